From an optimization exercise on the open Yosys and OpenROAD flow, aimed at small area and a short achievable clock period; shortcuts taken in it are not production practice.
Function was checked by simulation only, so behaviour that the tests miss may differ from the original.
The runs stand in the order in which they began. Some may have run side by side, so a run need not build on the results above it, and the first need not be the original design.
The series may have gaps, and a smaller design here may also do less where the tests do not look.

`design/flow/run.sh`:
```
#!/bin/bash
# synth_recipe.tcl (not shown) runs the flow's synth.tcl, then flattens the netlist and writes it again
# the make line also repeats each setting of config.mk as NAME=value (left out here)
make -C /OpenROAD-flow-scripts/flow DESIGN_CONFIG=/design/flow/config.mk WORK_HOME=/design/flow/orfs CLKGATE_MAP_FILE= SYNTH_SCRIPT=/design/flow/synth_recipe.tcl finish
```
`design/flow/config.mk`:
```
export PLATFORM = sky130hd
export DESIGN_NAME = neuron
export DESIGN_NICKNAME = neuron
export VERILOG_FILES = /design/flow/design.v
export SDC_FILE = /design/flow/constraint.sdc
export NUM_CORES = 4
export LEC_CHECK = 0
export CAP_MARGIN = 20
export CORE_MARGIN = 2
export CORE_UTILIZATION = 40
export PLACE_DENSITY = 0.6
export SLEW_MARGIN = 20
```
`design/flow/constraint.sdc`:
```
create_clock -name core_clock -period 120.0 [get_ports {CLK}]
set_input_delay 24.0000 -clock core_clock [delete_from_list [all_inputs] [get_ports {CLK}]]
set_output_delay 24.0000 -clock core_clock [all_outputs]
set_load 0.01 [all_outputs]
```
`design/flow/design.v`:
```
`timescale 1ns/100ps
module priority_encoder(
			input [24:0] significand,
			input [7:0] Exponent_a,
			output reg [24:0] Significand,
			output [7:0] Exponent_sub
			);
reg [4:0] shift;
always @(significand)
begin
	casex (significand)
		25'b1_1xxx_xxxx_xxxx_xxxx_xxxx_xxxx :	begin
													Significand = significand;
									 				shift = 5'd0;
								 			  	end
		25'b1_01xx_xxxx_xxxx_xxxx_xxxx_xxxx : 	begin						
										 			Significand = significand << 1;
									 				shift = 5'd1;
								 			  	end
		25'b1_001x_xxxx_xxxx_xxxx_xxxx_xxxx : 	begin						
										 			Significand = significand << 2;
									 				shift = 5'd2;
								 				end
		25'b1_0001_xxxx_xxxx_xxxx_xxxx_xxxx : 	begin 							
													Significand = significand << 3;
								 	 				shift = 5'd3;
								 				end
		25'b1_0000_1xxx_xxxx_xxxx_xxxx_xxxx : 	begin						
									 				Significand = significand << 4;
								 	 				shift = 5'd4;
								 				end
		25'b1_0000_01xx_xxxx_xxxx_xxxx_xxxx : 	begin						
									 				Significand = significand << 5;
								 	 				shift = 5'd5;
								 				end
		25'b1_0000_001x_xxxx_xxxx_xxxx_xxxx : 	begin						 
									 				Significand = significand << 6;
								 	 				shift = 5'd6;
								 				end
		25'b1_0000_0001_xxxx_xxxx_xxxx_xxxx : 	begin						 
									 				Significand = significand << 7;
								 	 				shift = 5'd7;
								 				end
		25'b1_0000_0000_1xxx_xxxx_xxxx_xxxx : 	begin						 
									 				Significand = significand << 8;
								 	 				shift = 5'd8;
								 				end
		25'b1_0000_0000_01xx_xxxx_xxxx_xxxx : 	begin						 
									 				Significand = significand << 9;
								 	 				shift = 5'd9;
								 				end
		25'b1_0000_0000_001x_xxxx_xxxx_xxxx : 	begin						 
									 				Significand = significand << 10;
								 	 				shift = 5'd10;
								 				end
		25'b1_0000_0000_0001_xxxx_xxxx_xxxx : 	begin						 
									 				Significand = significand << 11;
								 	 				shift = 5'd11;
								 				end
		25'b1_0000_0000_0000_1xxx_xxxx_xxxx : 	begin						 
									 				Significand = significand << 12;
								 	 				shift = 5'd12;
								 				end
		25'b1_0000_0000_0000_01xx_xxxx_xxxx : 	begin						 
									 				Significand = significand << 13;
								 	 				shift = 5'd13;
								 				end
		25'b1_0000_0000_0000_001x_xxxx_xxxx : 	begin						 
									 				Significand = significand << 14;
								 	 				shift = 5'd14;
								 				end
		25'b1_0000_0000_0000_0001_xxxx_xxxx  : 	begin						 
									 				Significand = significand << 15;
								 	 				shift = 5'd15;
								 				end
		25'b1_0000_0000_0000_0000_1xxx_xxxx : 	begin						 
									 				Significand = significand << 16;
								 	 				shift = 5'd16;
								 				end
		25'b1_0000_0000_0000_0000_01xx_xxxx : 	begin						 
											 		Significand = significand << 17;
										 	 		shift = 5'd17;
												end
		25'b1_0000_0000_0000_0000_001x_xxxx : 	begin						 
									 				Significand = significand << 18;
								 	 				shift = 5'd18;
								 				end
		25'b1_0000_0000_0000_0000_0001_xxxx : 	begin						 
									 				Significand = significand << 19;
								 	 				shift = 5'd19;
												end
		25'b1_0000_0000_0000_0000_0000_1xxx :	begin						 
									 				Significand = significand << 20;
								 					shift = 5'd20;
								 				end
		25'b1_0000_0000_0000_0000_0000_01xx : 	begin						 
									 				Significand = significand << 21;
								 	 				shift = 5'd21;
								 				end
		25'b1_0000_0000_0000_0000_0000_001x : 	begin						 
									 				Significand = significand << 22;
								 	 				shift = 5'd22;
								 				end
		25'b1_0000_0000_0000_0000_0000_0001 : 	begin						 
									 				Significand = significand << 23;
								 	 				shift = 5'd23;
								 				end
		25'b1_0000_0000_0000_0000_0000_0000 : 	begin						 
								 					Significand = significand << 24;
							 	 					shift = 5'd24;
								 				end
		default : 	begin
						Significand = (~significand) + 1'b1;
						shift = 8'd0;
					end
	endcase
end
assign Exponent_sub = Exponent_a - shift;
endmodule
`timescale 1ns/100ps
module Addition_Subtraction(
input [31:0] a_operand,b_operand,  
input AddBar_Sub,				   
output Exception,
output [31:0] result               
);
wire operation_sub_addBar;
wire Comp_enable;
wire output_sign;
wire [31:0] operand_a,operand_b;
wire [23:0] significand_a,significand_b;
wire [7:0] exponent_diff;
wire [23:0] significand_b_add_sub;
wire [7:0] exponent_b_add_sub;
wire [24:0] significand_add;
wire [30:0] add_sum;
wire [23:0] significand_sub_complement;
wire [24:0] significand_sub;
wire [30:0] sub_diff;
wire [24:0] subtraction_diff; 
wire [7:0] exponent_sub;
wire [7:0] exp_a, exp_b;
wire perform;
assign {Comp_enable,operand_a,operand_b} = (a_operand[30:0] < b_operand[30:0]) ? {1'b1,b_operand,a_operand} : {1'b0,a_operand,b_operand};
assign exp_a = operand_a[30:23];
assign exp_b = operand_b[30:23];
assign Exception = (&operand_a[30:23]) | (&operand_b[30:23]);
assign output_sign = AddBar_Sub ? Comp_enable ? !operand_a[31] : operand_a[31] : operand_a[31] ;
assign operation_sub_addBar = AddBar_Sub ? operand_a[31] ^ operand_b[31] : ~(operand_a[31] ^ operand_b[31]);
assign significand_a = (|operand_a[30:23]) ? {1'b1,operand_a[22:0]} : {1'b0,operand_a[22:0]};
assign significand_b = (|operand_b[30:23]) ? {1'b1,operand_b[22:0]} : {1'b0,operand_b[22:0]};
assign exponent_diff = operand_a[30:23] - operand_b[30:23];
assign significand_b_add_sub = significand_b >> exponent_diff;
assign exponent_b_add_sub = operand_b[30:23] + exponent_diff; 
assign perform = (operand_a[30:23] == exponent_b_add_sub);
assign significand_add = (perform & operation_sub_addBar) ? (significand_a + significand_b_add_sub) : 25'd0; 
assign add_sum[22:0] = significand_add[24] ? significand_add[23:1] : significand_add[22:0];
assign add_sum[30:23] = significand_add[24] ? (1'b1 + operand_a[30:23]) : operand_a[30:23];
assign significand_sub_complement = (perform & !operation_sub_addBar) ? ~(significand_b_add_sub) + 24'd1 : 24'd0 ; 
assign significand_sub = perform ? (significand_a + significand_sub_complement) : 25'd0;
priority_encoder pe(significand_sub,operand_a[30:23],subtraction_diff,exponent_sub);
assign sub_diff[30:23] = exponent_sub;
assign sub_diff[22:0] = subtraction_diff[22:0];
assign result = Exception ? 32'b0 : ((!operation_sub_addBar) ? {output_sign,sub_diff} : {output_sign,add_sum});
endmodule
`timescale 1ns/100ps
module Multiplication(
		input [31:0] a_operand,
		input [31:0] b_operand,
		output Exception,Overflow,Underflow,
		output [31:0] result
		);
wire sign,product_round,normalised,zero;
wire [8:0] exponent,sum_exponent;
wire [22:0] product_mantissa;
wire [23:0] operand_a,operand_b;
wire [47:0] product,product_normalised;  
assign sign = a_operand[31] ^ b_operand[31];
assign Exception = (&a_operand[30:23]) | (&b_operand[30:23]);
assign operand_a = (|a_operand[30:23]) ? {1'b1,a_operand[22:0]} : {1'b0,a_operand[22:0]};
assign operand_b = (|b_operand[30:23]) ? {1'b1,b_operand[22:0]} : {1'b0,b_operand[22:0]};
assign product = operand_a * operand_b;			 
assign product_round = |product_normalised[22:0];   
assign normalised = product[47] ? 1'b1 : 1'b0;	
assign product_normalised = normalised ? product : product << 1;	 
assign product_mantissa = product_normalised[46:24] + {21'b0,(product_normalised[23] & product_round)};
assign zero = Exception ? 1'b0 : (product_mantissa == 23'd0) ? 1'b1 : 1'b0;
assign sum_exponent = a_operand[30:23] + b_operand[30:23];
assign exponent = sum_exponent - 8'd127 + normalised;
assign Overflow = ((exponent[8] & !exponent[7]) & !zero) ;  
assign Underflow = ((exponent[8] & exponent[7]) & !zero) ? 1'b1 : 1'b0; 
assign result = Exception ? 32'd0 : zero ? {sign,31'd0} : Overflow ? {sign,8'hFF,23'd0} : Underflow ? {sign,31'd0} : {sign,exponent[7:0],product_mantissa};
endmodule
`timescale 1ns/100ps
module Comparison (
	input [31:0] a_operand,
	input [31:0] b_operand,
	output reg [1:0] result
	);
    always @ (*) 
    begin
      result = 2'b00;
      if (a_operand[31] == 1'b1 & b_operand[31] == 1'b1)
      begin
        if (a_operand[30:23] == b_operand[30:23]) 
          begin
          if (a_operand[22:0] == b_operand[22:0]) begin
              result = 2'b00;
          end 
          else begin
            if (a_operand[22:0] > b_operand[22:0]) result = 2'b10;
            else result = 2'b01;
          end
        end
        else begin
          if (a_operand[30:23] > b_operand[30:23]) result = 2'b10;
          else result = 2'b01;
        end
      end 
      if (a_operand[31] == 1'b0 & b_operand[31] == 1'b1)
      begin
        result = 2'b01;
      end 
      if (a_operand[31] == 1'b1 & b_operand[31] == 1'b0)
      begin
        result = 2'b10;
      end 
      if (a_operand[31] == 1'b0 & b_operand[31] == 1'b0)
      begin
        if (a_operand[30:23] == b_operand[30:23]) begin
          if (a_operand[22:0] == b_operand[22:0]) begin
              result = 2'b00;
          end 
          else begin
            if (a_operand[22:0] > b_operand[22:0]) result = 2'b01;
            else result = 2'b10;
          end
        end
        else begin
          if (a_operand[30:23] > b_operand[30:23]) result = 2'b01;
          else result = 2'b10;
        end
      end    
    end
endmodule
`timescale 1ns/100ps
module neuron (CLK, INIT, RESET, SPIKED, V_OUT, U_OUT, I, a, b, c, d);
    localparam POINT_ZERO_FOUR = 32'h3d23d70a;
    localparam FIVE = 32'h40a00000;
    localparam ONE_FORTY = 32'h430c0000;
    localparam THIRTY = 32'h41f00000;
    input CLK, INIT, RESET;
    input [31:0] I, a, b, c, d;
    output SPIKED;
    output [31:0] V_OUT, U_OUT;
    reg [31:0] V;    
    reg [31:0] U;    
    assign V_OUT = V;
    assign U_OUT = U;
    wire [31:0] POINT_ZERO_FOUR_V, POINT_ZERO_FOUR_V_SQUARED, FIVE_V, B_V, 
                B_V_MINUS_U, ADD1_OUT, ADD2_OUT, ADD3_OUT, DV, DU, V_NEW, U_NEW, U_PLUS_D;
    wire [1:0] COMPARE_RESULT;
    wire Mul1_Exception, Mul1_Overflow, Mul1_Underflow,
         Mul2_Exception, Mul2_Overflow, Mul2_Underflow,
         Mul3_Exception, Mul3_Overflow, Mul3_Underflow,
         Mul4_Exception, Mul4_Overflow, Mul4_Underflow,
         Mul5_Exception, Mul5_Overflow, Mul5_Underflow,
         Add1_Exception, Add2_Exception, Add3_Exception,
         Add4_Exception, Add5_Exception, Add6_Exception,
         Add7_Exception, Add8_Exception;
    Multiplication mul1 (POINT_ZERO_FOUR, V, Mul1_Exception, Mul1_Overflow, Mul1_Underflow, POINT_ZERO_FOUR_V);
    Multiplication mul2 (POINT_ZERO_FOUR_V, V, Mul2_Exception, Mul2_Overflow, Mul2_Underflow, POINT_ZERO_FOUR_V_SQUARED);
    Multiplication mul3 (FIVE, V, Mul3_Exception, Mul3_Overflow, Mul3_Underflow, FIVE_V);
    Addition_Subtraction add1 (POINT_ZERO_FOUR_V_SQUARED, FIVE_V, 1'b0, Add1_Exception, ADD1_OUT);
    Addition_Subtraction add2 (ADD1_OUT, ONE_FORTY, 1'b0, Add2_Exception, ADD2_OUT);
    Addition_Subtraction add3 (ADD2_OUT, U, 1'b1, Add3_Exception, ADD3_OUT);
    Addition_Subtraction add4 (ADD3_OUT, I, 1'b0, Add4_Exception, DV);
    Addition_Subtraction add7 (V, DV, 1'b0, Add7_Exception, V_NEW);
    Multiplication mul4 (b, V, Mul4_Exception, Mul4_Overflow, Mul4_Underflow, B_V);
    Addition_Subtraction add5 (B_V, U, 1'b1, Add5_Exception, B_V_MINUS_U);
    Multiplication mul5 (a, B_V_MINUS_U, Mul5_Exception, Mul5_Overflow, Mul5_Underflow, DU);
    Addition_Subtraction add8 (U, DU, 1'b0, Add8_Exception, U_NEW);
    Addition_Subtraction add6 (U, d, 1'b0, Add6_Exception, U_PLUS_D);
    Comparison CuI (V, THIRTY, COMPARE_RESULT);
    assign SPIKED = (COMPARE_RESULT == 2'b00) | (COMPARE_RESULT == 2'b01);
    always @ (posedge CLK)
    begin
        if (INIT)
        begin
            V <= c;
            U <= 32'd0;
        end
        else if (RESET)
        begin
            V <= c;
            U <= U_PLUS_D;
        end
        else
        begin
            V <= V_NEW;
            U <= U_NEW;
        end
    end
endmodule
```
==> impl_metrics.ini, run 1 <==
[synth]
syn_avg_cell_area_um2 = 7.18
synthTopCellsByArea = fa_1 (22%), ha_1 (13%), nand2_1 (6.7%), inv_1 (6.4%), xnor2_1 (4.7%)
syn_inst = 21700
synth_edf_count = 0
yosysWarnings = 3
synth_top_area_cell = fa_1
synth_top_area_share_pct = 21.8
yosysSeqAreaShare_pct = 0.824
netlist_area_um2 = 155000
synth_common_cells = nand2_1 (2775), inv_1 (2637), fa_1 (1696)
ys.flop_type = dfxtp_1
async_flop_share_pct = 0
yosys_register_bits = 64
synth_cell_types = 135
synth_most_common_cell = nand2_1

[setup_path]
arrival_ps = 108620
slowest_stage = nor3_1
reg2reg_from = V[28]
path_class = flop to flop
endpoint_kind = flop
critical_path.startpoint_type = flop
cpPeakStageDelay_ps = 850
cp_common_cell = a21oi_1
critPathBufInv = 37
reg2regPathDepth = 395
crit_family = compound AO/OA/AOI/OAI gates
cp_num_cells = 395
cp_max_fo = 69
cp_data_required_time_ps = 120310
crit_path_start = V[28]

[timing]
max_freq_mhz = 9.23
drv_slew = 0
worstMarginPinSlew_ps = 1330
setup_tns_ps = 0
setup_viol_count_final = 0
hold_violations = 0
finClkSkew_ps = 25.6
min_period_over_period_pct = 90.3
rsz0062_at_grt = false
finalCriticalPeriod_ps = 108320
relSlewSlack_pct = 10.6
whs_ps = 1010
fin_ws_ps = 11680

[clock_tree]
cts.reportedPaths.clkPinSlew_ps = 60
cts_tree = done
cts-htree-levels = 3
cts_root_buf = clkbuf_16
postCtsSetupBuffers = 0
cts_resized = 0
clock-sinks = 64
ctsHoldBuffers = 0
numCtsBuffers = 9
cts_buffer_depth = 2
clk_latency_ps = 440

[layout]
final_layout_size_suffix_gt1_share_pct = 5.44
n_fill_cell = 40500
nets = 24800
synthToLayoutAreaGrowth_pct = 6.49

[place]
place_ws_ps = 13870
dp_hpwl_mm = 552
port_buffers = 227
gp_congestion = 1.07

[die]
io-pin-count = 228
start_util_pct = 40.2
die_w_um = 627
fp.dieH_um = 627
coreArea_um2 = 386000
core.rowCount = 228
fp.dieArea_um2 = 394000

[route]
top_layer = met5
met1_length_mm = 291
drc = 0
dr.pass1.iters = 13
ant_nets = 0
dr_total_vias = 167000
drtIter0Drc = 21900
viasPerCell = 6.29
wl_met2_mm = 298
drt_wl_total_mm = 702
wl_met3_mm = 71.6
avgRoutedWirePerCell_um = 26.5

[min_path]
hold_path_class = flop to flop
holdPathStages = 3
hp-start = V[31]

[global_route]
track_usage_pct = 34.7
grt_pass1_vias = 162000
grt_antenna_before_repair = 45
grt_pass1_wl_mm = 1050
grt-ovfl-total = 0
grt_max_degree = 79

[flow_run]
cap_violations = 0

[status]
status = finished clean
==> worst paths after layout <==
| check | endpoint | slack (ps) |
|---|---|---|
| max | V[30] | 11680 |
| min | V[31] | 1010 |
| max reg2reg | V[30] | 11680 |
| min reg2reg | V[31] | 1010 |
==> cell type report <==
class                           instances  area [um2]  area share, %
Antenna cell                           23        57.6         0.0348
Clock buffer                            9         225          0.136
Clock inverter                          7        62.6         0.0378
Inverter                             2686       10100           6.09
Multi-Input combinational cell      17700      140000           84.7
Sequential cell                        64        1340          0.809
Tap cell                             5175        6470           3.91
Timing Repair Buffer                  871        7080           4.28
==> cells by family after synthesis <==
| family | after synthesis | synth area share [%] |
|---|---|---|
| AO/OA/AOI/OAI | 5310 | 22.7 |
| flip-flops | 64 | 0.824 |
| multiplexers | 489 | 3.41 |
| adder cells (fa/ha/maj) | 3303 | 34.8 |
| buffers and inverters | 3897 | 9.50 |
| XOR/XNOR | 1151 | 6.53 |
| other | 1 | 0.00241 |
| AND/OR/NAND/NOR | 7442 | 22.3 |
==> sequential cells by signal, indices dropped and copies added, names as in the netlist <==
signal,count
U,32
V,32
==> layout by cell type, fill, tap and decap left out, types with 369 or more instances in the layout <==
cell / synthesis / final
mux2i_1: 369 / 369
a21oi_1: 1365 / 1355
o21ai_0: 1058 / 1056
nor3_1: 623 / 609
nand2_1: 2775 / 2774
nor2_1: 1694 / 1678
xnor2_1: 829 / 796
ha_1: 1607 / 1607
fa_1: 1696 / 1696
inv_1: 2637 / 2637
and2_1: 440 / 442
nand3_1: 500 / 499
buf_4: 15 / 643
==> worst min-delay path, cell delays in order, from the launching register on <==
cell     delay (ps)
dfxtp_1         560
nand2_1         150
nand2_1          70
a22o_1          190
==> layer usage <==
layer	vias up	global-route usage, %
li1	74400	-
met1	81300	46.9
met2	9296	52.6
met3	1928	7.00
met4	32	16.8
met5	-	0
==> stage by stage <==
stage	instance area, um2	cells	utilization, %
floorplan	155000	21700	-
global placement	165000	26500	42.8
detailed placement	165000	26500	42.8
CTS	165000	26500	42.8
global route	166000	26500	42.9
finish	166000	26500	42.9
Power of run 1 is not shown: default switching activity piles up to over one toggle a cycle in this logic, so the estimate is an artifact.
==> run 2: changes to the inputs <==
==> design/flow/design.v (replaced) <==
module lzc24 (
    input  [23:0] d,
    output reg [4:0] lz
);
    integer i;
    always @(*) begin
        lz = 5'd24;
        for (i = 0; i < 24; i = i + 1)
            if (d[i]) lz = 5'd23 - i;
    end
endmodule
module fp_add (
    input  [31:0] x,
    input  [31:0] y,
    input         sub,
    output [31:0] r
);
    wire        swap = x[30:0] < y[30:0];
    wire [31:0] A = swap ? y : x;
    wire [31:0] B = swap ? x : y;
    wire        exc = (&x[30:23]) | (&y[30:23]);
    wire        sign = (sub & swap) ? ~A[31] : A[31];
    wire        addop = ~(sub ^ x[31] ^ y[31]);
    wire [23:0] sa = {|A[30:23], A[22:0]};
    wire [23:0] sbr = {|B[30:23], B[22:0]};
    wire [7:0]  ed = A[30:23] - B[30:23];
    wire [23:0] sb = (ed > 8'd23) ? 24'd0 : (sbr >> ed[4:0]);
    wire [24:0] S = {1'b0, sa} + {1'b0, addop ? sb : ~sb} + {24'd0, ~addop};
    wire        sbz = ~|sb;
    wire [22:0] m_add = S[24] ? S[23:1] : S[22:0];
    wire [7:0]  e_add = A[30:23] + {7'd0, S[24]};
    wire [23:0] D = S[23:0];
    wire [4:0]  lz;
    lzc24 u_lzc (.d(D), .lz(lz));
    wire [23:0] Dn = D << lz;
    wire [22:0] m_neg = ~sa[22:0] + 23'd1;
    wire [22:0] m_sub = sbz ? m_neg : Dn[22:0];
    wire [7:0]  e_sub = sbz ? A[30:23] : (A[30:23] - {3'd0, lz});
    assign r = exc ? 32'd0 : addop ? {sign, e_add, m_add} : {sign, e_sub, m_sub};
endmodule
module fp_mul_round (
    input  [31:0] x,
    input  [31:0] y,
    input  [47:0] P,
    output [31:0] r
);
    wire        sign = x[31] ^ y[31];
    wire        exc = (&x[30:23]) | (&y[30:23]);
    wire        n = P[47];
    wire [22:0] hi = n ? P[46:24] : P[45:23];
    wire        rb = n ? P[23] : P[22];
    wire        st = n ? (|P[22:0]) : (|P[21:0]);
    wire        inc = rb & st;
    wire [22:0] mant = hi + {22'd0, inc};
    wire        zero = inc ? (&hi) : ~|hi;
    wire [8:0]  e9 = {1'b0, x[30:23]} + {1'b0, y[30:23]} - 9'd127 + {8'd0, n};
    assign r = exc ? 32'd0 :
               zero ? {sign, 31'd0} :
               e9[8] ? (e9[7] ? {sign, 31'd0} : {sign, 8'hff, 23'd0}) :
               {sign, e9[7:0], mant};
endmodule
module fp_mul (
    input  [31:0] x,
    input  [31:0] y,
    output [31:0] r
);
    wire [23:0] mx = {|x[30:23], x[22:0]};
    wire [23:0] my = {|y[30:23], y[22:0]};
    wire [47:0] P = mx * my;
    fp_mul_round u_r (.x(x), .y(y), .P(P), .r(r));
endmodule
module fp_mul_c004 (
    input  [31:0] y,
    output [31:0] r
);
    wire [23:0] my = {|y[30:23], y[22:0]};
    wire [47:0] m = {24'd0, my};
    wire [47:0] P = (m << 23) + (m << 21) + (m << 18) + (m << 3) + (m << 1)
                  - (m << 13) - (m << 11) - (m << 8);
    fp_mul_round u_r (.x(32'h3d23d70a), .y(y), .P(P), .r(r));
endmodule
module fp_mul_c5 (
    input  [31:0] y,
    output [31:0] r
);
    wire [23:0] my = {|y[30:23], y[22:0]};
    wire [26:0] q = {3'd0, my} + {1'b0, my, 2'b00};
    wire [47:0] P = {q, 21'd0};
    fp_mul_round u_r (.x(32'h40a00000), .y(y), .P(P), .r(r));
endmodule
module ge_thirty (
    input  [31:0] v,
    output        ge
);
    assign ge = ~v[31] & (v[30:0] >= 31'h41f00000);
endmodule
`timescale 1ns/100ps
module neuron (CLK, INIT, RESET, SPIKED, V_OUT, U_OUT, I, a, b, c, d);
    localparam ONE_FORTY = 32'h430c0000;
    input CLK, INIT, RESET;
    input [31:0] I, a, b, c, d;
    output SPIKED;
    output [31:0] V_OUT, U_OUT;
    reg [31:0] V;    
    reg [31:0] U;    
    assign V_OUT = V;
    assign U_OUT = U;
    wire [31:0] P04V, P04VV, FIVE_V, ADD1_OUT, ADD2_OUT, ADD3_OUT, DV, V_NEW;
    wire [31:0] B_V, B_V_MINUS_U, DU, U_ADDEND, U_SUM;
    fp_mul_c004 mul1 (.y(V), .r(P04V));
    fp_mul      mul2 (.x(P04V), .y(V), .r(P04VV));
    fp_mul_c5   mul3 (.y(V), .r(FIVE_V));
    fp_add      add1 (.x(P04VV), .y(FIVE_V), .sub(1'b0), .r(ADD1_OUT));
    fp_add      add2 (.x(ADD1_OUT), .y(ONE_FORTY), .sub(1'b0), .r(ADD2_OUT));
    fp_add      add3 (.x(ADD2_OUT), .y(U), .sub(1'b1), .r(ADD3_OUT));
    fp_add      add4 (.x(ADD3_OUT), .y(I), .sub(1'b0), .r(DV));
    fp_add      add7 (.x(V), .y(DV), .sub(1'b0), .r(V_NEW));
    fp_mul      mul4 (.x(b), .y(V), .r(B_V));
    fp_add      add5 (.x(B_V), .y(U), .sub(1'b1), .r(B_V_MINUS_U));
    fp_mul      mul5 (.x(a), .y(B_V_MINUS_U), .r(DU));
    assign U_ADDEND = RESET ? d : DU;
    fp_add      add8 (.x(U), .y(U_ADDEND), .sub(1'b0), .r(U_SUM));
    ge_thirty cmp (.v(V), .ge(SPIKED));
    always @(posedge CLK) begin
        if (INIT) begin
            V <= c;
            U <= 32'd0;
        end else if (RESET) begin
            V <= c;
            U <= U_SUM;
        end else begin
            V <= V_NEW;
            U <= U_SUM;
        end
    end
endmodule
--- a/design/flow/config.mk
+++ b/design/flow/config.mk
@@ -7,2 +7,3 @@
 export LEC_CHECK = 0
+export ABC_AREA = 1
 export CAP_MARGIN = 20
==> impl_metrics.ini, run 2 <==
[clock_tree]
numCtsBuffers = 9
cts_tree = done
cts-htree-levels = 3
postCtsSetupBuffers = 0
clock-sinks = 64
cts_resized = 0
ctsHoldBuffers = 0
clk_latency_ps = 450
cts_buffer_depth = 2
cts.reportedPaths.clkPinSlew_ps = 90
cts_root_buf = clkbuf_16

[timing]
drv_slew = 0
max_freq_mhz = 13.4
min_period_over_period_pct = 62.4
relSlewSlack_pct = 16.4
setup_tns_ps = 0
worstMarginPinSlew_ps = 1250
rsz0062_at_grt = false
hold_violations = 0
setup_viol_count_final = 0
finClkSkew_ps = 24.9
finalCriticalPeriod_ps = 74870

[setup_path]
endpoint_kind = flop
cp_max_fo = 94
critical_path.startpoint_type = flop
arrival_ps = 75190
path_class = flop to flop
cpPeakStageDelay_ps = 930
cp_common_cell = nand2_1
slowest_stage = o21ai_0
cp_data_required_time_ps = 120320

[synth]
yosysSeqAreaShare_pct = 1.06
syn_avg_cell_area_um2 = 6.46
ys.flop_type = dfxtp_1
synth_most_common_cell = nand2_1
synth_common_cells = nand2_1 (4881), inv_1 (3324), fa_1 (1559)
async_flop_share_pct = 0
syn_inst = 18900
synthTopCellsByArea = fa_1 (26%), nand2_1 (15%), ha_1 (12%), inv_1 (10%), nor2_1 (4.6%)
synth_cell_types = 108
synth_edf_count = 1
netlist_area_um2 = 122000
synth_top_area_cell = fa_1
yosysWarnings = 2
yosys_register_bits = 64
synth_top_area_share_pct = 25.6

[place]
port_buffers = 227
gp_congestion = 1.00
dp_hpwl_mm = 397

[layout]
final_cell_mix = nand2_1 (4879), inv_1 (3322), fa_1 (1559)
synthToLayoutAreaGrowth_pct = 4.53
final_common_cell = nand2_1
largest_registers = U (32), V (32)
nets = 21500
final_layout_size_suffix_gt1_share_pct = 4.93
fin_util_pct = 42.1
n_fill_cell = 32700

[die]
fp.dieArea_um2 = 309000
fp.dieH_um = 556
start_util_pct = 40.2
die_w_um = 556
coreArea_um2 = 303000
core.rowCount = 202
io-pin-count = 228

[global_route]
grt_antenna_before_repair = 16
track_usage_pct = 30.6
grt_pass1_vias = 118000
grt_max_degree = 95
grt-ovfl-total = 0
grt_pass1_wl_mm = 731

[min_path]
hold_path_class = flop to flop

[route]
drc = 0
dr.pass1.iters = 7
drtIter0Drc = 13000
ant_nets = 0
dr_total_vias = 124000
drt_wl_total_mm = 484
avgRoutedWirePerCell_um = 21.4
viasPerCell = 5.50

[flow_run]
cap_violations = 0

[status]
status = finished clean
run 2: kinds of logic after synthesis:
group / share of synthesized area [%]
flops: 1.06
other cells: 0.00308
buf+inv: 14.0
xor+xnor: 4.87
mux: 0.254
compound gates: 13.4
simple gates: 28.8
fa+ha+maj: 37.6
run 2: final timing paths:
kind               from     to  slack, ps  depth (start not counted)
setup / recovery  V[14]  V[29]      45130                        338
hold / removal    U[30]  U[30]        920                          4
setup reg to reg  V[14]  V[29]      45130                        338
hold reg to reg   U[30]  U[30]        920                          4
run 2: through the flow:
stage | hold WS (ps) | area (um2) | worst slack [ps] | instances
5_1_grt | 965 | 127000 | 37870 | 22600
3_5_place_dp | 897 | 127000 | 45830 | 22600
2_1_floorplan | 567 | 122000 | 57150 | 18900
6_report | 925 | 127000 | 45130 | 22600
3_3_place_gp | 899 | 127000 | 46400 | 22600
4_1_cts | 908 | 127000 | 45550 | 22600
run 2: area by class of cell:
cell class / count / area [um2] / share of cell area, %
inverters: 3503 / 13200 / 10.3
well taps: 3978 / 4980 / 3.90
repair buffers: 449 / 3940 / 3.09
flip-flops and latches: 64 / 1330 / 1.04
clock buffers: 10 / 229 / 0.180
diodes: 5 / 12.5 / 0.00982
clock inverters: 6 / 68.8 / 0.0540
multi-input cells: 14600 / 104000 / 81.4
run 2: metal layers:
layer | wire length, um | vias up | GRT usage (%)
met5 | 42 | - | 0
met4 | 19800 | 6 | 10.8
met3 | 41900 | 760 | 4.41
met2 | 207000 | 5262 | 46.9
met1 | 215000 | 59600 | 43.6
li1 | - | 58600 | -
run 2: critical path, delay by kind of cell (launching register included):
kind,cells,cell delay [ps]
AOI/OAI and AO/OA,109,22890
xor gates and xnor gates,11,2330
adders and majority gates,38,15970
buffers and inverters,45,8870
DFF,1,320
and+or+nand+nor,135,24000
Power of run 2 is left out for the same reason.
--- run 3: outline of the changes from run 2 ---
design/flow/design.v: 136 -> 3174 lines; modules unchanged: 3
  bk_add8: new, 23 lines
  bk_add23: new, 66 lines
  bk_add24: new, 67 lines
  bk_add31: new, 90 lines
  bk_add48: new, 137 lines
  fp_add: edited, 29 -> 39 lines
  fp_mul_round: edited, 21 -> 23 lines
  fp_mul: edited, 10 -> 11 lines
  fp_mul_c004: edited, 10 -> 9 lines
  fp_mul_c5: edited, 9 -> 11 lines
  mul24: new, 2035 lines, shown in part
  mul24_c004: new, 606 lines, not shown
==> module bk_add8 as of run 3 <==
module bk_add8 (input [7:0] a, input [7:0] b, input ci, output [7:0] s, output co);
    wire [7:0] p = a ^ b;
    wire [7:0] g = a & b;
    wire G1 = g[0] | (p[0] & ci);
    wire G2 = g[2] | (p[2] & g[1]);
    wire P2 = p[2] & p[1];
    wire G3 = g[4] | (p[4] & g[3]);
    wire P3 = p[4] & p[3];
    wire G4 = g[6] | (p[6] & g[5]);
    wire P4 = p[6] & p[5];
    wire G5 = G2 | (P2 & G1);
    wire G6 = G4 | (P4 & G3);
    wire P6 = P4 & P3;
    wire G7 = G6 | (P6 & G5);
    wire G8 = G3 | (P3 & G5);
    wire G9 = g[1] | (p[1] & G1);
    wire G10 = g[3] | (p[3] & G5);
    wire G11 = g[5] | (p[5] & G8);
    wire G12 = g[7] | (p[7] & G7);
    wire [8:0] c = {G12, G7, G11, G8, G10, G5, G9, G1, ci};
    assign s = p ^ c[7:0];
    assign co = c[8];
endmodule
==> module bk_add23 as of run 3 <==
module bk_add23 (input [22:0] a, input [22:0] b, input ci, output [22:0] s, output co);
    wire [22:0] p = a ^ b;
    wire [22:0] g = a & b;
    wire G1 = g[0] | (p[0] & ci);
    wire G2 = g[2] | (p[2] & g[1]);
    wire P2 = p[2] & p[1];
    wire G3 = g[4] | (p[4] & g[3]);
    wire P3 = p[4] & p[3];
    wire G4 = g[6] | (p[6] & g[5]);
    wire P4 = p[6] & p[5];
    wire G5 = g[8] | (p[8] & g[7]);
    wire P5 = p[8] & p[7];
    wire G6 = g[10] | (p[10] & g[9]);
    wire P6 = p[10] & p[9];
    wire G7 = g[12] | (p[12] & g[11]);
    wire P7 = p[12] & p[11];
    wire G8 = g[14] | (p[14] & g[13]);
    wire P8 = p[14] & p[13];
    wire G9 = g[16] | (p[16] & g[15]);
    wire P9 = p[16] & p[15];
    wire G10 = g[18] | (p[18] & g[17]);
    wire P10 = p[18] & p[17];
    wire G11 = g[20] | (p[20] & g[19]);
    wire P11 = p[20] & p[19];
    wire G12 = g[22] | (p[22] & g[21]);
    wire P12 = p[22] & p[21];
    wire G13 = G2 | (P2 & G1);
    wire G14 = G4 | (P4 & G3);
    wire P14 = P4 & P3;
    wire G15 = G6 | (P6 & G5);
    wire P15 = P6 & P5;
    wire G16 = G8 | (P8 & G7);
    wire P16 = P8 & P7;
    wire G17 = G10 | (P10 & G9);
    wire P17 = P10 & P9;
    wire G18 = G12 | (P12 & G11);
    wire P18 = P12 & P11;
    wire G19 = G14 | (P14 & G13);
    wire G20 = G16 | (P16 & G15);
    wire P20 = P16 & P15;
    wire G21 = G18 | (P18 & G17);
    wire P21 = P18 & P17;
    wire G22 = G20 | (P20 & G19);
    wire G23 = G21 | (P21 & G22);
    wire G24 = G15 | (P15 & G19);
    wire G25 = G17 | (P17 & G22);
    wire G26 = G3 | (P3 & G13);
    wire G27 = G5 | (P5 & G19);
    wire G28 = G7 | (P7 & G24);
    wire G29 = G9 | (P9 & G22);
    wire G30 = G11 | (P11 & G25);
    wire G31 = g[1] | (p[1] & G1);
    wire G32 = g[3] | (p[3] & G13);
    wire G33 = g[5] | (p[5] & G26);
    wire G34 = g[7] | (p[7] & G19);
    wire G35 = g[9] | (p[9] & G27);
    wire G36 = g[11] | (p[11] & G24);
    wire G37 = g[13] | (p[13] & G28);
    wire G38 = g[15] | (p[15] & G22);
    wire G39 = g[17] | (p[17] & G29);
    wire G40 = g[19] | (p[19] & G25);
    wire G41 = g[21] | (p[21] & G30);
    wire [23:0] c = {G23, G41, G30, G40, G25, G39, G29, G38, G22, G37, G28, G36, G24, G35, G27, G34, G19, G33, G26, G32, G13, G31, G1, ci};
    assign s = p ^ c[22:0];
    assign co = c[23];
endmodule
==> module bk_add24 as of run 3 <==
module bk_add24 (input [23:0] a, input [23:0] b, input ci, output [23:0] s, output co);
    wire [23:0] p = a ^ b;
    wire [23:0] g = a & b;
    wire G1 = g[0] | (p[0] & ci);
    wire G2 = g[2] | (p[2] & g[1]);
    wire P2 = p[2] & p[1];
    wire G3 = g[4] | (p[4] & g[3]);
    wire P3 = p[4] & p[3];
    wire G4 = g[6] | (p[6] & g[5]);
    wire P4 = p[6] & p[5];
    wire G5 = g[8] | (p[8] & g[7]);
    wire P5 = p[8] & p[7];
    wire G6 = g[10] | (p[10] & g[9]);
    wire P6 = p[10] & p[9];
    wire G7 = g[12] | (p[12] & g[11]);
    wire P7 = p[12] & p[11];
    wire G8 = g[14] | (p[14] & g[13]);
    wire P8 = p[14] & p[13];
    wire G9 = g[16] | (p[16] & g[15]);
    wire P9 = p[16] & p[15];
    wire G10 = g[18] | (p[18] & g[17]);
    wire P10 = p[18] & p[17];
    wire G11 = g[20] | (p[20] & g[19]);
    wire P11 = p[20] & p[19];
    wire G12 = g[22] | (p[22] & g[21]);
    wire P12 = p[22] & p[21];
    wire G13 = G2 | (P2 & G1);
    wire G14 = G4 | (P4 & G3);
    wire P14 = P4 & P3;
    wire G15 = G6 | (P6 & G5);
    wire P15 = P6 & P5;
    wire G16 = G8 | (P8 & G7);
    wire P16 = P8 & P7;
    wire G17 = G10 | (P10 & G9);
    wire P17 = P10 & P9;
    wire G18 = G12 | (P12 & G11);
    wire P18 = P12 & P11;
    wire G19 = G14 | (P14 & G13);
    wire G20 = G16 | (P16 & G15);
    wire P20 = P16 & P15;
    wire G21 = G18 | (P18 & G17);
    wire P21 = P18 & P17;
    wire G22 = G20 | (P20 & G19);
    wire G23 = G21 | (P21 & G22);
    wire G24 = G15 | (P15 & G19);
    wire G25 = G17 | (P17 & G22);
    wire G26 = G3 | (P3 & G13);
    wire G27 = G5 | (P5 & G19);
    wire G28 = G7 | (P7 & G24);
    wire G29 = G9 | (P9 & G22);
    wire G30 = G11 | (P11 & G25);
    wire G31 = g[1] | (p[1] & G1);
    wire G32 = g[3] | (p[3] & G13);
    wire G33 = g[5] | (p[5] & G26);
    wire G34 = g[7] | (p[7] & G19);
    wire G35 = g[9] | (p[9] & G27);
    wire G36 = g[11] | (p[11] & G24);
    wire G37 = g[13] | (p[13] & G28);
    wire G38 = g[15] | (p[15] & G22);
    wire G39 = g[17] | (p[17] & G29);
    wire G40 = g[19] | (p[19] & G25);
    wire G41 = g[21] | (p[21] & G30);
    wire G42 = g[23] | (p[23] & G23);
    wire [24:0] c = {G42, G23, G41, G30, G40, G25, G39, G29, G38, G22, G37, G28, G36, G24, G35, G27, G34, G19, G33, G26, G32, G13, G31, G1, ci};
    assign s = p ^ c[23:0];
    assign co = c[24];
endmodule
==> module bk_add31 as of run 3 <==
module bk_add31 (input [30:0] a, input [30:0] b, input ci, output [30:0] s, output co);
    wire [30:0] p = a ^ b;
    wire [30:0] g = a & b;
    wire G1 = g[0] | (p[0] & ci);
    wire G2 = g[2] | (p[2] & g[1]);
    wire P2 = p[2] & p[1];
    wire G3 = g[4] | (p[4] & g[3]);
    wire P3 = p[4] & p[3];
    wire G4 = g[6] | (p[6] & g[5]);
    wire P4 = p[6] & p[5];
    wire G5 = g[8] | (p[8] & g[7]);
    wire P5 = p[8] & p[7];
    wire G6 = g[10] | (p[10] & g[9]);
    wire P6 = p[10] & p[9];
    wire G7 = g[12] | (p[12] & g[11]);
    wire P7 = p[12] & p[11];
    wire G8 = g[14] | (p[14] & g[13]);
    wire P8 = p[14] & p[13];
    wire G9 = g[16] | (p[16] & g[15]);
    wire P9 = p[16] & p[15];
    wire G10 = g[18] | (p[18] & g[17]);
    wire P10 = p[18] & p[17];
    wire G11 = g[20] | (p[20] & g[19]);
    wire P11 = p[20] & p[19];
    wire G12 = g[22] | (p[22] & g[21]);
    wire P12 = p[22] & p[21];
    wire G13 = g[24] | (p[24] & g[23]);
    wire P13 = p[24] & p[23];
    wire G14 = g[26] | (p[26] & g[25]);
    wire P14 = p[26] & p[25];
    wire G15 = g[28] | (p[28] & g[27]);
    wire P15 = p[28] & p[27];
    wire G16 = g[30] | (p[30] & g[29]);
    wire P16 = p[30] & p[29];
    wire G17 = G2 | (P2 & G1);
    wire G18 = G4 | (P4 & G3);
    wire P18 = P4 & P3;
    wire G19 = G6 | (P6 & G5);
    wire P19 = P6 & P5;
    wire G20 = G8 | (P8 & G7);
    wire P20 = P8 & P7;
    wire G21 = G10 | (P10 & G9);
    wire P21 = P10 & P9;
    wire G22 = G12 | (P12 & G11);
    wire P22 = P12 & P11;
    wire G23 = G14 | (P14 & G13);
    wire P23 = P14 & P13;
    wire G24 = G16 | (P16 & G15);
    wire P24 = P16 & P15;
    wire G25 = G18 | (P18 & G17);
    wire G26 = G20 | (P20 & G19);
    wire P26 = P20 & P19;
    wire G27 = G22 | (P22 & G21);
    wire P27 = P22 & P21;
    wire G28 = G24 | (P24 & G23);
    wire P28 = P24 & P23;
    wire G29 = G26 | (P26 & G25);
    wire G30 = G28 | (P28 & G27);
    wire P30 = P28 & P27;
    wire G31 = G30 | (P30 & G29);
    wire G32 = G27 | (P27 & G29);
    wire G33 = G19 | (P19 & G25);
    wire G34 = G21 | (P21 & G29);
    wire G35 = G23 | (P23 & G32);
    wire G36 = G3 | (P3 & G17);
    wire G37 = G5 | (P5 & G25);
    wire G38 = G7 | (P7 & G33);
    wire G39 = G9 | (P9 & G29);
    wire G40 = G11 | (P11 & G34);
    wire G41 = G13 | (P13 & G32);
    wire G42 = G15 | (P15 & G35);
    wire G43 = g[1] | (p[1] & G1);
    wire G44 = g[3] | (p[3] & G17);
    wire G45 = g[5] | (p[5] & G36);
    wire G46 = g[7] | (p[7] & G25);
    wire G47 = g[9] | (p[9] & G37);
    wire G48 = g[11] | (p[11] & G33);
    wire G49 = g[13] | (p[13] & G38);
    wire G50 = g[15] | (p[15] & G29);
    wire G51 = g[17] | (p[17] & G39);
    wire G52 = g[19] | (p[19] & G34);
    wire G53 = g[21] | (p[21] & G40);
    wire G54 = g[23] | (p[23] & G32);
    wire G55 = g[25] | (p[25] & G41);
    wire G56 = g[27] | (p[27] & G35);
    wire G57 = g[29] | (p[29] & G42);
    wire [31:0] c = {G31, G57, G42, G56, G35, G55, G41, G54, G32, G53, G40, G52, G34, G51, G39, G50, G29, G49, G38, G48, G33, G47, G37, G46, G25, G45, G36, G44, G17, G43, G1, ci};
    assign s = p ^ c[30:0];
    assign co = c[31];
endmodule
==> module bk_add48 as of run 3 <==
module bk_add48 (input [47:0] a, input [47:0] b, input ci, output [47:0] s, output co);
    wire [47:0] p = a ^ b;
    wire [47:0] g = a & b;
    wire G1 = g[0] | (p[0] & ci);
    wire G2 = g[2] | (p[2] & g[1]);
    wire P2 = p[2] & p[1];
    wire G3 = g[4] | (p[4] & g[3]);
    wire P3 = p[4] & p[3];
    wire G4 = g[6] | (p[6] & g[5]);
    wire P4 = p[6] & p[5];
    wire G5 = g[8] | (p[8] & g[7]);
    wire P5 = p[8] & p[7];
    wire G6 = g[10] | (p[10] & g[9]);
    wire P6 = p[10] & p[9];
    wire G7 = g[12] | (p[12] & g[11]);
    wire P7 = p[12] & p[11];
    wire G8 = g[14] | (p[14] & g[13]);
    wire P8 = p[14] & p[13];
    wire G9 = g[16] | (p[16] & g[15]);
    wire P9 = p[16] & p[15];
    wire G10 = g[18] | (p[18] & g[17]);
    wire P10 = p[18] & p[17];
    wire G11 = g[20] | (p[20] & g[19]);
    wire P11 = p[20] & p[19];
    wire G12 = g[22] | (p[22] & g[21]);
    wire P12 = p[22] & p[21];
    wire G13 = g[24] | (p[24] & g[23]);
    wire P13 = p[24] & p[23];
    wire G14 = g[26] | (p[26] & g[25]);
    wire P14 = p[26] & p[25];
    wire G15 = g[28] | (p[28] & g[27]);
    wire P15 = p[28] & p[27];
    wire G16 = g[30] | (p[30] & g[29]);
    wire P16 = p[30] & p[29];
    wire G17 = g[32] | (p[32] & g[31]);
    wire P17 = p[32] & p[31];
    wire G18 = g[34] | (p[34] & g[33]);
    wire P18 = p[34] & p[33];
    wire G19 = g[36] | (p[36] & g[35]);
    wire P19 = p[36] & p[35];
    wire G20 = g[38] | (p[38] & g[37]);
    wire P20 = p[38] & p[37];
    wire G21 = g[40] | (p[40] & g[39]);
    wire P21 = p[40] & p[39];
    wire G22 = g[42] | (p[42] & g[41]);
    wire P22 = p[42] & p[41];
    wire G23 = g[44] | (p[44] & g[43]);
    wire P23 = p[44] & p[43];
    wire G24 = g[46] | (p[46] & g[45]);
    wire P24 = p[46] & p[45];
    wire G25 = G2 | (P2 & G1);
    wire G26 = G4 | (P4 & G3);
    wire P26 = P4 & P3;
    wire G27 = G6 | (P6 & G5);
    wire P27 = P6 & P5;
    wire G28 = G8 | (P8 & G7);
    wire P28 = P8 & P7;
    wire G29 = G10 | (P10 & G9);
    wire P29 = P10 & P9;
    wire G30 = G12 | (P12 & G11);
    wire P30 = P12 & P11;
    wire G31 = G14 | (P14 & G13);
    wire P31 = P14 & P13;
    wire G32 = G16 | (P16 & G15);
    wire P32 = P16 & P15;
    wire G33 = G18 | (P18 & G17);
    wire P33 = P18 & P17;
    wire G34 = G20 | (P20 & G19);
    wire P34 = P20 & P19;
    wire G35 = G22 | (P22 & G21);
    wire P35 = P22 & P21;
    wire G36 = G24 | (P24 & G23);
    wire P36 = P24 & P23;
    wire G37 = G26 | (P26 & G25);
    wire G38 = G28 | (P28 & G27);
    wire P38 = P28 & P27;
    wire G39 = G30 | (P30 & G29);
    wire P39 = P30 & P29;
    wire G40 = G32 | (P32 & G31);
    wire P40 = P32 & P31;
    wire G41 = G34 | (P34 & G33);
    wire P41 = P34 & P33;
    wire G42 = G36 | (P36 & G35);
    wire P42 = P36 & P35;
    wire G43 = G38 | (P38 & G37);
    wire G44 = G40 | (P40 & G39);
    wire P44 = P40 & P39;
    wire G45 = G42 | (P42 & G41);
    wire P45 = P42 & P41;
    wire G46 = G44 | (P44 & G43);
    wire G47 = G45 | (P45 & G46);
    wire G48 = G39 | (P39 & G43);
    wire G49 = G41 | (P41 & G46);
    wire G50 = G27 | (P27 & G37);
    wire G51 = G29 | (P29 & G43);
    wire G52 = G31 | (P31 & G48);
    wire G53 = G33 | (P33 & G46);
    wire G54 = G35 | (P35 & G49);
    wire G55 = G3 | (P3 & G25);
    wire G56 = G5 | (P5 & G37);
    wire G57 = G7 | (P7 & G50);
    wire G58 = G9 | (P9 & G43);
    wire G59 = G11 | (P11 & G51);
    wire G60 = G13 | (P13 & G48);
    wire G61 = G15 | (P15 & G52);
    wire G62 = G17 | (P17 & G46);
    wire G63 = G19 | (P19 & G53);
    wire G64 = G21 | (P21 & G49);
    wire G65 = G23 | (P23 & G54);
    wire G66 = g[1] | (p[1] & G1);
    wire G67 = g[3] | (p[3] & G25);
    wire G68 = g[5] | (p[5] & G55);
    wire G69 = g[7] | (p[7] & G37);
    wire G70 = g[9] | (p[9] & G56);
    wire G71 = g[11] | (p[11] & G50);
    wire G72 = g[13] | (p[13] & G57);
    wire G73 = g[15] | (p[15] & G43);
    wire G74 = g[17] | (p[17] & G58);
    wire G75 = g[19] | (p[19] & G51);
    wire G76 = g[21] | (p[21] & G59);
    wire G77 = g[23] | (p[23] & G48);
    wire G78 = g[25] | (p[25] & G60);
    wire G79 = g[27] | (p[27] & G52);
    wire G80 = g[29] | (p[29] & G61);
    wire G81 = g[31] | (p[31] & G46);
    wire G82 = g[33] | (p[33] & G62);
    wire G83 = g[35] | (p[35] & G53);
    wire G84 = g[37] | (p[37] & G63);
    wire G85 = g[39] | (p[39] & G49);
    wire G86 = g[41] | (p[41] & G64);
    wire G87 = g[43] | (p[43] & G54);
    wire G88 = g[45] | (p[45] & G65);
    wire G89 = g[47] | (p[47] & G47);
    wire [48:0] c = {G89, G47, G88, G65, G87, G54, G86, G64, G85, G49, G84, G63, G83, G53, G82, G62, G81, G46, G80, G61, G79, G52, G78, G60, G77, G48, G76, G59, G75, G51, G74, G58, G73, G43, G72, G57, G71, G50, G70, G56, G69, G37, G68, G55, G67, G25, G66, G1, ci};
    assign s = p ^ c[47:0];
    assign co = c[48];
endmodule
==> module fp_add as of run 3 <==
module fp_add (
    input  [31:0] x,
    input  [31:0] y,
    input         sub,
    output [31:0] r
);
    wire [30:0] cmp_s;
    wire        x_ge_y;
    bk_add31 u_cmp (.a(x[30:0]), .b(~y[30:0]), .ci(1'b1), .s(cmp_s), .co(x_ge_y));
    wire        swap = ~x_ge_y;
    wire [30:0] A = swap ? y[30:0] : x[30:0];
    wire [30:0] B = swap ? x[30:0] : y[30:0];
    wire        exc = (&x[30:23]) | (&y[30:23]);
    wire        sign = swap ? (y[31] ^ sub) : x[31];
    wire        addop = ~(sub ^ x[31] ^ y[31]);
    wire [23:0] sa = {|A[30:23], A[22:0]};
    wire [23:0] sbr = {|B[30:23], B[22:0]};
    wire [7:0]  ed;
    wire        ed_co;
    bk_add8 u_ed (.a(A[30:23]), .b(~B[30:23]), .ci(1'b1), .s(ed), .co(ed_co));
    wire        far = (|ed[7:5]) | (&ed[4:3]);
    wire [23:0] sh = sbr >> ed[4:0];
    wire [23:0] sb = far ? 24'd0 : sh;
    wire        neg = ~addop & ~|sb;
    wire [23:0] ia = sa ^ {24{neg}};
    wire [23:0] ib = (sb ^ {24{~addop}}) & {24{~neg}};
    wire [24:0] S;
    bk_add24 u_add (.a(ia), .b(ib), .ci(~addop), .s(S[23:0]), .co(S[24]));
    wire        rsh = addop & S[24];
    wire [23:0] X = rsh ? S[24:1] : S[23:0];
    wire [4:0]  lz;
    lzc24 u_lzc (.d(S[23:0]), .lz(lz));
    wire [4:0]  lzf = (addop | neg) ? 5'd0 : lz;
    wire [23:0] M = X << lzf;
    wire [7:0]  e;
    wire        e_co;
    bk_add8 u_e (.a(A[30:23]), .b(rsh ? 8'd0 : ~{3'd0, lzf}), .ci(1'b1), .s(e), .co(e_co));
    assign r = exc ? 32'd0 : {sign, e, M[22:0]};
endmodule
==> module fp_mul_round, changes in run 3 <==
@@ -13,3 +13,5 @@
     wire        inc = rb & st;
-    wire [22:0] mant = hi + {22'd0, inc};
+    wire [22:0] mant;
+    wire        mant_co;
+    bk_add23 u_inc (.a(hi), .b(23'd0), .ci(inc), .s(mant), .co(mant_co));
     wire        zero = inc ? (&hi) : ~|hi;
==> module fp_mul as of run 3 <==
module fp_mul (
    input  [31:0] x,
    input  [31:0] y,
    output [31:0] r
);
    wire [23:0] mx = {|x[30:23], x[22:0]};
    wire [23:0] my = {|y[30:23], y[22:0]};
    wire [47:0] P;
    mul24 u_m (.x(mx), .y(my), .P(P));
    fp_mul_round u_r (.x(x), .y(y), .P(P), .r(r));
endmodule
==> module fp_mul_c004 as of run 3 <==
module fp_mul_c004 (
    input  [31:0] y,
    output [31:0] r
);
    wire [23:0] my = {|y[30:23], y[22:0]};
    wire [47:0] P;
    mul24_c004 u_m (.m(my), .P(P));
    fp_mul_round u_r (.x(32'h3d23d70a), .y(y), .P(P), .r(r));
endmodule
==> module fp_mul_c5 as of run 3 <==
module fp_mul_c5 (
    input  [31:0] y,
    output [31:0] r
);
    wire [23:0] my = {|y[30:23], y[22:0]};
    wire [26:0] q;
    assign q[1:0] = my[1:0];
    bk_add24 u_q (.a({2'd0, my[23:2]}), .b(my), .ci(1'b0), .s(q[25:2]), .co(q[26]));
    wire [47:0] P = {q, 21'd0};
    fp_mul_round u_r (.x(32'h40a00000), .y(y), .P(P), .r(r));
endmodule
==> module mul24 as of run 3, first 42 of 2035 lines <==
module mul24 (x, y, P);
    input [23:0] x;
    input [23:0] y;
    output [47:0] P;
    wire g1;
    wire g2;
    assign g1 = ~(~(x[0] & y[19]) ^ ~(x[1] & y[18]));
    assign g2 = ~(x[0] & y[19]) | ~(x[1] & y[18]);
    wire g3;
    wire g4;
    assign g3 = ~(x[0] & y[20]) ^ ~(x[1] & y[19]) ^ ~(x[2] & y[18]);
    assign g4 = (~(x[0] & y[20]) & ~(x[1] & y[19])) | (~(x[2] & y[18]) & (~(x[0] & y[20]) ^ ~(x[1] & y[19])));
    wire g5;
    wire g6;
    assign g5 = ~(~(x[3] & y[17]) ^ ~(x[4] & y[16]));
    assign g6 = ~(x[3] & y[17]) | ~(x[4] & y[16]);
    wire g7;
    wire g8;
    assign g7 = ~(x[0] & y[21]) ^ ~(x[1] & y[20]) ^ ~(x[2] & y[19]);
    assign g8 = (~(x[0] & y[21]) & ~(x[1] & y[20])) | (~(x[2] & y[19]) & (~(x[0] & y[21]) ^ ~(x[1] & y[20])));
    wire g9;
    wire g10;
    assign g9 = ~(x[3] & y[18]) ^ ~(x[4] & y[17]) ^ ~(x[5] & y[16]);
    assign g10 = (~(x[3] & y[18]) & ~(x[4] & y[17])) | (~(x[5] & y[16]) & (~(x[3] & y[18]) ^ ~(x[4] & y[17])));
    wire g11;
    wire g12;
    assign g11 = ~(~(x[6] & y[15]) ^ ~(x[7] & y[14]));
    assign g12 = ~(x[6] & y[15]) | ~(x[7] & y[14]);
    wire g13;
    wire g14;
    assign g13 = ~(x[0] & y[22]) ^ ~(x[1] & y[21]) ^ ~(x[2] & y[20]);
    assign g14 = (~(x[0] & y[22]) & ~(x[1] & y[21])) | (~(x[2] & y[20]) & (~(x[0] & y[22]) ^ ~(x[1] & y[21])));
    wire g15;
    wire g16;
    assign g15 = ~(x[3] & y[19]) ^ ~(x[4] & y[18]) ^ ~(x[5] & y[17]);
    assign g16 = (~(x[3] & y[19]) & ~(x[4] & y[18])) | (~(x[5] & y[17]) & (~(x[3] & y[19]) ^ ~(x[4] & y[18])));
    wire g17;
    wire g18;
    assign g17 = ~(x[6] & y[16]) ^ ~(x[7] & y[15]) ^ ~(x[8] & y[14]);
    assign g18 = (~(x[6] & y[16]) & ~(x[7] & y[15])) | (~(x[8] & y[14]) & (~(x[6] & y[16]) ^ ~(x[7] & y[15])));
    wire g19;
    wire g20;
--- a/design/flow/config.mk
+++ b/design/flow/config.mk
@@ -10,4 +10,4 @@
 export CORE_MARGIN = 2
-export CORE_UTILIZATION = 40
-export PLACE_DENSITY = 0.6
+export CORE_UTILIZATION = 60
+export PLACE_DENSITY = 0.75
 export SLEW_MARGIN = 20
==> impl_metrics.ini, run 3 <==
[min_path]
hp-start = U[30]
holdPathEnd = U[30]
hold_path_class = flop to flop
holdPathStages = 4

[timing]
worstMarginPinSlew_ps = 1190
max_freq_mhz = 12.5
finClkSkew_ps = 15.9
finalCriticalPeriod_ps = 80090
setup_tns_ps = 0
relSlewSlack_pct = 20.1
setup_viol_count_final = 0
drv_slew = 0
min_period_over_period_pct = 66.7
hold_violations = 0
rsz0062_at_grt = false

[layout]
largest_registers = U (32), V (32)
synthToLayoutAreaGrowth_pct = 2.40
final_layout_size_suffix_gt1_share_pct = 6.45
n_fill_cell = 17500
multiInputGateArea_um2 = 93900
final_cell_mix = nand2_1 (4066), inv_1 (2706), fa_1 (1766)
nets = 18300
final_common_cell = nand2_1
fin_util_pct = 61.7
register_area_um2 = 1320

[synth]
syn_avg_cell_area_um2 = 6.97
ys.flop_type = dfxtp_1
synth_cell_types = 104
yosysWarnings = 2
async_flop_share_pct = 0
synthTopCellsByArea = fa_1 (32%), nand2_1 (14%), ha_1 (9.5%), inv_1 (9.2%), o21ai_0 (4.9%)
syn_inst = 15800
synth_most_common_cell = nand2_1
netlist_area_um2 = 110000
synth_common_cells = nand2_1 (4068), inv_1 (2706), fa_1 (1766)
synth_top_area_cell = fa_1
yosys_register_bits = 64
synth_edf_count = 1
synth_top_area_share_pct = 32.1
yosysSeqAreaShare_pct = 1.17

[route]
drt_wl_total_mm = 389
ant_nets = 0
avgRoutedWirePerCell_um = 21.6
dr.pass1.iters = 7
drc = 0
viasPerCell = 5.89
drtIter0Drc = 11400
dr_total_vias = 106000

[setup_path]
cp_max_fo = 92
reg2reg_from = V[9]
cp_data_required_time_ps = 120310
slowest_stage = clkinv_1
cp_common_cell = nand2_1
crit_path_start = V[9]
rrSetupSlack_ps = 39910
arrival_ps = 80400
crit_family = simple AND/OR/NAND/NOR gates
endpoint_kind = flop
reg2regPathDepth = 386
rr_endpoint = V[30]
path_class = flop to flop
cpPeakStageDelay_ps = 910
critPathBufInv = 46
critical_path.startpoint_type = flop

[clock_tree]
postCtsSetupBuffers = 0
cts-htree-levels = 3
cts_buffer_depth = 2
ctsHoldBuffers = 0
cts.reportedPaths.clkPinSlew_ps = 60
cts_tree = done
cts_resized = 0
cts_root_buf = clkbuf_16
numCtsBuffers = 9
clk_latency_ps = 420
clock-sinks = 64

[die]
core.rowCount = 157
fp.dieArea_um2 = 187000
io-pin-count = 228
fp.dieH_um = 433
coreArea_um2 = 183000
die_w_um = 433
start_util_pct = 60.3

[global_route]
grt_pass1_wl_mm = 599
grt_max_degree = 125
grt-ovfl-total = 0
track_usage_pct = 41.6
grt_antenna_before_repair = 18
grt_pass1_vias = 104000

[status]
status = finished clean

[place]
gp_congestion = 1.07
dp_hpwl_mm = 310
port_buffers = 227

[flow_run]
cap_violations = 0
## run 3: cell types whose count changed in the layout (fill, tap and decap cells not counted), sizes merged, moves of 128 or more
cell,change
ha,-333
a21oi,-468
o211ai,-128
nand2,-694
inv,-699
xor2,-251
fa,+207
o21ai,-189
nor2,-398
## run 3: cell type report
class	count	area share [%]
Multi-Input combinational cell	12200	83.1
Clock inverter	5	0.0698
Timing Repair Buffer	416	3.26
Clock buffer	11	0.215
Inverter	2810	9.39
Tap cell	2464	2.73
Antenna cell	19	0.0421
Sequential cell	64	1.17
## run 3: kinds of logic after synthesis
logic type	share of synthesized area [%]
xor+xnor	3.77
flops	1.17
other cells	0.00340
mux	0.372
simple gates	29.1
compound gates	10.3
fa+ha+maj	41.5
buf+inv	13.8
## run 3: routing by layer
layer	routed length, um	vias to the layer above	GRT usage, %	share of wire (%)
met5	21	-	0	0.0054
met4	32200	4	27.4	8.3
met3	42100	1482	9.33	11
met2	169000	5803	64.2	43
met1	146000	50200	52.4	38
li1	-	48600	-	-
## run 3: tightest hold or removal path, delay by kind of cell (launching register included)
kind	cells	cell delay [ps]
buffers and inverters	1	80
and+or+nand+nor	1	70
AOI/OAI and AO/OA	2	150
DFF	1	340
## run 3: worst max path at each step
stage                     endpoint  slack, ps  cells after the start
after global placement       V[30]      42990                    390
final                        V[30]      39910                    386
after CTS                    V[30]      41200                    388
after floorplan              V[30]      57190                    402
after detailed placement     V[30]      41340                    383
after global routing         V[30]      32740                    388
## run 3: metrics by stage
step,setup WS (ps),cells,instance area [um2],hold WS (ps)
after global placement,42990,18000,113000,686
after floorplan,57190,15800,110000,593
after global routing,32740,18000,113000,777
after CTS,41200,18000,113000,687
final,39910,18000,113000,700
after detailed placement,41340,18000,113000,676
Power of run 3 is left out for the same reason.
==> run 4: changes to the inputs <==
--- a/design/flow/config.mk
+++ b/design/flow/config.mk
@@ -10,4 +10,4 @@
 export CORE_MARGIN = 2
-export CORE_UTILIZATION = 60
-export PLACE_DENSITY = 0.75
+export CORE_UTILIZATION = 40
+export PLACE_DENSITY = 0.6
 export SLEW_MARGIN = 20
==> impl_metrics.ini, run 4 <==
[clock_tree]
cts_root_buf = clkbuf_16
clock-sinks = 64
postCtsSetupBuffers = 0
numCtsBuffers = 9
cts_buffer_depth = 2
cts.reportedPaths.clkPinSlew_ps = 70
clk_latency_ps = 450
cts-htree-levels = 3
cts_resized = 0
cts_tree = done
ctsHoldBuffers = 0

[synth]
synth_common_cells = nand2_1 (4068), inv_1 (2706), fa_1 (1766)
ys.flop_type = dfxtp_1
syn_inst = 15800
yosysWarnings = 2
synth_edf_count = 1
netlist_area_um2 = 110000
yosys_register_bits = 64
synth_most_common_cell = nand2_1
async_flop_share_pct = 0
synthTopCellsByArea = fa_1 (32%), nand2_1 (14%), ha_1 (9.5%), inv_1 (9.2%), o21ai_0 (4.9%)
syn_avg_cell_area_um2 = 6.97
yosysSeqAreaShare_pct = 1.17
synth_top_area_share_pct = 32.1
synth_top_area_cell = fa_1
synth_cell_types = 104

[setup_path]
path_class = flop to flop
reg2regPathDepth = 374
endpoint_kind = flop
crit_path_start = V[26]
cp_data_required_time_ps = 120310
slowest_stage = o21ai_0
cp_max_fo = 90
arrival_ps = 78190
reg2reg_from = V[26]
cpPeakStageDelay_ps = 1010
rr_endpoint = V[30]
cp_common_cell = nand2_1
rrSetupSlack_ps = 42120
critical_path.endpoint = V[30]
critical_path.startpoint_type = flop

[place]
port_buffers = 227
gp_congestion = 1.00
dp_hpwl_mm = 327

[die]
fp.dieArea_um2 = 280000
coreArea_um2 = 274000
die_w_um = 529
io-pin-count = 228
core.rowCount = 192
start_util_pct = 40.3
fp.dieH_um = 529

[global_route]
grt_pass1_wl_mm = 624
grt_antenna_before_repair = 12
grt_max_degree = 125
track_usage_pct = 28.9
grt-ovfl-total = 0
grt_pass1_vias = 103000

[layout]
final_cell_mix = nand2_1 (4066), inv_1 (2705), fa_1 (1766)
nets = 18300
final_common_cell = nand2_1
largest_registers = U (32), V (32)
final_layout_size_suffix_gt1_share_pct = 6.60
synthToLayoutAreaGrowth_pct = 3.79

[timing]
setup_tns_ps = 0
hold_violations = 0
worstMarginPinSlew_ps = 1370
rsz0062_at_grt = false
drv_slew = 0
finalCriticalPeriod_ps = 77880
setup_viol_count_final = 0
finClkSkew_ps = 41.1
min_period_over_period_pct = 64.9
max_freq_mhz = 12.8
relSlewSlack_pct = 7.72

[route]
avgRoutedWirePerCell_um = 21.4
drt_wl_total_mm = 409
dr.pass1.iters = 6
drtIter0Drc = 9983
dr_total_vias = 104000
ant_nets = 0
drc = 0
viasPerCell = 5.44

[flow_run]
cap_violations = 0

[min_path]
hold_path_class = flop to flop

[status]
status = finished clean
-- run 4: cell types whose count changed in the layout (fill, tap and decap cells not counted), moves of 3 or more --
cell | before | now
buf_4 | 189 | 207
dfxtp_2 | 22 | 19
diode_2 | 19 | 4
dfxtp_4 | 1 | 4
clkdlybuf4s50_1 | 226 | 223
buf_2 | 1 | 4
-- run 4: stage by stage --
step	cell area (um2)	worst slack [ps]	utilization, %	std cells	hold WS (ps)
finish	114000	42120	41.8	19100	744
global route	114000	34970	41.8	19100	797
CTS	114000	42320	41.8	19100	738
detailed placement	114000	42570	41.7	19100	727
global placement	114000	43800	41.7	19100	734
floorplan	110000	57190	-	15800	593
-- run 4: layout make-up --
cell class / count / area [um2]
Inverter: 2810 / 10600
Clock buffer: 11 / 254
Antenna cell: 4 / 10.0
Sequential cell: 64 / 1330
Timing Repair Buffer: 435 / 3830
Clock inverter: 5 / 62.6
Tap cell: 3589 / 4490
Multi-Input combinational cell: 12200 / 93900
Fill cell: 29100 / 159000
-- run 4: routing by layer --
metal	global-route usage, %	up-vias	part of all wire (%)
met5	0	-	0.016
met2	47.9	4321	46
met1	37.5	50300	40
met4	12.3	10	5.1
met3	4.25	877	8.3
li1	-	48600	-
-- run 4: worst min path at each step --
stage / startpoint / to / slack [ps] / depth (start not counted)
floorplan: U[31] / U[31] / 590 / 2
global placement: U[30] / U[30] / 730 / 4
detailed placement: U[30] / U[30] / 730 / 4
CTS: U[30] / U[30] / 740 / 4
global route: U[30] / U[30] / 800 / 4
finish: U[30] / U[30] / 740 / 4
-- run 4: cells by family (layout without fill, tap and decap cells) --
family / count (synthesis) / count (layout) / share of synthesized area (%)
DFF: 64 / 64 / 1.17
AOI/OAI and AO/OA: 1999 / 1999 / 10.3
and+or+nand+nor: 7132 / 7132 / 29.1
other: 1 / 5 / 0.00340
xor gates and xnor gates: 456 / 456 / 3.77
muxes: 41 / 41 / 0.372
buffers and inverters: 3524 / 3261 / 13.8
adders and majority gates: 2600 / 2600 / 41.5
-- run 4: worst max-delay path: cells and delay by family, from the launching register on --
kind	cells	cell delay (ps)
AO/OA/AOI/OAI	78	13980
AND/OR/NAND/NOR	202	34010
flip-flops	1	440
XOR/XNOR	11	2290
buffers and inverters	42	9820
adder cells (fa/ha/maj)	41	16950
Power of run 4 is left out for the same reason.
==> run 5: changes to the inputs <==
--- a/design/flow/config.mk
+++ b/design/flow/config.mk
@@ -8,6 +8,6 @@
 export ABC_AREA = 1
-export CAP_MARGIN = 20
+export CAP_MARGIN = 50
 export CORE_MARGIN = 2
-export CORE_UTILIZATION = 40
-export PLACE_DENSITY = 0.6
-export SLEW_MARGIN = 20
+export CORE_UTILIZATION = 60
+export PLACE_DENSITY = 0.75
+export SLEW_MARGIN = 70
==> impl_metrics.ini, run 5 <==
[status]
status = finished clean

[synth]
ys.flop_type = dfxtp_1
yosysWarnings = 2
synth_most_common_cell = nand2_1
async_flop_share_pct = 0
synth_top_area_cell = fa_1
synth_common_cells = nand2_1 (4068), inv_1 (2706), fa_1 (1766)
yosysSeqAreaShare_pct = 1.17
syn_inst = 15800
synth_cell_types = 104
synth_edf_count = 1
yosys_register_bits = 64
synthTopCellsByArea = fa_1 (32%), nand2_1 (14%), ha_1 (9.5%), inv_1 (9.2%), o21ai_0 (4.9%)
netlist_area_um2 = 110000
synth_top_area_share_pct = 32.1
syn_avg_cell_area_um2 = 6.97

[route]
drc = 0
avgRoutedWirePerCell_um = 21.6
dr_total_vias = 107000
drtIter0Drc = 11300
viasPerCell = 5.90
drt_wl_total_mm = 391
dr.pass1.iters = 6
ant_nets = 0

[timing]
drv_slew = 0
setup_tns_ps = 0
rsz0062_at_grt = false
relSlewSlack_pct = 66.0
hold_violations = 0
setup_viol_count_final = 0
finClkSkew_ps = 23.9
finalCriticalPeriod_ps = 69560
max_freq_mhz = 14.4
worstMarginPinSlew_ps = 508
min_period_over_period_pct = 58.0

[setup_path]
slowest_stage = ha_2
cpPeakStageDelay_ps = 630
rrSetupSlack_ps = 50440
path_class = flop to flop
cp_data_required_time_ps = 120290
endpoint_kind = flop
reg2regPathDepth = 390
cp_common_cell = nand2_1
crit_family = simple AND/OR/NAND/NOR gates
critical_path.startpoint_type = flop
cp_max_fo = 39
critPathBufInv = 53
arrival_ps = 69860
cp_num_cells = 390

[clock_tree]
ctsHoldBuffers = 0
clock-sinks = 64
cts.reportedPaths.clkPinSlew_ps = 70
cts-htree-levels = 3
cts_buffer_depth = 2
numCtsBuffers = 9
cts_tree = done
postCtsSetupBuffers = 0
cts_root_buf = clkbuf_16
cts_resized = 0
clk_latency_ps = 410

[global_route]
track_usage_pct = 41.7
grt-ovfl-total = 0
grt_pass1_wl_mm = 602
grt_antenna_before_repair = 16
grt_pass1_vias = 104000
grt_max_degree = 71

[layout]
largest_registers = U (32), V (32)
synthToLayoutAreaGrowth_pct = 4.73
final_common_cell = nand2_1
final_cell_mix = nand2_1 (4044), inv_1 (2635), fa_1 (1766)
nets = 18400
final_layout_size_suffix_gt1_share_pct = 9.21

[die]
fp.dieH_um = 433
coreArea_um2 = 183000
core.rowCount = 157
start_util_pct = 60.3
die_w_um = 433
fp.dieArea_um2 = 187000
io-pin-count = 228

[flow_run]
cap_violations = 0

[place]
port_buffers = 227
gp_congestion = 1.07
dp_hpwl_mm = 312

[min_path]
holdPathStages = 4
hold_path_class = flop to flop
## run 5: cell counts after synthesis
Identical to the previous run, type by type.
## run 5: worst paths after layout
path | to | start
max | V[30] | V[11]
min | U[30] | U[30]
max reg2reg | V[30] | V[11]
min reg2reg | U[30] | U[30]
## run 5: layout make-up
type	instances	area, um2
Multi-Input combinational cell	12200	95600
Fill cell	17100	67400
Inverter	2810	10700
Timing Repair Buffer	476	4410
Tap cell	2464	3080
Sequential cell	64	1370
Clock buffer	11	254
Clock inverter	5	53.8
Antenna cell	17	42.5
## run 5: worst min-delay path, cell delays in order (launching register included)
cell and delay, ps:
dfxtp_1 350, nand2_1 80, o21ai_0 100, inv_1 80, a21oi_1 50
## run 5: cell families after synthesis
family	after synthesis	share of synthesized area [%]
adders and majority gates	2600	41.5
buffers and inverters	3524	13.8
DFF	64	1.17
other	1	0.00340
AOI/OAI and AO/OA	1999	10.3
xor gates and xnor gates	456	3.77
and+or+nand+nor	7132	29.1
muxes	41	0.372
## run 5: through the flow
stage | utilization, % | area [um2] | setup slack [ps] | hold WS (ps) | instances
after floorplan | - | 110000 | 57190 | 593 | 15800
after global placement | 61.5 | 113000 | 42990 | 686 | 18000
after detailed placement | 62.7 | 115000 | 50910 | 680 | 18000
after CTS | 62.9 | 115000 | 50760 | 695 | 18100
after global routing | 63.1 | 115000 | 44140 | 795 | 18100
final | 63.1 | 115000 | 50440 | 710 | 18100
## run 5: metal layers
| metal | part of all wire [%] | vias to the layer above | track usage [%] |
|---|---|---|---|
| li1 | - | 48700 | - |
| met1 | 37 | 50700 | 52.8 |
| met2 | 44 | 5849 | 64.8 |
| met3 | 11 | 1420 | 8.88 |
| met4 | 8.0 | 2 | 26.5 |
| met5 | 0.0023 | - | 0 |
Power of run 5 is left out for the same reason.
## Run 6: large edit since run 5, in outline
design/flow/design.v: 3174 -> 3085 lines; modules unchanged: 0
  mul24: edited, 2035 -> 1694 lines, shown in part
  mul24_c004: edited, 606 -> 631 lines, not shown
  fa_cell: new, 4 lines
  neuron: edited, 39 -> 388 lines
  u_update: new, 367 lines
  removed: lzc24, bk_add8, bk_add23, bk_add24, bk_add31, bk_add48, fp_add, fp_mul_round, fp_mul, fp_mul_c004, fp_mul_c5, ge_thirty
==> module mul24, changes in run 6, first 30 of 2590 lines <==
@@ -10,4 +10,3 @@
     wire g4;
-    assign g3 = ~(x[0] & y[20]) ^ ~(x[1] & y[19]) ^ ~(x[2] & y[18]);
-    assign g4 = (~(x[0] & y[20]) & ~(x[1] & y[19])) | (~(x[2] & y[18]) & (~(x[0] & y[20]) ^ ~(x[1] & y[19])));
+    fa_cell g3_fa (.a(~(x[0] & y[20])), .b(~(x[1] & y[19])), .c(~(x[2] & y[18])), .s(g3), .co(g4));
     wire g5;
@@ -18,8 +17,6 @@
     wire g8;
-    assign g7 = ~(x[0] & y[21]) ^ ~(x[1] & y[20]) ^ ~(x[2] & y[19]);
-    assign g8 = (~(x[0] & y[21]) & ~(x[1] & y[20])) | (~(x[2] & y[19]) & (~(x[0] & y[21]) ^ ~(x[1] & y[20])));
+    fa_cell g7_fa (.a(~(x[0] & y[21])), .b(~(x[1] & y[20])), .c(~(x[2] & y[19])), .s(g7), .co(g8));
     wire g9;
     wire g10;
-    assign g9 = ~(x[3] & y[18]) ^ ~(x[4] & y[17]) ^ ~(x[5] & y[16]);
-    assign g10 = (~(x[3] & y[18]) & ~(x[4] & y[17])) | (~(x[5] & y[16]) & (~(x[3] & y[18]) ^ ~(x[4] & y[17])));
+    fa_cell g9_fa (.a(~(x[3] & y[18])), .b(~(x[4] & y[17])), .c(~(x[5] & y[16])), .s(g9), .co(g10));
     wire g11;
@@ -30,12 +27,9 @@
     wire g14;
-    assign g13 = ~(x[0] & y[22]) ^ ~(x[1] & y[21]) ^ ~(x[2] & y[20]);
-    assign g14 = (~(x[0] & y[22]) & ~(x[1] & y[21])) | (~(x[2] & y[20]) & (~(x[0] & y[22]) ^ ~(x[1] & y[21])));
+    fa_cell g13_fa (.a(~(x[0] & y[22])), .b(~(x[1] & y[21])), .c(~(x[2] & y[20])), .s(g13), .co(g14));
     wire g15;
     wire g16;
-    assign g15 = ~(x[3] & y[19]) ^ ~(x[4] & y[18]) ^ ~(x[5] & y[17]);
-    assign g16 = (~(x[3] & y[19]) & ~(x[4] & y[18])) | (~(x[5] & y[17]) & (~(x[3] & y[19]) ^ ~(x[4] & y[18])));
+    fa_cell g15_fa (.a(~(x[3] & y[19])), .b(~(x[4] & y[18])), .c(~(x[5] & y[17])), .s(g15), .co(g16));
     wire g17;
     wire g18;
-    assign g17 = ~(x[6] & y[16]) ^ ~(x[7] & y[15]) ^ ~(x[8] & y[14]);
==> module fa_cell as of run 6 <==
module fa_cell (input a, input b, input c, output s, output co);
    assign s = a ^ b ^ c;
    assign co = (a & b) | (c & (a ^ b));
endmodule
==> module neuron as of run 6 <==
module neuron (CLK, INIT, RESET, SPIKED, V_OUT, U_OUT, I, a, b, c, d);
    input CLK, INIT, RESET;
    input [31:0] I, a, b, c, d;
    output SPIKED;
    output [31:0] V_OUT, U_OUT;
    reg [31:0] V;    
    reg [31:0] U;    
    assign V_OUT = V;
    assign U_OUT = U;
    function [8:0] bk_add8;
        input [7:0] a;
        input [7:0] b;
        input ci;
        reg [7:0] p, g;
        reg [8:0] c;
        reg G1, G2, G3, G4, G5, G6, G7, G8, G9, G10, G11, G12, P2, P3, P4, P6;
        begin
            p = a ^ b;
            g = a & b;
            G1 = g[0] | (p[0] & ci);
            G2 = g[2] | (p[2] & g[1]);
            P2 = p[2] & p[1];
            G3 = g[4] | (p[4] & g[3]);
            P3 = p[4] & p[3];
            G4 = g[6] | (p[6] & g[5]);
            P4 = p[6] & p[5];
            G5 = G2 | (P2 & G1);
            G6 = G4 | (P4 & G3);
            P6 = P4 & P3;
            G7 = G6 | (P6 & G5);
            G8 = G3 | (P3 & G5);
            G9 = g[1] | (p[1] & G1);
            G10 = g[3] | (p[3] & G5);
            G11 = g[5] | (p[5] & G8);
            G12 = g[7] | (p[7] & G7);
            c = {G12, G7, G11, G8, G10, G5, G9, G1, ci};
            bk_add8 = {c[8], p ^ c[7:0]};
        end
    endfunction
    function [24:0] bk_add24;
        input [23:0] a;
        input [23:0] b;
        input ci;
        reg [23:0] p, g;
        reg [24:0] c;
        reg G1, G2, G3, G4, G5, G6, G7, G8, G9, G10, G11, G12, G13, G14, G15, G16, G17, G18, G19, G20, G21, G22, G23, G24, G25, G26, G27, G28, G29, G30, G31, G32, G33, G34, G35, G36, G37, G38, G39, G40, G41, G42, P2, P3, P4, P5, P6, P7, P8, P9, P10, P11, P12, P14, P15, P16, P17, P18, P20, P21;
        begin
            p = a ^ b;
            g = a & b;
            G1 = g[0] | (p[0] & ci);
            G2 = g[2] | (p[2] & g[1]);
            P2 = p[2] & p[1];
            G3 = g[4] | (p[4] & g[3]);
            P3 = p[4] & p[3];
            G4 = g[6] | (p[6] & g[5]);
            P4 = p[6] & p[5];
            G5 = g[8] | (p[8] & g[7]);
            P5 = p[8] & p[7];
            G6 = g[10] | (p[10] & g[9]);
            P6 = p[10] & p[9];
            G7 = g[12] | (p[12] & g[11]);
            P7 = p[12] & p[11];
            G8 = g[14] | (p[14] & g[13]);
            P8 = p[14] & p[13];
            G9 = g[16] | (p[16] & g[15]);
            P9 = p[16] & p[15];
            G10 = g[18] | (p[18] & g[17]);
            P10 = p[18] & p[17];
            G11 = g[20] | (p[20] & g[19]);
            P11 = p[20] & p[19];
            G12 = g[22] | (p[22] & g[21]);
            P12 = p[22] & p[21];
            G13 = G2 | (P2 & G1);
            G14 = G4 | (P4 & G3);
            P14 = P4 & P3;
            G15 = G6 | (P6 & G5);
            P15 = P6 & P5;
            G16 = G8 | (P8 & G7);
            P16 = P8 & P7;
            G17 = G10 | (P10 & G9);
            P17 = P10 & P9;
            G18 = G12 | (P12 & G11);
            P18 = P12 & P11;
            G19 = G14 | (P14 & G13);
            G20 = G16 | (P16 & G15);
            P20 = P16 & P15;
            G21 = G18 | (P18 & G17);
            P21 = P18 & P17;
            G22 = G20 | (P20 & G19);
            G23 = G21 | (P21 & G22);
            G24 = G15 | (P15 & G19);
            G25 = G17 | (P17 & G22);
            G26 = G3 | (P3 & G13);
            G27 = G5 | (P5 & G19);
            G28 = G7 | (P7 & G24);
            G29 = G9 | (P9 & G22);
            G30 = G11 | (P11 & G25);
            G31 = g[1] | (p[1] & G1);
            G32 = g[3] | (p[3] & G13);
            G33 = g[5] | (p[5] & G26);
            G34 = g[7] | (p[7] & G19);
            G35 = g[9] | (p[9] & G27);
            G36 = g[11] | (p[11] & G24);
            G37 = g[13] | (p[13] & G28);
            G38 = g[15] | (p[15] & G22);
            G39 = g[17] | (p[17] & G29);
            G40 = g[19] | (p[19] & G25);
            G41 = g[21] | (p[21] & G30);
            G42 = g[23] | (p[23] & G23);
            c = {G42, G23, G41, G30, G40, G25, G39, G29, G38, G22, G37, G28, G36, G24, G35, G27, G34, G19, G33, G26, G32, G13, G31, G1, ci};
            bk_add24 = {c[24], p ^ c[23:0]};
        end
    endfunction
    function [31:0] bk_add31;
        input [30:0] a;
        input [30:0] b;
        input ci;
        reg [30:0] p, g;
        reg [31:0] c;
        reg G1, G2, G3, G4, G5, G6, G7, G8, G9, G10, G11, G12, G13, G14, G15, G16, G17, G18, G19, G20, G21, G22, G23, G24, G25, G26, G27, G28, G29, G30, G31, G32, G33, G34, G35, G36, G37, G38, G39, G40, G41, G42, G43, G44, G45, G46, G47, G48, G49, G50, G51, G52, G53, G54, G55, G56, G57, P2, P3, P4, P5, P6, P7, P8, P9, P10, P11, P12, P13, P14, P15, P16, P18, P19, P20, P21, P22, P23, P24, P26, P27, P28, P30;
        begin
            p = a ^ b;
            g = a & b;
            G1 = g[0] | (p[0] & ci);
            G2 = g[2] | (p[2] & g[1]);
            P2 = p[2] & p[1];
            G3 = g[4] | (p[4] & g[3]);
            P3 = p[4] & p[3];
            G4 = g[6] | (p[6] & g[5]);
            P4 = p[6] & p[5];
            G5 = g[8] | (p[8] & g[7]);
            P5 = p[8] & p[7];
            G6 = g[10] | (p[10] & g[9]);
            P6 = p[10] & p[9];
            G7 = g[12] | (p[12] & g[11]);
            P7 = p[12] & p[11];
            G8 = g[14] | (p[14] & g[13]);
            P8 = p[14] & p[13];
            G9 = g[16] | (p[16] & g[15]);
            P9 = p[16] & p[15];
            G10 = g[18] | (p[18] & g[17]);
            P10 = p[18] & p[17];
            G11 = g[20] | (p[20] & g[19]);
            P11 = p[20] & p[19];
            G12 = g[22] | (p[22] & g[21]);
            P12 = p[22] & p[21];
            G13 = g[24] | (p[24] & g[23]);
            P13 = p[24] & p[23];
            G14 = g[26] | (p[26] & g[25]);
            P14 = p[26] & p[25];
            G15 = g[28] | (p[28] & g[27]);
            P15 = p[28] & p[27];
            G16 = g[30] | (p[30] & g[29]);
            P16 = p[30] & p[29];
            G17 = G2 | (P2 & G1);
            G18 = G4 | (P4 & G3);
            P18 = P4 & P3;
            G19 = G6 | (P6 & G5);
            P19 = P6 & P5;
            G20 = G8 | (P8 & G7);
            P20 = P8 & P7;
            G21 = G10 | (P10 & G9);
            P21 = P10 & P9;
            G22 = G12 | (P12 & G11);
            P22 = P12 & P11;
            G23 = G14 | (P14 & G13);
            P23 = P14 & P13;
            G24 = G16 | (P16 & G15);
            P24 = P16 & P15;
            G25 = G18 | (P18 & G17);
            G26 = G20 | (P20 & G19);
            P26 = P20 & P19;
            G27 = G22 | (P22 & G21);
            P27 = P22 & P21;
            G28 = G24 | (P24 & G23);
            P28 = P24 & P23;
            G29 = G26 | (P26 & G25);
            G30 = G28 | (P28 & G27);
            P30 = P28 & P27;
            G31 = G30 | (P30 & G29);
            G32 = G27 | (P27 & G29);
            G33 = G19 | (P19 & G25);
            G34 = G21 | (P21 & G29);
            G35 = G23 | (P23 & G32);
            G36 = G3 | (P3 & G17);
            G37 = G5 | (P5 & G25);
            G38 = G7 | (P7 & G33);
            G39 = G9 | (P9 & G29);
            G40 = G11 | (P11 & G34);
            G41 = G13 | (P13 & G32);
            G42 = G15 | (P15 & G35);
            G43 = g[1] | (p[1] & G1);
            G44 = g[3] | (p[3] & G17);
            G45 = g[5] | (p[5] & G36);
            G46 = g[7] | (p[7] & G25);
            G47 = g[9] | (p[9] & G37);
            G48 = g[11] | (p[11] & G33);
            G49 = g[13] | (p[13] & G38);
            G50 = g[15] | (p[15] & G29);
            G51 = g[17] | (p[17] & G39);
            G52 = g[19] | (p[19] & G34);
            G53 = g[21] | (p[21] & G40);
            G54 = g[23] | (p[23] & G32);
            G55 = g[25] | (p[25] & G41);
            G56 = g[27] | (p[27] & G35);
            G57 = g[29] | (p[29] & G42);
            c = {G31, G57, G42, G56, G35, G55, G41, G54, G32, G53, G40, G52, G34, G51, G39, G50, G29, G49, G38, G48, G33, G47, G37, G46, G25, G45, G36, G44, G17, G43, G1, ci};
            bk_add31 = {c[31], p ^ c[30:0]};
        end
    endfunction
    function [4:0] lzc24;
        input [23:0] d;
        integer i;
        begin
            lzc24 = 5'd24;
            for (i = 0; i < 24; i = i + 1)
                if (d[i]) lzc24 = 5'd23 - i;
        end
    endfunction
    function [31:0] fp_add;
        input [31:0] x;
        input [31:0] y;
        input sub;
        reg [31:0] cmp;
        reg swap, exc, sign, addop, far, neg, rsh;
        reg [30:0] A, B;
        reg [23:0] sa, sbr, sh, sb, ia, ib, X, M;
        reg [8:0] dxy, dyx, e;
        reg [7:0] ed;
        reg [24:0] S;
        reg [4:0] lz, lzf;
        begin
            cmp = bk_add31(x[30:0], ~y[30:0], 1'b1);
            swap = ~cmp[31];
            A = swap ? y[30:0] : x[30:0];
            B = swap ? x[30:0] : y[30:0];
            exc = (&x[30:23]) | (&y[30:23]);
            sign = swap ? (y[31] ^ sub) : x[31];
            addop = ~(sub ^ x[31] ^ y[31]);
            sa = {|A[30:23], A[22:0]};
            sbr = {|B[30:23], B[22:0]};
            dxy = bk_add8(x[30:23], ~y[30:23], 1'b1);
            dyx = bk_add8(y[30:23], ~x[30:23], 1'b1);
            ed = swap ? dyx[7:0] : dxy[7:0];
            far = (|ed[7:5]) | (&ed[4:3]);
            sh = sbr >> ed[4:0];
            sb = far ? 24'd0 : sh;
            neg = ~addop & ~|sb;
            ia = sa ^ {24{neg}};
            ib = (sb ^ {24{~addop}}) & {24{~neg}};
            S = bk_add24(ia, ib, ~addop);
            rsh = addop & S[24];
            X = rsh ? S[24:1] : S[23:0];
            lz = lzc24(S[23:0]);
            lzf = (addop | neg) ? 5'd0 : lz;
            M = X << lzf;
            e = bk_add8(A[30:23], rsh ? 8'd0 : ~{3'd0, lzf}, 1'b1);
            fp_add = exc ? 32'd0 : {sign, e[7:0], M[22:0]};
        end
    endfunction
    function [23:0] bk_add23;
        input [22:0] a;
        input [22:0] b;
        input ci;
        reg [22:0] p, g;
        reg [23:0] c;
        reg G1, G2, G3, G4, G5, G6, G7, G8, G9, G10, G11, G12, G13, G14, G15, G16, G17, G18, G19, G20, G21, G22, G23, G24, G25, G26, G27, G28, G29, G30, G31, G32, G33, G34, G35, G36, G37, G38, G39, G40, G41, P2, P3, P4, P5, P6, P7, P8, P9, P10, P11, P12, P14, P15, P16, P17, P18, P20, P21;
        begin
            p = a ^ b;
            g = a & b;
            G1 = g[0] | (p[0] & ci);
            G2 = g[2] | (p[2] & g[1]);
            P2 = p[2] & p[1];
            G3 = g[4] | (p[4] & g[3]);
            P3 = p[4] & p[3];
            G4 = g[6] | (p[6] & g[5]);
            P4 = p[6] & p[5];
            G5 = g[8] | (p[8] & g[7]);
            P5 = p[8] & p[7];
            G6 = g[10] | (p[10] & g[9]);
            P6 = p[10] & p[9];
            G7 = g[12] | (p[12] & g[11]);
            P7 = p[12] & p[11];
            G8 = g[14] | (p[14] & g[13]);
            P8 = p[14] & p[13];
            G9 = g[16] | (p[16] & g[15]);
            P9 = p[16] & p[15];
            G10 = g[18] | (p[18] & g[17]);
            P10 = p[18] & p[17];
            G11 = g[20] | (p[20] & g[19]);
            P11 = p[20] & p[19];
            G12 = g[22] | (p[22] & g[21]);
            P12 = p[22] & p[21];
            G13 = G2 | (P2 & G1);
            G14 = G4 | (P4 & G3);
            P14 = P4 & P3;
            G15 = G6 | (P6 & G5);
            P15 = P6 & P5;
            G16 = G8 | (P8 & G7);
            P16 = P8 & P7;
            G17 = G10 | (P10 & G9);
            P17 = P10 & P9;
            G18 = G12 | (P12 & G11);
            P18 = P12 & P11;
            G19 = G14 | (P14 & G13);
            G20 = G16 | (P16 & G15);
            P20 = P16 & P15;
            G21 = G18 | (P18 & G17);
            P21 = P18 & P17;
            G22 = G20 | (P20 & G19);
            G23 = G21 | (P21 & G22);
            G24 = G15 | (P15 & G19);
            G25 = G17 | (P17 & G22);
            G26 = G3 | (P3 & G13);
            G27 = G5 | (P5 & G19);
            G28 = G7 | (P7 & G24);
            G29 = G9 | (P9 & G22);
            G30 = G11 | (P11 & G25);
            G31 = g[1] | (p[1] & G1);
            G32 = g[3] | (p[3] & G13);
            G33 = g[5] | (p[5] & G26);
            G34 = g[7] | (p[7] & G19);
            G35 = g[9] | (p[9] & G27);
            G36 = g[11] | (p[11] & G24);
            G37 = g[13] | (p[13] & G28);
            G38 = g[15] | (p[15] & G22);
            G39 = g[17] | (p[17] & G29);
            G40 = g[19] | (p[19] & G25);
            G41 = g[21] | (p[21] & G30);
            c = {G23, G41, G30, G40, G25, G39, G29, G38, G22, G37, G28, G36, G24, G35, G27, G34, G19, G33, G26, G32, G13, G31, G1, ci};
            bk_add23 = {c[23], p ^ c[22:0]};
        end
    endfunction
    function [31:0] fp_mul_round;
        input [31:0] x;
        input [31:0] y;
        input [47:0] P;
        reg sign, exc, n, rb, st, inc, zero;
        reg [22:0] hi;
        reg [23:0] mant;
        reg [8:0] e9;
        begin
            sign = x[31] ^ y[31];
            exc = (&x[30:23]) | (&y[30:23]);
            n = P[47];
            hi = n ? P[46:24] : P[45:23];
            rb = n ? P[23] : P[22];
            st = n ? (|P[22:0]) : (|P[21:0]);
            inc = rb & st;
            mant = bk_add23(hi, 23'd0, inc);
            zero = inc ? (&hi) : ~|hi;
            e9 = {1'b0, x[30:23]} + {1'b0, y[30:23]} - 9'd127 + {8'd0, n};
            fp_mul_round = exc ? 32'd0 :
                           zero ? {sign, 31'd0} :
                           e9[8] ? (e9[7] ? {sign, 31'd0} : {sign, 8'hff, 23'd0}) :
                           {sign, e9[7:0], mant[22:0]};
        end
    endfunction
    wire [31:0] P04V, P04VV, FIVE_V, ADD1_OUT, ADD2_OUT, ADD3_OUT, DV, V_NEW, U_SUM;
    wire [23:0] mV = {|V[30:23], V[22:0]};
    wire [47:0] P1, P2, P3;
    mul24_c004 m1 (.m(mV), .P(P1));
    assign P04V = fp_mul_round(32'h3d23d70a, V, P1);
    mul24 m2 (.x({|P04V[30:23], P04V[22:0]}), .y(mV), .P(P2));
    assign P04VV = fp_mul_round(P04V, V, P2);
    wire [24:0] q5 = bk_add24({2'd0, mV[23:2]}, mV, 1'b0);
    assign P3 = {q5, mV[1:0], 21'd0};
    assign FIVE_V = fp_mul_round(32'h40a00000, V, P3);
    assign ADD1_OUT = fp_add(P04VV, FIVE_V, 1'b0);
    assign ADD2_OUT = fp_add(ADD1_OUT, 32'h430c0000, 1'b0);
    assign ADD3_OUT = fp_add(ADD2_OUT, U, 1'b1);
    assign DV = fp_add(ADD3_OUT, I, 1'b0);
    assign V_NEW = fp_add(V, DV, 1'b0);
    u_update upd (.V(V), .U(U), .a(a), .b(b), .d(d), .RESET(RESET), .U_SUM(U_SUM));
    assign SPIKED = ~V[31] & (V[30:0] >= 31'h41f00000);
    always @(posedge CLK) begin
        if (INIT) begin
            V <= c;
            U <= 32'd0;
        end else if (RESET) begin
            V <= c;
            U <= U_SUM;
        end else begin
            V <= V_NEW;
            U <= U_SUM;
        end
    end
endmodule
==> module u_update as of run 6 <==
module u_update (
    input  [31:0] V,
    input  [31:0] U,
    input  [31:0] a,
    input  [31:0] b,
    input  [31:0] d,
    input         RESET,
    output [31:0] U_SUM
);
    function [8:0] bk_add8;
        input [7:0] a;
        input [7:0] b;
        input ci;
        reg [7:0] p, g;
        reg [8:0] c;
        reg G1, G2, G3, G4, G5, G6, G7, G8, G9, G10, G11, G12, P2, P3, P4, P6;
        begin
            p = a ^ b;
            g = a & b;
            G1 = g[0] | (p[0] & ci);
            G2 = g[2] | (p[2] & g[1]);
            P2 = p[2] & p[1];
            G3 = g[4] | (p[4] & g[3]);
            P3 = p[4] & p[3];
            G4 = g[6] | (p[6] & g[5]);
            P4 = p[6] & p[5];
            G5 = G2 | (P2 & G1);
            G6 = G4 | (P4 & G3);
            P6 = P4 & P3;
            G7 = G6 | (P6 & G5);
            G8 = G3 | (P3 & G5);
            G9 = g[1] | (p[1] & G1);
            G10 = g[3] | (p[3] & G5);
            G11 = g[5] | (p[5] & G8);
            G12 = g[7] | (p[7] & G7);
            c = {G12, G7, G11, G8, G10, G5, G9, G1, ci};
            bk_add8 = {c[8], p ^ c[7:0]};
        end
    endfunction
    function [24:0] bk_add24;
        input [23:0] a;
        input [23:0] b;
        input ci;
        reg [23:0] p, g;
        reg [24:0] c;
        reg G1, G2, G3, G4, G5, G6, G7, G8, G9, G10, G11, G12, G13, G14, G15, G16, G17, G18, G19, G20, G21, G22, G23, G24, G25, G26, G27, G28, G29, G30, G31, G32, G33, G34, G35, G36, G37, G38, G39, G40, G41, G42, P2, P3, P4, P5, P6, P7, P8, P9, P10, P11, P12, P14, P15, P16, P17, P18, P20, P21;
        begin
            p = a ^ b;
            g = a & b;
            G1 = g[0] | (p[0] & ci);
            G2 = g[2] | (p[2] & g[1]);
            P2 = p[2] & p[1];
            G3 = g[4] | (p[4] & g[3]);
            P3 = p[4] & p[3];
            G4 = g[6] | (p[6] & g[5]);
            P4 = p[6] & p[5];
            G5 = g[8] | (p[8] & g[7]);
            P5 = p[8] & p[7];
            G6 = g[10] | (p[10] & g[9]);
            P6 = p[10] & p[9];
            G7 = g[12] | (p[12] & g[11]);
            P7 = p[12] & p[11];
            G8 = g[14] | (p[14] & g[13]);
            P8 = p[14] & p[13];
            G9 = g[16] | (p[16] & g[15]);
            P9 = p[16] & p[15];
            G10 = g[18] | (p[18] & g[17]);
            P10 = p[18] & p[17];
            G11 = g[20] | (p[20] & g[19]);
            P11 = p[20] & p[19];
            G12 = g[22] | (p[22] & g[21]);
            P12 = p[22] & p[21];
            G13 = G2 | (P2 & G1);
            G14 = G4 | (P4 & G3);
            P14 = P4 & P3;
            G15 = G6 | (P6 & G5);
            P15 = P6 & P5;
            G16 = G8 | (P8 & G7);
            P16 = P8 & P7;
            G17 = G10 | (P10 & G9);
            P17 = P10 & P9;
            G18 = G12 | (P12 & G11);
            P18 = P12 & P11;
            G19 = G14 | (P14 & G13);
            G20 = G16 | (P16 & G15);
            P20 = P16 & P15;
            G21 = G18 | (P18 & G17);
            P21 = P18 & P17;
            G22 = G20 | (P20 & G19);
            G23 = G21 | (P21 & G22);
            G24 = G15 | (P15 & G19);
            G25 = G17 | (P17 & G22);
            G26 = G3 | (P3 & G13);
            G27 = G5 | (P5 & G19);
            G28 = G7 | (P7 & G24);
            G29 = G9 | (P9 & G22);
            G30 = G11 | (P11 & G25);
            G31 = g[1] | (p[1] & G1);
            G32 = g[3] | (p[3] & G13);
            G33 = g[5] | (p[5] & G26);
            G34 = g[7] | (p[7] & G19);
            G35 = g[9] | (p[9] & G27);
            G36 = g[11] | (p[11] & G24);
            G37 = g[13] | (p[13] & G28);
            G38 = g[15] | (p[15] & G22);
            G39 = g[17] | (p[17] & G29);
            G40 = g[19] | (p[19] & G25);
            G41 = g[21] | (p[21] & G30);
            G42 = g[23] | (p[23] & G23);
            c = {G42, G23, G41, G30, G40, G25, G39, G29, G38, G22, G37, G28, G36, G24, G35, G27, G34, G19, G33, G26, G32, G13, G31, G1, ci};
            bk_add24 = {c[24], p ^ c[23:0]};
        end
    endfunction
    function [31:0] bk_add31;
        input [30:0] a;
        input [30:0] b;
        input ci;
        reg [30:0] p, g;
        reg [31:0] c;
        reg G1, G2, G3, G4, G5, G6, G7, G8, G9, G10, G11, G12, G13, G14, G15, G16, G17, G18, G19, G20, G21, G22, G23, G24, G25, G26, G27, G28, G29, G30, G31, G32, G33, G34, G35, G36, G37, G38, G39, G40, G41, G42, G43, G44, G45, G46, G47, G48, G49, G50, G51, G52, G53, G54, G55, G56, G57, P2, P3, P4, P5, P6, P7, P8, P9, P10, P11, P12, P13, P14, P15, P16, P18, P19, P20, P21, P22, P23, P24, P26, P27, P28, P30;
        begin
            p = a ^ b;
            g = a & b;
            G1 = g[0] | (p[0] & ci);
            G2 = g[2] | (p[2] & g[1]);
            P2 = p[2] & p[1];
            G3 = g[4] | (p[4] & g[3]);
            P3 = p[4] & p[3];
            G4 = g[6] | (p[6] & g[5]);
            P4 = p[6] & p[5];
            G5 = g[8] | (p[8] & g[7]);
            P5 = p[8] & p[7];
            G6 = g[10] | (p[10] & g[9]);
            P6 = p[10] & p[9];
            G7 = g[12] | (p[12] & g[11]);
            P7 = p[12] & p[11];
            G8 = g[14] | (p[14] & g[13]);
            P8 = p[14] & p[13];
            G9 = g[16] | (p[16] & g[15]);
            P9 = p[16] & p[15];
            G10 = g[18] | (p[18] & g[17]);
            P10 = p[18] & p[17];
            G11 = g[20] | (p[20] & g[19]);
            P11 = p[20] & p[19];
            G12 = g[22] | (p[22] & g[21]);
            P12 = p[22] & p[21];
            G13 = g[24] | (p[24] & g[23]);
            P13 = p[24] & p[23];
            G14 = g[26] | (p[26] & g[25]);
            P14 = p[26] & p[25];
            G15 = g[28] | (p[28] & g[27]);
            P15 = p[28] & p[27];
            G16 = g[30] | (p[30] & g[29]);
            P16 = p[30] & p[29];
            G17 = G2 | (P2 & G1);
            G18 = G4 | (P4 & G3);
            P18 = P4 & P3;
            G19 = G6 | (P6 & G5);
            P19 = P6 & P5;
            G20 = G8 | (P8 & G7);
            P20 = P8 & P7;
            G21 = G10 | (P10 & G9);
            P21 = P10 & P9;
            G22 = G12 | (P12 & G11);
            P22 = P12 & P11;
            G23 = G14 | (P14 & G13);
            P23 = P14 & P13;
            G24 = G16 | (P16 & G15);
            P24 = P16 & P15;
            G25 = G18 | (P18 & G17);
            G26 = G20 | (P20 & G19);
            P26 = P20 & P19;
            G27 = G22 | (P22 & G21);
            P27 = P22 & P21;
            G28 = G24 | (P24 & G23);
            P28 = P24 & P23;
            G29 = G26 | (P26 & G25);
            G30 = G28 | (P28 & G27);
            P30 = P28 & P27;
            G31 = G30 | (P30 & G29);
            G32 = G27 | (P27 & G29);
            G33 = G19 | (P19 & G25);
            G34 = G21 | (P21 & G29);
            G35 = G23 | (P23 & G32);
            G36 = G3 | (P3 & G17);
            G37 = G5 | (P5 & G25);
            G38 = G7 | (P7 & G33);
            G39 = G9 | (P9 & G29);
            G40 = G11 | (P11 & G34);
            G41 = G13 | (P13 & G32);
            G42 = G15 | (P15 & G35);
            G43 = g[1] | (p[1] & G1);
            G44 = g[3] | (p[3] & G17);
            G45 = g[5] | (p[5] & G36);
            G46 = g[7] | (p[7] & G25);
            G47 = g[9] | (p[9] & G37);
            G48 = g[11] | (p[11] & G33);
            G49 = g[13] | (p[13] & G38);
            G50 = g[15] | (p[15] & G29);
            G51 = g[17] | (p[17] & G39);
            G52 = g[19] | (p[19] & G34);
            G53 = g[21] | (p[21] & G40);
            G54 = g[23] | (p[23] & G32);
            G55 = g[25] | (p[25] & G41);
            G56 = g[27] | (p[27] & G35);
            G57 = g[29] | (p[29] & G42);
            c = {G31, G57, G42, G56, G35, G55, G41, G54, G32, G53, G40, G52, G34, G51, G39, G50, G29, G49, G38, G48, G33, G47, G37, G46, G25, G45, G36, G44, G17, G43, G1, ci};
            bk_add31 = {c[31], p ^ c[30:0]};
        end
    endfunction
    function [4:0] lzc24;
        input [23:0] d;
        integer i;
        begin
            lzc24 = 5'd24;
            for (i = 0; i < 24; i = i + 1)
                if (d[i]) lzc24 = 5'd23 - i;
        end
    endfunction
    function [31:0] fp_add;
        input [31:0] x;
        input [31:0] y;
        input sub;
        reg [31:0] cmp;
        reg swap, exc, sign, addop, far, neg, rsh;
        reg [30:0] A, B;
        reg [23:0] sa, sbr, sh, sb, ia, ib, X, M;
        reg [8:0] dxy, dyx, e;
        reg [7:0] ed;
        reg [24:0] S;
        reg [4:0] lz, lzf;
        begin
            cmp = bk_add31(x[30:0], ~y[30:0], 1'b1);
            swap = ~cmp[31];
            A = swap ? y[30:0] : x[30:0];
            B = swap ? x[30:0] : y[30:0];
            exc = (&x[30:23]) | (&y[30:23]);
            sign = swap ? (y[31] ^ sub) : x[31];
            addop = ~(sub ^ x[31] ^ y[31]);
            sa = {|A[30:23], A[22:0]};
            sbr = {|B[30:23], B[22:0]};
            dxy = bk_add8(x[30:23], ~y[30:23], 1'b1);
            dyx = bk_add8(y[30:23], ~x[30:23], 1'b1);
            ed = swap ? dyx[7:0] : dxy[7:0];
            far = (|ed[7:5]) | (&ed[4:3]);
            sh = sbr >> ed[4:0];
            sb = far ? 24'd0 : sh;
            neg = ~addop & ~|sb;
            ia = sa ^ {24{neg}};
            ib = (sb ^ {24{~addop}}) & {24{~neg}};
            S = bk_add24(ia, ib, ~addop);
            rsh = addop & S[24];
            X = rsh ? S[24:1] : S[23:0];
            lz = lzc24(S[23:0]);
            lzf = (addop | neg) ? 5'd0 : lz;
            M = X << lzf;
            e = bk_add8(A[30:23], rsh ? 8'd0 : ~{3'd0, lzf}, 1'b1);
            fp_add = exc ? 32'd0 : {sign, e[7:0], M[22:0]};
        end
    endfunction
    function [23:0] bk_add23;
        input [22:0] a;
        input [22:0] b;
        input ci;
        reg [22:0] p, g;
        reg [23:0] c;
        reg G1, G2, G3, G4, G5, G6, G7, G8, G9, G10, G11, G12, G13, G14, G15, G16, G17, G18, G19, G20, G21, G22, G23, G24, G25, G26, G27, G28, G29, G30, G31, G32, G33, G34, G35, G36, G37, G38, G39, G40, G41, P2, P3, P4, P5, P6, P7, P8, P9, P10, P11, P12, P14, P15, P16, P17, P18, P20, P21;
        begin
            p = a ^ b;
            g = a & b;
            G1 = g[0] | (p[0] & ci);
            G2 = g[2] | (p[2] & g[1]);
            P2 = p[2] & p[1];
            G3 = g[4] | (p[4] & g[3]);
            P3 = p[4] & p[3];
            G4 = g[6] | (p[6] & g[5]);
            P4 = p[6] & p[5];
            G5 = g[8] | (p[8] & g[7]);
            P5 = p[8] & p[7];
            G6 = g[10] | (p[10] & g[9]);
            P6 = p[10] & p[9];
            G7 = g[12] | (p[12] & g[11]);
            P7 = p[12] & p[11];
            G8 = g[14] | (p[14] & g[13]);
            P8 = p[14] & p[13];
            G9 = g[16] | (p[16] & g[15]);
            P9 = p[16] & p[15];
            G10 = g[18] | (p[18] & g[17]);
            P10 = p[18] & p[17];
            G11 = g[20] | (p[20] & g[19]);
            P11 = p[20] & p[19];
            G12 = g[22] | (p[22] & g[21]);
            P12 = p[22] & p[21];
            G13 = G2 | (P2 & G1);
            G14 = G4 | (P4 & G3);
            P14 = P4 & P3;
            G15 = G6 | (P6 & G5);
            P15 = P6 & P5;
            G16 = G8 | (P8 & G7);
            P16 = P8 & P7;
            G17 = G10 | (P10 & G9);
            P17 = P10 & P9;
            G18 = G12 | (P12 & G11);
            P18 = P12 & P11;
            G19 = G14 | (P14 & G13);
            G20 = G16 | (P16 & G15);
            P20 = P16 & P15;
            G21 = G18 | (P18 & G17);
            P21 = P18 & P17;
            G22 = G20 | (P20 & G19);
            G23 = G21 | (P21 & G22);
            G24 = G15 | (P15 & G19);
            G25 = G17 | (P17 & G22);
            G26 = G3 | (P3 & G13);
            G27 = G5 | (P5 & G19);
            G28 = G7 | (P7 & G24);
            G29 = G9 | (P9 & G22);
            G30 = G11 | (P11 & G25);
            G31 = g[1] | (p[1] & G1);
            G32 = g[3] | (p[3] & G13);
            G33 = g[5] | (p[5] & G26);
            G34 = g[7] | (p[7] & G19);
            G35 = g[9] | (p[9] & G27);
            G36 = g[11] | (p[11] & G24);
            G37 = g[13] | (p[13] & G28);
            G38 = g[15] | (p[15] & G22);
            G39 = g[17] | (p[17] & G29);
            G40 = g[19] | (p[19] & G25);
            G41 = g[21] | (p[21] & G30);
            c = {G23, G41, G30, G40, G25, G39, G29, G38, G22, G37, G28, G36, G24, G35, G27, G34, G19, G33, G26, G32, G13, G31, G1, ci};
            bk_add23 = {c[23], p ^ c[22:0]};
        end
    endfunction
    function [31:0] fp_mul_round;
        input [31:0] x;
        input [31:0] y;
        input [47:0] P;
        reg sign, exc, n, rb, st, inc, zero;
        reg [22:0] hi;
        reg [23:0] mant;
        reg [8:0] e9;
        begin
            sign = x[31] ^ y[31];
            exc = (&x[30:23]) | (&y[30:23]);
            n = P[47];
            hi = n ? P[46:24] : P[45:23];
            rb = n ? P[23] : P[22];
            st = n ? (|P[22:0]) : (|P[21:0]);
            inc = rb & st;
            mant = bk_add23(hi, 23'd0, inc);
            zero = inc ? (&hi) : ~|hi;
            e9 = {1'b0, x[30:23]} + {1'b0, y[30:23]} - 9'd127 + {8'd0, n};
            fp_mul_round = exc ? 32'd0 :
                           zero ? {sign, 31'd0} :
                           e9[8] ? (e9[7] ? {sign, 31'd0} : {sign, 8'hff, 23'd0}) :
                           {sign, e9[7:0], mant[22:0]};
        end
    endfunction
    wire [31:0] B_V, B_V_MINUS_U, DU;
    wire [47:0] P4, P5;
    mul24 m4 (.x({|b[30:23], b[22:0]}), .y({|V[30:23], V[22:0]}), .P(P4));
    assign B_V = fp_mul_round(b, V, P4);
    assign B_V_MINUS_U = fp_add(B_V, U, 1'b1);
    mul24 m5 (.x({|a[30:23], a[22:0]}), .y({|B_V_MINUS_U[30:23], B_V_MINUS_U[22:0]}), .P(P5));
    assign DU = fp_mul_round(a, B_V_MINUS_U, P5);
    assign U_SUM = fp_add(U, RESET ? d : DU, 1'b0);
endmodule
--- a/design/flow/config.mk
+++ b/design/flow/config.mk
@@ -13 +13,3 @@
 export SLEW_MARGIN = 70
+export SYNTH_HIERARCHICAL = 1
+export SYNTH_MINIMUM_KEEP_SIZE = 0
==> impl_metrics.ini, run 6 <==
[status]
status = finished clean

[die]
fp.dieArea_um2 = 182000
die_w_um = 427
fp.dieH_um = 427
core.rowCount = 155
coreArea_um2 = 178000
start_util_pct = 60.3
io-pin-count = 228

[global_route]
grt_pass1_wl_mm = 582
grt_max_degree = 72
grt_antenna_before_repair = 18
track_usage_pct = 40.8
grt-ovfl-total = 0
grt_pass1_vias = 103000

[setup_path]
slowest_stage = fa_1
cp_data_required_time_ps = 120260
cp_common_cell = nand2_1
arrival_ps = 68400
cpPeakStageDelay_ps = 590
path_class = flop to flop
cp_max_fo = 43
endpoint_kind = flop
critical_path.startpoint_type = flop

[layout]
final_layout_size_suffix_gt1_share_pct = 7.19
fin_util_pct = 63.7
synthToLayoutAreaGrowth_pct = 5.75
final_common_cell = nand2_1
final_cell_mix = nand2_1 (4691), fa_1 (1819), inv_1 (1797)
nets = 18000
largest_registers = U (32), V (32)

[timing]
relSlewSlack_pct = 61.8
setup_viol_count_final = 0
finalCriticalPeriod_ps = 68140
drv_slew = 0
rsz0062_at_grt = false
finClkSkew_ps = 13.5
min_period_over_period_pct = 56.8
worstMarginPinSlew_ps = 569
setup_tns_ps = 0
fin_ws_ps = 51860
max_freq_mhz = 14.7
hold_violations = 0

[synth]
ys.flop_type = dfxtp_1
synth_top_area_cell = fa_1
synth_cell_types = 89
yosys_register_bits = 64
syn_inst = 15400
async_flop_share_pct = 0
yosysWarnings = 10
synth_most_common_cell = nand2_1
yosysSeqAreaShare_pct = 1.20
netlist_area_um2 = 107000
synth_edf_count = 1
synthTopCellsByArea = fa_1 (34%), nand2_1 (16%), ha_1 (9.9%), nand3_1 (7.2%), inv_1 (6.4%)
synth_common_cells = nand2_1 (4703), fa_1 (1819), inv_1 (1816)
synth_top_area_share_pct = 33.9
syn_avg_cell_area_um2 = 6.96

[clock_tree]
ctsHoldBuffers = 0
cts_resized = 0
clk_latency_ps = 370
cts.reportedPaths.clkPinSlew_ps = 60
clock-sinks = 64
cts_buffer_depth = 2
numCtsBuffers = 9
cts-htree-levels = 3
cts_root_buf = clkbuf_16
cts_tree = done
postCtsSetupBuffers = 0

[min_path]
hold_path_class = flop to flop

[route]
dr_total_vias = 105000
viasPerCell = 5.99
ant_nets = 0
drt_wl_total_mm = 376
avgRoutedWirePerCell_um = 21.4
drtIter0Drc = 11200
drc = 0
dr.pass1.iters = 7

[place]
place_ws_ps = 51150
gp_congestion = 1.02
port_buffers = 227
dp_hpwl_mm = 298

[flow_run]
cap_violations = 0
==> run 6: logic make-up (layout without fill, tap and decap cells) <==
kind of cell	count (synthesis)	after routing	synth area share [%]
AOI/OAI and AO/OA	1787	1787	9.25
xor gates and xnor gates	490	490	4.01
adders and majority gates	2669	2669	43.8
buffers and inverters	2710	2485	10.6
DFF	64	64	1.20
muxes	28	28	0.261
other	1	31	0.00349
and+or+nand+nor	7680	7680	30.9
==> run 6: critical path, delay by kind of cell, from the launching register on <==
family | cells | cell delay, ps
AND/OR/NAND/NOR | 195 | 26600
adder cells (fa/ha/maj) | 39 | 15530
AO/OA/AOI/OAI | 79 | 14230
flip-flops | 1 | 430
XOR/XNOR | 11 | 2000
buffers and inverters | 52 | 8950
==> run 6: per-stage QoR <==
| stage | cells | hold WS (ps) | cell area (um2) |
|---|---|---|---|
| 2_1_floorplan | 15400 | 652 | 107000 |
| 3_3_place_gp | 17500 | 1060 | 111000 |
| 3_5_place_dp | 17500 | 805 | 113000 |
| 4_1_cts | 17600 | 814 | 113000 |
| 5_1_grt | 17600 | 845 | 113000 |
| 6_report | 17600 | 823 | 113000 |
==> run 6: final cells by class <==
class | count | area (um2)
multi-input combinational | 12700 | 96400
fill | 16500 | 64500
tap | 2355 | 2950
clock buffer | 9 | 225
sequential | 64 | 1380
clock inverter | 7 | 76.3
inverter | 1936 | 7340
timing repair buffer | 533 | 5130
antenna | 16 | 40.0
==> run 6: path summary, 6_finish.rpt <==
check / start / endpoint / slack, ps / depth (start not counted)
setup / recovery: V[23] / V[30] / 51860 / 376
hold / removal: U[31] / U[31] / 820 / 4
setup reg to reg: V[23] / V[30] / 51860 / 376
hold reg to reg: U[31] / U[31] / 820 / 4
==> run 6: per-module statistics from Yosys, one instance, submodules excluded <==
module	area [um2]	times used	flip-flops and latches	cells inside
mul24_c004	2640	1	0	375
fa_cell	20.0	1566	0	1
neuron	40500	1	64	7180
u_update	17000	1	0	3068
mul24	5260	3	0	1080
==> run 6: layer usage <==
metal | wire, um | up-vias | track usage (%)
li1 | - | 48500 | -
met1 | 143000 | 49800 | 51.8
met2 | 173000 | 5772 | 66.4
met3 | 36000 | 1272 | 7.01
met4 | 24500 | 14 | 22.2
met5 | 103 | - | 0
Power of run 6 is left out for the same reason.
==> run 7: changes to the inputs <==
--- a/design/flow/config.mk
+++ b/design/flow/config.mk
@@ -12,3 +12,3 @@
 export PLACE_DENSITY = 0.75
-export SLEW_MARGIN = 70
+export SLEW_MARGIN = 80
 export SYNTH_HIERARCHICAL = 1
==> impl_metrics.ini, run 7 <==
[setup_path]
critical_path.startpoint_type = flop
endpoint_kind = flop
crit_path_start = V[28]
critPathBufInv = 71
cp_common_cell = nand2_1
cpPeakStageDelay_ps = 610
rrSetupSlack_ps = 52270
slowest_stage = clkdlybuf4s50_1
reg2regPathDepth = 400
arrival_ps = 67990
rr_endpoint = V[30]
path_class = flop to flop
cp_max_fo = 40
crit_family = simple AND/OR/NAND/NOR gates
critical_path.endpoint = V[30]
reg2reg_from = V[28]
cp_data_required_time_ps = 120260
cp_num_cells = 400

[synth]
synthTopCellsByArea = fa_1 (34%), nand2_1 (16%), ha_1 (9.9%), nand3_1 (7.2%), inv_1 (6.4%)
syn_avg_cell_area_um2 = 6.96
yosysWarnings = 10
synth_top_area_share_pct = 33.9
synth_top_area_cell = fa_1
synth_common_cells = nand2_1 (4703), fa_1 (1819), inv_1 (1816)
async_flop_share_pct = 0
ys.flop_type = dfxtp_1
netlist_area_um2 = 107000
synth_edf_count = 1
syn_inst = 15400
yosysSeqAreaShare_pct = 1.20
synth_cell_types = 89
synth_most_common_cell = nand2_1
yosys_register_bits = 64

[timing]
finalCriticalPeriod_ps = 67730
min_period_over_period_pct = 56.4
setup_tns_ps = 0
finClkSkew_ps = 18.6
fin_ws_ps = 52270
setup_viol_count_final = 0
rsz0062_at_grt = false
max_freq_mhz = 14.8
drv_slew = 0
hold_violations = 0

[global_route]
grt_pass1_vias = 106000
grt-ovfl-total = 0
grt_pass1_wl_mm = 593
track_usage_pct = 41.5
grt_max_degree = 54
grt_antenna_before_repair = 22

[die]
start_util_pct = 60.3
die_w_um = 427
coreArea_um2 = 178000
fp.dieH_um = 427
core.rowCount = 155
io-pin-count = 228
fp.dieArea_um2 = 182000

[route]
avgRoutedWirePerCell_um = 21.6
dr.pass1.iters = 9
viasPerCell = 6.04
drt_wl_total_mm = 385
drc = 0
drtIter0Drc = 11300
dr_total_vias = 108000
ant_nets = 0

[layout]
synthToLayoutAreaGrowth_pct = 12.5
largest_registers = U (32), V (32)
nets = 18300
final_layout_size_suffix_gt1_share_pct = 12.1
fin_cells = 17800
final_common_cell = nand2_1
final_cell_mix = nand2_1 (4662), fa_1 (1812), inv_1 (1771)

[clock_tree]
cts_buffer_depth = 2
cts.reportedPaths.clkPinSlew_ps = 60
clock-sinks = 64
cts_resized = 0
cts-htree-levels = 3
cts_root_buf = clkbuf_16
cts_tree = done
postCtsSetupBuffers = 0
ctsHoldBuffers = 0
clk_latency_ps = 380
numCtsBuffers = 9

[place]
port_buffers = 227
placed_cells = 17700
place_ws_ps = 53040
gp_congestion = 1.02
dp_hpwl_mm = 308

[flow_run]
cap_violations = 0

[min_path]
hold_path_class = flop to flop

[status]
status = finished clean
[run 7: cell counts after synthesis]
Identical to the previous run, type by type.
[run 7: worst min path at each step]
stage	startpoint	end	cells past startpoint
global route	U[31]	U[31]	4
floorplan	U[31]	U[31]	4
detailed placement	U[31]	U[31]	4
global placement	U[31]	U[31]	4
CTS	U[31]	U[31]	4
finish	U[31]	U[31]	4
[run 7: layout make-up]
class                      instances  area, um2
clock buffer                      10        250
clock inverter                     6       71.3
fill                           15400      57300
sequential                        64       1390
antenna                           15       37.5
timing repair buffer             766       8220
multi-input combinational      12700     100000
tap                             2355       2950
inverter                        1936       7470
[run 7: layer usage]
| metal | GRT usage, % | up-vias | part of all wire [%] |
|---|---|---|---|
| met5 | 0 | - | 0.048 |
| met4 | 23.9 | 22 | 6.9 |
| met3 | 7.54 | 1370 | 9.5 |
| met2 | 67.5 | 5973 | 46 |
| met1 | 52.0 | 51200 | 38 |
| li1 | - | 49000 | - |
[run 7: worst reg2reg max path: cells and delay by family (launching register included)]
kind                       cells  cell delay (ps)
AOI/OAI and AO/OA             78            11680
xor gates and xnor gates      12             2010
adders and majority gates     39            15530
buffers and inverters         71            13150
DFF                            1              310
and+or+nand+nor              200            24910
[run 7: cell families after synthesis]
group | after synthesis | synth area share [%]
other | 1 | 0.00349
buffers and inverters | 2710 | 10.6
multiplexers | 28 | 0.261
XOR/XNOR | 490 | 4.01
AO/OA/AOI/OAI | 1787 | 9.25
AND/OR/NAND/NOR | 7680 | 30.9
flip-flops | 64 | 1.20
adder cells (fa/ha/maj) | 2669 | 43.8
[run 7: through the flow]
stage | instance area (um2) | utilization (%) | hold WS (ps)
after floorplan | 107000 | - | 652
after global placement | 111000 | 62.1 | 1060
after detailed placement | 119000 | 66.6 | 768
after CTS | 119000 | 66.8 | 778
after global routing | 121000 | 67.8 | 831
final | 121000 | 67.8 | 787
[run 7: per-module statistics from Yosys (local to each module, per instance)]
module / flip-flops and latches / copies in the design / cells inside / area [um2]
neuron: 64 / 1 / 7180 / 40500
mul24: 0 / 3 / 1080 / 5260
u_update: 0 / 1 / 3068 / 17000
fa_cell: 0 / 1566 / 1 / 20.0
mul24_c004: 0 / 1 / 375 / 2640
Power of run 7 is left out for the same reason.
==> run 8: changes to the inputs <==
==> design/flow/flow/run.sh (new file) <==
#!/bin/bash
set -euo pipefail
W=$(pwd)
bash "$W/standard.sh" SETUP_SLACK_MARGIN=60 finish > "$W/flow_make.log" 2>&1
==> design/flow/standard.sh (new file) <==
#!/bin/bash
# synth_recipe.tcl (not shown) runs the flow's synth.tcl, then flattens the netlist and writes it again
# the make line also repeats each setting of config.mk as NAME=value (left out here)
make -C /OpenROAD-flow-scripts/flow DESIGN_CONFIG=/design/flow/config.mk WORK_HOME=/design/flow/orfs CLKGATE_MAP_FILE= SYNTH_SCRIPT=/design/flow/synth_recipe.tcl "${@:-finish}"
--- a/design/flow/config.mk
+++ b/design/flow/config.mk
@@ -12,3 +12,3 @@
 export PLACE_DENSITY = 0.75
-export SLEW_MARGIN = 80
+export SLEW_MARGIN = 70
 export SYNTH_HIERARCHICAL = 1
removed: design/flow/run.sh
==> impl_metrics.ini, run 8 <==
[layout]
final_common_cell = nand2_1
n_fill_cell = 15100
multiInputGateArea_um2 = 100000
largest_registers = U (32), V (32)
fin_area_um2 = 123000
final_layout_size_suffix_gt1_share_pct = 14.1
nets = 18600
register_area_um2 = 1380
synthToLayoutAreaGrowth_pct = 14.5
final_cell_mix = nand2_1 (4618), fa_1 (1751), inv_1 (1746)

[setup_path]
cp_data_required_time_ps = 120280
slowest_stage = fa_2
path_class = input port to flop
cp_max_fo = 24
arrival_ps = 58860
reg2reg_from = V[22]
critical_path.startpoint_type = input port
cpPeakStageDelay_ps = 610
cp_common_cell = nand2_1
endpoint_kind = flop
crit_path_start = b[5]

[min_path]
hold_path_class = flop to flop
hp-start = U[31]

[timing]
drv_slew = 0
whs_ps = 806
finalCriticalPeriod_ps = 58580
setup_viol_count_final = 0
rsz0062_at_grt = false
max_freq_mhz = 17.1
finClkSkew_ps = 18.7
setup_tns_ps = 0
relSlewSlack_pct = 60.1
min_period_over_period_pct = 48.8
worstMarginPinSlew_ps = 592
hold_violations = 0

[route]
viasPerCell = 6.12
avgRoutedWirePerCell_um = 22.4
drc = 0
wl_met3_mm = 44.3
wl_met2_mm = 178
drt_wl_total_mm = 405
dr.pass1.iters = 10
dr_total_vias = 111000
met1_length_mm = 150
ant_nets = 0
drtIter0Drc = 12600
top_layer = met5

[clock_tree]
cts-htree-levels = 3
cts.reportedPaths.clkPinSlew_ps = 60
cts_buffer_depth = 2
cts_tree = done
cts_root_buf = clkbuf_16
clk_latency_ps = 400
ctsHoldBuffers = 0
numCtsBuffers = 9
clock-sinks = 64

[synth]
yosys_register_bits = 64
yosysSeqAreaShare_pct = 1.20
synth_top_area_share_pct = 33.9
synth_top_family_by_area = adder cells
synthMuxAreaShare_pct = 0.261
async_flop_share_pct = 0
synth_edf_count = 1
syn_inst = 15400
synth_common_cells = nand2_1 (4703), fa_1 (1819), inv_1 (1816)
synth_compound_area_share_pct = 9.25
synthAdderAreaFrac_pct = 43.8
synth_cell_types = 89
synthTopCellsByArea = fa_1 (34%), nand2_1 (16%), ha_1 (9.9%), nand3_1 (7.2%), inv_1 (6.4%)
synth-xor-area-share_pct = 4.01
yosysWarnings = 10
ys.flop_type = dfxtp_1
yosys.area_share.simple_pct = 30.9
synth_top_area_cell = fa_1
syn_avg_cell_area_um2 = 6.96
netlist_area_um2 = 107000
synth_most_common_cell = nand2_1

[die]
die_w_um = 427
fp.dieArea_um2 = 182000
start_util_pct = 60.3
fp.dieH_um = 427
io-pin-count = 228
coreArea_um2 = 178000
core.rowCount = 155

[global_route]
grt_pass1_vias = 105000
grt_antenna_before_repair = 9
grt_pass1_wl_mm = 596
grt_max_degree = 54
grt-ovfl-total = 0
track_usage_pct = 41.8

[status]
status = finished clean

[place]
place_area_um2 = 113000
dp_hpwl_mm = 297
gp_congestion = 1.08
port_buffers = 227

[flow_run]
cap_violations = 0
## run 8: cell count changes in the layout (fill, tap and decap cells not counted), sizes merged, moves of 7 or more
cell,previous run,this run
nand2,4873,4898
diode,15,8
buf,507,739
bufbuf,0,11
clkdlybuf4s50,219,192
clkbuf,41,68
clkinvlp,0,10
nand3,1567,1575
inv,1915,1906
## run 8: per-module statistics from Yosys (local to each module, per instance)
module	cell area [um2]	flip-flops and latches	cells inside	times used
u_update	17000	0	3068	1
neuron	40500	64	7180	1
mul24_c004	2640	0	375	1
mul24	5260	0	1080	3
fa_cell	20.0	0	1	1566
## run 8: cell families (layout without fill, tap and decap cells)
| kind of cell | after synthesis | in the layout |
|---|---|---|
| multiplexers | 28 | 28 |
| AND/OR/NAND/NOR | 7680 | 7716 |
| AO/OA/AOI/OAI | 1787 | 1788 |
| flip-flops | 64 | 64 |
| buffers and inverters | 2710 | 2969 |
| XOR/XNOR | 490 | 490 |
| adder cells (fa/ha/maj) | 2669 | 2669 |
| other | 1 | 23 |
## run 8: critical path, delay by kind of cell
family / cells / cell delay [ps]
adders and majority gates: 29 / 12070
and+or+nand+nor: 87 / 10960
AOI/OAI and AO/OA: 38 / 5940
buffers and inverters: 36 / 4650
xor gates and xnor gates: 6 / 1100
## run 8: path summary, 6_finish.rpt
path	endpoint	slack, ps	cells past startpoint
setup / recovery	U[30]	61420	196
hold / removal	U[31]	810	4
setup reg to reg	V[30]	62670	381
hold reg to reg	U[31]	810	4
## run 8: stage by stage
| stage | worst slack [ps] | util (%) | cells |
|---|---|---|---|
| after global placement | 47670 | 62.0 | 17500 |
| after detailed placement | 50790 | 63.3 | 17500 |
| after floorplan | 60130 | - | 15400 |
| after CTS | 60000 | 65.2 | 17700 |
| after global routing | 58910 | 69.0 | 18100 |
| final | 61420 | 69.0 | 18100 |
## run 8: layout make-up
class	count	area share, %
antenna	8	0.0163
clock buffer	10	0.186
clock inverter	6	0.0682
inverter	1936	6.17
multi-input combinational	12700	81.5
sequential	64	1.12
tap	2355	2.40
timing repair buffer	1011	8.54
timing repair inverter	6	0.0367
## run 8: per-layer routing
metal / GRT usage, % / vias up
met1: 53.9 / 52400
met3: 7.81 / 1642
met4: 26.2 / 4
met5: 0 / -
met2: 65.1 / 7094
li1: - / 49600
## run 8: what timing repair did
action | in CTS | in global routing
cloned | 43 | 63
gates resized for setup | 336 | 770
setup endpoints to repair | 63 | 62
pin swaps | 94 | 326
buffers inserted | 124 | 295
Power of run 8 is left out for the same reason.
==> run 9: changes to the inputs <==
==> design/flow/run.sh (new file) <==
#!/bin/bash
# synth_recipe.tcl (not shown) runs the flow's synth.tcl, then flattens the netlist and writes it again
# the make line also repeats each setting of config.mk as NAME=value (left out here)
make -C /OpenROAD-flow-scripts/flow DESIGN_CONFIG=/design/flow/config.mk WORK_HOME=/design/flow/orfs CLKGATE_MAP_FILE= SYNTH_SCRIPT=/design/flow/synth_recipe.tcl finish
--- a/design/flow/config.mk
+++ b/design/flow/config.mk
@@ -8,3 +8,3 @@
 export ABC_AREA = 1
-export CAP_MARGIN = 50
+export CAP_MARGIN = 30
 export CORE_MARGIN = 2
removed: design/flow/flow/run.sh
removed: design/flow/standard.sh
==> impl_metrics.ini, run 9 <==
[status]
status = finished clean

[setup_path]
endpoint_kind = flop
cp_common_cell = nand2_1
critical_path.startpoint_type = flop
cp_data_required_time_ps = 120250
cp_max_fo = 43
path_class = flop to flop
cpPeakStageDelay_ps = 690
slowest_stage = fa_1
arrival_ps = 69060

[layout]
fin_area_um2 = 113000
final_common_cell = nand2_1
final_cell_mix = nand2_1 (4691), fa_1 (1819), inv_1 (1796)
final_layout_size_suffix_gt1_share_pct = 7.12
nets = 18000
largest_registers = U (32), V (32)
synthToLayoutAreaGrowth_pct = 5.70

[route]
dr_total_vias = 105000
drc = 0
avgRoutedWirePerCell_um = 21.4
dr.pass1.iters = 8
viasPerCell = 6.00
drtIter0Drc = 11200
ant_nets = 0
drt_wl_total_mm = 376

[synth]
synth_common_cells = nand2_1 (4703), fa_1 (1819), inv_1 (1816)
yosys_register_bits = 64
synth_cell_types = 89
yosysSeqAreaShare_pct = 1.20
syn_inst = 15400
synthAdderAreaFrac_pct = 43.8
synth_compound_area_share_pct = 9.25
synth_most_common_cell = nand2_1
async_flop_share_pct = 0
synth-xor-area-share_pct = 4.01
synth_top_area_cell = fa_1
synth_edf_count = 1
yosys.area_share.simple_pct = 30.9
netlist_area_um2 = 107000
synth_top_area_share_pct = 33.9
synthMuxAreaShare_pct = 0.261
syn_avg_cell_area_um2 = 6.96
ys.flop_type = dfxtp_1
yosysWarnings = 10
synthTopCellsByArea = fa_1 (34%), nand2_1 (16%), ha_1 (9.9%), nand3_1 (7.2%), inv_1 (6.4%)
synth_top_family_by_area = adder cells

[global_route]
grt_pass1_vias = 104000
grt_max_degree = 72
grt_antenna_before_repair = 18
grt_pass1_wl_mm = 581
track_usage_pct = 40.7
grt-ovfl-total = 0

[timing]
setup_tns_ps = 0
fin_ws_ps = 51190
hold_violations = 0
drv_slew = 0
min_period_over_period_pct = 57.3
finalCriticalPeriod_ps = 68810
rsz0062_at_grt = false
finClkSkew_ps = 11.5
worstMarginPinSlew_ps = 658
relSlewSlack_pct = 55.7
setup_viol_count_final = 0
max_freq_mhz = 14.5

[clock_tree]
postCtsSetupBuffers = 0
ctsHoldBuffers = 0
clk_latency_ps = 370
numCtsBuffers = 9
cts_root_buf = clkbuf_16
cts.reportedPaths.clkPinSlew_ps = 60
clock-sinks = 64
cts_buffer_depth = 2
cts_tree = done
cts-htree-levels = 3
cts_resized = 0

[die]
fp.dieH_um = 427
start_util_pct = 60.3
die_w_um = 427
coreArea_um2 = 178000
fp.dieArea_um2 = 182000
io-pin-count = 228
core.rowCount = 155

[place]
dp_hpwl_mm = 297
port_buffers = 227
place_area_um2 = 113000
place_ws_ps = 51270
gp_congestion = 1.02

[min_path]
hold_path_class = flop to flop

[flow_run]
cap_violations = 0
## run 9: cell count changes in the layout (fill, tap and decap cells not counted), sizes merged, moves of 9 or more
cell	delta
clkbuf	-57
inv	+10
nand2	-25
bufbuf	-11
clkinvlp	-9
buf	-442
diode	+10
clkdlybuf4s50	+34
## run 9: final cells by class
cell class | count | area (um2)
Antenna cell | 18 | 45.0
Clock buffer | 9 | 225
Clock inverter | 7 | 76.3
Fill cell | 16500 | 64600
Inverter | 1936 | 7340
Multi-Input combinational cell | 12700 | 96300
Sequential cell | 64 | 1380
Tap cell | 2355 | 2950
Timing Repair Buffer | 530 | 5090
## run 9: worst paths after layout
path         startpoint    end  slack [ps]  cells past startpoint
max               V[23]  V[30]       51190                    373
min               U[31]  U[31]         800                      4
max reg2reg       V[23]  V[30]       51190                    373
min reg2reg       U[31]  U[31]         800                      4
## run 9: cells by family (layout without fill, tap and decap cells)
logic type / Yosys count / after routing
simple gates: 7680 / 7680
other cells: 1 / 33
fa+ha+maj: 2669 / 2669
mux: 28 / 28
compound gates: 1787 / 1787
buf+inv: 2710 / 2482
flops: 64 / 64
xor+xnor: 490 / 490
## run 9: Yosys stat by module, one instance, submodules excluded
module,times used,flops+latches,cells inside
neuron,1,64,7180
u_update,1,0,3068
mul24,3,0,1080
mul24_c004,1,0,375
fa_cell,1566,0,1
## run 9: per-stage QoR
stage | std cells | hold slack, ps | utilization [%]
detailed placement | 17500 | 803 | 63.2
finish | 17600 | 797 | 63.7
CTS | 17600 | 813 | 63.4
global placement | 17500 | 1060 | 62.1
floorplan | 15400 | 652 | -
global route | 17600 | 821 | 63.7
## run 9: metal layers
layer	vias to the layer above	global-route usage (%)	part of all wire, %
met5	-	0.0794	0.019
met4	10	22.8	6.6
li1	48500	-	-
met3	1265	7.17	9.5
met2	5697	66.2	46
met1	50000	51.3	38
## run 9: critical path, delay by kind of cell, from the launching register on
kind	cells	cell delay, ps
AO/OA/AOI/OAI	81	14960
XOR/XNOR	11	1980
adder cells (fa/ha/maj)	39	15670
buffers and inverters	50	8880
flip-flops	1	550
AND/OR/NAND/NOR	192	26360
Power of run 9 is left out for the same reason.
==> run 10: too many edits to list; what changed since run 9 <==
design/flow/design.v: 3085 -> 2522 lines; modules unchanged: 4
  mul24: edited, 1694 -> 1131 lines, shown in part
==> module mul24 as of run 10, first 36 of 1131 lines <==
module mul24 (x, y, P);
    input [23:0] x;
    input [23:0] y;
    output [47:0] P;
    wire [25:0] yy = {1'b0, y, 1'b0};    
    wire [24:0] xx = {1'b0, x};
    wire one0 = yy[1] ^ yy[0];
    wire two0 = (yy[2] & ~yy[1] & ~yy[0]) | (~yy[2] & yy[1] & yy[0]);
    wire neg0 = yy[2];
    wire [24:0] pp0 = (({25{one0}} & xx) | ({25{two0}} & {xx[23:0], 1'b0})) ^ {25{neg0}};
    wire one1 = yy[3] ^ yy[2];
    wire two1 = (yy[4] & ~yy[3] & ~yy[2]) | (~yy[4] & yy[3] & yy[2]);
    wire neg1 = yy[4];
    wire [24:0] pp1 = (({25{one1}} & xx) | ({25{two1}} & {xx[23:0], 1'b0})) ^ {25{neg1}};
    wire one2 = yy[5] ^ yy[4];
    wire two2 = (yy[6] & ~yy[5] & ~yy[4]) | (~yy[6] & yy[5] & yy[4]);
    wire neg2 = yy[6];
    wire [24:0] pp2 = (({25{one2}} & xx) | ({25{two2}} & {xx[23:0], 1'b0})) ^ {25{neg2}};
    wire one3 = yy[7] ^ yy[6];
    wire two3 = (yy[8] & ~yy[7] & ~yy[6]) | (~yy[8] & yy[7] & yy[6]);
    wire neg3 = yy[8];
    wire [24:0] pp3 = (({25{one3}} & xx) | ({25{two3}} & {xx[23:0], 1'b0})) ^ {25{neg3}};
    wire one4 = yy[9] ^ yy[8];
    wire two4 = (yy[10] & ~yy[9] & ~yy[8]) | (~yy[10] & yy[9] & yy[8]);
    wire neg4 = yy[10];
    wire [24:0] pp4 = (({25{one4}} & xx) | ({25{two4}} & {xx[23:0], 1'b0})) ^ {25{neg4}};
    wire one5 = yy[11] ^ yy[10];
    wire two5 = (yy[12] & ~yy[11] & ~yy[10]) | (~yy[12] & yy[11] & yy[10]);
    wire neg5 = yy[12];
    wire [24:0] pp5 = (({25{one5}} & xx) | ({25{two5}} & {xx[23:0], 1'b0})) ^ {25{neg5}};
    wire one6 = yy[13] ^ yy[12];
    wire two6 = (yy[14] & ~yy[13] & ~yy[12]) | (~yy[14] & yy[13] & yy[12]);
    wire neg6 = yy[14];
    wire [24:0] pp6 = (({25{one6}} & xx) | ({25{two6}} & {xx[23:0], 1'b0})) ^ {25{neg6}};
    wire one7 = yy[15] ^ yy[14];
    wire two7 = (yy[16] & ~yy[15] & ~yy[14]) | (~yy[16] & yy[15] & yy[14]);
removed: design/flow/run.sh
==> design/flow/flow/run.sh (new file) <==
#!/bin/bash
set -euo pipefail
W=$(pwd)
bash "$W/standard.sh" SETUP_SLACK_MARGIN=60 finish > "$W/flow_make.log" 2>&1
==> design/flow/standard.sh (new file) <==
#!/bin/bash
# synth_recipe.tcl (not shown) runs the flow's synth.tcl, then flattens the netlist and writes it again
# the make line also repeats each setting of config.mk as NAME=value (left out here)
make -C /OpenROAD-flow-scripts/flow DESIGN_CONFIG=/design/flow/config.mk WORK_HOME=/design/flow/orfs CLKGATE_MAP_FILE= SYNTH_SCRIPT=/design/flow/synth_recipe.tcl "${@:-finish}"
--- a/design/flow/config.mk
+++ b/design/flow/config.mk
@@ -8,3 +8,3 @@
 export ABC_AREA = 1
-export CAP_MARGIN = 30
+export CAP_MARGIN = 50
 export CORE_MARGIN = 2
==> impl_metrics.ini, run 10 <==
[place]
place_area_um2 = 108000
gp_congestion = 1.05
placed_cells = 16900
dp_hpwl_mm = 293
port_buffers = 227

[route]
met1_length_mm = 153
dr_total_vias = 110000
wl_met3_mm = 43.7
drc = 0
drtIter0Drc = 14200
avgRoutedWirePerCell_um = 22.8
ant_nets = 0
viasPerCell = 6.34
drt_wl_total_mm = 396
wl_met2_mm = 170
dr.pass1.iters = 10
top_layer = met5

[synth]
synth_top_area_cell = fa_1
syn_inst = 15000
synth_edf_count = 1
synth_top_area_share_pct = 22.6
netlist_area_um2 = 103000
synth_cell_types = 98
syn_avg_cell_area_um2 = 6.87
yosysWarnings = 10
synth_most_common_cell = nand2_1
ys.flop_type = dfxtp_1
async_flop_share_pct = 0
yosys_register_bits = 64
synth_common_cells = nand2_1 (3030), inv_1 (1685), nand3_1 (1474)
synthTopCellsByArea = fa_1 (23%), nand2_1 (11%), ha_1 (11%), xor2_1 (9.8%), nand3_1 (7.2%)
yosysSeqAreaShare_pct = 1.25

[clock_tree]
clk_latency_ps = 380
numCtsBuffers = 9
cts_root_buf = clkbuf_16
clock-sinks = 64
cts.reportedPaths.clkPinSlew_ps = 60
cts_buffer_depth = 2
cts-htree-levels = 3
cts_tree = done

[timing]
worstMarginPinSlew_ps = 662
drv_slew = 0
rsz0062_at_grt = true
setup_tns_ps = 0
hold_violations = 0
min_period_over_period_pct = 48.9
setup_viol_count_final = 0
finalCriticalPeriod_ps = 58630
finClkSkew_ps = 19.3
relSlewSlack_pct = 55.6
max_freq_mhz = 17.1

[setup_path]
cpPeakStageDelay_ps = 560
critical_path.startpoint_type = input port
rrSetupSlack_ps = 62340
path_class = input port to flop
reg2regPathDepth = 381
cp_max_fo = 54
cp_data_required_time_ps = 120300
arrival_ps = 58920
cp_common_cell = nand2_1
slowest_stage = fa_2
rr_endpoint = V[30]
reg2reg_from = V[26]
critical_path.endpoint = U[29]
crit_path_start = b[27]
endpoint_kind = flop

[layout]
largest_registers = U (32), V (32)
final_cell_mix = nand2_1 (2921), inv_1 (1557), nand3_1 (1377)
final_common_cell = nand2_1
final_layout_size_suffix_gt1_share_pct = 15.4
fin_cells = 17400
fin_area_um2 = 117000
nets = 17400
synthToLayoutAreaGrowth_pct = 13.6

[die]
fp.dieArea_um2 = 175000
fp.dieH_um = 418
core.rowCount = 152
start_util_pct = 60.2
io-pin-count = 228
coreArea_um2 = 171000
die_w_um = 418

[global_route]
grt-ovfl-total = 0
grt_pass1_wl_mm = 589
track_usage_pct = 42.7
grt_pass1_vias = 101000
grt_max_degree = 54
grt_antenna_before_repair = 23

[min_path]
hold_path_class = flop to flop

[flow_run]
cap_violations = 0

[status]
status = finished clean
[run 10: cell types whose count changed in the layout (fill, tap and decap cells not counted), moves of 59 or more]
cell     delta
a21oi_1    -86
a21oi_2    +59
buf_4     +329
fa_1      -713
inv_1     -239
nand2_1  -1770
nand2_2    +86
nand2_4    +65
nand3_1   -159
nand3_2   +120
o22ai_1   +816
xor2_1    +861
[run 10: cells by family after synthesis]
logic type	synth area share [%]
AOI/OAI and AO/OA	15.6
xor gates and xnor gates	11.5
adders and majority gates	33.2
buffers and inverters	11.3
DFF	1.25
muxes	0.204
other	0.0146
and+or+nand+nor	26.8
[run 10: critical path, delay by kind of cell]
family,cells,cell delay (ps)
xor+xnor,7,1330
buf+inv,41,5080
simple gates,94,10490
compound gates,43,6780
fa+ha+maj,29,11030
[run 10: how the worst min path moves through the flow]
stage | endpoint | slack, ps | cells after the start | startpoint
after global placement | U[31] | 990 | 4 | U[31]
after detailed placement | U[31] | 780 | 4 | U[31]
final | U[31] | 810 | 4 | U[31]
after CTS | U[31] | 790 | 4 | U[31]
after global routing | U[31] | 800 | 4 | U[31]
after floorplan | U[31] | 650 | 4 | U[31]
[run 10: metrics by stage]
| stage | util, % | worst slack, ps | hold WS (ps) |
|---|---|---|---|
| after floorplan | - | 60010 | 652 |
| after global placement | 61.5 | 46360 | 993 |
| after detailed placement | 62.8 | 50680 | 782 |
| after CTS | 64.6 | 59970 | 794 |
| after global routing | 68.4 | 59040 | 803 |
| final | 68.4 | 61370 | 812 |
[run 10: metal layers]
metal | up-vias | track usage, %
li1 | 50100 | -
met1 | 51700 | 56.9
met2 | 7090 | 64.2
met3 | 1599 | 8.04
met4 | 10 | 25.5
met5 | - | 0
[run 10: area by class of cell]
| cell class | instances | area (um2) |
|---|---|---|
| clock buffer | 11 | 253 |
| antenna | 21 | 52.6 |
| multi-input combinational | 12300 | 95800 |
| tap | 2233 | 2790 |
| inverter | 1782 | 7150 |
| clock inverter | 5 | 52.6 |
| timing repair buffer | 964 | 9560 |
| fill | 15100 | 54100 |
| timing repair inverter | 5 | 37.5 |
| sequential | 64 | 1370 |
[run 10: per-module statistics from Yosys (local to each module, per instance)]
module	flops+latches	cells inside	cell area, um2	times used
mul24_c004	0	375	2640	1
fa_cell	0	1	20.0	909
neuron	64	7157	41200	1
mul24	0	1159	7980	3
u_update	0	3068	17000	1
[run 10: what timing repair did]
item | CTS | global route
gates cloned | 45 | 47
setup endpoints to repair | 63 | 62
setup buffers | 104 | 304
resized for setup | 298 | 741
hold buffers | 0 | 0
pin swaps | 111 | 315
Power of run 10 is left out for the same reason.
==> run 11: changes to the inputs <==
--- a/design/flow/config.mk
+++ b/design/flow/config.mk
@@ -10,4 +10,4 @@
 export CORE_MARGIN = 2
-export CORE_UTILIZATION = 60
-export PLACE_DENSITY = 0.75
+export CORE_UTILIZATION = 70
+export PLACE_DENSITY = 0.85
 export SLEW_MARGIN = 70
==> impl_metrics.ini, run 11 <==
[place]
gp_congestion = 1.13
port_buffers = 227
dp_hpwl_mm = 322
place_area_um2 = 107000

[synth]
synth_edf_count = 1
synth_top_area_cell = fa_1
syn_inst = 15000
ys.flop_type = dfxtp_1
synth_top_area_share_pct = 22.6
synthTopCellsByArea = fa_1 (23%), nand2_1 (11%), ha_1 (11%), xor2_1 (9.8%), nand3_1 (7.2%)
synth_common_cells = nand2_1 (3030), inv_1 (1685), nand3_1 (1474)
netlist_area_um2 = 103000
yosysWarnings = 10
async_flop_share_pct = 0
synth_cell_types = 98
yosys_register_bits = 64
yosysSeqAreaShare_pct = 1.25
synth_most_common_cell = nand2_1
syn_avg_cell_area_um2 = 6.87

[clock_tree]
cts-htree-levels = 3
numCtsBuffers = 9
ctsHoldBuffers = 0
cts_root_buf = clkbuf_16
clock-sinks = 64
cts_buffer_depth = 2

[status]
tool.error = [ERROR GRT-0232] Routing congestion too high. Check the congestion heatmap in the GUI.
haltStage = global routing (5_1_grt)
status = did not finish

[die]
start_util_pct = 70.6
io-pin-count = 228
core.rowCount = 140
fp.dieH_um = 388
die_w_um = 388

[timing]
worstEndpointType = register data pin
grt-worst-endpoint = V[30]$_DFF_P_/D

[global_route]
grt-ovfl-total = 123
track_usage_pct = 68.6
grt_max_degree = 51
## run 11: worst max-delay path by stage
stage | startpoint | end | slack (ps) | cells after the start
2_1_floorplan | V[28] | V[30] | 60010 | 388
3_3_place_gp | V[27] | V[29] | 47000 | 367
4_1_cts | V[24] | V[30] | 58960 | 384
3_5_place_dp | V[27] | V[29] | 50060 | 382
## run 11: cell families after synthesis
kind of cell	count (synthesis)	synth area share, %
AOI/OAI and AO/OA	2769	15.6
xor gates and xnor gates	1355	11.5
adders and majority gates	2039	33.2
buffers and inverters	2684	11.3
DFF	64	1.25
muxes	21	0.204
other	4	0.0146
and+or+nand+nor	6050	26.8
## run 11: repair_timing
item | CTS
gates cloned | 47
pin swaps | 98
setup endpoints to repair | 64
gates resized for setup | 329
buffers inserted | 92
## run 11: layer usage
metal / GRT overflow / track usage [%]
met2: 71 / 88.0
met4: 39 / 63.3
met3: 6 / 49.8
met5: 2 / 29.3
met1: 5 / 69.7
## run 11: metrics by stage
stage | util, % | worst slack (ps) | cells
2_1_floorplan | - | 60010 | 15000
3_3_place_gp | 71.7 | 47000 | 16500
3_5_place_dp | 73.6 | 50060 | 16600
4_1_cts | 75.7 | 58960 | 16700
## run 11: Yosys stat by module, one instance, submodules excluded
module	cells	times used	flops+latches	cell area, um2
fa_cell	1	909	0	20.0
mul24	1159	3	0	7980
mul24_c004	375	1	0	2640
neuron	7157	1	64	41200
u_update	3068	1	0	17000
==> run 12: changes to the inputs <==
==> design/flow/flow/run.sh (replaced) <==
#!/bin/bash
set -euo pipefail
W=$(pwd)
bash "$W/standard.sh" SETUP_SLACK_MARGIN=60 SKIP_GATE_CLONING=1 SKIP_PIN_SWAP=1 finish > "$W/flow_make.log" 2>&1
--- a/design/flow/config.mk
+++ b/design/flow/config.mk
@@ -10,4 +10,4 @@
 export CORE_MARGIN = 2
-export CORE_UTILIZATION = 70
-export PLACE_DENSITY = 0.85
+export CORE_UTILIZATION = 60
+export PLACE_DENSITY = 0.75
 export SLEW_MARGIN = 70
==> impl_metrics.ini, run 12 <==
[clock_tree]
ctsHoldBuffers = 0
cts.reportedPaths.clkPinSlew_ps = 60
clock-sinks = 64
cts_buffer_depth = 2
cts_tree = done
numCtsBuffers = 9
clk_latency_ps = 390
cts_root_buf = clkbuf_16
cts-htree-levels = 3

[synth]
synth_top_area_share_pct = 22.6
synth_edf_count = 1
synth_most_common_cell = nand2_1
yosys_register_bits = 64
netlist_area_um2 = 103000
yosysSeqAreaShare_pct = 1.25
syn_inst = 15000
async_flop_share_pct = 0
syn_avg_cell_area_um2 = 6.87
yosysWarnings = 10
synth_common_cells = nand2_1 (3030), inv_1 (1685), nand3_1 (1474)
ys.flop_type = dfxtp_1
synth_cell_types = 98
synthTopCellsByArea = fa_1 (23%), nand2_1 (11%), ha_1 (11%), xor2_1 (9.8%), nand3_1 (7.2%)
synth_top_area_cell = fa_1

[die]
start_util_pct = 60.2
fp.dieArea_um2 = 175000
die_w_um = 418
coreArea_um2 = 171000
core.rowCount = 152
fp.dieH_um = 418
io-pin-count = 228

[route]
viasPerCell = 6.29
ant_nets = 0
avgRoutedWirePerCell_um = 22.5
drt_wl_total_mm = 390
dr.pass1.iters = 7
dr_total_vias = 109000
drtIter0Drc = 13700
drc = 0

[setup_path]
reg2regPathDepth = 375
crit_family = adder cells
cp_data_required_time_ps = 120290
path_class = input port to flop
cp_num_cells = 209
cp_common_cell = nand2_1
endpoint_kind = flop
crit_path_start = b[23]
cp_max_fo = 32
cpPeakStageDelay_ps = 600
rrSetupSlack_ps = 62820
critical_path.startpoint_type = input port
arrival_ps = 58730
critPathBufInv = 38
slowest_stage = fa_2
reg2reg_from = V[23]

[timing]
drv_slew = 0
worstMarginPinSlew_ps = 595
min_period_over_period_pct = 48.7
finClkSkew_ps = 17.8
setup_tns_ps = 0
rsz0062_at_grt = false
hold_violations = 0
max_freq_mhz = 17.1
setup_viol_count_final = 0
relSlewSlack_pct = 59.9
finalCriticalPeriod_ps = 58440

[global_route]
grt-ovfl-total = 0
grt_pass1_vias = 100000
track_usage_pct = 42.3
grt_antenna_before_repair = 21
grt_max_degree = 54
grt_pass1_wl_mm = 584

[layout]
final_common_cell = nand2_1
nets = 17300
largest_registers = U (32), V (32)
synthToLayoutAreaGrowth_pct = 11.8
final_layout_size_suffix_gt1_share_pct = 14.3
final_cell_mix = nand2_1 (2947), inv_1 (1561), nand3_1 (1416)

[min_path]
hp-start = U[31]
holdPathStages = 4
hold_path_class = flop to flop

[flow_run]
cap_violations = 0

[status]
status = finished clean

[place]
port_buffers = 227
dp_hpwl_mm = 293
gp_congestion = 1.05
[run 12: cell counts after synthesis]
No cell type changed its count.
[run 12: Yosys stat by module (local to each module, per instance)]
module      flip-flops and latches  copies in the design
u_update                         0                     1
mul24_c004                       0                     1
fa_cell                          0                   909
mul24                            0                     3
neuron                          64                     1
[run 12: worst min-delay path: cells and delay by family, from the launching register on]
kind            cells  cell delay, ps
buf+inv             2             210
flops               1             460
simple gates        1              30
compound gates      1              70
[run 12: stage by stage]
step                hold WS [ps]  instance area (um2)  setup WS (ps)  util (%)  instances
floorplan                    652               103000          60010         -      15000
global placement             993               105000          46360      61.5      16800
detailed placement           782               108000          50680      62.8      16900
CTS                          794               110000          60010      64.2      17000
global route                 803               115000          59190      67.3      17300
finish                       805               115000          61560      67.3      17300
[run 12: kinds of logic after synthesis]
kind of cell	after synthesis	synth area share (%)
AOI/OAI and AO/OA	2769	15.6
buffers and inverters	2684	11.3
other	4	0.0146
adders and majority gates	2039	33.2
xor gates and xnor gates	1355	11.5
and+or+nand+nor	6050	26.8
muxes	21	0.204
DFF	64	1.25
[run 12: worst paths after layout]
check / to
setup / recovery: U[27]
hold / removal: U[31]
hold reg to reg: U[31]
setup reg to reg: V[30]
[run 12: metal layers]
| metal | wire length (um) | GRT usage [%] | up-vias |
|---|---|---|---|
| met2 | 166000 | 63.1 | 6751 |
| met5 | 78 | 0 | - |
| met3 | 42200 | 8.13 | 1463 |
| met1 | 152000 | 56.3 | 51100 |
| li1 | - | - | 49800 |
| met4 | 29900 | 26.4 | 12 |
[run 12: final cells by class]
cell class	instances	area [um2]
Sequential cell	64	1370
Multi-Input combinational cell	12300	94600
Fill cell	15400	55900
Timing Repair Buffer	949	8980
Clock inverter	5	52.6
Clock buffer	11	253
Inverter	1782	7140
Antenna cell	18	45.0
Tap cell	2233	2790
[run 12: repair_timing]
| item | in CTS | in global routing |
|---|---|---|
| setup endpoints to repair | 63 | 62 |
| resized for setup | 264 | 592 |
| pin swaps | 0 | 0 |
| setup buffers | 110 | 322 |
Power of run 12 is left out for the same reason.
==> run 13: changes to the inputs <==
==> design/flow/flow/run.sh (replaced) <==
#!/bin/bash
set -euo pipefail
W=$(pwd)
bash "$W/standard.sh" SETUP_SLACK_MARGIN=60 SKIP_GATE_CLONING=1 SKIP_PIN_SWAP=1 SETUP_MOVE_SEQUENCE=unbuffer,sizeup,buffer finish > "$W/flow_make.log" 2>&1
==> impl_metrics.ini, run 13 <==
[place]
gp_congestion = 1.05
port_buffers = 227
dp_hpwl_mm = 293

[timing]
setup_tns_ps = 0
rsz0062_at_grt = false
min_period_over_period_pct = 48.9
relSlewSlack_pct = 58.4
finalCriticalPeriod_ps = 58660
finClkSkew_ps = 17.3
drv_slew = 0
worstMarginPinSlew_ps = 619
setup_viol_count_final = 0
hold_violations = 0
max_freq_mhz = 17.0

[route]
dr.pass1.iters = 10
drtIter0Drc = 13000
dr_total_vias = 108000
avgRoutedWirePerCell_um = 22.4
drc = 0
drt_wl_total_mm = 385
viasPerCell = 6.28
ant_nets = 0

[global_route]
grt_pass1_wl_mm = 579
grt_pass1_vias = 99800
grt-ovfl-total = 0
track_usage_pct = 41.9
grt_max_degree = 74
grt_antenna_before_repair = 20

[die]
coreArea_um2 = 171000
start_util_pct = 60.2
die_w_um = 418
fp.dieH_um = 418
fp.dieArea_um2 = 175000
core.rowCount = 152
io-pin-count = 228

[synth]
synth_common_cells = nand2_1 (3030), inv_1 (1685), nand3_1 (1474)
yosys_register_bits = 64
synth_most_common_cell = nand2_1
yosysSeqAreaShare_pct = 1.25
synth_cell_types = 98
async_flop_share_pct = 0
yosysWarnings = 10
syn_avg_cell_area_um2 = 6.87
synth_top_area_cell = fa_1
synthTopCellsByArea = fa_1 (23%), nand2_1 (11%), ha_1 (11%), xor2_1 (9.8%), nand3_1 (7.2%)
syn_inst = 15000
synth_top_area_share_pct = 22.6
ys.flop_type = dfxtp_1
synth_edf_count = 1
netlist_area_um2 = 103000

[layout]
register_area_um2 = 1370
n_fill_cell = 15200
final_common_cell = nand2_1
multiInputGateArea_um2 = 96800
final_cell_mix = nand2_1 (2834), inv_1 (1546), nand3_1 (1255)
final_layout_size_suffix_gt1_share_pct = 16.2
synthToLayoutAreaGrowth_pct = 13.0
nets = 17200
largest_registers = U (32), V (32)

[setup_path]
arrival_ps = 58960
crit_family = adder cells
cp_max_fo = 73
cp_common_cell = nand2_2
path_class = input port to flop
endpoint_kind = flop
slowest_stage = fa_2
critical_path.startpoint_type = input port
cpPeakStageDelay_ps = 630
critPathBufInv = 34
cp_data_required_time_ps = 120290

[min_path]
hold_path_class = flop to flop

[clock_tree]
ctsHoldBuffers = 0
cts_buffer_depth = 2
clk_latency_ps = 380
numCtsBuffers = 9
clock-sinks = 64
cts_root_buf = clkbuf_16
cts-htree-levels = 3
cts.reportedPaths.clkPinSlew_ps = 60
cts_tree = done

[flow_run]
cap_violations = 0

[status]
status = finished clean
==> run 13: cell counts after synthesis <==
Identical to the previous run, type by type.
==> run 13: stage by stage <==
stage,utilization [%],setup slack (ps),area (um2),std cells,hold WS (ps)
after global routing,68.0,59000,116000,17200,803
final,68.0,61340,116000,17200,813
after floorplan,-,60010,103000,15000,652
after global placement,61.5,46360,105000,16800,993
after CTS,64.3,60000,110000,17000,794
after detailed placement,62.8,50680,108000,16900,782
==> run 13: worst paths after layout <==
kind | from | endpoint | slack, ps | cells after the start
setup / recovery | b[22] | U[29] | 61340 | 208
hold / removal | U[31] | U[31] | 810 | 4
setup reg to reg | V[23] | V[30] | 62300 | 368
hold reg to reg | U[31] | U[31] | 810 | 4
==> run 13: area by class of cell <==
class	instances	share of cell area (%)
diodes	17	0.0365
clock buffers	11	0.217
clock inverters	5	0.0451
inverters	1782	6.26
multi-input cells	12300	83.2
flip-flops and latches	64	1.18
well taps	2233	2.40
repair buffers	830	6.71
==> run 13: kinds of logic (layout without fill, tap and decap cells) <==
group / count (synthesis) / count (layout) / share of synthesized area (%)
fa+ha+maj: 2039 / 2039 / 33.2
xor+xnor: 1355 / 1355 / 11.5
other cells: 4 / 62 / 0.0146
compound gates: 2769 / 2769 / 15.6
simple gates: 6050 / 6050 / 26.8
mux: 21 / 21 / 0.204
flops: 64 / 64 / 1.25
buf+inv: 2684 / 2628 / 11.3
==> run 13: worst register-to-register path: cells and delay by family (launching register included) <==
family | cells | cell delay (ps)
buffers and inverters | 60 | 8160
XOR/XNOR | 14 | 2680
AND/OR/NAND/NOR | 186 | 22000
adder cells (fa/ha/maj) | 39 | 14350
AO/OA/AOI/OAI | 69 | 10090
flip-flops | 1 | 320
==> run 13: what timing repair did <==
item                                    CTS  global route
buffers inserted                         91           221
endpoints found under the setup margin   63            62
resized for setup                       352          1063
==> run 13: layer usage <==
metal | track usage, % | part of all wire [%] | vias to the layer above
met3 | 7.45 | 10 | 1411
met4 | 26.1 | 7.5 | 10
met2 | 62.7 | 43 | 6512
met1 | 56.0 | 39 | 50700
met5 | 0 | 0.017 | -
li1 | - | - | 49600
==> run 13: modules after synthesis, one instance, submodules excluded <==
module | flip-flops and latches | copies in the design | cells | cell area [um2]
fa_cell | 0 | 909 | 1 | 20.0
u_update | 0 | 1 | 3068 | 17000
neuron | 64 | 1 | 7157 | 41200
mul24 | 0 | 3 | 1159 | 7980
mul24_c004 | 0 | 1 | 375 | 2640
Power of run 13 is left out for the same reason.
==> run 14: changes to the inputs <==
==> design/flow/run.sh (new file) <==
#!/bin/bash
# synth_recipe.tcl (not shown) runs the flow's synth.tcl, then flattens the netlist and writes it again
# the make line also repeats each setting of config.mk as NAME=value (left out here)
make -C /OpenROAD-flow-scripts/flow DESIGN_CONFIG=/design/flow/config.mk WORK_HOME=/design/flow/orfs CLKGATE_MAP_FILE= SYNTH_SCRIPT=/design/flow/synth_recipe.tcl finish
removed: design/flow/flow/run.sh
removed: design/flow/standard.sh
==> impl_metrics.ini, run 14 <==
[timing]
relSlewSlack_pct = 65.6
max_freq_mhz = 14.5
min_period_over_period_pct = 57.5
rsz0062_at_grt = false
finalCriticalPeriod_ps = 69000
hold_violations = 0
setup_viol_count_final = 0
finClkSkew_ps = 16.4
worstMarginPinSlew_ps = 513
setup_tns_ps = 0
drv_slew = 0

[min_path]
hold_path_class = flop to flop
holdPathEnd = U[31]
hp-start = U[31]
holdPathStages = 5

[setup_path]
critPathBufInv = 56
reg2reg_from = V[27]
cp_data_required_time_ps = 120270
critical_path.startpoint_type = flop
rr_endpoint = V[30]
cp_max_fo = 42
arrival_ps = 69270
reg2regPathDepth = 388
path_class = flop to flop
cp_common_cell = nand2_1
slowest_stage = fa_1
cpPeakStageDelay_ps = 540
endpoint_kind = flop
crit_family = simple AND/OR/NAND/NOR gates
rrSetupSlack_ps = 51000

[die]
start_util_pct = 60.2
io-pin-count = 228
coreArea_um2 = 171000
fp.dieH_um = 418
fp.dieArea_um2 = 175000
core.rowCount = 152
die_w_um = 418

[global_route]
grt_pass1_vias = 99600
grt_pass1_wl_mm = 571
track_usage_pct = 41.2
grt-ovfl-total = 0
grt_antenna_before_repair = 9
grt_max_degree = 78

[layout]
final_common_cell = nand2_1
nets = 16900
synthToLayoutAreaGrowth_pct = 5.22
final_cell_mix = nand2_1 (3016), inv_1 (1603), nand3_1 (1470)
final_layout_size_suffix_gt1_share_pct = 8.53
largest_registers = U (32), V (32)

[synth]
synth_cell_types = 98
syn_inst = 15000
synth_top_area_cell = fa_1
yosysWarnings = 10
synth_top_area_share_pct = 22.6
netlist_area_um2 = 103000
yosys_register_bits = 64
synth_most_common_cell = nand2_1
async_flop_share_pct = 0
synth_edf_count = 1
syn_avg_cell_area_um2 = 6.87
yosysSeqAreaShare_pct = 1.25
ys.flop_type = dfxtp_1
synthTopCellsByArea = fa_1 (23%), nand2_1 (11%), ha_1 (11%), xor2_1 (9.8%), nand3_1 (7.2%)
synth_common_cells = nand2_1 (3030), inv_1 (1685), nand3_1 (1474)

[route]
drc = 0
ant_nets = 0
wl_met3_mm = 36.9
top_layer = met5
drt_wl_total_mm = 371
wl_met2_mm = 161
dr_total_vias = 106000
met1_length_mm = 147
viasPerCell = 6.24
avgRoutedWirePerCell_um = 21.9
drtIter0Drc = 12500
dr.pass1.iters = 9

[clock_tree]
cts_root_buf = clkbuf_16
clk_latency_ps = 370
cts_tree = done
clock-sinks = 64
numCtsBuffers = 9
cts_resized = 0
ctsHoldBuffers = 0
cts-htree-levels = 3
cts.reportedPaths.clkPinSlew_ps = 70
postCtsSetupBuffers = 0
cts_buffer_depth = 2

[place]
port_buffers = 227
dp_hpwl_mm = 292
gp_congestion = 1.03

[status]
status = finished clean

[flow_run]
cap_violations = 0
## run 14: cell types whose count changed in the layout (fill, tap and decap cells not counted), moves of 88 or more
cell,previous run,this run
nand2_1,2834,3016
o21ai_0,699,787
nand3_1,1255,1470
nand3_2,248,52
buf_4,449,204
nand2_2,265,126
## run 14: worst max-delay path by stage
stage / start / endpoint / slack (ps) / depth (start not counted)
global placement: V[24] / V[30] / 47430 / 366
detailed placement: V[27] / V[30] / 51030 / 387
CTS: V[27] / V[30] / 50820 / 387
global route: V[27] / V[30] / 44050 / 390
floorplan: V[28] / V[30] / 58590 / 389
finish: V[27] / V[30] / 51000 / 388
## run 14: cell families after synthesis
| kind of cell | after synthesis | share of synthesized area [%] |
|---|---|---|
| other | 4 | 0.0146 |
| muxes | 21 | 0.204 |
| buffers and inverters | 2684 | 11.3 |
| AOI/OAI and AO/OA | 2769 | 15.6 |
| xor gates and xnor gates | 1355 | 11.5 |
| DFF | 64 | 1.25 |
| and+or+nand+nor | 6050 | 26.8 |
| adders and majority gates | 2039 | 33.2 |
## run 14: area by class of cell
class                   count  area, um2
repair buffers            531       5110
diodes                     11       27.5
inverters                1782       6880
well taps                2233       2790
clock buffers              11        264
fillers                 16300      62800
flip-flops and latches     64       1360
clock inverters             5       33.8
multi-input cells       12300      91900
## run 14: worst min-delay path: stages (launching register included)
cell	delay [ps]
dfxtp_1	300
buf_4	200
inv_1	100
a21oi_1	70
inv_1	50
nor2_1	80
## run 14: metal layers
metal	GRT usage (%)	up-vias
met4	24.3	4
met1	54.3	49100
li1	-	49000
met2	63.3	6133
met3	7.12	1330
met5	0	-
## run 14: modules after synthesis, one instance, submodules excluded
module / flops+latches / cell area, um2
fa_cell: 0 / 20.0
neuron: 64 / 41200
mul24: 0 / 7980
u_update: 0 / 17000
mul24_c004: 0 / 2640
## run 14: through the flow
stage	worst slack [ps]	std cells	hold slack (ps)	utilization, %	instance area, um2
global placement	47430	16800	846	61.5	105000
CTS	50820	16900	858	62.9	108000
floorplan	58590	15000	652	-	103000
detailed placement	51030	16900	844	62.8	107000
global route	44050	16900	894	63.3	108000
finish	51000	16900	863	63.3	108000
Power of run 14 is left out for the same reason.

## port drivers added, routing unchanged
The results above use ideal ports. As a check the final layouts listed here were re-extracted and re-timed, cells and wires unchanged. Step 1, drivers: a clkbuf_16 drives CLK and a buf_2 each remaining input, both assumed. Step 2, shift: input delay + t, output delay - t, t = (earliest + latest rising clock arrival at the registers) / 2. This alone moves slack from input paths to output paths. Three values: no drivers, after step 1, after step 2; two values: the first two.
| run | t, ns | setup WS [ns] | worst hold slack (ns) | worst setup path at the end | pins driven straight from the clock port |
|---|---|---|---|---|---|
| run 1 | 0.516 | 11.685 / 11.685 / 11.685 | 1.014 / 1.014 / 1.014 | register to register | 1 |
| run 2 | 0.512 | 45.129 / 45.129 / 45.129 | 0.925 / 0.925 / 0.925 | register to register | 1 |
| run 3 | 0.483 | 39.906 / 39.906 / 39.906 | 0.700 / 0.700 / 0.700 | register to register | 1 |
| run 4 | 0.490 | 42.123 / 42.123 / 42.123 | 0.744 / 0.744 / 0.744 | register to register | 1 |
| run 5 | 0.478 | 50.435 / 50.435 / 50.435 | 0.710 / 0.710 / 0.710 | register to register | 1 |
| run 6 | 0.412 | 51.860 / 51.860 / 51.860 | 0.823 / 0.823 / 0.823 | register to register | 1 |
| run 7 | 0.418 | 52.271 / 52.271 / 52.271 | 0.787 / 0.787 / 0.787 | register to register | 1 |
| run 8 | 0.450 | 61.420 / 61.457 / 61.007 | 0.806 / 0.806 / 0.806 | input to register | 1 |
| run 9 | 0.416 | 51.193 / 51.193 / 51.193 | 0.797 / 0.797 / 0.797 | register to register | 1 |
| run 10 | 0.428 | 61.373 / 61.409 / 60.981 | 0.812 / 0.812 / 0.812 | input to register | 1 |
| run 12 | 0.438 | 61.558 / 61.531 / 61.093 | 0.805 / 0.805 / 0.805 | input to register | 1 |
| run 13 | 0.434 | 61.336 / 61.316 / 60.882 | 0.813 / 0.813 / 0.813 | input to register | 1 |
| run 14 | 0.438 | 51.002 / 51.002 / 51.002 | 0.863 / 0.863 / 0.863 | register to register | 1 |
After both steps every run listed still meets setup and hold. The setup slack of run 12, which loses most, moves by -0.027 ns with the drivers and by -0.465 ns with both steps.
